Background: an optimization exercise with open tools, aiming at small area. Do not read the settings as production practice. RTL that was checked went through simulation tests only; none was proved equivalent to the original. The runs stand in the order in which they began. Some may have run side by side, so a run need not build on the results above it, and the first need not be the original design. The series may have gaps, and a smaller design here may also do less where the tests do not look. Only the layout flow was run in runs 16 and 20; the RTL was not checked for function there. The clock cells of runs 9 to 21 come from the design's own scripts or RTL, not from TritonCTS. The clock input has no modelled driver; a real chip could not lean on it and would need a root buffer or a full tree.

==> design.v <==
module arpreq (
    input transinit_v,
    input [1:0] bresp_v,
    input bvalid_v,
    output bready_v,
    output [12:0] awaddr_Waddr,
    output awvalid_Waddr,
    input awready_Waddr,
    input wready_Wdata,
    output wvalid_Wdata,
    output [3:0] wstrb_Wdata,
    output [31:0] wdata_Wdata,
    input arready_Raddr,
    output arvalid_Raddr,
    output [12:0] araddr_Raddr,
    input [31:0] rdata_Rdata,
    input [1:0] rresp_Rdata,
    output rready_Rdata,
    input rvalid_Rdata,
    input CLK,
    input RST
);
    logic [12:0] awaddr_in_Waddr;
    logic [3:0] wstrb_in_Wdata;
    logic [31:0] wdata_in_Wdata;
    logic [12:0] araddr_in_Raddr;
    logic [31:0] rdata_v;
    logic valid_to_lower_port1_v;
    logic valid_from_upper_port1_Waddr;
    logic update_from_lower_port1_v;
    logic update_to_upper_port1_Waddr;
    logic valid_from_upper_port1_Wdata;
    logic update_to_upper_port1_Wdata;
    logic valid_to_lower_port2_v;
    logic valid_from_upper_port2_Raddr;
    logic update_from_lower_port2_v;
    logic update_to_upper_port2_Raddr;
    logic valid_to_lower_port2_Rdata;
    logic valid_from_upper_port2_v;
    logic update_from_lower_port2_Rdata;
    logic update_to_upper_port2_v;
    logic [1:0] bundle_valid_SUML_from_v_port1;
    logic [1:0] bundle_update_SUML_from_v_port1;
    logic bundle_valid_SUML_from_v_port2;
    logic bundle_update_SUML_from_v_port2;
    logic bundle_valid_SUML_from_Rdata_port2;
    logic bundle_update_SUML_from_Rdata_port2;
    logic bundle_valid_MUSL_from_Waddr_port1;
    logic bundle_update_MUSL_from_Waddr_port1;
    logic bundle_valid_MUSL_from_Wdata_port1;
    logic bundle_update_MUSL_from_Wdata_port1;
    logic bundle_valid_MUSL_from_Raddr_port2;
    logic bundle_update_MUSL_from_Raddr_port2;
    logic bundle_valid_MUSL_from_v_port2;
    logic bundle_update_MUSL_from_v_port2;
    logic CLK_Raddr;
    logic CLK_Rdata;
    logic CLK_Waddr;
    logic CLK_Wdata;
    logic CLK_v;
    logic RST_Raddr;
    logic RST_Rdata;
    logic RST_Waddr;
    logic RST_Wdata;
    logic RST_v;
    logic [12:0] araddr_v;
    logic [12:0] awaddr_v;
    logic [31:0] rdata_out_Rdata;
    logic update_mlay2suml_from_Rdata_port2;
    logic update_mlay2suml_from_v_port1;
    logic update_mlay2suml_from_v_port2;
    logic update_musl2mlay_to_Raddr_port2;
    logic update_musl2mlay_to_Waddr_port1;
    logic update_musl2mlay_to_Wdata_port1;
    logic update_musl2mlay_to_v_port2;
    logic update_suml2musl_Rdata_port2_to_v_port2;
    logic update_suml2musl_v_port1_to_Waddr_port1;
    logic update_suml2musl_v_port1_to_Wdata_port1;
    logic update_suml2musl_v_port2_to_Raddr_port2;
    logic valid_mlay2suml_from_Rdata_port2;
    logic valid_mlay2suml_from_v_port1;
    logic valid_mlay2suml_from_v_port2;
    logic valid_musl2mlay_to_Raddr_port2;
    logic valid_musl2mlay_to_Waddr_port1;
    logic valid_musl2mlay_to_Wdata_port1;
    logic valid_musl2mlay_to_v_port2;
    logic valid_suml2musl_Rdata_port2_to_v_port2;
    logic valid_suml2musl_v_port1_to_Waddr_port1;
    logic valid_suml2musl_v_port1_to_Wdata_port1;
    logic valid_suml2musl_v_port2_to_Raddr_port2;
    logic [31:0] wdata_v;
    logic [3:0] wstrb_v;
    imSUML_v_port1_to_Waddr_port1_and_Wdata_port1 uSUML_from_v_port1 (
        .CLK(CLK),
        .RST(RST),
        .valid_to_lower_port0(valid_mlay2suml_from_v_port1),
        .update_from_lower_port0(update_mlay2suml_from_v_port1),
        .valid_from_upper_port0(bundle_valid_SUML_from_v_port1),
        .update_to_upper_port0(bundle_update_SUML_from_v_port1)
    );
    imSUML_v_port2_to_Raddr_port2 uSUML_from_v_port2 (
        .CLK(CLK),
        .RST(RST),
        .valid_to_lower_port0(valid_mlay2suml_from_v_port2),
        .update_from_lower_port0(update_mlay2suml_from_v_port2),
        .valid_from_upper_port0(bundle_valid_SUML_from_v_port2),
        .update_to_upper_port0(bundle_update_SUML_from_v_port2)
    );
    imSUML_Rdata_port2_to_v_port2 uSUML_from_Rdata_port2 (
        .CLK(CLK),
        .RST(RST),
        .valid_to_lower_port0(valid_mlay2suml_from_Rdata_port2),
        .update_from_lower_port0(update_mlay2suml_from_Rdata_port2),
        .valid_from_upper_port0(bundle_valid_SUML_from_Rdata_port2),
        .update_to_upper_port0(bundle_update_SUML_from_Rdata_port2)
    );
    imMUSL_Waddr_port1_from_v_port1 uMUSL_from_Waddr_port1 (
        .CLK(CLK),
        .RST(RST),
        .valid_to_lower_port0(bundle_valid_MUSL_from_Waddr_port1),
        .update_from_lower_port0(bundle_update_MUSL_from_Waddr_port1),
        .valid_from_upper_port0(valid_musl2mlay_to_Waddr_port1),
        .update_to_upper_port0(update_musl2mlay_to_Waddr_port1)
    );
    imMUSL_Wdata_port1_from_v_port1 uMUSL_from_Wdata_port1 (
        .CLK(CLK),
        .RST(RST),
        .valid_to_lower_port0(bundle_valid_MUSL_from_Wdata_port1),
        .update_from_lower_port0(bundle_update_MUSL_from_Wdata_port1),
        .valid_from_upper_port0(valid_musl2mlay_to_Wdata_port1),
        .update_to_upper_port0(update_musl2mlay_to_Wdata_port1)
    );
    imMUSL_Raddr_port2_from_v_port2 uMUSL_from_Raddr_port2 (
        .CLK(CLK),
        .RST(RST),
        .valid_to_lower_port0(bundle_valid_MUSL_from_Raddr_port2),
        .update_from_lower_port0(bundle_update_MUSL_from_Raddr_port2),
        .valid_from_upper_port0(valid_musl2mlay_to_Raddr_port2),
        .update_to_upper_port0(update_musl2mlay_to_Raddr_port2)
    );
    imMUSL_v_port2_from_Rdata_port2 uMUSL_from_v_port2 (
        .CLK(CLK),
        .RST(RST),
        .valid_to_lower_port0(bundle_valid_MUSL_from_v_port2),
        .update_from_lower_port0(bundle_update_MUSL_from_v_port2),
        .valid_from_upper_port0(valid_musl2mlay_to_v_port2),
        .update_to_upper_port0(update_musl2mlay_to_v_port2)
    );
    v v_inst (
        .bready(bready_v),
        .bresp(bresp_v),
        .bvalid(bvalid_v),
        .awaddr(awaddr_v),
        .araddr(araddr_v),
        .wstrb(wstrb_v),
        .wdata(wdata_v),
        .rdata(rdata_v),
        .transinit(transinit_v),
        .CLK(CLK_v),
        .RST(RST_v),
        .valid_to_lower_port1(valid_to_lower_port1_v),
        .update_from_lower_port1(update_from_lower_port1_v),
        .valid_to_lower_port2(valid_to_lower_port2_v),
        .update_from_lower_port2(update_from_lower_port2_v),
        .valid_from_upper_port2(valid_from_upper_port2_v),
        .update_to_upper_port2(update_to_upper_port2_v)
    );
    Waddr Waddr_inst (
        .awaddr(awaddr_Waddr),
        .awready(awready_Waddr),
        .awvalid(awvalid_Waddr),
        .awaddr_in(awaddr_in_Waddr),
        .CLK(CLK_Waddr),
        .RST(RST_Waddr),
        .valid_from_upper_port1(valid_from_upper_port1_Waddr),
        .update_to_upper_port1(update_to_upper_port1_Waddr)
    );
    Wdata Wdata_inst (
        .wdata(wdata_Wdata),
        .wstrb(wstrb_Wdata),
        .wvalid(wvalid_Wdata),
        .wready(wready_Wdata),
        .wdata_in(wdata_in_Wdata),
        .wstrb_in(wstrb_in_Wdata),
        .CLK(CLK_Wdata),
        .RST(RST_Wdata),
        .valid_from_upper_port1(valid_from_upper_port1_Wdata),
        .update_to_upper_port1(update_to_upper_port1_Wdata)
    );
    Raddr Raddr_inst (
        .araddr(araddr_Raddr),
        .arready(arready_Raddr),
        .arvalid(arvalid_Raddr),
        .araddr_in(araddr_in_Raddr),
        .CLK(CLK_Raddr),
        .RST(RST_Raddr),
        .valid_from_upper_port2(valid_from_upper_port2_Raddr),
        .update_to_upper_port2(update_to_upper_port2_Raddr)
    );
    Rdata Rdata_inst (
        .rready(rready_Rdata),
        .rvalid(rvalid_Rdata),
        .rdata(rdata_Rdata),
        .rresp(rresp_Rdata),
        .rdata_out(rdata_out_Rdata),
        .CLK(CLK_Rdata),
        .RST(RST_Rdata),
        .valid_to_lower_port2(valid_to_lower_port2_Rdata),
        .update_from_lower_port2(update_from_lower_port2_Rdata)
    );
    always_comb begin
        awaddr_in_Waddr = awaddr_v;
        wstrb_in_Wdata = wstrb_v;
        wdata_in_Wdata = wdata_v;
        araddr_in_Raddr = araddr_v;
        rdata_v = rdata_out_Rdata;
    end
    always_comb begin
        valid_suml2musl_v_port1_to_Waddr_port1 = bundle_valid_SUML_from_v_port1[0];
        valid_suml2musl_v_port1_to_Wdata_port1 = bundle_valid_SUML_from_v_port1[1];
        bundle_update_SUML_from_v_port1[0] = update_suml2musl_v_port1_to_Waddr_port1;
        bundle_update_SUML_from_v_port1[1] = update_suml2musl_v_port1_to_Wdata_port1;
    end
    always_comb begin
        valid_suml2musl_v_port2_to_Raddr_port2 = bundle_valid_SUML_from_v_port2;
        bundle_update_SUML_from_v_port2 = update_suml2musl_v_port2_to_Raddr_port2;
    end
    always_comb begin
        valid_suml2musl_Rdata_port2_to_v_port2 = bundle_valid_SUML_from_Rdata_port2;
        bundle_update_SUML_from_Rdata_port2 = update_suml2musl_Rdata_port2_to_v_port2;
    end
    always_comb begin
        bundle_valid_MUSL_from_Waddr_port1 = valid_suml2musl_v_port1_to_Waddr_port1;
        update_suml2musl_v_port1_to_Waddr_port1 = bundle_update_MUSL_from_Waddr_port1;
    end
    always_comb begin
        bundle_valid_MUSL_from_Wdata_port1 = valid_suml2musl_v_port1_to_Wdata_port1;
        update_suml2musl_v_port1_to_Wdata_port1 = bundle_update_MUSL_from_Wdata_port1;
    end
    always_comb begin
        bundle_valid_MUSL_from_Raddr_port2 = valid_suml2musl_v_port2_to_Raddr_port2;
        update_suml2musl_v_port2_to_Raddr_port2 = bundle_update_MUSL_from_Raddr_port2;
    end
    always_comb begin
        bundle_valid_MUSL_from_v_port2 = valid_suml2musl_Rdata_port2_to_v_port2;
        update_suml2musl_Rdata_port2_to_v_port2 = bundle_update_MUSL_from_v_port2;
    end
    always_comb begin
        update_from_lower_port1_v = update_mlay2suml_from_v_port1;
        valid_mlay2suml_from_v_port1 = valid_to_lower_port1_v;
        update_from_lower_port2_v = update_mlay2suml_from_v_port2;
        valid_mlay2suml_from_v_port2 = valid_to_lower_port2_v;
        update_from_lower_port2_Rdata = update_mlay2suml_from_Rdata_port2;
        valid_mlay2suml_from_Rdata_port2 = valid_to_lower_port2_Rdata;
    end
    always_comb begin
        update_musl2mlay_to_Waddr_port1 = update_to_upper_port1_Waddr;
        valid_from_upper_port1_Waddr = valid_musl2mlay_to_Waddr_port1;
        update_musl2mlay_to_Wdata_port1 = update_to_upper_port1_Wdata;
        valid_from_upper_port1_Wdata = valid_musl2mlay_to_Wdata_port1;
        update_musl2mlay_to_Raddr_port2 = update_to_upper_port2_Raddr;
        valid_from_upper_port2_Raddr = valid_musl2mlay_to_Raddr_port2;
        update_musl2mlay_to_v_port2 = update_to_upper_port2_v;
        valid_from_upper_port2_v = valid_musl2mlay_to_v_port2;
    end
    always_comb begin
        CLK_v = CLK;
        RST_v = RST;
    end
    always_comb begin
        CLK_Waddr = CLK;
        RST_Waddr = RST;
    end
    always_comb begin
        CLK_Wdata = CLK;
        RST_Wdata = RST;
    end
    always_comb begin
        CLK_Raddr = CLK;
        RST_Raddr = RST;
    end
    always_comb begin
        CLK_Rdata = CLK;
        RST_Rdata = RST;
    end
endmodule
module v (
    output logic bready,
    input [1:0] bresp,
    input bvalid,
    output logic [12:0] awaddr,
    output logic [12:0] araddr,
    output logic [3:0] wstrb,
    output logic [31:0] wdata,
    input [31:0] rdata,
    input transinit,
    input CLK,
    input RST,
    output logic valid_to_lower_port1,
    input logic update_from_lower_port1,
    output logic valid_to_lower_port2,
    input logic update_from_lower_port2,
    input logic valid_from_upper_port2,
    output logic update_to_upper_port2
);
    localparam idle = 0;
    localparam addr1 = 1;
    localparam addr2 = 2;
    localparam addr3 = 3;
    localparam typeRegister = 4;
    localparam lenRegister = 5;
    localparam dataRegister = 6;
    localparam setStatus = 7;
    localparam readStatus = 8;
    localparam waitStatus = 9;
    localparam readall = 10;
    logic [(32 * 7)-1:0] dvec;
    logic [(32 * 7)-1:0] dbuf;
    logic [(32 * 7)-1:0] dtarget;
    reg [3:0] etherrecv;
    logic [31:0] _count;
    logic [31:0] _counter;
    logic [31:0] _subcount;
    logic [31:0] _waitcount;
    logic [3:0] ether;
    logic fire;
    logic phybusy;
    logic rissued;
    logic [31:0] rtemp;
    logic waitStatusDone;
    always_ff @( posedge CLK ) begin
        if (RST) begin
            etherrecv <= 0;
        end else begin
            case (etherrecv)
                idle: begin
                    if (transinit) begin
                        etherrecv <= addr1;
                    end
                end
                addr1: begin
                    if (((valid_from_upper_port2 & update_to_upper_port2) & (_subcount == 2))) begin
                        etherrecv <= addr2;
                    end
                end
                addr2: begin
                    if (((valid_from_upper_port2 & update_to_upper_port2) & (_counter == 2))) begin
                        etherrecv <= addr3;
                    end
                end
                addr3: begin
                    if (((valid_from_upper_port2 & update_to_upper_port2) & (_counter == 2))) begin
                        etherrecv <= typeRegister;
                    end
                end
                typeRegister: begin
                    if (((valid_from_upper_port2 & update_to_upper_port2) & (_counter == 2))) begin
                        etherrecv <= lenRegister;
                    end
                end
                lenRegister: begin
                    if (((valid_from_upper_port2 & update_to_upper_port2) & (_counter == 2))) begin
                        etherrecv <= dataRegister;
                    end
                end
                dataRegister: begin
                    if (((valid_from_upper_port2 & update_to_upper_port2) & ((_count == (7 - 1)) & (_subcount == 2)))) begin
                        etherrecv <= readall;
                    end
                end
                setStatus: begin
                    if (((valid_to_lower_port1 & update_from_lower_port1) & (_count == 2))) begin
                        etherrecv <= readStatus;
                    end
                end
                readStatus: begin
                    if (rissued) begin
                        etherrecv <= waitStatus;
                    end
                end
                waitStatus: begin
                    if (waitStatusDone) begin
                        etherrecv <= idle;
                    end else if (phybusy) begin
                        etherrecv <= readStatus;
                    end
                end
                readall: begin
                    if (((_waitcount == 200) & (_count == 11))) begin
                        etherrecv <= setStatus;
                    end
                end
            endcase
        end
    end
    always_comb begin
        ether = etherrecv;
        dvec[31:0] = 67502088;
        dvec[63:32] = 256;
        dvec[95:64] = 3472490590;
        dvec[127:96] = 33558700;
        dvec[159:128] = 0;
        dvec[191:160] = 279707648;
        dvec[223:192] = 256;
        rissued = (valid_to_lower_port2 & update_from_lower_port2);
        phybusy = ((valid_from_upper_port2 & update_to_upper_port2) & rdata[0]);
        waitStatusDone = ((valid_from_upper_port2 & update_to_upper_port2) & (~rdata[0]));
        bready = 1;
    end
    always_comb begin
        awaddr = 0;
        wstrb = 0;
        wdata = 0;
        araddr = 0;
        valid_to_lower_port1 = 0;
        valid_to_lower_port2 = 0;
        update_to_upper_port2 = 0;
        if ((ether == addr1)) begin
            if ((_subcount == 0)) begin
                awaddr = 0;
                wstrb = 15;
                wdata = (~0);
                valid_to_lower_port1 = fire;
                if ((valid_to_lower_port1 & update_from_lower_port1)) begin
                end
            end else if ((_subcount == 1)) begin
                araddr = 0;
                valid_to_lower_port2 = 1;
                if ((valid_to_lower_port2 & update_from_lower_port2)) begin
                end
            end else if ((_subcount == 2)) begin
                update_to_upper_port2 = 1;
                if ((valid_from_upper_port2 & update_to_upper_port2)) begin
                end
            end
        end else if ((ether == addr2)) begin
            if ((_counter == 32'd0)) begin
                awaddr = 4;
                wstrb = 15;
                wdata = 65535;
                valid_to_lower_port1 = 1;
                if ((valid_to_lower_port1 & update_from_lower_port1)) begin
                end
            end else if ((_counter == 1)) begin
                araddr = 4;
                valid_to_lower_port2 = 1;
                if ((valid_to_lower_port2 & update_from_lower_port2)) begin
                end
            end else if ((_counter == 2)) begin
                update_to_upper_port2 = 1;
                if ((valid_from_upper_port2 & update_to_upper_port2)) begin
                end
            end
        end else if ((ether == addr3)) begin
            if ((_counter == 0)) begin
                awaddr = 8;
                wstrb = 15;
                wdata = 3472490590;
                valid_to_lower_port1 = 1;
                if ((valid_to_lower_port1 & update_from_lower_port1)) begin
                end
            end else if ((_counter == 1)) begin
                araddr = 8;
                valid_to_lower_port2 = 1;
                if ((valid_to_lower_port2 & update_from_lower_port2)) begin
                end
            end else if ((_counter == 2)) begin
                update_to_upper_port2 = 1;
                if ((valid_from_upper_port2 & update_to_upper_port2)) begin
                end
            end
        end else if ((ether == typeRegister)) begin
            if ((_counter == 0)) begin
                awaddr = 12;
                wstrb = 15;
                wdata = ((256 << 16) | 1544);
                valid_to_lower_port1 = 1;
                if ((valid_to_lower_port1 & update_from_lower_port1)) begin
                end
            end else if ((_counter == 1)) begin
                araddr = 12;
                valid_to_lower_port2 = 1;
                if ((valid_to_lower_port2 & update_from_lower_port2)) begin
                end
            end else if ((_counter == 2)) begin
                update_to_upper_port2 = 1;
                if ((valid_from_upper_port2 & update_to_upper_port2)) begin
                end
            end
        end else if ((ether == lenRegister)) begin
            if ((_counter == 0)) begin
                awaddr = 2036;
                wstrb = 3;
                wdata = (28 + 14);
                valid_to_lower_port1 = 1;
                if ((valid_to_lower_port1 & update_from_lower_port1)) begin
                end
            end else if ((_counter == 1)) begin
                araddr = 2036;
                valid_to_lower_port2 = 1;
                if ((valid_to_lower_port2 & update_from_lower_port2)) begin
                end
            end else if ((_counter == 2)) begin
                update_to_upper_port2 = 1;
                if ((valid_from_upper_port2 & update_to_upper_port2)) begin
                end
            end
        end else if ((ether == dataRegister)) begin
            if ((_subcount == 0)) begin
                awaddr = (16 + (_count[12:0] << 2));
                wstrb = 15;
                valid_to_lower_port1 = 1;
                wdata = dvec[((_count << 5) + 31) -: 32];
                if ((valid_to_lower_port1 & update_from_lower_port1)) begin
                end
            end else if ((_subcount == 1)) begin
                araddr = (16 + (_count[12:0] << 2));
                valid_to_lower_port2 = 1;
                if ((valid_to_lower_port2 & update_from_lower_port2)) begin
                end
            end else if ((_subcount == 2)) begin
                update_to_upper_port2 = 1;
                if ((valid_from_upper_port2 & update_to_upper_port2)) begin
                    if ((_count < (7 - 1))) begin
                    end else begin
                    end
                end
            end
        end else if ((ether == readall)) begin
            if ((_count == 11)) begin
                if ((_waitcount == 200)) begin
                end else begin
                end
            end else begin
                if ((_subcount == 0)) begin
                    araddr = (0 + (_count[12:0] << 2));
                    valid_to_lower_port2 = 1;
                    if ((valid_to_lower_port2 & update_from_lower_port2)) begin
                    end
                end else begin
                    update_to_upper_port2 = 1;
                    if ((valid_from_upper_port2 & update_to_upper_port2)) begin
                    end
                end
            end
        end else if ((ether == setStatus)) begin
            valid_to_lower_port1 = 0;
            if ((_count == 0)) begin
                araddr = 2044;
                valid_to_lower_port2 = 1;
                if ((valid_to_lower_port2 & update_from_lower_port2)) begin
                end
            end else if ((_count == 1)) begin
                update_to_upper_port2 = 1;
                if ((valid_from_upper_port2 & update_to_upper_port2)) begin
                end
            end else begin
                valid_to_lower_port1 = 1;
                awaddr = 2044;
                wstrb = 15;
                wdata[0] = 1;
                wdata[31:1] = rtemp[31:1];
                if ((valid_to_lower_port1 & update_from_lower_port1)) begin
                end
            end
        end else begin
            valid_to_lower_port1 = 0;
        end
        if ((ether == readStatus)) begin
            araddr = 2044;
            valid_to_lower_port2 = 1;
        end
        if ((ether == waitStatus)) begin
            update_to_upper_port2 = 1;
        end
    end
    always_ff @( posedge CLK ) begin
        if (RST) begin
            _count <= 0;
            _counter <= 0;
            _subcount <= 0;
            _waitcount <= 0;
            fire <= 0;
            rtemp <= 0;
        end else begin
            fire <= (fire | transinit);
            if ((ether == addr1)) begin
                if ((_subcount == 0)) begin
                    if ((valid_to_lower_port1 & update_from_lower_port1)) begin
                        _subcount <= 1;
                    end
                end else if ((_subcount == 1)) begin
                    if ((valid_to_lower_port2 & update_from_lower_port2)) begin
                        _subcount <= 2;
                    end
                end else if ((_subcount == 2)) begin
                    if ((valid_from_upper_port2 & update_to_upper_port2)) begin
                        _subcount <= 0;
                    end
                end
            end else if ((ether == addr2)) begin
                if ((_counter == 32'd0)) begin
                    if ((valid_to_lower_port1 & update_from_lower_port1)) begin
                        _counter <= 1;
                    end
                end else if ((_counter == 1)) begin
                    if ((valid_to_lower_port2 & update_from_lower_port2)) begin
                        _counter <= 2;
                    end
                end else if ((_counter == 2)) begin
                    if ((valid_from_upper_port2 & update_to_upper_port2)) begin
                        _counter <= 0;
                    end
                end
            end else if ((ether == addr3)) begin
                if ((_counter == 0)) begin
                    if ((valid_to_lower_port1 & update_from_lower_port1)) begin
                        _counter <= 1;
                    end
                end else if ((_counter == 1)) begin
                    if ((valid_to_lower_port2 & update_from_lower_port2)) begin
                        _counter <= 2;
                    end
                end else if ((_counter == 2)) begin
                    if ((valid_from_upper_port2 & update_to_upper_port2)) begin
                        _counter <= 0;
                    end
                end
            end else if ((ether == typeRegister)) begin
                if ((_counter == 0)) begin
                    if ((valid_to_lower_port1 & update_from_lower_port1)) begin
                        _counter <= 1;
                    end
                end else if ((_counter == 1)) begin
                    if ((valid_to_lower_port2 & update_from_lower_port2)) begin
                        _counter <= 2;
                    end
                end else if ((_counter == 2)) begin
                    if ((valid_from_upper_port2 & update_to_upper_port2)) begin
                        _counter <= 0;
                    end
                end
            end else if ((ether == lenRegister)) begin
                if ((_counter == 0)) begin
                    if ((valid_to_lower_port1 & update_from_lower_port1)) begin
                        _counter <= 1;
                    end
                end else if ((_counter == 1)) begin
                    if ((valid_to_lower_port2 & update_from_lower_port2)) begin
                        _counter <= 2;
                    end
                end else if ((_counter == 2)) begin
                    if ((valid_from_upper_port2 & update_to_upper_port2)) begin
                        _counter <= 0;
                    end
                end
            end else if ((ether == dataRegister)) begin
                if ((_subcount == 0)) begin
                    if ((valid_to_lower_port1 & update_from_lower_port1)) begin
                        _subcount <= 1;
                    end
                end else if ((_subcount == 1)) begin
                    if ((valid_to_lower_port2 & update_from_lower_port2)) begin
                        _subcount <= 2;
                    end
                end else if ((_subcount == 2)) begin
                    if ((valid_from_upper_port2 & update_to_upper_port2)) begin
                        _subcount <= 0;
                        if ((_count < (7 - 1))) begin
                            _count <= (_count + 1);
                        end else begin
                            _count <= 32'd0;
                        end
                    end
                end
            end else if ((ether == readall)) begin
                if ((_count == 11)) begin
                    if ((_waitcount == 200)) begin
                        _waitcount <= 0;
                        _count <= 0;
                    end else begin
                        _waitcount <= (_waitcount + 32'd1);
                    end
                end else begin
                    if ((_subcount == 0)) begin
                        if ((valid_to_lower_port2 & update_from_lower_port2)) begin
                            _subcount <= 1;
                        end
                    end else begin
                        if ((valid_from_upper_port2 & update_to_upper_port2)) begin
                            _subcount <= 32'd0;
                            _count <= (_count + 1);
                        end
                    end
                end
            end else if ((ether == setStatus)) begin
                if ((_count == 0)) begin
                    if ((valid_to_lower_port2 & update_from_lower_port2)) begin
                        _count <= (_count + 1);
                    end
                end else if ((_count == 1)) begin
                    rtemp <= rdata;
                    if ((valid_from_upper_port2 & update_to_upper_port2)) begin
                        _count <= (_count + 1);
                    end
                end else begin
                    if ((valid_to_lower_port1 & update_from_lower_port1)) begin
                        _count <= 0;
                    end
                end
            end else begin
            end
            if ((ether == readStatus)) begin
            end
            if ((ether == waitStatus)) begin
            end
        end
    end
endmodule
module Waddr (
    output logic [12:0] awaddr,
    input awready,
    output logic awvalid,
    input [12:0] awaddr_in,
    input CLK,
    input RST,
    input logic valid_from_upper_port1,
    output logic update_to_upper_port1
);
    always_comb begin
        awaddr = awaddr_in;
        update_to_upper_port1 = awready;
        awvalid = valid_from_upper_port1;
    end
endmodule
module Wdata (
    output logic [31:0] wdata,
    output logic [3:0] wstrb,
    output logic wvalid,
    input wready,
    input [31:0] wdata_in,
    input [3:0] wstrb_in,
    input CLK,
    input RST,
    input logic valid_from_upper_port1,
    output logic update_to_upper_port1
);
    always_comb begin
        wdata = wdata_in;
        wstrb = wstrb_in;
        update_to_upper_port1 = wready;
        wvalid = valid_from_upper_port1;
    end
endmodule
module Raddr (
    output logic [12:0] araddr,
    input arready,
    output logic arvalid,
    input [12:0] araddr_in,
    input CLK,
    input RST,
    input logic valid_from_upper_port2,
    output logic update_to_upper_port2
);
    always_comb begin
        araddr = araddr_in;
        update_to_upper_port2 = arready;
        arvalid = valid_from_upper_port2;
    end
endmodule
module Rdata (
    output logic rready,
    input rvalid,
    input [31:0] rdata,
    input [1:0] rresp,
    output logic [31:0] rdata_out,
    input CLK,
    input RST,
    output logic valid_to_lower_port2,
    input logic update_from_lower_port2
);
    always_comb begin
        rdata_out = rdata;
        valid_to_lower_port2 = rvalid;
        rready = update_from_lower_port2;
    end
endmodule
module imSUML_v_port1_to_Waddr_port1_and_Wdata_port1 (
    input valid_to_lower_port0,
    output logic update_from_lower_port0,
    output logic [1:0] valid_from_upper_port0,
    input [1:0] update_to_upper_port0,
    input CLK,
    input RST
);
    logic transphase_global;
    logic accepted_child1_comb;
    logic accepted_child1_reg;
    logic accepted_child2_comb;
    logic accepted_child2_reg;
    logic acceptedall;
    logic transphase_local_child1;
    logic transphase_local_child2;
    logic update_to_upper_port0_1;
    logic update_to_upper_port0_2;
    logic valid_from_upper_port0_1;
    logic valid_from_upper_port0_2;
    always_comb begin
        update_to_upper_port0_1 = update_to_upper_port0[0];
        update_to_upper_port0_2 = update_to_upper_port0[1];
    end
    always_comb begin
        valid_from_upper_port0[0] = valid_from_upper_port0_1;
        valid_from_upper_port0[1] = valid_from_upper_port0_2;
    end
    always_comb begin
        accepted_child1_comb = (valid_from_upper_port0_1 & update_to_upper_port0_1);
    end
    always_ff @( posedge CLK ) begin
        if (RST) begin
            accepted_child1_reg <= 0;
        end else begin
            if (acceptedall) begin
                accepted_child1_reg <= 0;
            end else begin
                accepted_child1_reg <= (accepted_child1_comb | accepted_child1_reg);
            end
        end
    end
    always_ff @( posedge CLK ) begin
        if (RST) begin
            transphase_local_child1 <= 0;
        end else begin
            if ((accepted_child1_comb | accepted_child1_reg)) begin
                transphase_local_child1 <= (~transphase_global);
            end
        end
    end
    always_comb begin
        valid_from_upper_port0_1 = (valid_to_lower_port0 & (~(~(transphase_local_child1 == transphase_global))));
    end
    always_comb begin
        accepted_child2_comb = (valid_from_upper_port0_2 & update_to_upper_port0_2);
    end
    always_ff @( posedge CLK ) begin
        if (RST) begin
            accepted_child2_reg <= 0;
        end else begin
            if (acceptedall) begin
                accepted_child2_reg <= 0;
            end else begin
                accepted_child2_reg <= (accepted_child2_comb | accepted_child2_reg);
            end
        end
    end
    always_ff @( posedge CLK ) begin
        if (RST) begin
            transphase_local_child2 <= 0;
        end else begin
            if ((accepted_child2_comb | accepted_child2_reg)) begin
                transphase_local_child2 <= (~transphase_global);
            end
        end
    end
    always_comb begin
        valid_from_upper_port0_2 = (valid_to_lower_port0 & (~(~(transphase_local_child2 == transphase_global))));
    end
    always_ff @( posedge CLK ) begin
        if (RST) begin
            transphase_global <= 0;
        end else begin
            if (acceptedall) begin
                transphase_global <= (~transphase_global);
            end
        end
    end
    always_comb begin
        acceptedall = ((1'd1 & (accepted_child1_comb | accepted_child1_reg)) & (accepted_child2_comb | accepted_child2_reg));
    end
    always_comb begin
        update_from_lower_port0 = ((1'd1 & ((accepted_child1_comb | accepted_child1_reg) | update_to_upper_port0_1)) & ((accepted_child2_comb | accepted_child2_reg) | update_to_upper_port0_2));
    end
endmodule
module imSUML_v_port2_to_Raddr_port2 (
    input valid_to_lower_port0,
    output logic update_from_lower_port0,
    output logic valid_from_upper_port0,
    input update_to_upper_port0,
    input CLK,
    input RST
);
    logic transphase_global;
    logic accepted_child1_comb;
    logic accepted_child1_reg;
    logic acceptedall;
    logic transphase_local_child1;
    logic update_to_upper_port0_1;
    logic valid_from_upper_port0_1;
    always_comb begin
        update_to_upper_port0_1 = update_to_upper_port0;
    end
    always_comb begin
        valid_from_upper_port0 = valid_from_upper_port0_1;
    end
    always_comb begin
        accepted_child1_comb = (valid_from_upper_port0_1 & update_to_upper_port0_1);
    end
    always_ff @( posedge CLK ) begin
        if (RST) begin
            accepted_child1_reg <= 0;
        end else begin
            if (acceptedall) begin
                accepted_child1_reg <= 0;
            end else begin
                accepted_child1_reg <= (accepted_child1_comb | accepted_child1_reg);
            end
        end
    end
    always_ff @( posedge CLK ) begin
        if (RST) begin
            transphase_local_child1 <= 0;
        end else begin
            if ((accepted_child1_comb | accepted_child1_reg)) begin
                transphase_local_child1 <= (~transphase_global);
            end
        end
    end
    always_comb begin
        valid_from_upper_port0_1 = (valid_to_lower_port0 & (~(~(transphase_local_child1 == transphase_global))));
    end
    always_ff @( posedge CLK ) begin
        if (RST) begin
            transphase_global <= 0;
        end else begin
            if (acceptedall) begin
                transphase_global <= (~transphase_global);
            end
        end
    end
    always_comb begin
        acceptedall = (1'd1 & (accepted_child1_comb | accepted_child1_reg));
    end
    always_comb begin
        update_from_lower_port0 = (1'd1 & ((accepted_child1_comb | accepted_child1_reg) | update_to_upper_port0_1));
    end
endmodule
module imSUML_Rdata_port2_to_v_port2 (
    input valid_to_lower_port0,
    output logic update_from_lower_port0,
    output logic valid_from_upper_port0,
    input update_to_upper_port0,
    input CLK,
    input RST
);
    logic transphase_global;
    logic accepted_child1_comb;
    logic accepted_child1_reg;
    logic acceptedall;
    logic transphase_local_child1;
    logic update_to_upper_port0_1;
    logic valid_from_upper_port0_1;
    always_comb begin
        update_to_upper_port0_1 = update_to_upper_port0;
    end
    always_comb begin
        valid_from_upper_port0 = valid_from_upper_port0_1;
    end
    always_comb begin
        accepted_child1_comb = (valid_from_upper_port0_1 & update_to_upper_port0_1);
    end
    always_ff @( posedge CLK ) begin
        if (RST) begin
            accepted_child1_reg <= 0;
        end else begin
            if (acceptedall) begin
                accepted_child1_reg <= 0;
            end else begin
                accepted_child1_reg <= (accepted_child1_comb | accepted_child1_reg);
            end
        end
    end
    always_ff @( posedge CLK ) begin
        if (RST) begin
            transphase_local_child1 <= 0;
        end else begin
            if ((accepted_child1_comb | accepted_child1_reg)) begin
                transphase_local_child1 <= (~transphase_global);
            end
        end
    end
    always_comb begin
        valid_from_upper_port0_1 = (valid_to_lower_port0 & (~(~(transphase_local_child1 == transphase_global))));
    end
    always_ff @( posedge CLK ) begin
        if (RST) begin
            transphase_global <= 0;
        end else begin
            if (acceptedall) begin
                transphase_global <= (~transphase_global);
            end
        end
    end
    always_comb begin
        acceptedall = (1'd1 & (accepted_child1_comb | accepted_child1_reg));
    end
    always_comb begin
        update_from_lower_port0 = (1'd1 & ((accepted_child1_comb | accepted_child1_reg) | update_to_upper_port0_1));
    end
endmodule
module imMUSL_Waddr_port1_from_v_port1 (
    input update_to_upper_port0,
    output logic valid_from_upper_port0,
    input valid_to_lower_port0,
    output logic update_from_lower_port0,
    input CLK,
    input RST
);
    always_comb begin
        update_from_lower_port0 = (update_to_upper_port0 & (&(valid_to_lower_port0)));
    end
    always_comb begin
        valid_from_upper_port0 = (&(valid_to_lower_port0));
    end
endmodule
module imMUSL_Wdata_port1_from_v_port1 (
    input update_to_upper_port0,
    output logic valid_from_upper_port0,
    input valid_to_lower_port0,
    output logic update_from_lower_port0,
    input CLK,
    input RST
);
    always_comb begin
        update_from_lower_port0 = (update_to_upper_port0 & (&(valid_to_lower_port0)));
    end
    always_comb begin
        valid_from_upper_port0 = (&(valid_to_lower_port0));
    end
endmodule
module imMUSL_Raddr_port2_from_v_port2 (
    input update_to_upper_port0,
    output logic valid_from_upper_port0,
    input valid_to_lower_port0,
    output logic update_from_lower_port0,
    input CLK,
    input RST
);
    always_comb begin
        update_from_lower_port0 = (update_to_upper_port0 & (&(valid_to_lower_port0)));
    end
    always_comb begin
        valid_from_upper_port0 = (&(valid_to_lower_port0));
    end
endmodule
module imMUSL_v_port2_from_Rdata_port2 (
    input update_to_upper_port0,
    output logic valid_from_upper_port0,
    input valid_to_lower_port0,
    output logic update_from_lower_port0,
    input CLK,
    input RST
);
    always_comb begin
        update_from_lower_port0 = (update_to_upper_port0 & (&(valid_to_lower_port0)));
    end
    always_comb begin
        valid_from_upper_port0 = (&(valid_to_lower_port0));
    end
endmodule
module arpreq_wrapper (
    input transinit,
    input [1:0] bresp,
    input bvalid,
    output bready,
    output [12:0] awaddr,
    output awvalid,
    input awready,
    input wready,
    output wvalid,
    output [3:0] wstrb,
    output [31:0] wdata,
    input arready,
    output arvalid,
    output [12:0] araddr,
    input [31:0] rdata,
    input [1:0] rresp,
    output rready,
    input rvalid,
    input CLK,
    input RST
);
    arpreq uarpreq (
        .transinit_v(transinit),
        .bresp_v(bresp),
        .bvalid_v(bvalid),
        .bready_v(bready),
        .awaddr_Waddr(awaddr),
        .awvalid_Waddr(awvalid),
        .awready_Waddr(awready),
        .wready_Wdata(wready),
        .wvalid_Wdata(wvalid),
        .wstrb_Wdata(wstrb),
        .wdata_Wdata(wdata),
        .arready_Raddr(arready),
        .arvalid_Raddr(arvalid),
        .araddr_Raddr(araddr),
        .rdata_Rdata(rdata),
        .rresp_Rdata(rresp),
        .rready_Rdata(rready),
        .rvalid_Rdata(rvalid),
        .CLK(CLK),
        .RST(RST)
    );
endmodule
==> run.sh <==
#!/bin/bash
# synth_recipe.tcl (not shown) runs the flow's synth.tcl, then flattens the netlist and writes it again
# the make line also repeats each setting of config.mk as NAME=value (left out here)
make -C /OpenROAD-flow-scripts/flow DESIGN_CONFIG=/design/flow/config.mk WORK_HOME=/design/flow/orfs CLKGATE_MAP_FILE= SYNTH_SCRIPT=/design/flow/synth_recipe.tcl finish
==> config.mk <==
export PLATFORM = sky130hd
export DESIGN_NAME = arpreq_wrapper
export DESIGN_NICKNAME = arpreq_wrapper
export VERILOG_FILES = /design/flow/design.v
export SDC_FILE = /design/flow/constraint.sdc
export NUM_CORES = 4
export LEC_CHECK = 0
export CAP_MARGIN = 20
export CORE_MARGIN = 2
export CORE_UTILIZATION = 40
export SLEW_MARGIN = 20
==> constraint.sdc <==
create_clock -name core_clock -period 10.0 [get_ports {CLK}]
set_input_delay 2.0000 -clock core_clock [delete_from_list [all_inputs] [get_ports {CLK}]]
set_output_delay 2.0000 -clock core_clock [all_outputs]
set_load 0.01 [all_outputs]
==> metrics.csv, run 1 <==
stage,metric,value,unit
setup_path,cell chain of the critical path,clkdlybuf4s50_1 > inv_1 > a2111oi_1 > a31oi_2 > inv_2 > clkdlybuf4s50_1,
route,DRC violations left,0,
timing,"Setup violations, final",0,
cts,sinks on the clock net,139,
logic_synthesis,sequential area share after synthesis,0.343,
setup_path,R2R Setup Slk,5570,ps
timing,Final Skew,15.1,ps
timing,"Period Utilization, post-route",0.635,
grt,global-route wire length before repair,39.2,mm
flow_run,max cap viols,0,
worst_hold_path,hold wc startpoint,uarpreq.v_inst.rtemp[15],
logic_synthesis,synthesized flop and latch total,139,
logic_synthesis,distinct cell type count after synthesis,80,
setup_path,Reg-to-Reg Start,uarpreq.v_inst.etherrecv[0],
route,post-route ant nets,0,
setup_path,critical-path maximum fanout,5,
cts,CTS root buf,clkbuf_16,
grt,grt ovf,0,
setup_path,R2R depth,8,
place,detailed placement HPWL,16.6,mm
die,width of the die,146,um
route,final WL,24.2,mm
cts,Skew-Pair Late Insertion Delay,430,ps
cts,H-Tree Depth,4,
die,Die Y,146,um
place,port buffer count,100,
cts,clock slew at reported path FFs,70,ps
run_status,status,timing/DRC/antenna clean,
setup_path,crit start category,input pin,
setup_path,WP data arrival,4350,ps
cts,total CTS buffers,17,
timing,setup TNS,0,ps
layout,design area,0.00982,mm2
route,via count,8169,
logic_synthesis,ys async rst share,0,
cts,number of setup buffers added after CTS,0,
setup_path,"most used cell, CP",clkdlybuf4s50_1,
setup_path,CP Data Required Time,8000,ps
place,Placer Congestion,0.920,
setup_path,"Slowest-stage cell, CP",a2111oi_1,
setup_path,reg-to-reg endpoint,uarpreq.v_inst._count[24],
worst_hold_path,Hold Path Depth,2,
layout,Layout Nets,1200,
setup_path,critical path class,in2out,
place,dpl cell area,0.00922,mm2
grt,antenna violations before repair,0,
worst_hold_path,worst hold-check path type,reg2reg,
route,DR WL/cell,16.9,um
layout,ant diodes,0,
layout,Top Registers,"uarpreq.v_inst._count (32), uarpreq.v_inst._subcount (32), uarpreq.v_inst._waitcount (32)",
timing,post-layout minimum cycle time,6350,ps
logic_synthesis,prevailing post-synth register cell,dfxtp_1,
timing,Hold Fails Final Rpt,0,
die,core outline area,0.0201,mm2
timing,Rel. slew slack,0.273,
route,1st-pass router iterations,5,
logic_synthesis,Post-synth EDFFs,0,
setup_path,Max stage delay on crit path,740,ps
logic_synthesis,Netlist Area Pre-Place,0.00812,mm2
setup_path,kind of end point of the critical path,output pin,
layout,share of layout cells above drive strength 1,0.0595,
logic_synthesis,Synth Area per Inst,7.45,um2
die,Std-Cell Rows,52,
logic_synthesis,Synth Warn #,13,
route,DR vias/cell,5.72,
layout,area growth from synthesis to layout,21.0,%
timing,worst-margin pin slew,1090,ps
route,initial drt markers,697,
cts,CTS tree,built,
die,die area,0.0215,mm2
timing,f_max,0.157,GHz
die,IO Count,111,
die,Starting Density,0.404,
worst_hold_path,hold endpoint,uarpreq.v_inst.rtemp[15],
cts,Clock Tree Buf Depth,2,
timing,RSZ-0062 raised after global routing,no,
grt,largest net degree at the start of global routing,80,
grt,vias in the first global route,7640,
cts,hold buffer count at CTS,0,
timing,Slew Limit Fails,0,
cts,post-cts resize count,0,
grt,total track usage,0.224,
logic_synthesis,Post-Synthesis Cells,1090,
[worst max-delay path, delay by kind of cell]
kind,cells,cell delay (ps)
buf+inv,4,1390
compound gates,2,960
[final cells by class]
cell class / instances / area, um2
inverter: 20 / 75.1
tap: 270 / 338
sequential: 139 / 2780
fill: 1984 / 10300
multi-input combinational: 860 / 4970
clock inverter: 14 / 146
timing repair buffer: 108 / 1060
clock buffer: 18 / 439
[stage by stage]
stage,setup WS (ps),std cells,hold WS [ps],util
after floorplan,5160,1093,420,-
after global placement,3720,1396,435,0.459
after detailed placement,3680,1396,440,0.459
after CTS,3680,1428,452,0.488
after global routing,3600,1429,470,0.488
final,3650,1429,451,0.488
[how the worst max path moves through the flow]
stage	start	endpoint	slack [ps]	depth (start not counted)
2_1_floorplan	rvalid	rready	5160	4
3_3_place_gp	rvalid	rready	3720	6
3_5_place_dp	rvalid	rready	3680	6
4_1_cts	rvalid	rready	3680	6
5_1_grt	rvalid	rready	3600	6
6_report	rvalid	rready	3650	6
[routing by layer]
layer | track usage | up-vias | routed length (um)
li1 | - | 4052 | -
met1 | 0.316 | 3851 | 11600
met2 | 0.345 | 230 | 10900
met3 | 0.0431 | 36 | 1350
met4 | 0.0757 | 0 | 404
met5 | 0 | - | 0
[placed cells by master (no fill, tap or decap), types with 16 or more instances in the layout]
| cell type | n |
|---|---|
| nand4_1 | 23 |
| or3_1 | 19 |
| clkbuf_16 | 17 |
| clkdlybuf4s50_1 | 99 |
| o21ai_0 | 70 |
| xnor2_1 | 22 |
| nor4_1 | 21 |
| nand3_1 | 40 |
| a311oi_1 | 16 |
| a21oi_1 | 97 |
| dfxtp_1 | 139 |
| and2_1 | 38 |
| nor2_1 | 104 |
| inv_1 | 17 |
| nand2_1 | 167 |
| nor3_1 | 22 |
[cells in the mapped netlist (7+ instances only)]
library cell,number,area [um2]
nor3_1,22,110
nand3_1,40,200
ha_1,10,125
nand4_1,23,144
a41oi_1,7,61.3
o31ai_1,11,82.6
inv_1,17,63.8
a311oi_1,16,140
and2_1,38,238
and4_1,9,78.8
a211oi_1,9,67.6
nor4_1,21,131
nor2_1,106,398
or3_1,19,119
buf_4,7,52.6
nor2b_1,8,50.1
or4_1,9,67.6
and3_1,12,75.1
a31oi_1,14,87.6
o21a_1,15,113
xnor2_1,22,193
buf_2,11,55.1
clkbuf_1,51,191
o21ai_0,70,350
xor2_1,12,105
dfxtp_1,139,2780
a21oi_1,98,490
nand2b_1,8,50.1
nand2_1,167,627
[kinds of logic after synthesis]
logic type | synth area share
other | 0.000925
multiplexers | 0.00139
AO/OA/AOI/OAI | 0.232
AND/OR/NAND/NOR | 0.321
flip-flops | 0.343
adder cells (fa/ha/maj) | 0.0154
XOR/XNOR | 0.0367
buffers and inverters | 0.0493
Power of run 1 is not shown: the default activity estimate is doubtful for this run.
==> run 2, diff against run 1 <==
==> design.v (replaced) <==
module arpreq (
    input transinit_v,
    input [1:0] bresp_v,
    input bvalid_v,
    output bready_v,
    output [12:0] awaddr_Waddr,
    output awvalid_Waddr,
    input awready_Waddr,
    input wready_Wdata,
    output wvalid_Wdata,
    output [3:0] wstrb_Wdata,
    output [31:0] wdata_Wdata,
    input arready_Raddr,
    output arvalid_Raddr,
    output [12:0] araddr_Raddr,
    input [31:0] rdata_Rdata,
    input [1:0] rresp_Rdata,
    output rready_Rdata,
    input rvalid_Rdata,
    input CLK,
    input RST
);
    localparam [1:0] P_NONE = 2'd0, P_W = 2'd1, P_A = 2'd2, P_R = 2'd3;
    localparam [2:0] S_IDLE = 3'd0,  
                     S_WS   = 3'd1,  
                     S_LEN  = 3'd2,  
                     S_RA   = 3'd3,  
                     S_WAIT = 3'd4,  
                     S_ST   = 3'd5,  
                     S_POLL = 3'd6;  
    reg [1:0] ph;
    reg [2:0] sec;
    reg [7:0] c;
    reg awd, wd;           
    reg [31:1] rt;         
    wire pw = (ph == P_W);
    wire pa = (ph == P_A);
    wire pr = (ph == P_R);
    wire wdone = (awd | awready_Waddr) & (wd | wready_Wdata);
    wire hi = (sec == S_LEN) | (sec == S_ST) | (sec == S_POLL);
    wire stp = (sec == S_ST) | (sec == S_POLL);
    assign bready_v = 1'b1;
    assign awvalid_Waddr = pw & ~awd;
    assign wvalid_Wdata = pw & ~wd;
    assign arvalid_Raddr = pa;
    assign rready_Rdata = pr;
    wire [12:0] addr = {2'b00, {5{hi}}, c[3] | hi, c[2] | hi, c[1] | stp, c[0] | hi, 2'b00};
    assign awaddr_Waddr = addr;
    assign araddr_Raddr = addr;
    assign wstrb_Wdata = {{2{sec != S_LEN}}, 2'b11};
    localparam [32*11-1:0] KTAB = {32'h00000100, 32'h10AC0000, 32'h00000000,
        32'h020010AC, 32'hCEFA005E, 32'h00000100, 32'h04060008, 32'h01000608,
        32'hCEFA005E, 32'h0000FFFF, 32'hFFFFFFFF};
    reg [31:0] k;
    integer i;
    always @(*) begin
        k = 32'd0;
        for (i = 0; i < 11; i = i + 1)
            if (c[3:0] == i) k = k | KTAB[32*i +: 32];
        if (sec == S_LEN) k = 32'h0000002A;
        if (sec == S_ST) k = 32'h00000001;
    end
    assign wdata_Wdata = {rt, 1'b0} | k;
    always @(posedge CLK) begin
        awd <= pw & ~wdone & (awd | awready_Waddr);
        wd <= pw & ~wdone & (wd | wready_Wdata);
        if (sec == S_ST && pr) rt <= rdata_Rdata[31:1];
        else if (!(sec == S_ST && pw)) rt <= 31'd0;
    end
    always @(posedge CLK) begin
        if (RST) begin
            ph <= P_NONE;
            sec <= S_IDLE;
        end else begin
            case (sec)
                S_IDLE: if (transinit_v) begin
                    sec <= S_WS;
                    ph <= P_W;
                end
                S_WS, S_LEN: begin
                    if (pw && wdone) ph <= P_A;
                    if (pa && arready_Raddr) ph <= P_R;
                    if (pr && rvalid_Rdata) begin
                        if (sec == S_LEN) begin
                            sec <= S_WS;
                            ph <= P_W;
                        end else if (c == 8'd3) begin
                            sec <= S_LEN;
                            ph <= P_W;
                        end else if (c == 8'd10) begin
                            sec <= S_RA;
                            ph <= P_A;
                        end else begin
                            ph <= P_W;
                        end
                    end
                end
                S_RA: begin
                    if (pa && arready_Raddr) ph <= P_R;
                    if (pr && rvalid_Rdata) begin
                        if (c == 8'd10) begin
                            sec <= S_WAIT;
                            ph <= P_NONE;
                        end else begin
                            ph <= P_A;
                        end
                    end
                end
                S_WAIT: if (c == 8'd211) begin
                    sec <= S_ST;
                    ph <= P_A;
                end
                S_ST: begin
                    if (pa && arready_Raddr) ph <= P_R;
                    if (pr && rvalid_Rdata) ph <= P_W;
                    if (pw && wdone) begin
                        sec <= S_POLL;
                        ph <= P_A;
                    end
                end
                default: begin
                    if (pa && arready_Raddr) ph <= P_R;
                    if (pr && rvalid_Rdata) begin
                        if (rdata_Rdata[0]) begin
                            ph <= P_A;
                        end else begin
                            sec <= S_IDLE;
                            ph <= P_NONE;
                        end
                    end
                end
            endcase
        end
    end
    always @(posedge CLK) begin
        case (sec)
            S_WS: if (pr && rvalid_Rdata) c <= (c == 8'd10) ? 8'd0 : c + 8'd1;
            S_LEN: ;
            S_RA: if (pr && rvalid_Rdata) c <= c + 8'd1;
            S_WAIT: c <= (c == 8'd211) ? 8'd0 : c + 8'd1;
            default: c <= 8'd0;
        endcase
    end
endmodule
module arpreq_wrapper (
    input transinit,
    input [1:0] bresp,
    input bvalid,
    output bready,
    output [12:0] awaddr,
    output awvalid,
    input awready,
    input wready,
    output wvalid,
    output [3:0] wstrb,
    output [31:0] wdata,
    input arready,
    output arvalid,
    output [12:0] araddr,
    input [31:0] rdata,
    input [1:0] rresp,
    output rready,
    input rvalid,
    input CLK,
    input RST
);
    arpreq uarpreq (
        .transinit_v(transinit),
        .bresp_v(bresp),
        .bvalid_v(bvalid),
        .bready_v(bready),
        .awaddr_Waddr(awaddr),
        .awvalid_Waddr(awvalid),
        .awready_Waddr(awready),
        .wready_Wdata(wready),
        .wvalid_Wdata(wvalid),
        .wstrb_Wdata(wstrb),
        .wdata_Wdata(wdata),
        .arready_Raddr(arready),
        .arvalid_Raddr(arvalid),
        .araddr_Raddr(araddr),
        .rdata_Rdata(rdata),
        .rresp_Rdata(rresp),
        .rready_Rdata(rready),
        .rvalid_Rdata(rvalid),
        .CLK(CLK),
        .RST(RST)
    );
endmodule
==> metrics.csv, run 2 <==
stage,metric,value,unit,change
layout,largest reg by FF count,uarpreq.rt,,
logic_synthesis,Post-Synthesis Cells,305,,-72%
die,core outline area,0.00714,mm2,-65%
grt,total track usage,0.171,,-0.0531
logic_synthesis,compound-gate portion of the synthesized area,0.153,,-0.0791
cts,CTS tree,built,,
route,DR WL/cell,13.9,um,-18%
timing,worst-margin pin slew,745,ps,-343 ps
setup_path,WP depth,6,,unchanged
worst_hold_path,hold wc startpoint,uarpreq.awd,,
timing,f_max,0.200,GHz,+27%
place,port buffer count,94,,-6.0%
logic_synthesis,synthesized flop and latch total,46,,-67%
logic_synthesis,post-synth top area share,0.402,,+0.0589
route,final WL,6.66,mm,-72%
setup_path,Critical path origin,uarpreq.sec[0],,
setup_path,kind of end point of the critical path,output pin,,
layout,design area,0.00387,mm2,-61%
grt,antenna violations before repair,0,,unchanged
worst_hold_path,worst hold-check path type,reg2reg,,
layout,area growth from synthesis to layout,32.6,%,
die,Starting Density,0.408,,+0.00470
setup_path,R2R depth,6,,-2
grt,global-route wire length before repair,10.6,mm,-73%
layout,ant diodes,0,,unchanged
logic_synthesis,mux share of post-synthesis cell area,0.00687,,+0.00548
logic_synthesis,top post-synthesis cells by count,"39 x edfxtp_1, 32 x and2_1, 26 x buf_4",,
layout,Layout Nets,426,,-65%
setup_path,worst setup path end,wdata[27],,
logic_synthesis,post-synthesis adder-cell area fraction,0.0172,,+0.00175
setup_path,worst path bufs/invs,2,,-2
die,Die Y,89.4,um,-39%
cts,Skew-Pair Late Insertion Delay,300,ps,-130 ps
layout,max reg flops,31,,
timing,Final Skew,4.08,ps,-11.1 ps
timing,Slew Limit Fails,0,,unchanged
logic_synthesis,ys async rst share,0,,unchanged
place,detailed placement HPWL,4.85,mm,-71%
setup_path,"Slowest-stage cell, CP",dfxtp_1,,
cts,clock slew at reported path FFs,90,ps,+20 ps
timing,RSZ-0062 raised after global routing,no,,
route,1st-pass router iterations,4,,-1
logic_synthesis,Post-synth EDFFs,39,,+39
cts,post-cts resize count,0,,unchanged
timing,Rel. slew slack,0.500,,+0.227
logic_synthesis,Synth Area per Inst,9.56,um2,+28%
layout,share of layout cells above drive strength 1,0.0633,,+0.00379
place,Placer Congestion,0.898,,-2.4%
layout,Top Registers,"uarpreq.rt (31), uarpreq.c (8), uarpreq.sec (3)",,
logic_synthesis,distinct cell type count after synthesis,51,,-36%
die,die area,0.00799,mm2,-63%
setup_path,CP top delay family,simple AND/OR/NAND/NOR gates,,
logic_synthesis,fraction of the mapped netlist area in simple logic gates,0.251,,-0.0701
cts,H-Tree Depth,2,,-2
route,DR vias/cell,5.03,,-12%
cts,CTS root buf,clkbuf_8,,
layout,"leading cell type in the layout, fill and taps excluded",clkdlybuf4s50_1,,
place,dpl cell area,0.00378,mm2,-59%
timing,setup TNS,0,ps,unchanged
setup_path,cell chain of the critical path,inv_1 > nand2_1 > nand2_1 > nor3_1 > or2_2 > clkdlybuf4s50_1,,
logic_synthesis,prevailing post-synth register cell,edfxtp_1,,
timing,"Setup violations, final",0,,unchanged
grt,vias in the first global route,2222,,-71%
layout,"commonest cells after routing, fill and taps aside","94 x clkdlybuf4s50_1, 39 x edfxtp_1, 32 x and2_1",,
setup_path,WP data arrival,2990,ps,-1360 ps
logic_synthesis,xor/xnor share of the synthesized area,0.0210,,-0.0157
die,IO Count,111,,unchanged
cts,number of setup buffers added after CTS,0,,unchanged
route,via count,2404,,-71%
cts,hold buffer count at CTS,0,,unchanged
die,Std-Cell Rows,31,,-40%
setup_path,critical path class,reg2out,,
route,initial drt markers,95,,-86%
setup_path,Max stage delay on crit path,690,ps,-50 ps
setup_path,crit start category,flip-flop,,
logic_synthesis,Synth Warn #,1,,-12
logic_synthesis,top post-synthesis cells by area,"edfxtp_1 40%, and2_1 6.9%, buf_4 6.7%",,
logic_synthesis,Yosys top cell by area,edfxtp_1,,
timing,post-layout minimum cycle time,4990,ps,-1360 ps
timing,"Period Utilization, post-route",0.499,,-0.136
grt,grt ovf,0,,unchanged
cts,total CTS buffers,5,,-12
die,width of the die,89.4,um,-39%
cts,Clock Tree Buf Depth,2,,unchanged
logic_synthesis,sequential area share after synthesis,0.450,,+0.107
setup_path,reg-to-reg endpoint,uarpreq.ph[0],,
cts,sinks on the clock net,46,,-67%
setup_path,R2R Setup Slk,7530,ps,+1960 ps
run_status,status,timing/DRC/antenna clean,,
route,DRC violations left,0,,unchanged
setup_path,"most used cell, CP",nand2_1,,
timing,Hold Fails Final Rpt,0,,unchanged
grt,largest net degree at the start of global routing,32,,-60%
flow_run,max cap viols,0,,unchanged
setup_path,Reg-to-Reg Start,uarpreq.c[0],,
logic_synthesis,largest family of logic cells by synthesized area,simple AND/OR/NAND/NOR gates,,
setup_path,CP Data Required Time,8000,ps,about the same
setup_path,critical-path maximum fanout,17,,+12
route,post-route ant nets,0,,unchanged
logic_synthesis,Netlist Area Pre-Place,0.00292,mm2,-64%
logic_synthesis,most numerous cell in the Yosys netlist,edfxtp_1,,
-- run 2: changes by cell type in the layout (fill, tap and decap cells not counted), moves of 19 or more --
cell / previous run / this run
a21oi_1: 97 / 14
dfxtp_1: 139 / 7
edfxtp_1: 0 / 39
nand2_1: 167 / 18
nand3_1: 40 / 9
nand4_1: 23 / 3
nor2_1: 104 / 24
nor3_1: 22 / 3
nor4_1: 21 / 2
o21ai_0: 70 / 12
xnor2_1: 22 / 2
-- run 2: worst min path at each step --
stage | to | slack (ps) | depth (start not counted)
2_1_floorplan | uarpreq.awd | 420 | 1
3_3_place_gp | uarpreq.awd | 450 | 1
3_5_place_dp | uarpreq.wd | 450 | 1
4_1_cts | uarpreq.wd | 460 | 1
5_1_grt | uarpreq.awd | 470 | 1
6_report | uarpreq.wd | 450 | 1
-- run 2: layout make-up --
class / instances / area [um2]
tap: 99 / 124
fill: 678 / 3270
sequential: 46 / 1310
clock inverter: 3 / 16.3
multi-input combinational: 220 / 1360
clock buffer: 5 / 68.8
timing repair buffer: 96 / 956
inverter: 9 / 33.8
-- run 2: cells by family after synthesis --
group / count (synthesis)
xor gates and xnor gates: 7
and+or+nand+nor: 132
buffers and inverters: 48
DFF: 46
other: 2
adders and majority gates: 4
AOI/OAI and AO/OA: 64
muxes: 2
-- run 2: routing by layer --
| metal | part of all wire | wire [um] | global-route usage |
|---|---|---|---|
| met5 | 0 | 0 | 0 |
| met4 | 0.0051 | 34 | 0.0502 |
| met3 | 0.085 | 569 | 0.0554 |
| met2 | 0.48 | 3210 | 0.276 |
| met1 | 0.43 | 2850 | 0.220 |
-- run 2: metrics by stage --
| step | std cells | hold WS, ps | setup WS [ps] | utilization |
|---|---|---|---|---|
| after global placement | 470 | 448 | 5340 | 0.530 |
| after floorplan | 314 | 423 | 6100 | - |
| after global routing | 478 | 474 | 4750 | 0.542 |
| final | 478 | 453 | 5010 | 0.542 |
| after detailed placement | 470 | 446 | 5340 | 0.530 |
| after CTS | 478 | 459 | 4980 | 0.542 |
Power of run 2 is not shown: the default activity estimate is doubtful for this run.
==> run 3, diff against run 2 <==
==> design.v (replaced) <==
module arpreq (
    input transinit_v,
    input [1:0] bresp_v,
    input bvalid_v,
    output bready_v,
    output [12:0] awaddr_Waddr,
    output awvalid_Waddr,
    input awready_Waddr,
    input wready_Wdata,
    output wvalid_Wdata,
    output [3:0] wstrb_Wdata,
    output [31:0] wdata_Wdata,
    input arready_Raddr,
    output arvalid_Raddr,
    output [12:0] araddr_Raddr,
    input [31:0] rdata_Rdata,
    input [1:0] rresp_Rdata,
    output rready_Rdata,
    input rvalid_Rdata,
    input CLK,
    input RST
);
    localparam [2:0] S_IDLE = 3'b000,  
                     S_WS   = 3'b001,  
                     S_RA   = 3'b010,  
                     S_WAIT = 3'b011,  
                     S_LEN  = 3'b100,  
                     S_ST   = 3'b110,  
                     S_POLL = 3'b111;  
    reg awv, wv, arv, rr;   
    reg [2:0] sec;
    reg [3:0] c;            
    reg [31:5] rtn;         
    wire hi = sec[2];
    wire stp = sec[2] & sec[1];
    wire [3:0] word = {c[3] | hi, c[2] | hi, c[1] | stp, c[0] | hi};
    assign bready_v = 1'b1;
    assign awvalid_Waddr = awv;
    assign wvalid_Wdata = wv;
    assign arvalid_Raddr = arv;
    assign rready_Rdata = rr;
    assign awaddr_Waddr = {2'b00, {5{hi}}, word, 2'b00};
    assign araddr_Raddr = {2'b00, {5{hi}}, word, 2'b00};
    assign wstrb_Wdata = {{2{sec != S_LEN}}, 2'b11};
    localparam [32*16-1:0] KTAB = {
        32'h00000001, 32'hC8F80108, 32'h0000002A, 32'h0000002A,
        32'h11AC0601, 32'h00000100, 32'h10AC0000, 32'h00000000,
        32'h020010AC, 32'hCEFA005E, 32'h00000100, 32'h04060008,
        32'h01000608, 32'hCEFA005E, 32'h0000FFFF, 32'hFFFFFFFF};
    reg [31:0] k;
    integer i;
    always @(*) begin
        k = 32'd0;
        for (i = 0; i < 16; i = i + 1)
            if (word == i) k = k | KTAB[32*i +: 32];
    end
    assign wdata_Wdata = {~rtn, {4{sec == S_ST}} & c, 1'b0} | k;
    wire wdone = (awv | wv) & (~awv | awready_Waddr) & (~wv | wready_Wdata);
    wire adone = arv & arready_Raddr;
    wire rdone = rr & rvalid_Rdata;
    wire c3 = ~c[2] & c[1] & c[0];
    wire c10 = c[3] & c[1];
    wire wend = (rtn[12:5] == 8'b11110100);
    wire start = (sec == S_IDLE) & transinit_v;
    wire enter_w = start | (rdone & (((sec == S_WS) & ~c10) | (sec == S_LEN) | (sec == S_ST)));
    wire enter_a = wdone | ((sec == S_WAIT) & wend) |
                   (rdone & (((sec == S_WS) & c10) | ((sec == S_RA) & ~c10) |
                             ((sec == S_POLL) & rdata_Rdata[0])));
    always @(posedge CLK) begin
        if (RST) begin
            awv <= 1'b0;
            wv <= 1'b0;
            arv <= 1'b0;
            rr <= 1'b0;
        end else begin
            awv <= enter_w | (awv & ~awready_Waddr);
            wv <= enter_w | (wv & ~wready_Wdata);
            arv <= enter_a | (arv & ~arready_Raddr);
            rr <= adone | (rr & ~rvalid_Rdata);
        end
    end
    always @(posedge CLK) begin
        if (RST) begin
            sec <= S_IDLE;
        end else begin
            case (sec)
                S_IDLE: if (transinit_v) sec <= S_WS;
                S_WS: if (rdone) begin
                    if (c3) sec <= S_LEN;
                    else if (c10) sec <= S_RA;
                end
                S_LEN: if (rdone) sec <= S_WS;
                S_RA: if (rdone & c10) sec <= S_WAIT;
                S_WAIT: if (wend) sec <= S_ST;
                S_ST: if (wdone) sec <= S_POLL;
                S_POLL: if (rdone & ~rdata_Rdata[0]) sec <= S_IDLE;
                default: sec <= S_IDLE;
            endcase
        end
    end
    always @(posedge CLK) begin
        case (sec)
            S_IDLE: c <= 4'd0;
            S_WS: if (rdone) c <= c10 ? 4'd0 : c + 4'd1;
            S_RA: if (rdone) c <= c + 4'd1;
            S_ST: if (rr) c <= rdata_Rdata[4:1];
            default: ;
        endcase
    end
    always @(posedge CLK) begin
        if (sec == S_WAIT)
            rtn <= {{19{1'b1}}, rtn[11:5], rtn[12] ^ rtn[10] ^ rtn[9] ^ rtn[8]};
        else
            rtn <= ~({27{sec == S_ST}} & (rr ? rdata_Rdata[31:5] : ~rtn));
    end
endmodule
module arpreq_wrapper (
    input transinit,
    input [1:0] bresp,
    input bvalid,
    output bready,
    output [12:0] awaddr,
    output awvalid,
    input awready,
    input wready,
    output wvalid,
    output [3:0] wstrb,
    output [31:0] wdata,
    input arready,
    output arvalid,
    output [12:0] araddr,
    input [31:0] rdata,
    input [1:0] rresp,
    output rready,
    input rvalid,
    input CLK,
    input RST
);
    arpreq uarpreq (
        .transinit_v(transinit),
        .bresp_v(bresp),
        .bvalid_v(bvalid),
        .bready_v(bready),
        .awaddr_Waddr(awaddr),
        .awvalid_Waddr(awvalid),
        .awready_Waddr(awready),
        .wready_Wdata(wready),
        .wvalid_Wdata(wvalid),
        .wstrb_Wdata(wstrb),
        .wdata_Wdata(wdata),
        .arready_Raddr(arready),
        .arvalid_Raddr(arvalid),
        .araddr_Raddr(araddr),
        .rdata_Rdata(rdata),
        .rresp_Rdata(rresp),
        .rready_Rdata(rready),
        .rvalid_Rdata(rvalid),
        .CLK(CLK),
        .RST(RST)
    );
endmodule
==> flow/run.sh (new file) <==
#!/bin/bash
# The standard layout, with three changes:
#  - synthesis maps the logic with flow/area.abc (registers untouched);
#  - port buffers use the smallest buffer cell;
set -euo pipefail
here=$(pwd)
cp standard.sh standard_sh.txt
# synthesis script: the standard flow's, with the ABC mapping script replaced
{
  echo "source $here/flow/abc_override.tcl"
  cat synth_recipe.tcl
} > my_synth.tcl
sed "s#SYNTH_SCRIPT=[^ ]*#SYNTH_SCRIPT=$here/my_synth.tcl#" standard.sh > my_standard.sh
export AREA_ABC_SCRIPT="$here/flow/area.abc"
export BUFFER_PORTS_ARGS="-buffer_cell sky130_fd_sc_hd__buf_1"
bash my_standard.sh > standard.log 2>&1
==> flow/abc_override.tcl (new file) <==
# Map the logic with flow/area.abc instead of ORFS's ABC script; everything
# else in the synthesis (registers included) is the standard synthesis.
proc abc {args} {
  set i [lsearch -exact $args -script]
  if {$i >= 0} {
    set args [lreplace $args [expr {$i + 1}] [expr {$i + 1}] $::env(AREA_ABC_SCRIPT)]
  }
  puts "abc (area.abc): $args"
  yosys abc {*}$args
}
==> flow/area.abc (new file) <==
&get -n
&st
&dch
&nf
&put
==> standard.sh (new file) <==
#!/bin/bash
# synth_recipe.tcl (not shown) runs the flow's synth.tcl, then flattens the netlist and writes it again
# the make line also repeats each setting of config.mk as NAME=value (left out here)
make -C /OpenROAD-flow-scripts/flow DESIGN_CONFIG=/design/flow/config.mk WORK_HOME=/design/flow/orfs CLKGATE_MAP_FILE= SYNTH_SCRIPT=/design/flow/synth_recipe.tcl "${@:-finish}"
--- a/config.mk
+++ b/config.mk
@@ -7,2 +7,3 @@
 export LEC_CHECK = 0
+export ABC_AREA = 1
 export CAP_MARGIN = 20
removed: run.sh
==> metrics.csv, run 3 <==
stage,metric,value,unit,change
cts,hold buffer count at CTS,0,,unchanged
worst_hold_path,worst hold-check path type,reg2reg,,
grt,largest net degree at the start of global routing,60,,+88%
place,pre-CTS setup slack,5700,ps,+360 ps
logic_synthesis,Synth Area per Inst,7.30,um2,-24%
timing,hold_ws,482,ps,+28.6 ps
cts,total CTS buffers,5,,unchanged
setup_path,kind of end point of the critical path,output pin,,
cts,CTS root buf,clkbuf_8,,
logic_synthesis,post-synth top area share,0.321,,-0.0804
die,die area,0.00589,mm2,-26%
route,post-route ant nets,0,,unchanged
grt,antenna violations before repair,0,,unchanged
layout,share of layout cells above drive strength 1,0.0317,,-0.0316
grt,GR Layer Usage met1,0.266,,+0.0456
layout,FILL cells,570,,-16%
logic_synthesis,top post-synthesis cells by count,"84 x nand2_1, 34 x dfxtp_1, 34 x o21ai_0",,
logic_synthesis,prevailing post-synth register cell,dfxtp_1,,
layout,area growth from synthesis to layout,18.7,%,
die,width of the die,76.8,um,-14%
place,detailed placement HPWL,3.86,mm,-20%
route,1st-pass router iterations,4,,unchanged
logic_synthesis,Netlist Area Pre-Place,0.00212,mm2,-27%
logic_synthesis,most numerous cell in the Yosys netlist,nand2_1,,
place,Placed Cells,440,,-6.4%
route,initial drt markers,130,,+37%
logic_synthesis,synthesized flop and latch total,38,,-17%
layout,"commonest cells after routing, fill and taps aside","94 x buf_1, 84 x nand2_1, 34 x o21ai_0",,
cts,H-Tree Depth,2,,unchanged
logic_synthesis,Synth Warn #,1,,unchanged
route,final WL,5.41,mm,-19%
place,port buffer count,94,,unchanged
timing,Final Skew,3.91,ps,-0.166 ps
logic_synthesis,Yosys top cell by area,dfxtp_1,,
logic_synthesis,Post-Synthesis Cells,290,,-4.9%
logic_synthesis,ys async rst share,0,,unchanged
grt,total track usage,0.185,,+0.0134
setup_path,CP Data Required Time,8000,ps,about the same
die,IO Count,111,,unchanged
layout,max reg flops,27,,-13%
grt,grt ovf,0,,unchanged
layout,Top Registers,"uarpreq.rtn (27), uarpreq.c (4), uarpreq.sec (3)",,
cts,Skew-Pair Late Insertion Delay,290,ps,about the same
logic_synthesis,distinct cell type count after synthesis,39,,-24%
layout,"leading cell type in the layout, fill and taps excluded",buf_1,,
logic_synthesis,sequential area share after synthesis,0.378,,-0.0718
timing,Hold Fails Final Rpt,0,,unchanged
die,Die Y,76.8,um,-14%
route,DR vias/cell,4.94,,-1.8%
logic_synthesis,top post-synthesis cells by area,"dfxtp_1 32%, nand2_1 15%, buf_4 9.2%",,
flow_run,max cap viols,0,,unchanged
die,core outline area,0.00511,mm2,-28%
layout,Layout Nets,422,,-0.94%
timing,RSZ-0062 raised after global routing,no,,
timing,"Setup violations, final",0,,unchanged
cts,post-cts resize count,0,,unchanged
layout,Finished Layout Cells,448,,-6.3%
setup_path,crit start category,flip-flop,,
route,via count,2212,,-8.0%
grt,vias in the first global route,1956,,-12%
setup_path,critical-path maximum fanout,28,,+11
cts,CTS tree,built,,
run_status,status,timing/DRC/antenna clean,,
cts,sinks on the clock net,38,,-17%
timing,f_max,0.218,GHz,+8.8%
route,DRC violations left,0,,unchanged
place,Placer Congestion,0.788,,-12%
layout,largest reg by FF count,uarpreq.rtn,,
timing,post-layout minimum cycle time,4590,ps,-406 ps
layout,ant diodes,0,,unchanged
timing,"Worst Setup Slack, final",5410,ps,+406 ps
grt,GR Util met2,0.274,,-0.00241
cts,number of setup buffers added after CTS,0,,unchanged
die,Std-Cell Rows,26,,-16%
cts,clock slew at reported path FFs,70,ps,-20 ps
timing,worst-margin pin slew,808,ps,+62.9 ps
grt,busiest grt layer,met2,,
route,DR WL/cell,12.1,um,-13%
setup_path,WP data arrival,2590,ps,-400 ps
timing,Slew Limit Fails,0,,unchanged
timing,Rel. slew slack,0.461,,-0.0393
logic_synthesis,Post-synth EDFFs,4,,-90%
die,Starting Density,0.415,,+0.00626
timing,"Period Utilization, post-route",0.459,,-0.0406
grt,global-route wire length before repair,9.07,mm,-15%
grt,M3 GR Usage,0.0412,,-0.0142
cts,Clock Tree Buf Depth,2,,unchanged
setup_path,critical path class,reg2out,,
timing,setup TNS,0,ps,unchanged
run 3: cell count changes after synthesis, moves of 7 or more:
cell      change
a21o_1        -7
and2_1       -32
clkbuf_1     -11
clkinv_1      +7
dfxtp_1      +27
edfxtp_1     -35
inv_1         -9
nand2_1      +66
nand2b_1     -15
nor2_1        -7
o21ai_0      +20
run 3: logic make-up (layout without fill, tap and decap cells):
logic type | count (synthesis) | after routing | share of synthesized area
adder cells (fa/ha/maj) | 1 | 1 | 0.00591
other | 2 | 11 | 0.00355
AND/OR/NAND/NOR | 138 | 138 | 0.285
flip-flops | 38 | 38 | 0.378
buffers and inverters | 33 | 112 | 0.105
AO/OA/AOI/OAI | 73 | 73 | 0.202
XOR/XNOR | 5 | 5 | 0.0207
run 3: metrics by stage:
step                 util  area (um2)
global route        0.492        2510
CTS                 0.492        2510
floorplan               -        2150
finish              0.492        2510
global placement    0.475        2420
detailed placement  0.475        2420
run 3: area by class of cell:
type,count,area (um2),share of cell area
Clock inverter,1,5.00,0.00199
Tap cell,70,87.6,0.0348
Sequential cell,38,802,0.319
Timing Repair Buffer,97,375,0.149
Inverter,7,26.3,0.0104
Multi-Input combinational cell,228,1130,0.450
Clock buffer,7,86.3,0.0343
run 3: final timing paths:
kind / slack [ps] / cells after the start / end / start
setup / recovery: 5410 / 6 / wdata[3] / uarpreq.sec[2]
hold / removal: 480 / 2 / uarpreq.rtn[29] / uarpreq.rtn[29]
setup reg to reg: 7360 / 7 / uarpreq.sec[0] / uarpreq.sec[2]
hold reg to reg: 480 / 2 / uarpreq.rtn[29] / uarpreq.rtn[29]
run 3: critical path, stage by stage (launching register included):
cell and delay (ps):
dfxtp_1 850, nand2_1 140, nor2_2 550, buf_4 370, nand2_1 80, nand4_1 110, buf_1 180
run 3: metal layers:
| metal | up-vias | part of all wire |
|---|---|---|
| met4 | 0 | 0.0092 |
| met3 | 7 | 0.072 |
| met1 | 988 | 0.50 |
| met5 | - | 0 |
| li1 | 1139 | - |
| met2 | 78 | 0.42 |
Power of run 3 is not shown: the default activity estimate is doubtful for this run.
==> run 4, diff against run 3 <==
--- a/flow/run.sh
+++ b/flow/run.sh
@@ -4,2 +4,3 @@
 #  - port buffers use the smallest buffer cell;
+#  - the clock tree is one cluster of sinks, with no dummy loads.
 set -euo pipefail
@@ -15,2 +16,3 @@
 export BUFFER_PORTS_ARGS="-buffer_cell sky130_fd_sc_hd__buf_1"
+export CTS_ARGS="-sink_clustering_enable -sink_clustering_size 50 -sink_clustering_max_diameter 500 -buf_list sky130_fd_sc_hd__clkbuf_8 -root_buf sky130_fd_sc_hd__clkbuf_8 -dont_use_dummy_load -repair_clock_nets"
 bash my_standard.sh > standard.log 2>&1
==> metrics.csv, run 4 <==
stage,metric,value,unit,change
run_status,status,timing/DRC/antenna clean,,
logic_synthesis,Post-synth EDFFs,4,,unchanged
timing,f_max,0.218,GHz,about the same
place,port buffer count,94,,unchanged
setup_path,critical path class,reg2out,,
grt,global-route wire length before repair,9.07,mm,about the same
layout,ant diodes,0,,unchanged
place,dpl cell area,0.00242,mm2,unchanged
cts,total CTS buffers,5,,unchanged
logic_synthesis,Synth Area per Inst,7.30,um2,unchanged
die,width of the die,76.8,um,unchanged
cts,clock slew at reported path FFs,70,ps,about the same
timing,Final Skew,5.07,ps,+1.16 ps
cts,sinks on the clock net,38,,unchanged
setup_path,Max stage delay on crit path,850,ps,about the same
logic_synthesis,synthesized flop and latch total,38,,unchanged
setup_path,"Slowest-stage cell, CP",dfxtp_1,,
die,die area,0.00589,mm2,unchanged
layout,max reg flops,27,,unchanged
layout,FILL cells,572,,+0.35%
logic_synthesis,top post-synthesis cells by count,"84 x nand2_1, 34 x dfxtp_1, 34 x o21ai_0",,
layout,Layout Nets,422,,unchanged
layout,design area,0.00249,mm2,-0.90%
logic_synthesis,sequential area share after synthesis,0.378,,unchanged
cts,Skew-Pair Late Insertion Delay,280,ps,about the same
route,via count,2203,,-0.41%
logic_synthesis,top post-synthesis cells by area,"dfxtp_1 32%, nand2_1 15%, buf_4 9.2%",,
grt,vias in the first global route,1953,,-0.15%
logic_synthesis,Yosys top cell by area,dfxtp_1,,
setup_path,WP data arrival,2590,ps,about the same
flow_run,max cap viols,0,,unchanged
die,Std-Cell Rows,26,,unchanged
timing,hold_ws,477,ps,-4.49 ps
setup_path,"most used cell, CP",nand2_1,,
layout,multi-input logic area,0.00113,mm2,unchanged
logic_synthesis,most numerous cell in the Yosys netlist,nand2_1,,
logic_synthesis,ys async rst share,0,,unchanged
setup_path,CP top delay family,simple AND/OR/NAND/NOR gates,,
logic_synthesis,Netlist Area Pre-Place,0.00212,mm2,unchanged
timing,worst-margin pin slew,813,ps,+5.05 ps
grt,largest net degree at the start of global routing,60,,unchanged
layout,"leading cell type in the layout, fill and taps excluded",buf_1,,
place,pre-CTS setup slack,5700,ps,unchanged
route,initial drt markers,124,,-4.6%
layout,share of layout cells above drive strength 1,0.0267,,-0.00508
timing,Hold Fails Final Rpt,0,,unchanged
route,DR vias/cell,4.95,,+0.26%
setup_path,worst path bufs/invs,2,,unchanged
route,post-route ant nets,0,,unchanged
layout,Top Registers,"uarpreq.rtn (27), uarpreq.c (4), uarpreq.sec (3)",,
logic_synthesis,post-synth top area share,0.321,,unchanged
layout,"commonest cells after routing, fill and taps aside","94 x buf_1, 84 x nand2_1, 34 x o21ai_0",,
layout,FF/Latch Area,802,um2,unchanged
setup_path,CP Data Required Time,8000,ps,about the same
cts,Clock Tree Buf Depth,2,,unchanged
layout,area growth from synthesis to layout,17.7,%,
logic_synthesis,Post-Synthesis Cells,290,,unchanged
timing,RSZ-0062 raised after global routing,no,,
timing,Rel. slew slack,0.457,,-0.00337
setup_path,critical-path maximum fanout,28,,unchanged
timing,"Setup violations, final",0,,unchanged
die,core outline area,0.00511,mm2,unchanged
place,detailed placement HPWL,3.86,mm,unchanged
die,Starting Density,0.415,,unchanged
timing,Slew Limit Fails,0,,unchanged
route,final WL,5.41,mm,about the same
setup_path,cell chain of the critical path,nand2_1 > nor2_2 > buf_4 > nand2_1 > nand4_1 > buf_1,,
setup_path,kind of end point of the critical path,output pin,,
cts,H-Tree Depth,2,,unchanged
setup_path,crit start category,flip-flop,,
grt,total track usage,0.186,,+0.00125
cts,post-cts resize count,0,,unchanged
timing,post-layout minimum cycle time,4590,ps,+4.30 ps
grt,antenna violations before repair,0,,unchanged
worst_hold_path,worst hold-check path type,reg2reg,,
place,Placer Congestion,0.788,,unchanged
die,Die Y,76.8,um,unchanged
cts,hold buffer count at CTS,0,,unchanged
timing,"Period Utilization, post-route",0.459,,about the same
cts,number of setup buffers added after CTS,0,,unchanged
grt,grt ovf,0,,unchanged
logic_synthesis,Synth Warn #,1,,unchanged
cts,CTS tree,built,,
layout,largest reg by FF count,uarpreq.rtn,,
route,1st-pass router iterations,4,,unchanged
cts,CTS root buf,clkbuf_8,,
die,IO Count,111,,unchanged
logic_synthesis,distinct cell type count after synthesis,39,,unchanged
logic_synthesis,prevailing post-synth register cell,dfxtp_1,,
timing,"Worst Setup Slack, final",5410,ps,-4.30 ps
route,DR WL/cell,12.2,um,+0.75%
timing,setup TNS,0,ps,unchanged
route,DRC violations left,0,,unchanged
run 4: metal layers:
metal	share of wire	routed length (um)	global-route usage
met1	0.50	2730	0.264
met2	0.42	2260	0.275
met3	0.075	405	0.0553
met4	0.0035	19	0.0455
met5	0	0	0
run 4: path summary, 6_finish.rpt:
check	start	to	slack (ps)	cells past startpoint
max	uarpreq.sec[2]	wdata[3]	5410	6
min	uarpreq.rtn[29]	uarpreq.rtn[29]	480	2
min reg2reg	uarpreq.rtn[29]	uarpreq.rtn[29]	480	2
max reg2reg	uarpreq.sec[2]	uarpreq.sec[0]	7340	7
run 4: cell families (layout without fill, tap and decap cells):
kind of cell,after synthesis,after routing,synth area share
adders and majority gates,1,1,0.00591
AOI/OAI and AO/OA,73,73,0.202
xor gates and xnor gates,5,5,0.0207
other,2,11,0.00355
and+or+nand+nor,138,138,0.285
DFF,38,38,0.378
buffers and inverters,33,109,0.105
run 4: worst register-to-register path: cells and delay by family, from the launching register on:
family / cells / cell delay, ps
buffers and inverters: 2 / 560
flip-flops: 1 / 850
AND/OR/NAND/NOR: 4 / 1030
AO/OA/AOI/OAI: 1 / 160
run 4: through the flow:
step / util / instances
floorplan: - / 299
global placement: 0.475 / 440
detailed placement: 0.475 / 440
CTS: 0.488 / 445
global route: 0.488 / 445
finish: 0.488 / 445
run 4: final cells by class:
cell class                      count  area share
Timing Repair Buffer               97       0.151
Multi-Input combinational cell    228       0.454
Tap cell                           70      0.0351
Sequential cell                    38       0.322
Clock buffer                        5      0.0276
Inverter                            7      0.0105
Power of run 4 is not shown: the default activity estimate is doubtful for this run.
==> run 5, diff against run 4 <==
--- a/design.v
+++ b/design.v
@@ -109,2 +109,4 @@
     end
+    wire st_cap = (sec == S_ST) & rr;     
+    wire st_hold = (sec == S_ST) & ~rr;   
     always @(posedge CLK) begin
@@ -113,3 +115,3 @@
         else
-            rtn <= ~({27{sec == S_ST}} & (rr ? rdata_Rdata[31:5] : ~rtn));
+            rtn <= ~(({27{st_cap}} & rdata_Rdata[31:5]) | ({27{st_hold}} & ~rtn));
     end
==> flow/area.abc (replaced) <==
&get -n
&st
&dch -f
&nf -R 1000
&put
topo
==> metrics.csv, run 5 <==
stage,metric,value,unit,change
run_status,status,timing/DRC/antenna clean,,
layout,max reg flops,27,,unchanged
timing,worst-margin pin slew,997,ps,+184 ps
setup_path,"Slowest-stage cell, CP",dfxtp_1,,
route,initial drt markers,92,,-26%
timing,Rel. slew slack,0.336,,-0.122
logic_synthesis,prevailing post-synth register cell,dfxtp_1,,
logic_synthesis,xor/xnor share of the synthesized area,0.0261,,+0.00543
die,Die Y,74.9,um,-2.4%
route,final WL,5.35,mm,-1.1%
grt,largest net degree at the start of global routing,29,,-52%
logic_synthesis,synthesized flop and latch total,38,,unchanged
timing,"Setup violations, final",0,,unchanged
die,IO Count,111,,unchanged
logic_synthesis,Post-synth EDFFs,4,,unchanged
logic_synthesis,Synth Area per Inst,7.46,um2,+2.1%
route,1st-pass router iterations,4,,unchanged
place,Placer Congestion,0.842,,+6.8%
flow_run,max cap viols,0,,unchanged
route,via count,2080,,-5.6%
layout,largest reg by FF count,uarpreq.rtn,,
route,post-route ant nets,0,,unchanged
place,detailed placement HPWL,3.95,mm,+2.3%
route,DR vias/cell,4.95,,about the same
setup_path,worst path bufs/invs,2,,unchanged
route,DR WL/cell,12.7,um,+4.8%
timing,f_max,0.209,GHz,-4.1%
setup_path,critical-path maximum fanout,22,,-21%
layout,ant diodes,0,,unchanged
die,Starting Density,0.421,,+0.00591
layout,share of layout cells above drive strength 1,0.0170,,-0.00967
grt,global-route wire length before repair,8.59,mm,-5.3%
timing,post-layout minimum cycle time,4780,ps,+194 ps
cts,H-Tree Depth,2,,unchanged
logic_synthesis,distinct cell type count after synthesis,29,,-26%
cts,Clock Tree Buf Depth,2,,unchanged
layout,FILL cells,538,,-5.9%
setup_path,cell chain of the critical path,nor2_1 > clkinv_1 > nor2_1 > nand3_1 > o21ai_0 > a31oi_1 > o31a_1 > nand2_1 > buf_1,,
cts,total CTS buffers,5,,unchanged
setup_path,CP top delay family,compound AO/OA/AOI/OAI gates,,
cts,sinks on the clock net,38,,unchanged
logic_synthesis,fraction of the mapped netlist area in simple logic gates,0.273,,-0.0125
logic_synthesis,Yosys top cell by area,dfxtp_1,,
setup_path,CP Data Required Time,8000,ps,about the same
grt,vias in the first global route,1908,,-2.3%
setup_path,crit start category,flip-flop,,
layout,"commonest cells after routing, fill and taps aside","94 x buf_1, 52 x nor2_1, 43 x nand2_1",,
layout,FF/Latch Area,801,um2,-0.16%
worst_hold_path,worst hold-check path type,reg2reg,,
timing,setup TNS,0,ps,unchanged
logic_synthesis,compound-gate portion of the synthesized area,0.181,,-0.0205
cts,Skew-Pair Late Insertion Delay,280,ps,about the same
layout,Layout Nets,400,,-5.2%
logic_synthesis,top post-synthesis cells by area,"dfxtp_1 34%, buf_4 9.7%, nor2_1 9.7%",,
logic_synthesis,Synth Warn #,1,,unchanged
setup_path,Critical path origin,uarpreq.sec[2],,
place,port buffer count,94,,unchanged
die,core outline area,0.00479,mm2,-6.3%
timing,Slew Limit Fails,0,,unchanged
die,die area,0.00562,mm2,-4.7%
grt,grt ovf,0,,unchanged
logic_synthesis,mux share of post-synthesis cell area,0,,unchanged
cts,post-cts resize count,0,,unchanged
setup_path,Max stage delay on crit path,730,ps,-120 ps
grt,total track usage,0.199,,+0.0132
logic_synthesis,most numerous cell in the Yosys netlist,nor2_1,,
logic_synthesis,top post-synthesis cells by count,"52 x nor2_1, 43 x nand2_1, 34 x dfxtp_1",,
layout,area growth from synthesis to layout,17.5,%,
setup_path,kind of end point of the critical path,output pin,,
setup_path,critical path class,reg2out,,
layout,Top Registers,"uarpreq.rtn (27), uarpreq.c (4), uarpreq.sec (3)",,
cts,number of setup buffers added after CTS,0,,unchanged
cts,clock slew at reported path FFs,70,ps,about the same
logic_synthesis,post-synth top area share,0.338,,+0.0168
timing,Final Skew,13.6,ps,+8.58 ps
cts,CTS root buf,clkbuf_8,,
worst_hold_path,hold wc startpoint,uarpreq.rtn[29],,
layout,multi-input logic area,0.00102,mm2,-9.8%
logic_synthesis,ys async rst share,0,,unchanged
layout,"leading cell type in the layout, fill and taps excluded",buf_1,,
setup_path,"most used cell, CP",nor2_1,,
timing,RSZ-0062 raised after global routing,no,,
timing,Hold Fails Final Rpt,0,,unchanged
setup_path,Reg-to-Reg Start,uarpreq.sec[2],,
grt,antenna violations before repair,0,,unchanged
setup_path,WP data arrival,2780,ps,+190 ps
timing,"Period Utilization, post-route",0.478,,+0.0194
logic_synthesis,largest family of logic cells by synthesized area,simple AND/OR/NAND/NOR gates,,
die,Std-Cell Rows,25,,-3.8%
route,DRC violations left,0,,unchanged
logic_synthesis,Post-Synthesis Cells,270,,-6.9%
cts,CTS tree,built,,
die,width of the die,74.9,um,-2.4%
logic_synthesis,sequential area share after synthesis,0.398,,+0.0197
logic_synthesis,Netlist Area Pre-Place,0.00201,mm2,-5.0%
logic_synthesis,post-synthesis adder-cell area fraction,0.00622,,+0.000308
cts,hold buffer count at CTS,0,,unchanged
[run 5: cell count changes after synthesis, sizes merged, moves of 6 or more]
cell / change
nor2: +35
nand2: -41
a211oi: +6
o21ai: -22
a21oi: +9
[run 5: cells by family (layout without fill, tap and decap cells)]
group / after synthesis / after routing
xor+xnor: 6 / 6
simple gates: 129 / 129
fa+ha+maj: 1 / 1
flops: 38 / 38
compound gates: 60 / 60
other cells: 2 / 11
buf+inv: 34 / 108
[run 5: final timing paths]
kind / to / slack [ps] / depth (start not counted)
max: wdata[21] / 5220 / 9
min: uarpreq.rtn[29] / 490 / 2
max reg2reg: uarpreq.sec[1] / 7110 / 8
min reg2reg: uarpreq.rtn[29] / 490 / 2
[run 5: final cells by class]
type                    instances  area share
multi-input cells             207       0.432
flip-flops and latches         38       0.339
well taps                      67      0.0354
repair buffers                 95       0.152
inverters                       8      0.0127
clock buffers                   5      0.0291
[run 5: per-layer routing]
metal  part of all wire  wire, um  vias up  global-route usage
li1                   -         -     1062                   -
met1               0.44      2330      938               0.242
met2               0.47      2510       76               0.341
met3              0.087       467        4              0.0616
met4             0.0078        42        0              0.0536
met5                  0         0        -                   0
[run 5: through the flow]
stage	cell area, um2	setup slack (ps)	utilization	hold slack (ps)	cells
5_1_grt	2360	4860	0.494	506	420
3_5_place_dp	2300	5460	0.480	478	415
2_1_floorplan	2050	6030	-	466	279
4_1_cts	2360	5160	0.494	492	420
3_3_place_gp	2300	5480	0.480	474	415
6_report	2360	5220	0.494	489	420
[run 5: worst min-delay path, delay by kind of cell, from the launching register on]
family | cells | cell delay (ps)
simple gates | 1 | 90
flops | 1 | 310
compound gates | 1 | 40
Power of run 5 is not shown: the default activity estimate is doubtful for this run.
==> run 6, diff against run 5 <==
--- a/flow/run.sh
+++ b/flow/run.sh
@@ -16,3 +16,3 @@
 export BUFFER_PORTS_ARGS="-buffer_cell sky130_fd_sc_hd__buf_1"
-export CTS_ARGS="-sink_clustering_enable -sink_clustering_size 50 -sink_clustering_max_diameter 500 -buf_list sky130_fd_sc_hd__clkbuf_8 -root_buf sky130_fd_sc_hd__clkbuf_8 -dont_use_dummy_load -repair_clock_nets"
+export CTS_ARGS="-sink_clustering_enable -sink_clustering_size 50 -sink_clustering_max_diameter 500 -sink_buffer_max_cap_derate 1.0 -buf_list sky130_fd_sc_hd__clkbuf_16 -root_buf sky130_fd_sc_hd__clkbuf_4 -dont_use_dummy_load -repair_clock_nets"
 bash my_standard.sh > standard.log 2>&1
==> metrics.csv, run 6 <==
stage,metric,value,unit,change
layout,area growth from synthesis to layout,15.9,%,
logic_synthesis,post-synth top area share,0.338,,unchanged
setup_path,Reg-to-Reg Start,uarpreq.sec[2],,
timing,Slew Limit Fails,0,,unchanged
route,post-route ant nets,0,,unchanged
grt,largest net degree at the start of global routing,29,,unchanged
logic_synthesis,distinct cell type count after synthesis,29,,unchanged
cts,Skew-Pair Late Insertion Delay,350,ps,+70 ps
die,Std-Cell Rows,25,,unchanged
layout,ant diodes,0,,unchanged
cts,H-Tree Depth,2,,unchanged
cts,number of setup buffers added after CTS,0,,unchanged
grt,antenna violations before repair,0,,unchanged
place,detailed placement HPWL,3.95,mm,unchanged
logic_synthesis,prevailing post-synth register cell,dfxtp_1,,
place,Placer Congestion,0.842,,unchanged
setup_path,reg-to-reg endpoint,uarpreq.sec[2],,
layout,max reg flops,27,,unchanged
timing,Hold Fails Final Rpt,0,,unchanged
logic_synthesis,sequential area share after synthesis,0.398,,unchanged
cts,clock slew at reported path FFs,110,ps,+40 ps
logic_synthesis,Post-Synthesis Cells,270,,unchanged
worst_hold_path,worst hold-check path type,reg2reg,,
grt,global-route wire length before repair,8.58,mm,-0.16%
cts,total CTS buffers,5,,unchanged
layout,Layout Nets,400,,unchanged
cts,Clock Tree Buf Depth,2,,unchanged
cts,post-cts resize count,0,,unchanged
place,dpl cell area,0.00230,mm2,unchanged
run_status,status,timing/DRC/antenna clean,,
logic_synthesis,ys async rst share,0,,unchanged
die,die area,0.00562,mm2,unchanged
timing,worst-margin pin slew,992,ps,-4.81 ps
logic_synthesis,Netlist Area Pre-Place,0.00201,mm2,unchanged
logic_synthesis,top post-synthesis cells by count,"52 x nor2_1, 43 x nand2_1, 34 x dfxtp_1",,
route,final WL,5.34,mm,-0.32%
die,IO Count,111,,unchanged
timing,setup TNS,0,ps,unchanged
logic_synthesis,Post-synth EDFFs,4,,unchanged
setup_path,R2R Setup Slk,7150,ps,+40 ps
cts,sinks on the clock net,38,,unchanged
die,core outline area,0.00479,mm2,unchanged
timing,f_max,0.206,GHz,-1.6%
grt,total track usage,0.200,,+0.000835
timing,Final Skew,25.6,ps,+12.0 ps
layout,"commonest cells after routing, fill and taps aside","94 x buf_1, 52 x nor2_1, 43 x nand2_1",,
timing,Rel. slew slack,0.339,,+0.00321
grt,grt ovf,0,,unchanged
layout,"leading cell type in the layout, fill and taps excluded",buf_1,,
route,DR vias/cell,4.97,,+0.34%
timing,post-layout minimum cycle time,4860,ps,+75.5 ps
layout,design area,0.00233,mm2,-1.3%
timing,"Setup violations, final",0,,unchanged
route,1st-pass router iterations,4,,unchanged
place,port buffer count,94,,unchanged
logic_synthesis,most numerous cell in the Yosys netlist,nor2_1,,
layout,FILL cells,539,,+0.19%
die,width of the die,74.9,um,unchanged
die,Die Y,74.9,um,unchanged
die,Starting Density,0.421,,unchanged
setup_path,critical-path maximum fanout,22,,unchanged
logic_synthesis,Synth Area per Inst,7.46,um2,unchanged
route,via count,2087,,+0.34%
grt,vias in the first global route,1905,,-0.16%
layout,largest reg by FF count,uarpreq.rtn,,
layout,share of layout cells above drive strength 1,0.0170,,unchanged
setup_path,kind of end point of the critical path,output pin,,
logic_synthesis,Yosys top cell by area,dfxtp_1,,
timing,RSZ-0062 raised after global routing,no,,
cts,hold buffer count at CTS,0,,unchanged
setup_path,WP data arrival,2860,ps,+80 ps
setup_path,Critical path origin,uarpreq.sec[2],,
setup_path,CP Data Required Time,8000,ps,about the same
setup_path,crit start category,flip-flop,,
logic_synthesis,Synth Warn #,1,,unchanged
cts,CTS root buf,clkbuf_4,,
flow_run,max cap viols,0,,unchanged
timing,"Period Utilization, post-route",0.486,,+0.00755
logic_synthesis,top post-synthesis cells by area,"dfxtp_1 34%, buf_4 9.7%, nor2_1 9.7%",,
route,DRC violations left,0,,unchanged
setup_path,critical path class,reg2out,,
cts,CTS tree,built,,
logic_synthesis,synthesized flop and latch total,38,,unchanged
setup_path,worst setup path end,wdata[21],,
setup_path,R2R depth,8,,unchanged
layout,Top Registers,"uarpreq.rtn (27), uarpreq.c (4), uarpreq.sec (3)",,
route,DR WL/cell,12.7,um,-0.32%
route,initial drt markers,92,,unchanged
[run 6: cell families after synthesis]
family | count (synthesis) | synth area share
AND/OR/NAND/NOR | 129 | 0.273
AO/OA/AOI/OAI | 60 | 0.181
flip-flops | 38 | 0.398
buffers and inverters | 34 | 0.112
XOR/XNOR | 6 | 0.0261
other | 2 | 0.00373
adder cells (fa/ha/maj) | 1 | 0.00621
[run 6: area by class of cell]
| type | count | area [um2] | area share |
|---|---|---|---|
| clock buffer | 5 | 37.5 | 0.0161 |
| timing repair buffer | 95 | 360 | 0.154 |
| tap | 67 | 83.8 | 0.0359 |
| multi-input combinational | 207 | 1020 | 0.438 |
| inverter | 8 | 30.0 | 0.0129 |
| sequential | 38 | 801 | 0.343 |
[run 6: worst min-delay path by stage]
stage                                from         endpoint  depth (start not counted)
after global routing      uarpreq.rtn[18]  uarpreq.rtn[18]                          2
after floorplan           uarpreq.rtn[18]  uarpreq.rtn[18]                          2
after detailed placement  uarpreq.rtn[19]  uarpreq.rtn[19]                          2
after global placement        uarpreq.arv       uarpreq.rr                          2
final                     uarpreq.rtn[25]  uarpreq.rtn[25]                          2
after CTS                     uarpreq.arv       uarpreq.rr                          2
[run 6: critical path, cell delays in order (launching register included)]
cell and delay [ps]:
dfxtp_1 740, nor2_1 320, clkinv_1 150, nor2_1 60, nand3_1 220, o21ai_0 130, a31oi_1 440, o31a_1 290
nand2_1 70, buf_1 120
[run 6: per-stage QoR]
step                worst slack (ps)  hold slack [ps]  instances   util
floorplan                       6030              466        279      -
global placement                5480              474        415  0.480
detailed placement              5460              478        415  0.480
CTS                             5090              498        420  0.488
global route                    4790              512        420  0.488
finish                          5140              494        420  0.488
[run 6: routing by layer]
| metal | track usage | wire length [um] | up-vias |
|---|---|---|---|
| li1 | - | - | 1062 |
| met1 | 0.246 | 2390 | 949 |
| met2 | 0.330 | 2470 | 70 |
| met3 | 0.0696 | 418 | 6 |
| met4 | 0.0595 | 54 | 0 |
| met5 | 0 | 0 | - |
Power of run 6 is not shown: the default activity estimate is doubtful for this run.
==> run 7, diff against run 6 <==
--- a/flow/run.sh
+++ b/flow/run.sh
@@ -4,3 +4,3 @@
 #  - port buffers use the smallest buffer cell;
-#  - the clock tree is one cluster of sinks, with no dummy loads.
+#  - the clock tree is a single clock buffer (flow/cts_override.tcl).
 set -euo pipefail
@@ -16,3 +16,4 @@
 export BUFFER_PORTS_ARGS="-buffer_cell sky130_fd_sc_hd__buf_1"
-export CTS_ARGS="-sink_clustering_enable -sink_clustering_size 50 -sink_clustering_max_diameter 500 -sink_buffer_max_cap_derate 1.0 -buf_list sky130_fd_sc_hd__clkbuf_16 -root_buf sky130_fd_sc_hd__clkbuf_4 -dont_use_dummy_load -repair_clock_nets"
+export PRE_CTS_TCL="$here/flow/cts_override.tcl"
+export CLK_ROOT_BUF=${CLK_ROOT_BUF:-sky130_fd_sc_hd__clkbuf_8}
 bash my_standard.sh > standard.log 2>&1
==> flow/cts_override.tcl (new file) <==
# Clock tree: a single clock buffer, placed at the centre of the registers,
# drives every register's clock pin (in place of TritonCTS's H-tree).
rename clock_tree_synthesis triton_clock_tree_synthesis
proc clock_tree_synthesis {args} {
  set block [ord::get_db_block]
  set clk_net [$block findNet CLK]
  set n 0
  set sx 0
  set sy 0
  foreach iterm [$clk_net getITerms] {
    set inst [$iterm getInst]
    set box [$inst getBBox]
    incr sx [expr {([$box xMin] + [$box xMax]) / 2}]
    incr sy [expr {([$box yMin] + [$box yMax]) / 2}]
    incr n
  }
  set dbu [$block getDbUnitsPerMicron]
  set x [expr {double($sx) / $n / $dbu}]
  set y [expr {double($sy) / $n / $dbu}]
  puts "clock buffer $::env(CLK_ROOT_BUF) for $n sinks at ($x, $y)"
  insert_buffer -buffer_cell $::env(CLK_ROOT_BUF) -net CLK -location [list $x $y] \
    -buffer_name clkbuf_root -net_name clknet_root
  [$block findNet clknet_root] setSigType CLOCK
  global_connect
}
==> metrics.csv, run 7 <==
stage,metric,value,unit,change
logic_synthesis,Yosys top cell by area,dfxtp_1,,
logic_synthesis,most numerous cell in the Yosys netlist,nor2_1,,
logic_synthesis,Synth Warn #,1,,unchanged
die,Starting Density,0.421,,unchanged
die,Die Y,74.9,um,unchanged
run_status,tool error,"Error: cts.tcl, 36 invalid command name ""NULL""",,
logic_synthesis,distinct cell type count after synthesis,29,,unchanged
logic_synthesis,Post-Synthesis Cells,270,,unchanged
logic_synthesis,Post-synth EDFFs,4,,unchanged
run_status,status,aborted with a tool error,,
place,detailed placement HPWL,3.95,mm,unchanged
die,width of the die,74.9,um,unchanged
place,port buffer count,94,,unchanged
logic_synthesis,ys async rst share,0,,unchanged
place,Placer Congestion,0.842,,unchanged
die,IO Count,111,,unchanged
logic_synthesis,sequential area share after synthesis,0.398,,unchanged
place,dpl cell area,0.00230,mm2,unchanged
logic_synthesis,Netlist Area Pre-Place,0.00201,mm2,unchanged
logic_synthesis,Synth Area per Inst,7.46,um2,unchanged
place,Placed Cells,415,,unchanged
logic_synthesis,top post-synthesis cells by area,"dfxtp_1 34%, buf_4 9.7%, nor2_1 9.7%",,
logic_synthesis,prevailing post-synth register cell,dfxtp_1,,
logic_synthesis,synthesized flop and latch total,38,,unchanged
logic_synthesis,top post-synthesis cells by count,"52 x nor2_1, 43 x nand2_1, 34 x dfxtp_1",,
logic_synthesis,post-synth top area share,0.338,,unchanged
run_status,Last stage,4_1_cts,,
die,Std-Cell Rows,25,,unchanged
-- run 7: cell counts after synthesis --
No cell type changed its count.
-- run 7: logic make-up after synthesis --
family / after synthesis / share of synthesized area
simple gates: 129 / 0.273
flops: 38 / 0.398
xor+xnor: 6 / 0.0261
other cells: 2 / 0.00373
buf+inv: 34 / 0.112
compound gates: 60 / 0.181
fa+ha+maj: 1 / 0.00621
-- run 7: worst max path at each step --
stage	from	endpoint	slack, ps	cells past startpoint
after floorplan	uarpreq.sec[2]	wdata[19]	6030	8
after global placement	uarpreq.sec[2]	wdata[21]	5480	9
after detailed placement	uarpreq.sec[2]	wdata[21]	5460	9
-- run 7: through the flow --
step,hold WS [ps],setup slack (ps)
after global placement,474,5480
after detailed placement,478,5460
after floorplan,466,6030
==> run 8, diff against run 7 <==
--- a/flow/run.sh
+++ b/flow/run.sh
@@ -17,3 +17,3 @@
 export PRE_CTS_TCL="$here/flow/cts_override.tcl"
-export CLK_ROOT_BUF=${CLK_ROOT_BUF:-sky130_fd_sc_hd__clkbuf_8}
+export CLK_ROOT_BUF=${CLK_ROOT_BUF:-sky130_fd_sc_hd__clkbuf_16}
 bash my_standard.sh > standard.log 2>&1
==> metrics.csv, run 8 <==
stage,metric,value,unit,change
run_status,status,aborted with a tool error,,
run_status,Last stage,4_1_cts,,
run_status,tool error,"Error: cts.tcl, 36 invalid command name ""NULL""",,
logic_synthesis,Post-Synthesis Cells,270,,unchanged
logic_synthesis,Netlist Area Pre-Place,0.00201,mm2,unchanged
logic_synthesis,Synth Area per Inst,7.46,um2,unchanged
place,detailed placement HPWL,3.95,mm,unchanged
logic_synthesis,top post-synthesis cells by count,"52 x nor2_1, 43 x nand2_1, 34 x dfxtp_1",,
logic_synthesis,most numerous cell in the Yosys netlist,nor2_1,,
logic_synthesis,ys async rst share,0,,unchanged
logic_synthesis,sequential area share after synthesis,0.398,,unchanged
logic_synthesis,Yosys top cell by area,dfxtp_1,,
die,Starting Density,0.421,,unchanged
logic_synthesis,post-synth top area share,0.338,,unchanged
die,IO Count,111,,unchanged
place,port buffer count,94,,unchanged
logic_synthesis,distinct cell type count after synthesis,29,,unchanged
die,Std-Cell Rows,25,,unchanged
die,Die Y,74.9,um,unchanged
die,width of the die,74.9,um,unchanged
logic_synthesis,Synth Warn #,1,,unchanged
logic_synthesis,top post-synthesis cells by area,"dfxtp_1 34%, buf_4 9.7%, nor2_1 9.7%",,
place,Placer Congestion,0.842,,unchanged
logic_synthesis,prevailing post-synth register cell,dfxtp_1,,
logic_synthesis,Post-synth EDFFs,4,,unchanged
logic_synthesis,synthesized flop and latch total,38,,unchanged
-- run 8: cell counts after synthesis --
Identical to the previous run, type by type.
-- run 8: worst max path at each step --
stage / start / to / slack, ps / cells after the start
3_5_place_dp: uarpreq.sec[2] / wdata[21] / 5460 / 9
3_3_place_gp: uarpreq.sec[2] / wdata[21] / 5480 / 9
2_1_floorplan: uarpreq.sec[2] / wdata[19] / 6030 / 8
-- run 8: metrics by stage --
step | setup WS (ps) | area, um2 | utilization | hold slack (ps) | instances
floorplan | 6030 | 2050 | - | 466 | 279
global placement | 5480 | 2300 | 0.480 | 474 | 415
detailed placement | 5460 | 2300 | 0.480 | 478 | 415
-- run 8: logic make-up after synthesis --
logic type	share of synthesized area
xor gates and xnor gates	0.0261
adders and majority gates	0.00621
and+or+nand+nor	0.273
DFF	0.398
buffers and inverters	0.112
AOI/OAI and AO/OA	0.181
other	0.00373
==> run 9, diff against run 8 <==
--- a/flow/run.sh
+++ b/flow/run.sh
@@ -4,3 +4,3 @@
 #  - port buffers use the smallest buffer cell;
-#  - the clock tree is a single clock buffer (flow/cts_override.tcl).
+#  - the clock tree is one level of clock buffers (flow/cts_override.tcl).
 set -euo pipefail
@@ -17,3 +17,4 @@
 export PRE_CTS_TCL="$here/flow/cts_override.tcl"
-export CLK_ROOT_BUF=${CLK_ROOT_BUF:-sky130_fd_sc_hd__clkbuf_16}
+export CLK_CLUSTERS=${CLK_CLUSTERS:-4}
+export CLK_LEAF_BUF=${CLK_LEAF_BUF:-sky130_fd_sc_hd__clkbuf_4}
 bash my_standard.sh > standard.log 2>&1
==> flow/cts_override.tcl (replaced) <==
# Clock tree: the registers are split into CLK_CLUSTERS groups by position
# (k-means), and each group's clock pins are driven by one clock buffer placed
# at the group's centre; the clock port drives only these buffers.
rename clock_tree_synthesis triton_clock_tree_synthesis
proc clock_tree_synthesis {args} {
  set block [ord::get_db_block]
  set clk_net [$block findNet CLK]
  set k $::env(CLK_CLUSTERS)
  set pts {}
  foreach iterm [$clk_net getITerms] {
    set inst [$iterm getInst]
    set box [$inst getBBox]
    lappend pts [list [expr {([$box xMin] + [$box xMax]) / 2.0}] \
      [expr {([$box yMin] + [$box yMax]) / 2.0}] \
      "[$inst getName]/[[$iterm getMTerm] getName]"]
  }
  set pts [lsort -real -index 0 $pts]
  set n [llength $pts]
  # initial centres: spread along x
  set cs {}
  for {set i 0} {$i < $k} {incr i} {
    set p [lindex $pts [expr {int(($i + 0.5) * $n / $k)}]]
    lappend cs [list [lindex $p 0] [lindex $p 1]]
  }
  for {set it 0} {$it < 50} {incr it} {
    set groups {}
    for {set i 0} {$i < $k} {incr i} { lappend groups {} }
    foreach p $pts {
      set best 0
      set bd 1e30
      for {set i 0} {$i < $k} {incr i} {
        set c [lindex $cs $i]
        set d [expr {abs([lindex $p 0] - [lindex $c 0]) + abs([lindex $p 1] - [lindex $c 1])}]
        if {$d < $bd} { set bd $d; set best $i }
      }
      lset groups $best [concat [lindex $groups $best] [list $p]]
    }
    set ncs {}
    for {set i 0} {$i < $k} {incr i} {
      set g [lindex $groups $i]
      if {[llength $g] == 0} { lappend ncs [lindex $cs $i]; continue }
      set sx 0; set sy 0
      foreach p $g { set sx [expr {$sx + [lindex $p 0]}]; set sy [expr {$sy + [lindex $p 1]}] }
      lappend ncs [list [expr {$sx / [llength $g]}] [expr {$sy / [llength $g]}]]
    }
    set cs $ncs
  }
  set dbu [$block getDbUnitsPerMicron]
  for {set i 0} {$i < $k} {incr i} {
    set g [lindex $groups $i]
    if {[llength $g] == 0} { continue }
    set pins {}
    foreach p $g { lappend pins [get_pins [lindex $p 2]] }
    set c [lindex $cs $i]
    set x [expr {[lindex $c 0] / $dbu}]
    set y [expr {[lindex $c 1] / $dbu}]
    puts "clock buffer $::env(CLK_LEAF_BUF) for [llength $g] sinks at ($x, $y)"
    insert_buffer -buffer_cell $::env(CLK_LEAF_BUF) -net CLK -load_pins $pins \
      -location [list $x $y] -buffer_name clkbuf_leaf_$i -net_name clknet_leaf_$i
  }
  global_connect
}
==> metrics.csv, run 9 <==
stage,metric,value,unit,change
cts,clock slew at reported path FFs,100,ps,
logic_synthesis,Post-Synthesis Cells,270,,unchanged
die,Die Y,74.9,um,unchanged
setup_path,R2R depth,8,,
grt,total track usage,0.186,,
timing,f_max,0.213,GHz,
worst_hold_path,worst hold-check path type,reg2reg,,
worst_hold_path,hold endpoint,uarpreq.rtn[25],,
cts,Skew-Pair Late Insertion Delay,160,ps,
layout,Layout Nets,399,,
timing,"Period Utilization, post-route",0.470,,
setup_path,crit start category,flip-flop,,
logic_synthesis,post-synth top area share,0.338,,unchanged
layout,max reg flops,27,,
logic_synthesis,Synth Area per Inst,7.46,um2,unchanged
run_status,status,timing/DRC/antenna clean,,
setup_path,CP Data Required Time,8000,ps,
grt,antenna violations before repair,0,,
route,via count,2075,,
route,1st-pass router iterations,4,,
route,post-route ant nets,0,,
layout,share of layout cells above drive strength 1,0.0142,,
cts,post-cts resize count,0,,
die,IO Count,111,,unchanged
logic_synthesis,Synth Warn #,1,,unchanged
timing,Final Skew,10.1,ps,
layout,area growth from synthesis to layout,15.5,%,
flow_run,max cap viols,0,,
setup_path,WP data arrival,2700,ps,
timing,setup TNS,0,ps,
logic_synthesis,prevailing post-synth register cell,dfxtp_1,,
die,Starting Density,0.421,,unchanged
setup_path,Reg-to-Reg Start,uarpreq.sec[2],,
cts,hold buffer count at CTS,0,,
place,Placer Congestion,0.842,,unchanged
worst_hold_path,hold wc startpoint,uarpreq.rtn[25],,
logic_synthesis,Netlist Area Pre-Place,0.00201,mm2,unchanged
route,initial drt markers,111,,
timing,post-layout minimum cycle time,4700,ps,
layout,"commonest cells after routing, fill and taps aside","94 x buf_1, 52 x nor2_1, 43 x nand2_1",,
setup_path,critical path class,reg2out,,
setup_path,critical-path maximum fanout,22,,
logic_synthesis,sequential area share after synthesis,0.398,,unchanged
logic_synthesis,top post-synthesis cells by count,"52 x nor2_1, 43 x nand2_1, 34 x dfxtp_1",,
grt,grt ovf,0,,
route,DRC violations left,0,,
cts,number of setup buffers added after CTS,0,,
timing,"Setup violations, final",0,,
die,core outline area,0.00479,mm2,
timing,Rel. slew slack,0.326,,
layout,"leading cell type in the layout, fill and taps excluded",buf_1,,
layout,Top Registers,"uarpreq.rtn (27), uarpreq.c (4), uarpreq.sec (3)",,
grt,global-route wire length before repair,8.47,mm,
grt,largest net degree at the start of global routing,29,,
logic_synthesis,synthesized flop and latch total,38,,unchanged
place,port buffer count,94,,unchanged
route,DR WL/cell,12.6,um,
route,DR vias/cell,4.95,,
logic_synthesis,most numerous cell in the Yosys netlist,nor2_1,,
setup_path,R2R Setup Slk,7120,ps,
route,final WL,5.26,mm,
layout,ant diodes,0,,
setup_path,reg-to-reg endpoint,uarpreq.sec[2],,
timing,Hold Fails Final Rpt,0,,
die,width of the die,74.9,um,unchanged
logic_synthesis,Yosys top cell by area,dfxtp_1,,
logic_synthesis,ys async rst share,0,,unchanged
logic_synthesis,distinct cell type count after synthesis,29,,unchanged
die,Std-Cell Rows,25,,unchanged
place,detailed placement HPWL,3.95,mm,unchanged
worst_hold_path,Hold Path Depth,2,,
logic_synthesis,Post-synth EDFFs,4,,unchanged
timing,RSZ-0062 raised after global routing,no,,
setup_path,kind of end point of the critical path,output pin,,
timing,Slew Limit Fails,0,,
die,die area,0.00562,mm2,
grt,vias in the first global route,1867,,
timing,worst-margin pin slew,1010,ps,
logic_synthesis,top post-synthesis cells by area,"dfxtp_1 34%, buf_4 9.7%, nor2_1 9.7%",,
layout,largest reg by FF count,uarpreq.rtn,,
[run 9: cell counts after synthesis]
No cell type changed its count.
[run 9: worst max-delay path by stage]
stage                   startpoint         to  slack [ps]  depth (start not counted)
CTS                 uarpreq.sec[2]  wdata[21]        5460                          9
finish              uarpreq.sec[2]  wdata[21]        5300                          9
global placement    uarpreq.sec[2]  wdata[21]        5480                          9
detailed placement  uarpreq.sec[2]  wdata[21]        5460                          9
floorplan           uarpreq.sec[2]  wdata[19]        6030                          8
global route        uarpreq.sec[2]  wdata[23]        4940                          9
[run 9: cell families after synthesis]
logic type,Yosys count,synth area share
other cells,2,0.00373
buf+inv,34,0.112
flops,38,0.398
fa+ha+maj,1,0.00621
xor+xnor,6,0.0261
simple gates,129,0.273
compound gates,60,0.181
[run 9: layout make-up, clock buffers not listed]
type                       count  area (um2)
fill                         542        2460
timing repair buffer          95         360
inverter                       8        30.0
sequential                    38         801
tap                           67        83.8
multi-input combinational    207        1020
[run 9: worst max-delay path, stage by stage (launching register included)]
cell and delay, ps:
dfxtp_1 740, nor2_1 320, clkinv_1 150, nor2_1 60, nand3_1 210, o21ai_0 130
a31oi_1 430, o31a_1 290, nand2_1 70, buf_1 120
[run 9: stage by stage]
step	setup slack (ps)	cell area (um2)	instances	hold slack [ps]	utilization
global route	4940	2330	419	512	0.486
global placement	5480	2300	415	474	0.480
CTS	5460	2330	419	482	0.486
floorplan	6030	2050	279	466	-
finish	5300	2330	419	492	0.486
detailed placement	5460	2300	415	478	0.480
[run 9: per-layer routing]
metal	GRT usage	vias to the layer above	part of all wire
met2	0.331	72	0.47
met4	0.0139	0	0.0091
met1	0.241	939	0.44
li1	-	1059	-
met5	0	-	0
met3	0.0415	5	0.074
Power of run 9 is not shown: the default activity estimate is doubtful for this run.
==> run 10, diff against run 9 <==
--- a/design.v
+++ b/design.v
@@ -32,3 +32,10 @@
     reg [3:0] c;            
-    reg [31:5] rtn;         
+    reg [31:5] rt;          
+    wire idle = (sec == S_IDLE);
+    wire ws = (sec == S_WS);
+    wire ra = (sec == S_RA);
+    wire wt = (sec == S_WAIT);
+    wire len = (sec == S_LEN);
+    wire st = (sec == S_ST);
+    wire poll = (sec == S_POLL);
     wire hi = sec[2];
@@ -43,3 +50,3 @@
     assign araddr_Raddr = {2'b00, {5{hi}}, word, 2'b00};
-    assign wstrb_Wdata = {{2{sec != S_LEN}}, 2'b11};
+    assign wstrb_Wdata = {{2{~len}}, 2'b11};
     localparam [32*16-1:0] KTAB = {
@@ -56,3 +63,3 @@
     end
-    assign wdata_Wdata = {~rtn, {4{sec == S_ST}} & c, 1'b0} | k;
+    assign wdata_Wdata = {rt, k[4:1] | ({4{st}} & c), k[0]};
     wire wdone = (awv | wv) & (~awv | awready_Waddr) & (~wv | wready_Wdata);
@@ -62,8 +69,7 @@
     wire c10 = c[3] & c[1];
-    wire wend = (rtn[12:5] == 8'b11110100);
-    wire start = (sec == S_IDLE) & transinit_v;
-    wire enter_w = start | (rdone & (((sec == S_WS) & ~c10) | (sec == S_LEN) | (sec == S_ST)));
-    wire enter_a = wdone | ((sec == S_WAIT) & wend) |
-                   (rdone & (((sec == S_WS) & c10) | ((sec == S_RA) & ~c10) |
-                             ((sec == S_POLL) & rdata_Rdata[0])));
+    wire wcount = wt & ~rr;
+    wire wrap = &c;
+    wire wend = wcount & c[1] & c[0] & (rt[8:5] == 4'b0100);
+    wire enter_w = (idle & transinit_v) | (rdone & (ws | len | st));
+    wire enter_a = wdone | wend | (rdone & (ra | (poll & rdata_Rdata[0])));
     always @(posedge CLK) begin
@@ -87,3 +93,3 @@
                 S_IDLE: if (transinit_v) sec <= S_WS;
-                S_WS: if (rdone) begin
+                S_WS: if (adone) begin
                     if (c3) sec <= S_LEN;
@@ -91,4 +97,4 @@
                 end
-                S_LEN: if (rdone) sec <= S_WS;
-                S_RA: if (rdone & c10) sec <= S_WAIT;
+                S_LEN: if (adone) sec <= S_WS;
+                S_RA: if (adone & c10) sec <= S_WAIT;
                 S_WAIT: if (wend) sec <= S_ST;
@@ -100,18 +106,19 @@
     end
+    wire c_inc = (adone & ((ws & ~c10) | ra)) | wcount;
+    wire c_hold = (~adone & (ws | ra)) | len | (st & ~rr) | (wt & rr);
+    wire c_cap = st & rr;
     always @(posedge CLK) begin
-        case (sec)
-            S_IDLE: c <= 4'd0;
-            S_WS: if (rdone) c <= c10 ? 4'd0 : c + 4'd1;
-            S_RA: if (rdone) c <= c + 4'd1;
-            S_ST: if (rr) c <= rdata_Rdata[4:1];
-            default: ;
-        endcase
+        c <= {4{~RST}} & (({4{c_inc}} & (c + 4'd1)) | ({4{c_hold}} & c) |
+                          ({4{c_cap}} & rdata_Rdata[4:1]));
     end
-    wire st_cap = (sec == S_ST) & rr;     
-    wire st_hold = (sec == S_ST) & ~rr;   
+    wire st_cap = st & rr;           
+    wire st_hold = st & ~rr;         
+    wire w_hold = st_hold | (wcount & ~wrap);    
+    wire w_step = wcount & wrap;                 
+    wire ld = ~st & ~wcount;                     
+    wire [8:5] lfsr_in = {rt[7:5], ~(rt[8] ^ rt[7])};
     always @(posedge CLK) begin
-        if (sec == S_WAIT)
-            rtn <= {{19{1'b1}}, rtn[11:5], rtn[12] ^ rtn[10] ^ rtn[9] ^ rtn[8]};
-        else
-            rtn <= ~(({27{st_cap}} & rdata_Rdata[31:5]) | ({27{st_hold}} & ~rtn));
+        rt[31:9] <= ({23{st_cap}} & rdata_Rdata[31:9]) | ({23{st_hold}} & rt[31:9]) | k[31:9];
+        rt[8:5] <= ({4{st_cap}} & rdata_Rdata[8:5]) | ({4{w_hold}} & rt[8:5]) |
+                   ({4{w_step}} & lfsr_in) | ({4{ld}} & k[8:5]);
     end
--- a/flow/run.sh
+++ b/flow/run.sh
@@ -18,3 +18,5 @@
 export CLK_CLUSTERS=${CLK_CLUSTERS:-4}
-export CLK_LEAF_BUF=${CLK_LEAF_BUF:-sky130_fd_sc_hd__clkbuf_4}
+export CLK_LEAF_BUF=${CLK_LEAF_BUF:-sky130_fd_sc_hd__clkbuf_8}
+export CLK_LEAF_BUF_BIG=${CLK_LEAF_BUF_BIG:-sky130_fd_sc_hd__clkbuf_8}
+export CLK_SLEW_UPSIZE=${CLK_SLEW_UPSIZE:-0.125}
 bash my_standard.sh > standard.log 2>&1
--- a/flow/cts_override.tcl
+++ b/flow/cts_override.tcl
@@ -1,4 +1,6 @@
-# Clock tree: the registers are split into CLK_CLUSTERS groups by position
-# (k-means), and each group's clock pins are driven by one clock buffer placed
-# at the group's centre; the clock port drives only these buffers.
+# Clock tree: the registers are split into CLK_CLUSTERS groups of nearly equal
+# size by position (k-means with a size cap), and each group's clock pins are
+# driven by one clock buffer placed at the group's centre; the clock port
+# drives only these buffers. A buffer whose estimated clock-pin slew is over
+# CLK_SLEW_UPSIZE ns is swapped for CLK_LEAF_BUF_BIG.
 rename clock_tree_synthesis triton_clock_tree_synthesis
@@ -18,3 +20,3 @@
   set n [llength $pts]
-  # initial centres: spread along x
+  set cap [expr {($n + $k - 1) / $k}]
   set cs {}
@@ -24,14 +26,22 @@
   }
-  for {set it 0} {$it < 50} {incr it} {
-    set groups {}
-    for {set i 0} {$i < $k} {incr i} { lappend groups {} }
-    foreach p $pts {
-      set best 0
-      set bd 1e30
+  for {set it 0} {$it < 30} {incr it} {
+    # assign points to centres, nearest pairs first, at most cap per centre
+    set pairs {}
+    for {set j 0} {$j < $n} {incr j} {
+      set p [lindex $pts $j]
       for {set i 0} {$i < $k} {incr i} {
         set c [lindex $cs $i]
-        set d [expr {abs([lindex $p 0] - [lindex $c 0]) + abs([lindex $p 1] - [lindex $c 1])}]
-        if {$d < $bd} { set bd $d; set best $i }
+        lappend pairs [list [expr {abs([lindex $p 0] - [lindex $c 0]) + abs([lindex $p 1] - [lindex $c 1])}] $j $i]
       }
-      lset groups $best [concat [lindex $groups $best] [list $p]]
+    }
+    set pairs [lsort -real -index 0 $pairs]
+    set taken [lrepeat $n 0]
+    set sizes [lrepeat $k 0]
+    set groups [lrepeat $k {}]
+    foreach pr $pairs {
+      lassign $pr d j i
+      if {[lindex $taken $j] || [lindex $sizes $i] >= $cap} { continue }
+      lset taken $j 1
+      lset sizes $i [expr {[lindex $sizes $i] + 1}]
+      lset groups $i [concat [lindex $groups $i] [list [lindex $pts $j]]]
     }
@@ -48,2 +58,3 @@
   set dbu [$block getDbUnitsPerMicron]
+  set bufs {}
   for {set i 0} {$i < $k} {incr i} {
@@ -57,6 +68,25 @@
     puts "clock buffer $::env(CLK_LEAF_BUF) for [llength $g] sinks at ($x, $y)"
-    insert_buffer -buffer_cell $::env(CLK_LEAF_BUF) -net CLK -load_pins $pins \
-      -location [list $x $y] -buffer_name clkbuf_leaf_$i -net_name clknet_leaf_$i
+    lappend bufs [insert_buffer -buffer_cell $::env(CLK_LEAF_BUF) -net CLK -load_pins $pins \
+      -location [list $x $y] -buffer_name clkbuf_leaf_$i -net_name clknet_leaf_$i]
   }
   global_connect
+  # upsize the buffers of slow groups
+  set_propagated_clock [all_clocks]
+  estimate_parasitics -placement
+  foreach b $bufs {
+    set name [get_full_name $b]
+    set out [get_pins $name/X]
+    set net [get_nets -of_objects $out]
+    set worst 0
+    foreach p [get_pins -of_objects $net -filter "direction==input"] {
+      set s [get_property $p slew_max]
+      if {$s > $worst} { set worst $s }
+    }
+    puts "clock buffer $name: estimated worst clock-pin slew $worst"
+    if {$worst > $::env(CLK_SLEW_UPSIZE)} {
+      puts "  swapped for $::env(CLK_LEAF_BUF_BIG)"
+      replace_cell $b $::env(CLK_LEAF_BUF_BIG)
+    }
+  }
+  unset_propagated_clock [all_clocks]
 }
==> metrics.csv, run 10 <==
stage,metric,value,unit,change
run_status,status,timing/DRC/antenna clean,,
layout,design area,0.00229,mm2,-1.4%
logic_synthesis,Synth Warn #,1,,unchanged
cts,hold buffer count at CTS,0,,unchanged
setup_path,cell chain of the critical path,nor2_1 > clkinv_1 > nor3_1 > nor2_1 > nand3_1 > buf_1,,
timing,post-layout minimum cycle time,4530,ps,-171 ps
logic_synthesis,Post-Synthesis Cells,240,,-11%
setup_path,"most used cell, CP",nor2_1,,
grt,largest net degree at the start of global routing,26,,-10%
route,1st-pass router iterations,4,,unchanged
layout,multi-input logic area,0.00100,mm2,-1.7%
logic_synthesis,top post-synthesis cells by area,"dfxtp_1 39%, buf_4 10%, a22oi_1 6.9%",,
timing,setup TNS,0,ps,unchanged
route,via count,1980,,-4.6%
die,die area,0.00546,mm2,-2.8%
place,Placer Congestion,0.834,,-0.89%
setup_path,WP data arrival,2530,ps,-170 ps
layout,FF/Latch Area,761,um2,-5.0%
cts,post-cts resize count,0,,unchanged
logic_synthesis,most numerous cell in the Yosys netlist,dfxtp_1,,
route,DR WL/cell,12.8,um,+2.1%
setup_path,worst path bufs/invs,2,,unchanged
layout,max reg flops,27,,unchanged
layout,FILL cells,510,,-5.9%
logic_synthesis,synthesized flop and latch total,38,,unchanged
route,final WL,4.99,mm,-5.2%
timing,"Setup violations, final",0,,unchanged
timing,Final Skew,3.85,ps,-6.26 ps
die,width of the die,73.9,um,-1.4%
grt,antenna violations before repair,0,,unchanged
logic_synthesis,Netlist Area Pre-Place,0.00195,mm2,-3.0%
grt,grt ovf,0,,unchanged
place,dpl cell area,0.00224,mm2,-2.5%
timing,Hold Fails Final Rpt,0,,unchanged
logic_synthesis,top post-synthesis cells by count,"38 x dfxtp_1, 34 x nand2_1, 26 x buf_4",,
setup_path,CP top delay family,simple AND/OR/NAND/NOR gates,,
place,port buffer count,94,,unchanged
timing,RSZ-0062 raised after global routing,no,,
timing,Slew Limit Fails,0,,unchanged
die,core outline area,0.00472,mm2,-1.3%
setup_path,critical path class,reg2out,,
cts,number of setup buffers added after CTS,0,,unchanged
die,Die Y,73.9,um,-1.4%
setup_path,kind of end point of the critical path,output pin,,
grt,total track usage,0.177,,-0.00874
cts,Skew-Pair Late Insertion Delay,130,ps,-30 ps
route,post-route ant nets,0,,unchanged
worst_hold_path,worst hold-check path type,reg2reg,,
layout,"commonest cells after routing, fill and taps aside","94 x buf_1, 38 x dfxtp_1, 34 x nand2_1",,
timing,Rel. slew slack,0.311,,-0.0148
layout,Layout Nets,370,,-7.3%
layout,share of layout cells above drive strength 1,0.0186,,+0.00443
layout,fin util,0.486,,about the same
logic_synthesis,ys async rst share,0,,unchanged
logic_synthesis,sequential area share after synthesis,0.389,,-0.00827
timing,hold_ws,461,ps,-30.8 ps
layout,ant diodes,0,,unchanged
setup_path,crit start category,flip-flop,,
timing,"Period Utilization, post-route",0.453,,-0.0171
logic_synthesis,Post-synth EDFFs,0,,-4
setup_path,"Slowest-stage cell, CP",nor3_1,,
setup_path,Max stage delay on crit path,640,ps,-100 ps
layout,"leading cell type in the layout, fill and taps excluded",buf_1,,
grt,global-route wire length before repair,8.00,mm,-5.5%
route,DR vias/cell,5.09,,+2.8%
timing,f_max,0.221,GHz,+3.8%
cts,clock slew at reported path FFs,70,ps,-30 ps
route,initial drt markers,186,,+68%
logic_synthesis,Yosys top cell by area,dfxtp_1,,
flow_run,max cap viols,0,,unchanged
logic_synthesis,distinct cell type count after synthesis,33,,+14%
grt,vias in the first global route,1763,,-5.6%
timing,worst-margin pin slew,1030,ps,+21.0 ps
logic_synthesis,prevailing post-synth register cell,dfxtp_1,,
layout,largest reg by FF count,uarpreq.rt,,
die,Std-Cell Rows,25,,unchanged
setup_path,CP Data Required Time,8000,ps,about the same
route,DRC violations left,0,,unchanged
die,IO Count,111,,unchanged
die,Starting Density,0.414,,-0.00714
logic_synthesis,post-synth top area share,0.389,,+0.0514
setup_path,critical-path maximum fanout,22,,unchanged
layout,Top Registers,"uarpreq.rt (27), uarpreq.c (4), uarpreq.sec (3)",,
place,detailed placement HPWL,3.71,mm,-6.1%
layout,area growth from synthesis to layout,17.4,%,
logic_synthesis,Synth Area per Inst,8.14,um2,+9.1%
run 10: cell count changes after synthesis, moves of 4 or more:
| cell | delta |
|---|---|
| nor2_1 | -29 |
| a22oi_1 | +18 |
| a21oi_1 | -11 |
| nand2_1 | -9 |
| a221o_1 | +8 |
| a222oi_1 | +5 |
| a211oi_1 | -4 |
| dfxtp_1 | +4 |
| edfxtp_1 | -4 |
run 10: routing by layer:
metal / global-route usage / part of all wire
met5: 0 / 0
met2: 0.304 / 0.46
met4: 0.0263 / 0.014
met3: 0.0165 / 0.054
met1: 0.247 / 0.47
run 10: metrics by stage:
step | std cells | worst slack, ps
finish | 389 | 5470
global route | 389 | 5170
CTS | 389 | 5620
detailed placement | 385 | 5630
global placement | 385 | 5640
floorplan | 249 | 6180
run 10: worst min-delay path, cell delays in order, from the launching register on:
cell and delay [ps]:
dfxtp_1 330, a21oi_1 60, nand2_1 50
run 10: final cells by class, clock buffers not listed:
class	count	area share
well taps	67	0.0366
inverters	8	0.0131
flip-flops and latches	38	0.332
multi-input cells	177	0.438
repair buffers	95	0.157
run 10: cells by family after synthesis:
logic type | count (synthesis) | share of synthesized area
flops | 38 | 0.389
simple gates | 88 | 0.201
buf+inv | 34 | 0.115
other cells | 2 | 0.00385
compound gates | 73 | 0.264
fa+ha+maj | 2 | 0.0128
xor+xnor | 3 | 0.0135
run 10: worst paths after layout:
check / slack, ps / from / endpoint / cells past startpoint
max: 5470 / uarpreq.sec[2] / wdata[2] / 6
min: 460 / uarpreq.rt[24] / uarpreq.rt[24] / 2
max reg2reg: 7440 / uarpreq.c[1] / uarpreq.sec[1] / 7
min reg2reg: 460 / uarpreq.rt[24] / uarpreq.rt[24] / 2
Power of run 10 is not shown: the default activity estimate is doubtful for this run.
==> run 11, diff against run 10 <==
--- a/flow/run.sh
+++ b/flow/run.sh
@@ -18,3 +18,3 @@
 export CLK_CLUSTERS=${CLK_CLUSTERS:-4}
-export CLK_LEAF_BUF=${CLK_LEAF_BUF:-sky130_fd_sc_hd__clkbuf_8}
+export CLK_LEAF_BUF=${CLK_LEAF_BUF:-sky130_fd_sc_hd__clkbuf_4}
 export CLK_LEAF_BUF_BIG=${CLK_LEAF_BUF_BIG:-sky130_fd_sc_hd__clkbuf_8}
==> metrics.csv, run 11 <==
stage,metric,value,unit,change
run_status,status,timing/DRC/antenna clean,,
logic_synthesis,top post-synthesis cells by count,"38 x dfxtp_1, 34 x nand2_1, 26 x buf_4",,
logic_synthesis,Netlist Area Pre-Place,0.00195,mm2,unchanged
die,Std-Cell Rows,25,,unchanged
layout,share of layout cells above drive strength 1,0.0186,,unchanged
die,die area,0.00546,mm2,unchanged
layout,FILL cells,511,,+0.20%
setup_path,WP data arrival,2590,ps,+60 ps
layout,largest reg by FF count,uarpreq.rt,,
route,DR WL/cell,12.7,um,-0.54%
timing,f_max,0.218,GHz,-1.3%
logic_synthesis,Yosys top cell by area,dfxtp_1,,
die,Starting Density,0.414,,unchanged
setup_path,cell chain of the critical path,nor2_1 > clkinv_1 > nor3_1 > nor2_1 > nand3_1 > buf_1,,
layout,FF/Latch Area,761,um2,unchanged
grt,vias in the first global route,1764,,+0.057%
cts,hold buffer count at CTS,0,,unchanged
grt,antenna violations before repair,0,,unchanged
worst_hold_path,worst hold-check path type,reg2reg,,
timing,"Period Utilization, post-route",0.459,,+0.00606
logic_synthesis,top post-synthesis cells by area,"dfxtp_1 39%, buf_4 10%, a22oi_1 6.9%",,
logic_synthesis,Post-Synthesis Cells,240,,unchanged
setup_path,critical-path maximum fanout,22,,unchanged
timing,worst-margin pin slew,1020,ps,-14.3 ps
logic_synthesis,distinct cell type count after synthesis,33,,unchanged
setup_path,critical path class,reg2out,,
setup_path,crit start category,flip-flop,,
logic_synthesis,synthesized flop and latch total,38,,unchanged
die,width of the die,73.9,um,unchanged
route,via count,1988,,+0.40%
layout,Top Registers,"uarpreq.rt (27), uarpreq.c (4), uarpreq.sec (3)",,
place,detailed placement HPWL,3.71,mm,unchanged
layout,max reg flops,27,,unchanged
setup_path,CP Data Required Time,8000,ps,about the same
grt,global-route wire length before repair,7.99,mm,about the same
timing,Slew Limit Fails,0,,unchanged
grt,largest net degree at the start of global routing,26,,unchanged
timing,post-layout minimum cycle time,4590,ps,+60.6 ps
route,initial drt markers,153,,-18%
grt,grt ovf,0,,unchanged
logic_synthesis,post-synth top area share,0.389,,unchanged
logic_synthesis,most numerous cell in the Yosys netlist,dfxtp_1,,
route,final WL,4.96,mm,-0.54%
setup_path,kind of end point of the critical path,output pin,,
flow_run,max cap viols,0,,unchanged
setup_path,Max stage delay on crit path,650,ps,about the same
cts,number of setup buffers added after CTS,0,,unchanged
cts,clock slew at reported path FFs,110,ps,+40 ps
layout,area growth from synthesis to layout,16.1,%,
route,DR vias/cell,5.11,,+0.40%
logic_synthesis,Synth Warn #,1,,unchanged
route,1st-pass router iterations,5,,+1
logic_synthesis,Synth Area per Inst,8.14,um2,unchanged
route,post-route ant nets,0,,unchanged
grt,total track usage,0.177,,-0.000284
setup_path,CP top delay family,simple AND/OR/NAND/NOR gates,,
place,port buffer count,94,,unchanged
route,DRC violations left,0,,unchanged
setup_path,"most used cell, CP",nor2_1,,
place,Placer Congestion,0.834,,unchanged
logic_synthesis,prevailing post-synth register cell,dfxtp_1,,
timing,hold_ws,470,ps,+9.08 ps
layout,multi-input logic area,0.00100,mm2,unchanged
cts,Skew-Pair Late Insertion Delay,170,ps,+40 ps
timing,Final Skew,5.09,ps,+1.23 ps
logic_synthesis,Post-synth EDFFs,0,,unchanged
timing,RSZ-0062 raised after global routing,no,,
layout,"leading cell type in the layout, fill and taps excluded",buf_1,,
layout,"commonest cells after routing, fill and taps aside","94 x buf_1, 38 x dfxtp_1, 34 x nand2_1",,
setup_path,worst path bufs/invs,2,,unchanged
timing,Rel. slew slack,0.320,,+0.00955
layout,ant diodes,0,,unchanged
layout,Layout Nets,370,,unchanged
logic_synthesis,ys async rst share,0,,unchanged
timing,setup TNS,0,ps,unchanged
logic_synthesis,sequential area share after synthesis,0.389,,unchanged
setup_path,"Slowest-stage cell, CP",nor3_1,,
cts,post-cts resize count,0,,unchanged
die,core outline area,0.00472,mm2,unchanged
timing,"Setup violations, final",0,,unchanged
die,IO Count,111,,unchanged
die,Die Y,73.9,um,unchanged
timing,Hold Fails Final Rpt,0,,unchanged
[run 11: cell counts after synthesis]
Identical to the previous run, type by type.
[run 11: area by class of cell, clock buffers not listed]
type	count	share of cell area
multi-input combinational	177	0.442
sequential	38	0.335
timing repair buffer	95	0.159
tap	67	0.0370
inverter	8	0.0132
[run 11: metrics by stage]
stage          utilization  area (um2)  cells  worst slack, ps
2_1_floorplan            -        1990    249             6180
3_3_place_gp         0.474        2240    385             5640
3_5_place_dp         0.474        2240    385             5630
4_1_cts              0.480        2270    389             5620
5_1_grt              0.480        2270    389             5120
6_report             0.480        2270    389             5410
[run 11: worst paths after layout]
check / start / to / slack (ps) / cells past startpoint
min reg2reg: uarpreq.rt[24] / uarpreq.rt[24] / 470 / 2
max: uarpreq.sec[2] / wdata[2] / 5410 / 6
min: uarpreq.rt[24] / uarpreq.rt[24] / 470 / 2
max reg2reg: uarpreq.c[1] / uarpreq.sec[1] / 7440 / 7
[run 11: worst min-delay path, cell delays in order, from the launching register on]
cell     delay (ps)
dfxtp_1         340
a21oi_1          60
nand2_1          50
[run 11: cell families (layout without fill, tap and decap cells)]
kind of cell,after synthesis,in the layout,synth area share
flops,38,38,0.389
simple gates,88,88,0.201
compound gates,73,73,0.264
fa+ha+maj,2,2,0.0128
buf+inv,34,107,0.115
other cells,2,11,0.00385
xor+xnor,3,3,0.0135
[run 11: per-layer routing]
layer  wire [um]  track usage  part of all wire  vias up
met4          63       0.0242             0.013        0
met1        2320        0.244              0.47      906
met5           0            0                 0        -
met2        2320        0.307              0.47       62
met3         250       0.0165             0.050        6
li1            -            -                 -     1014
Power of run 11 is not shown: the default activity estimate is doubtful for this run.
==> run 12, diff against run 11 <==
--- a/design.v
+++ b/design.v
@@ -22,9 +22,9 @@
 );
-    localparam [2:0] S_IDLE = 3'b000,  
-                     S_WS   = 3'b001,  
-                     S_RA   = 3'b010,  
-                     S_WAIT = 3'b011,  
-                     S_LEN  = 3'b100,  
-                     S_ST   = 3'b110,  
-                     S_POLL = 3'b111;  
+    localparam [2:0] S_IDLE = 3'b110,  
+                     S_WS   = 3'b000,  
+                     S_RA   = 3'b111,  
+                     S_WAIT = 3'b101,  
+                     S_LEN  = 3'b010,  
+                     S_ST   = 3'b011,  
+                     S_POLL = 3'b100;  
     reg awv, wv, arv, rr;   
@@ -40,4 +40,4 @@
     wire poll = (sec == S_POLL);
-    wire hi = sec[2];
-    wire stp = sec[2] & sec[1];
+    wire hi = len | st | poll;
+    wire stp = st | poll;
     wire [3:0] word = {c[3] | hi, c[2] | hi, c[1] | stp, c[0] | hi};
--- a/config.mk
+++ b/config.mk
@@ -8,5 +8,5 @@
 export ABC_AREA = 1
-export CAP_MARGIN = 20
+export CAP_MARGIN = 0
 export CORE_MARGIN = 2
 export CORE_UTILIZATION = 40
-export SLEW_MARGIN = 20
+export SLEW_MARGIN = 0
==> metrics.csv, run 12 <==
stage,metric,value,unit,change
die,core outline area,0.00469,mm2,-0.66%
route,post-route ant nets,0,,unchanged
logic_synthesis,Synth Area per Inst,8.36,um2,+2.7%
setup_path,reg-to-reg endpoint,uarpreq.rt[21],,
worst_hold_path,hold wc startpoint,uarpreq.rt[23],,
setup_path,R2R Setup Slk,6910,ps,-530 ps
grt,total track usage,0.174,,-0.00302
setup_path,worst path bufs/invs,2,,unchanged
setup_path,CP Data Required Time,8000,ps,about the same
setup_path,CP top delay family,simple AND/OR/NAND/NOR gates,,
setup_path,"most used cell, CP",nor2_1,,
grt,grt ovf,0,,unchanged
layout,Layout Nets,361,,-2.4%
layout,FILL cells,520,,+1.8%
timing,Final Skew,10.7,ps,+5.56 ps
timing,Slew Limit Fails,0,,unchanged
logic_synthesis,Yosys top cell by area,dfxtp_1,,
setup_path,Reg-to-Reg Start,uarpreq.sec[1],,
grt,vias in the first global route,1628,,-7.7%
logic_synthesis,synthesized flop and latch total,38,,unchanged
route,final WL,5.07,mm,+2.2%
route,DR vias/cell,5.40,,+5.7%
flow_run,max cap viols,0,,unchanged
timing,Rel. slew slack,0.364,,+0.0432
run_status,status,timing/DRC/antenna clean,,
logic_synthesis,Post-Synthesis Cells,230,,-4.2%
timing,hold_ws,481,ps,+11.0 ps
setup_path,WP data arrival,2950,ps,+360 ps
route,DRC violations left,0,,unchanged
layout,share of layout cells above drive strength 1,0.0224,,+0.00373
timing,"Setup violations, final",0,,unchanged
place,detailed placement HPWL,3.76,mm,+1.3%
layout,max reg flops,27,,unchanged
setup_path,Max stage delay on crit path,570,ps,-80 ps
setup_path,R2R depth,12,,+5
layout,ant diodes,0,,unchanged
cts,hold buffer count at CTS,0,,unchanged
timing,"Worst Setup Slack, final",5050,ps,-364 ps
layout,"leading cell type in the layout, fill and taps excluded",buf_1,,
timing,setup TNS,0,ps,unchanged
setup_path,crit start category,flip-flop,,
logic_synthesis,top post-synthesis cells by count,"38 x dfxtp_1, 35 x nand2_1, 26 x buf_4",,
route,initial drt markers,130,,-15%
cts,number of setup buffers added after CTS,0,,unchanged
logic_synthesis,most numerous cell in the Yosys netlist,dfxtp_1,,
logic_synthesis,distinct cell type count after synthesis,35,,+6.1%
logic_synthesis,Post-synth EDFFs,0,,unchanged
layout,area growth from synthesis to layout,16.1,%,about the same
worst_hold_path,worst hold-check path type,reg2reg,,
timing,RSZ-0062 raised after global routing,no,,
timing,Hold Fails Final Rpt,0,,unchanged
layout,multi-input logic area,975,um2,-2.9%
die,die area,0.00538,mm2,-1.5%
timing,worst-margin pin slew,947,ps,-71.0 ps
layout,FF/Latch Area,761,um2,unchanged
logic_synthesis,top post-synthesis cells by area,"dfxtp_1 40%, buf_4 10%, a221o_1 7.3%",,
logic_synthesis,post-synth top area share,0.396,,+0.00634
setup_path,critical path class,reg2out,,
place,port buffer count,94,,unchanged
die,Std-Cell Rows,25,,unchanged
layout,"commonest cells after routing, fill and taps aside","94 x buf_1, 38 x dfxtp_1, 35 x nand2_1",,
timing,f_max,0.202,GHz,-7.4%
die,width of the die,73.3,um,-0.76%
layout,Top Registers,"uarpreq.rt (27), uarpreq.c (4), uarpreq.sec (3)",,
cts,Skew-Pair Late Insertion Delay,170,ps,about the same
logic_synthesis,prevailing post-synth register cell,dfxtp_1,,
setup_path,worst setup path end,wdata[1],,
route,DR WL/cell,13.8,um,+8.3%
grt,global-route wire length before repair,7.75,mm,-3.0%
place,Placer Congestion,0.829,,-0.59%
worst_hold_path,Hold Path Depth,2,,unchanged
logic_synthesis,Netlist Area Pre-Place,0.00192,mm2,-1.6%
route,via count,1982,,-0.30%
setup_path,kind of end point of the critical path,output pin,,
die,Die Y,73.3,um,-0.76%
cts,clock slew at reported path FFs,110,ps,about the same
setup_path,Critical path origin,uarpreq.sec[1],,
layout,largest reg by FF count,uarpreq.rt,,
timing,"Period Utilization, post-route",0.495,,+0.0364
logic_synthesis,Synth Warn #,1,,unchanged
die,IO Count,111,,unchanged
place,pre-CTS setup slack,5290,ps,-334 ps
die,Starting Density,0.410,,-0.00391
setup_path,cell chain of the critical path,nand2_1 > nor2_1 > nor2_1 > nand2_1 > nor2_1 > clkinv_1 > o31ai_1 > a221o_1 > buf_1,,
setup_path,"Slowest-stage cell, CP",nor2_1,,
grt,antenna violations before repair,0,,unchanged
timing,post-layout minimum cycle time,4950,ps,+364 ps
logic_synthesis,ys async rst share,0,,unchanged
logic_synthesis,sequential area share after synthesis,0.396,,+0.00634
cts,post-cts resize count,0,,unchanged
grt,largest net degree at the start of global routing,26,,unchanged
setup_path,critical-path maximum fanout,13,,-41%
setup_path,WP depth,9,,+3
route,1st-pass router iterations,5,,unchanged
run 12: worst reg2reg max path, stage by stage, from the launching register on:
cell and delay (ps):
dfxtp_1 520, nand2_1 160, nor2_1 500, nor2_1 80
nand2_1 310, nor2_1 240, nand2_1 140, nor3_1 100
a31oi_1 210, and2_0 160, clkinv_1 160, a31oi_1 320
nand2_1 80
run 12: layer usage:
metal | wire length, um | vias to the layer above | GRT usage
met2 | 2380 | 77 | 0.303
met5 | 0 | - | 0
li1 | - | 992 | -
met3 | 290 | 4 | 0.0165
met4 | 47 | 0 | 0.0182
met1 | 2350 | 909 | 0.243
run 12: stage by stage:
step / util / std cells / area (um2)
3_3_place_gp: 0.469 / 363 / 2200
3_5_place_dp: 0.469 / 363 / 2200
5_1_grt: 0.475 / 367 / 2230
6_report: 0.475 / 367 / 2230
4_1_cts: 0.475 / 367 / 2230
2_1_floorplan: - / 239 / 1960
run 12: worst min path at each step:
stage                          end  slack [ps]
floorplan           uarpreq.rt[19]         520
global placement    uarpreq.rt[23]         460
detailed placement  uarpreq.rt[19]         460
CTS                 uarpreq.rt[23]         460
global route        uarpreq.rt[27]         510
finish              uarpreq.rt[23]         480
run 12: kinds of logic (layout without fill, tap and decap cells):
family                     count (synthesis)  count (layout)  share of synthesized area
buffers and inverters                     34             108                      0.117
and+or+nand+nor                           82              82                      0.188
other                                      2              11                    0.00391
AOI/OAI and AO/OA                         69              69                      0.268
xor gates and xnor gates                   2               2                    0.00912
muxes                                      1               1                    0.00521
DFF                                       38              38                      0.396
adders and majority gates                  2               2                     0.0130
run 12: final cells by class, clock buffers not listed:
| class | instances | share of cell area |
|---|---|---|
| inverter | 8 | 0.0135 |
| multi-input combinational | 167 | 0.437 |
| sequential | 38 | 0.341 |
| timing repair buffer | 96 | 0.165 |
| tap | 54 | 0.0303 |
Power of run 12 is not shown: the default activity estimate is doubtful for this run.
==> run 13, diff against run 12 <==
--- a/flow/run.sh
+++ b/flow/run.sh
@@ -16,2 +16,3 @@
 export BUFFER_PORTS_ARGS="-buffer_cell sky130_fd_sc_hd__buf_1"
+export PRE_GLOBAL_PLACE_TCL="$here/flow/pre_gpl.tcl"
 export PRE_CTS_TCL="$here/flow/cts_override.tcl"
==> flow/pre_gpl.tcl (new file) <==
# Global placement runs without timing-driven mode (which would do this), so
# remove the synthesis buffers here, before the port buffers go in.
remove_buffers
--- a/config.mk
+++ b/config.mk
@@ -8,5 +8,6 @@
 export ABC_AREA = 1
-export CAP_MARGIN = 0
+export CAP_MARGIN = 20
 export CORE_MARGIN = 2
 export CORE_UTILIZATION = 40
-export SLEW_MARGIN = 0
+export GPL_TIMING_DRIVEN = 0
+export SLEW_MARGIN = 20
==> metrics.csv, run 13 <==
stage,metric,value,unit,change
die,core outline area,0.00469,mm2,unchanged
route,met3 WL,273,um,-5.9%
flow_run,max cap viols,0,,unchanged
route,met2 wire length,2.39,mm,+0.76%
cts,hold buffer count at CTS,0,,unchanged
grt,grt ovf,0,,unchanged
die,Starting Density,0.410,,unchanged
timing,Final Skew,28.9,ps,+18.2 ps
place,Placer Congestion,0.843,,+1.6%
route,Metal-1 WL,2.33,mm,-1.1%
route,final WL,5.07,mm,about the same
layout,"leading cell type in the layout, fill and taps excluded",buf_1,,
layout,FILL cells,532,,+2.3%
route,via count,1978,,-0.20%
logic_synthesis,synthesized flop and latch total,38,,unchanged
logic_synthesis,top post-synthesis cells by area,"dfxtp_1 40%, buf_4 10%, a221o_1 7.3%",,
die,Die Y,73.3,um,unchanged
timing,f_max,0.204,GHz,+1.0%
route,initial drt markers,69,,-47%
die,die area,0.00538,mm2,unchanged
setup_path,CP Data Required Time,8000,ps,about the same
route,DRC violations left,0,,unchanged
die,IO Count,111,,unchanged
grt,largest net degree at the start of global routing,23,,-12%
grt,vias in the first global route,1718,,+5.5%
setup_path,critical path class,reg2out,,
cts,number of setup buffers added after CTS,0,,unchanged
layout,Top Registers,"uarpreq.rt (27), uarpreq.c (4), uarpreq.sec (3)",,
route,post-route ant nets,0,,unchanged
cts,post-cts resize count,0,,unchanged
logic_synthesis,Netlist Area Pre-Place,0.00192,mm2,unchanged
die,Std-Cell Rows,25,,unchanged
setup_path,crit start category,flip-flop,,
logic_synthesis,sequential area share after synthesis,0.396,,unchanged
setup_path,kind of end point of the critical path,output pin,,
layout,"commonest cells after routing, fill and taps aside","94 x buf_1, 38 x dfxtp_1, 35 x nand2_1",,
layout,ant diodes,0,,unchanged
logic_synthesis,Yosys top cell by area,dfxtp_1,,
cts,Skew-Pair Late Insertion Delay,170,ps,about the same
logic_synthesis,top post-synthesis cells by count,"38 x dfxtp_1, 35 x nand2_1, 26 x buf_4",,
timing,"Setup violations, final",0,,unchanged
logic_synthesis,most numerous cell in the Yosys netlist,dfxtp_1,,
setup_path,WP data arrival,2900,ps,-50 ps
logic_synthesis,Post-synth EDFFs,0,,unchanged
logic_synthesis,Synth Area per Inst,8.36,um2,unchanged
logic_synthesis,Synth Warn #,1,,unchanged
logic_synthesis,prevailing post-synth register cell,dfxtp_1,,
worst_hold_path,worst hold-check path type,reg2reg,,
timing,Slew Limit Fails,0,,unchanged
grt,global-route wire length before repair,7.95,mm,+2.6%
timing,post-layout minimum cycle time,4900,ps,-51.4 ps
route,1st-pass router iterations,4,,-1
setup_path,critical-path maximum fanout,13,,unchanged
layout,Layout Nets,362,,+0.28%
layout,area growth from synthesis to layout,17.2,%,
timing,setup TNS,0,ps,unchanged
timing,worst-margin pin slew,927,ps,-20.3 ps
layout,share of layout cells above drive strength 1,0.0255,,+0.00311
logic_synthesis,Post-Synthesis Cells,230,,unchanged
timing,RSZ-0062 raised after global routing,no,,
die,width of the die,73.3,um,unchanged
timing,Hold Fails Final Rpt,0,,unchanged
grt,antenna violations before repair,0,,unchanged
route,DR WL/cell,13.8,um,-0.23%
layout,largest reg by FF count,uarpreq.rt,,
logic_synthesis,ys async rst share,0,,unchanged
route,DR vias/cell,5.38,,-0.47%
place,detailed placement HPWL,3.80,mm,+1.1%
cts,clock slew at reported path FFs,100,ps,about the same
route,max layer used,met4,,
logic_synthesis,post-synth top area share,0.396,,unchanged
timing,"Period Utilization, post-route",0.490,,-0.00514
layout,max reg flops,27,,unchanged
logic_synthesis,distinct cell type count after synthesis,35,,unchanged
place,port buffer count,94,,unchanged
grt,total track usage,0.178,,+0.00411
timing,Rel. slew slack,0.377,,+0.0136
run_status,status,timing/DRC/antenna clean,,
run 13: logic make-up (layout without fill, tap and decap cells):
family                   after synthesis  in the layout  synth area share
buffers and inverters                 34            109             0.117
XOR/XNOR                               2              2           0.00912
adder cells (fa/ha/maj)                2              2            0.0130
AND/OR/NAND/NOR                       82             82             0.188
AO/OA/AOI/OAI                         69             69             0.268
flip-flops                            38             38             0.396
other                                  2             11           0.00391
multiplexers                           1              1           0.00521
run 13: per-stage QoR:
stage	area (um2)	hold slack (ps)	utilization	setup slack (ps)	cells
final	2250	490	0.480	5100	368
after global routing	2250	516	0.480	4790	368
after CTS	2250	471	0.480	5280	368
after detailed placement	2220	466	0.472	5290	364
after global placement	2180	462	0.465	5320	361
after floorplan	1960	516	-	5800	239
run 13: final timing paths:
| check | cells after the start | slack, ps | start | end |
|---|---|---|---|---|
| min | 2 | 490 | uarpreq.rt[19] | uarpreq.rt[19] |
| min reg2reg | 2 | 490 | uarpreq.rt[19] | uarpreq.rt[19] |
| max reg2reg | 12 | 6950 | uarpreq.sec[1] | uarpreq.rt[23] |
| max | 9 | 5100 | uarpreq.sec[1] | wdata[1] |
run 13: critical path, cell delays in order (launching register included):
cell and delay [ps]:
dfxtp_1 400, nand2_1 150, nor2_1 150, nor2_1 120, nand2_1 240, nor2_1 580, clkinv_1 250, o31ai_1 500
a221o_1 200, buf_1 170
run 13: layout make-up, clock buffers not listed:
class	count	area, um2	area share
Multi-Input combinational cell	167	975	0.433
Sequential cell	38	761	0.338
Timing Repair Buffer	97	383	0.170
Tap cell	54	67.6	0.0300
Inverter	8	30.0	0.0133
run 13: per-layer routing:
layer	global-route usage	vias up
met5	0	-
met4	0.0242	0
met3	0.0206	8
met2	0.311	63
met1	0.243	917
li1	-	990
Power of run 13 is not shown: the default activity estimate is doubtful for this run.
==> run 14, diff against run 13 <==
--- a/flow/run.sh
+++ b/flow/run.sh
@@ -16,3 +16,2 @@
 export BUFFER_PORTS_ARGS="-buffer_cell sky130_fd_sc_hd__buf_1"
-export PRE_GLOBAL_PLACE_TCL="$here/flow/pre_gpl.tcl"
 export PRE_CTS_TCL="$here/flow/cts_override.tcl"
--- a/config.mk
+++ b/config.mk
@@ -10,4 +10,3 @@
 export CORE_MARGIN = 2
-export CORE_UTILIZATION = 40
-export GPL_TIMING_DRIVEN = 0
+export CORE_UTILIZATION = 55
 export SLEW_MARGIN = 20
removed: flow/pre_gpl.tcl
==> metrics.csv, run 14 <==
stage,metric,value,unit,change
setup_path,reg-to-reg endpoint,uarpreq.rt[21],,
timing,"Period Utilization, post-route",0.489,,-0.000954
place,pre-CTS setup slack,5340,ps,+46.9 ps
timing,RSZ-0062 raised after global routing,no,,
setup_path,Critical path origin,uarpreq.sec[1],,
logic_synthesis,sequential area share after synthesis,0.396,,unchanged
die,Die Y,63.1,um,-14%
run_status,status,timing/DRC/antenna clean,,
timing,Slew Limit Fails,0,,unchanged
layout,design area,0.00222,mm2,-1.4%
die,die area,0.00398,mm2,-26%
logic_synthesis,synthesized flop and latch total,38,,unchanged
logic_synthesis,Yosys top cell by area,dfxtp_1,,
setup_path,R2R Setup Slk,6910,ps,-40 ps
cts,hold buffer count at CTS,0,,unchanged
setup_path,critical-path maximum fanout,13,,unchanged
setup_path,Reg-to-Reg Start,uarpreq.sec[1],,
grt,global-route wire length before repair,7.87,mm,-1.0%
layout,area growth from synthesis to layout,15.6,%,
grt,largest net degree at the start of global routing,32,,+39%
grt,grt ovf,0,,unchanged
cts,number of setup buffers added after CTS,0,,unchanged
logic_synthesis,distinct cell type count after synthesis,35,,unchanged
place,dpl cell area,0.00219,mm2,-1.1%
route,final WL,4.68,mm,-7.6%
setup_path,CP Data Required Time,8000,ps,about the same
logic_synthesis,most numerous cell in the Yosys netlist,dfxtp_1,,
grt,antenna violations before repair,0,,unchanged
timing,"Setup violations, final",0,,unchanged
timing,post-layout minimum cycle time,4890,ps,-9.54 ps
route,via count,1970,,-0.40%
place,detailed placement HPWL,3.45,mm,-9.3%
setup_path,kind of end point of the critical path,output pin,,
route,DR WL/cell,13.0,um,-5.3%
logic_synthesis,Netlist Area Pre-Place,0.00192,mm2,unchanged
layout,share of layout cells above drive strength 1,0.0224,,-0.00311
grt,total track usage,0.233,,+0.0549
layout,FF/Latch Area,761,um2,unchanged
cts,clock slew at reported path FFs,110,ps,about the same
layout,Layout Nets,361,,-0.28%
timing,Rel. slew slack,0.398,,+0.0207
logic_synthesis,top post-synthesis cells by area,"dfxtp_1 40%, buf_4 10%, a221o_1 7.3%",,
timing,"Worst Setup Slack, final",5110,ps,+9.54 ps
layout,Top Registers,"uarpreq.rt (27), uarpreq.c (4), uarpreq.sec (3)",,
route,1st-pass router iterations,4,,unchanged
setup_path,worst setup path end,wdata[1],,
die,width of the die,63.1,um,-14%
route,initial drt markers,142,,+110%
logic_synthesis,Post-synth EDFFs,0,,unchanged
logic_synthesis,Post-Synthesis Cells,230,,unchanged
setup_path,WP data arrival,2890,ps,about the same
layout,"commonest cells after routing, fill and taps aside","94 x buf_1, 38 x dfxtp_1, 35 x nand2_1",,
logic_synthesis,post-synth top area share,0.396,,unchanged
place,Placer Congestion,0.914,,+8.5%
layout,largest reg by FF count,uarpreq.rt,,
layout,"leading cell type in the layout, fill and taps excluded",buf_1,,
timing,Final Skew,10.6,ps,-18.3 ps
logic_synthesis,Synth Area per Inst,8.36,um2,unchanged
setup_path,critical path class,reg2out,,
layout,fin util,0.666,,+0.186
die,Std-Cell Rows,21,,-16%
layout,FILL cells,337,,-37%
route,DR vias/cell,5.49,,+2.1%
route,post-route ant nets,0,,unchanged
timing,setup TNS,0,ps,unchanged
route,DRC violations left,0,,unchanged
flow_run,max cap viols,0,,unchanged
die,core outline area,0.00334,mm2,-29%
setup_path,crit start category,flip-flop,,
logic_synthesis,ys async rst share,0,,unchanged
grt,vias in the first global route,1716,,-0.12%
timing,Hold Fails Final Rpt,0,,unchanged
cts,post-cts resize count,0,,unchanged
logic_synthesis,Synth Warn #,1,,unchanged
cts,Skew-Pair Late Insertion Delay,160,ps,about the same
timing,f_max,0.204,GHz,+0.20%
die,Starting Density,0.576,,+0.166
setup_path,R2R depth,12,,unchanged
die,IO Count,111,,unchanged
place,port buffer count,94,,unchanged
layout,max reg flops,27,,unchanged
logic_synthesis,prevailing post-synth register cell,dfxtp_1,,
worst_hold_path,worst hold-check path type,reg2reg,,
logic_synthesis,top post-synthesis cells by count,"38 x dfxtp_1, 35 x nand2_1, 26 x buf_4",,
timing,worst-margin pin slew,896,ps,-30.8 ps
layout,multi-input logic area,975,um2,unchanged
layout,ant diodes,0,,unchanged
-- run 14: cell counts after synthesis --
Identical to the previous run, type by type.
-- run 14: through the flow --
step,instances,hold slack (ps)
after floorplan,239,516
after global placement,355,462
after detailed placement,355,463
after CTS,359,466
after global routing,359,514
final,359,487
-- run 14: cell families after synthesis --
group / after synthesis / synth area share
compound gates: 69 / 0.268
simple gates: 82 / 0.188
buf+inv: 34 / 0.117
xor+xnor: 2 / 0.00912
mux: 1 / 0.00521
fa+ha+maj: 2 / 0.0130
other cells: 2 / 0.00391
flops: 38 / 0.396
-- run 14: area by class of cell, clock buffers not listed --
| type | instances | share of cell area |
|---|---|---|
| multi-input cells | 167 | 0.439 |
| flip-flops and latches | 38 | 0.343 |
| repair buffers | 96 | 0.166 |
| well taps | 46 | 0.0259 |
| inverters | 8 | 0.0135 |
-- run 14: how the worst min path moves through the flow --
stage | startpoint | to | slack [ps] | depth (start not counted)
floorplan | uarpreq.rt[19] | uarpreq.rt[19] | 520 | 2
global placement | uarpreq.rt[21] | uarpreq.rt[21] | 460 | 2
detailed placement | uarpreq.rt[19] | uarpreq.rt[19] | 460 | 2
CTS | uarpreq.rt[19] | uarpreq.rt[19] | 470 | 2
global route | uarpreq.rt[17] | uarpreq.rt[17] | 510 | 2
finish | uarpreq.rt[9] | uarpreq.rt[9] | 490 | 2
-- run 14: critical path, stage by stage (launching register included) --
cell and delay, ps:
dfxtp_1 420, nand2_1 150, nor2_1 150, nor2_1 130, nand2_1 230, nor2_1 560, clkinv_1 230, o31ai_1 510
a221o_1 210, buf_1 150
-- run 14: routing by layer --
metal / GRT usage / share of wire / up-vias
met1: 0.323 / 0.46 / 881
met4: 0.0556 / 0.018 / 0
met3: 0.0268 / 0.074 / 8
li1: - / - / 993
met2: 0.388 / 0.45 / 88
met5: 0 / 0 / -
Power of run 14 is not shown: the default activity estimate is doubtful for this run.
==> run 15, diff against run 14 <==
--- a/config.mk
+++ b/config.mk
@@ -10,3 +10,3 @@
 export CORE_MARGIN = 2
-export CORE_UTILIZATION = 55
+export CORE_UTILIZATION = 40
 export SLEW_MARGIN = 20
==> metrics.csv, run 15 <==
stage,metric,value,unit,change
timing,setup TNS,0,ps,unchanged
layout,"commonest cells after routing, fill and taps aside","94 x buf_1, 38 x dfxtp_1, 35 x nand2_1",,
logic_synthesis,post-synth top area share,0.396,,unchanged
logic_synthesis,largest family of logic cells by synthesized area,compound AO/OA/AOI/OAI gates,,
grt,busiest grt layer,met2,,
setup_path,R2R depth,12,,unchanged
logic_synthesis,post-synthesis adder-cell area fraction,0.0130,,unchanged
setup_path,reg-to-reg endpoint,uarpreq.rt[21],,
die,Die Y,73.3,um,+16%
route,via count,1982,,+0.61%
grt,total track usage,0.174,,-0.0590
timing,Final Skew,10.7,ps,+0.0833 ps
cts,hold buffer count at CTS,0,,unchanged
logic_synthesis,fraction of the mapped netlist area in simple logic gates,0.188,,unchanged
timing,Rel. slew slack,0.364,,-0.0343
setup_path,Reg-to-Reg Start,uarpreq.sec[1],,
timing,worst-margin pin slew,947,ps,+51.1 ps
logic_synthesis,synthesized flop and latch total,38,,unchanged
layout,share of layout cells above drive strength 1,0.0224,,unchanged
logic_synthesis,mux share of post-synthesis cell area,0.00521,,unchanged
setup_path,R2R Setup Slk,6910,ps,about the same
die,IO Count,111,,unchanged
grt,grt ovf,0,,unchanged
grt,largest net degree at the start of global routing,26,,-19%
route,DR vias/cell,5.40,,-1.6%
grt,M3 GR Usage,0.0165,,-0.0103
worst_hold_path,hold wc startpoint,uarpreq.rt[23],,
timing,Hold Fails Final Rpt,0,,unchanged
logic_synthesis,prevailing post-synth register cell,dfxtp_1,,
logic_synthesis,ys async rst share,0,,unchanged
setup_path,crit start category,flip-flop,,
grt,vias in the first global route,1628,,-5.1%
logic_synthesis,distinct cell type count after synthesis,35,,unchanged
worst_hold_path,hold endpoint,uarpreq.rt[23],,
worst_hold_path,Hold Path Depth,2,,unchanged
logic_synthesis,xor/xnor share of the synthesized area,0.00911,,unchanged
layout,fin util,0.475,,-0.190
die,core outline area,0.00469,mm2,+41%
logic_synthesis,Netlist Area Pre-Place,0.00192,mm2,unchanged
cts,clock slew at reported path FFs,110,ps,about the same
setup_path,critical-path maximum fanout,13,,unchanged
route,initial drt markers,130,,-8.5%
setup_path,kind of end point of the critical path,output pin,,
logic_synthesis,sequential area share after synthesis,0.396,,unchanged
layout,"leading cell type in the layout, fill and taps excluded",buf_1,,
setup_path,WP data arrival,2950,ps,+60 ps
timing,"Period Utilization, post-route",0.495,,+0.00609
run_status,status,timing/DRC/antenna clean,,
place,Placer Congestion,0.829,,-9.3%
layout,Layout Nets,361,,unchanged
layout,area growth from synthesis to layout,16.1,%,
die,Starting Density,0.410,,-0.166
place,port buffer count,94,,unchanged
timing,"Setup violations, final",0,,unchanged
route,1st-pass router iterations,5,,+1
worst_hold_path,worst hold-check path type,reg2reg,,
logic_synthesis,Post-Synthesis Cells,230,,unchanged
timing,RSZ-0062 raised after global routing,no,,
logic_synthesis,Yosys top cell by area,dfxtp_1,,
logic_synthesis,Synth Area per Inst,8.36,um2,unchanged
layout,largest reg by FF count,uarpreq.rt,,
logic_synthesis,compound-gate portion of the synthesized area,0.268,,unchanged
timing,f_max,0.202,GHz,-1.2%
cts,number of setup buffers added after CTS,0,,unchanged
flow_run,max cap viols,0,,unchanged
route,final WL,5.07,mm,+8.2%
grt,antenna violations before repair,0,,unchanged
setup_path,critical path class,reg2out,,
timing,post-layout minimum cycle time,4950,ps,+60.9 ps
timing,Slew Limit Fails,0,,unchanged
logic_synthesis,top post-synthesis cells by area,"dfxtp_1 40%, buf_4 10%, a221o_1 7.3%",,
route,DRC violations left,0,,unchanged
cts,Skew-Pair Late Insertion Delay,170,ps,about the same
layout,max reg flops,27,,unchanged
place,detailed placement HPWL,3.76,mm,+9.1%
logic_synthesis,Post-synth EDFFs,0,,unchanged
die,Std-Cell Rows,25,,+19%
route,post-route ant nets,0,,unchanged
setup_path,CP Data Required Time,8000,ps,about the same
grt,GR Util met2,0.303,,-0.0850
logic_synthesis,Synth Warn #,1,,unchanged
grt,GR Layer Usage met1,0.243,,-0.0806
die,width of the die,73.3,um,+16%
layout,Top Registers,"uarpreq.rt (27), uarpreq.c (4), uarpreq.sec (3)",,
cts,post-cts resize count,0,,unchanged
grt,global-route wire length before repair,7.75,mm,-1.5%
logic_synthesis,top post-synthesis cells by count,"38 x dfxtp_1, 35 x nand2_1, 26 x buf_4",,
die,die area,0.00538,mm2,+35%
logic_synthesis,most numerous cell in the Yosys netlist,dfxtp_1,,
layout,ant diodes,0,,unchanged
layout,FILL cells,520,,+54%
route,DR WL/cell,13.8,um,+5.8%
## run 15: cell counts after synthesis
Identical to the previous run, type by type.
## run 15: kinds of logic after synthesis
group	after synthesis
adder cells (fa/ha/maj)	2
buffers and inverters	34
XOR/XNOR	2
flip-flops	38
AND/OR/NAND/NOR	82
AO/OA/AOI/OAI	69
other	2
multiplexers	1
## run 15: how the worst max path moves through the flow
| stage | start | endpoint | slack (ps) | cells after the start |
|---|---|---|---|---|
| floorplan | uarpreq.sec[0] | wdata[1] | 5800 | 7 |
| global placement | uarpreq.sec[1] | wdata[1] | 5320 | 9 |
| detailed placement | uarpreq.sec[1] | wdata[1] | 5290 | 9 |
| CTS | uarpreq.sec[1] | wdata[1] | 5270 | 9 |
| global route | uarpreq.sec[1] | wdata[1] | 4770 | 9 |
| finish | uarpreq.sec[1] | wdata[1] | 5050 | 9 |
## run 15: critical path, stage by stage, from the launching register on
cell and delay (ps):
dfxtp_1 420, nand2_1 150, nor2_1 160, nor2_1 130
nand2_1 230, nor2_1 570, clkinv_1 250, o31ai_1 510
a221o_1 190, buf_1 170
## run 15: layout make-up, clock buffers not listed
cell class	count	area [um2]	area share
sequential	38	761	0.341
inverter	8	30.0	0.0135
multi-input combinational	167	975	0.437
tap	54	67.6	0.0303
timing repair buffer	96	368	0.165
## run 15: layer usage
metal	part of all wire	vias to the layer above
met1	0.46	909
met4	0.0093	0
met2	0.47	77
met3	0.057	4
li1	-	992
met5	0	-
## run 15: per-stage QoR
stage / hold WS, ps / cells / worst slack (ps) / cell area, um2
2_1_floorplan: 516 / 239 / 5800 / 1960
3_3_place_gp: 465 / 363 / 5320 / 2200
3_5_place_dp: 460 / 363 / 5290 / 2200
4_1_cts: 463 / 367 / 5270 / 2230
5_1_grt: 510 / 367 / 4770 / 2230
6_report: 481 / 367 / 5050 / 2230
Power of run 15 is not shown: the default activity estimate is doubtful for this run.
==> run 16, diff against run 15 <==
--- a/design.v
+++ b/design.v
@@ -40,4 +40,4 @@
     wire poll = (sec == S_POLL);
-    wire hi = len | st | poll;
-    wire stp = st | poll;
+    wire hi = sec[2] ^ sec[1];                             
+    wire stp = sec[2] ? ~sec[1] : (sec[1] & sec[0]);     
     wire [3:0] word = {c[3] | hi, c[2] | hi, c[1] | stp, c[0] | hi};
@@ -50,3 +50,3 @@
     assign araddr_Raddr = {2'b00, {5{hi}}, word, 2'b00};
-    assign wstrb_Wdata = {{2{~len}}, 2'b11};
+    assign wstrb_Wdata = {{2{~sec[1] | sec[0] | sec[2]}}, 2'b11};   
     localparam [32*16-1:0] KTAB = {
==> metrics.csv, run 16 <==
stage,metric,value,unit,change
run_status,status,timing/DRC/antenna clean,,
grt,grt ovf,0,,unchanged
setup_path,CP Data Required Time,8000,ps,about the same
die,width of the die,73.1,um,-0.28%
timing,f_max,0.211,GHz,+4.8%
logic_synthesis,Post-Synthesis Cells,235,,+2.2%
logic_synthesis,Post-synth EDFFs,0,,unchanged
route,via count,1918,,-3.2%
logic_synthesis,most numerous cell in the Yosys netlist,nand2_1,,
setup_path,Reg-to-Reg Start,uarpreq.sec[2],,
setup_path,R2R depth,9,,-3
cts,clock slew at reported path FFs,100,ps,about the same
layout,ant diodes,0,,unchanged
timing,Final Skew,3.12,ps,-7.53 ps
flow_run,max cap viols,0,,unchanged
timing,"Period Utilization, post-route",0.473,,-0.0226
setup_path,critical path class,reg2out,,
layout,"leading cell type in the layout, fill and taps excluded",buf_1,,
cts,number of setup buffers added after CTS,0,,unchanged
grt,global-route wire length before repair,7.38,mm,-4.7%
layout,max reg flops,27,,unchanged
logic_synthesis,ys async rst share,0,,unchanged
layout,share of layout cells above drive strength 1,0.0252,,+0.00279
cts,Skew-Pair Late Insertion Delay,160,ps,about the same
worst_hold_path,hold endpoint,uarpreq.rt[20],,
logic_synthesis,prevailing post-synth register cell,dfxtp_1,,
logic_synthesis,top post-synthesis cells by count,"39 x nand2_1, 38 x dfxtp_1, 26 x buf_4",,
place,port buffer count,94,,unchanged
setup_path,reg-to-reg endpoint,uarpreq.rt[21],,
grt,largest net degree at the start of global routing,32,,+23%
grt,total track usage,0.167,,-0.00676
timing,"Setup violations, final",0,,unchanged
grt,antenna violations before repair,0,,unchanged
logic_synthesis,Synth Warn #,1,,unchanged
logic_synthesis,post-synth top area share,0.398,,+0.00233
layout,"commonest cells after routing, fill and taps aside","94 x buf_1, 39 x nand2_1, 38 x dfxtp_1",,
timing,Slew Limit Fails,0,,unchanged
timing,post-layout minimum cycle time,4730,ps,-226 ps
timing,Rel. slew slack,0.529,,+0.165
worst_hold_path,hold wc startpoint,uarpreq.rt[20],,
timing,RSZ-0062 raised after global routing,no,,
layout,area growth from synthesis to layout,16.4,%,
route,DRC violations left,0,,unchanged
setup_path,kind of end point of the critical path,output pin,,
die,Starting Density,0.410,,about the same
timing,worst-margin pin slew,704,ps,-243 ps
logic_synthesis,sequential area share after synthesis,0.398,,+0.00233
place,Placer Congestion,0.799,,-3.7%
worst_hold_path,worst hold-check path type,reg2reg,,
timing,"Worst Setup Slack, final",5270,ps,+226 ps
logic_synthesis,Yosys top cell by area,dfxtp_1,,
die,IO Count,111,,unchanged
die,core outline area,0.00466,mm2,-0.67%
logic_synthesis,Netlist Area Pre-Place,0.00191,mm2,-0.59%
die,die area,0.00535,mm2,-0.56%
logic_synthesis,synthesized flop and latch total,38,,unchanged
grt,vias in the first global route,1577,,-3.1%
logic_synthesis,distinct cell type count after synthesis,30,,-14%
setup_path,WP data arrival,2730,ps,-220 ps
timing,setup TNS,0,ps,unchanged
layout,fin util,0.477,,+0.00185
layout,Top Registers,"uarpreq.rt (27), uarpreq.c (4), uarpreq.sec (3)",,
route,post-route ant nets,0,,unchanged
logic_synthesis,top post-synthesis cells by area,"dfxtp_1 40%, buf_4 10%, nand2_1 7.7%",,
route,1st-pass router iterations,4,,-1
cts,hold buffer count at CTS,0,,unchanged
route,initial drt markers,80,,-38%
cts,post-cts resize count,0,,unchanged
setup_path,R2R Setup Slk,7270,ps,+360 ps
layout,Layout Nets,366,,+1.4%
worst_hold_path,Hold Path Depth,1,,-1
route,DR vias/cell,5.16,,-4.5%
place,detailed placement HPWL,3.64,mm,-3.3%
timing,Hold Fails Final Rpt,0,,unchanged
layout,largest reg by FF count,uarpreq.rt,,
route,DR WL/cell,12.9,um,-6.6%
setup_path,crit start category,flip-flop,,
die,Std-Cell Rows,25,,unchanged
die,Die Y,73.1,um,-0.28%
setup_path,critical-path maximum fanout,13,,unchanged
place,pre-CTS setup slack,5490,ps,+199 ps
logic_synthesis,Synth Area per Inst,8.13,um2,-2.7%
route,final WL,4.79,mm,-5.4%
-- run 16: layer usage --
metal	track usage	share of wire
met1	0.247	0.47
met2	0.272	0.45
met3	0.0166	0.074
met4	0.0185	0.012
met5	0	0
-- run 16: cell families (layout without fill, tap and decap cells) --
logic type      after synthesis  in the layout  synth area share
buf+inv                      35            109             0.120
compound gates               63             63             0.240
flops                        38             38             0.398
simple gates                 91             91             0.206
xor+xnor                      3              3            0.0138
fa+ha+maj                     2              2            0.0131
mux                           1              1           0.00524
other cells                   2             11           0.00393
-- run 16: per-stage QoR --
step,cells,hold WS [ps],cell area [um2]
floorplan,244,495,1940
global placement,368,466,2190
detailed placement,368,473,2190
CTS,372,476,2220
global route,372,514,2220
finish,372,494,2220
-- run 16: worst max-delay path: stages, from the launching register on --
cell and delay [ps]:
dfxtp_1 620, xor2_1 330, nor2_1 500, nand2_1 140, nor2_1 460, nor2_1 200, nand3_1 150, buf_1 160
-- run 16: cell type report, clock buffers not listed --
type	count	area, um2
multi-input combinational	171	965
sequential	38	761
fill	505	2440
inverter	9	33.8
timing repair buffer	96	368
tap	54	67.6
-- run 16: worst max path at each step --
stage                               from       end  cells past startpoint
after CTS                 uarpreq.sec[2]  wdata[2]                      7
after global routing      uarpreq.sec[2]  wdata[1]                      7
final                     uarpreq.sec[2]  wdata[2]                      7
after detailed placement  uarpreq.sec[2]  wdata[2]                      7
after floorplan           uarpreq.sec[2]  wdata[1]                      7
after global placement    uarpreq.sec[2]  wdata[2]                      7
Power of run 16 is not shown: the default activity estimate is doubtful for this run.
==> run 17, diff against run 16 <==
--- a/design.v
+++ b/design.v
@@ -22,8 +22,8 @@
 );
-    localparam [2:0] S_IDLE = 3'b110,  
-                     S_WS   = 3'b000,  
-                     S_RA   = 3'b111,  
-                     S_WAIT = 3'b101,  
-                     S_LEN  = 3'b010,  
-                     S_ST   = 3'b011,  
+    localparam [2:0] S_IDLE = 3'b000,  
+                     S_WS   = 3'b001,  
+                     S_RA   = 3'b011,  
+                     S_WAIT = 3'b111,  
+                     S_LEN  = 3'b101,  
+                     S_ST   = 3'b110,  
                      S_POLL = 3'b100;  
@@ -33,11 +33,9 @@
     reg [31:5] rt;          
-    wire idle = (sec == S_IDLE);
-    wire ws = (sec == S_WS);
-    wire ra = (sec == S_RA);
-    wire wt = (sec == S_WAIT);
-    wire len = (sec == S_LEN);
-    wire st = (sec == S_ST);
-    wire poll = (sec == S_POLL);
-    wire hi = sec[2] ^ sec[1];                             
-    wire stp = sec[2] ? ~sec[1] : (sec[1] & sec[0]);     
+    wire idle = ~sec[2] & ~sec[0];
+    wire wsra = ~sec[2] & sec[0];                  
+    wire wt = sec[2] & sec[1] & sec[0];
+    wire len = sec[2] & ~sec[1] & sec[0];
+    wire st = sec[1] & ~sec[0];
+    wire hi = sec[2];                              
+    wire stp = sec[2] & ~sec[0];                   
     wire [3:0] word = {c[3] | hi, c[2] | hi, c[1] | stp, c[0] | hi};
@@ -50,3 +48,3 @@
     assign araddr_Raddr = {2'b00, {5{hi}}, word, 2'b00};
-    assign wstrb_Wdata = {{2{~sec[1] | sec[0] | sec[2]}}, 2'b11};   
+    assign wstrb_Wdata = {{2{~(sec[2] & sec[0])}}, 2'b11};   
     localparam [32*16-1:0] KTAB = {
@@ -63,3 +61,3 @@
     end
-    assign wdata_Wdata = {rt, k[4:1] | ({4{st}} & c), k[0]};
+    assign wdata_Wdata = {rt, k[4:1] | ({4{sec[1]}} & c), k[0]};
     wire wdone = (awv | wv) & (~awv | awready_Waddr) & (~wv | wready_Wdata);
@@ -72,4 +70,9 @@
     wire wend = wcount & c[1] & c[0] & (rt[8:5] == 4'b0100);
-    wire enter_w = (idle & transinit_v) | (rdone & (ws | len | st));
-    wire enter_a = wdone | wend | (rdone & (ra | (poll & rdata_Rdata[0])));
+    wire r_wls = sec[0] ^ sec[1];                  
+    wire r_ra = ~sec[2] & sec[1];                  
+    wire r_poll = sec[2] & ~sec[1] & ~sec[0];      
+    wire a_ws = ~sec[2] & ~sec[1];                 
+    wire a_ra = ~sec[2] & sec[1];                  
+    wire enter_w = (idle & transinit_v) | (rdone & r_wls);
+    wire enter_a = wdone | wend | (rdone & (r_ra | (r_poll & rdata_Rdata[0])));
     always @(posedge CLK) begin
@@ -88,22 +91,10 @@
     always @(posedge CLK) begin
-        if (RST) begin
-            sec <= S_IDLE;
-        end else begin
-            case (sec)
-                S_IDLE: if (transinit_v) sec <= S_WS;
-                S_WS: if (adone) begin
-                    if (c3) sec <= S_LEN;
-                    else if (c10) sec <= S_RA;
-                end
-                S_LEN: if (adone) sec <= S_WS;
-                S_RA: if (adone & c10) sec <= S_WAIT;
-                S_WAIT: if (wend) sec <= S_ST;
-                S_ST: if (wdone) sec <= S_POLL;
-                S_POLL: if (rdone & ~rdata_Rdata[0]) sec <= S_IDLE;
-                default: sec <= S_IDLE;
-            endcase
-        end
+        sec[0] <= ~RST & ((idle & transinit_v) | (sec[0] & ~wend));
+        sec[1] <= ~RST & ((adone & a_ws & c10) | (sec[1] & ~wdone));
+        sec[2] <= ~RST & ((adone & ((a_ws & c3) | (a_ra & c10))) |
+                          (sec[2] & ~(adone & sec[0]) &
+                           ~(rdone & ~sec[1] & ~sec[0] & ~rdata_Rdata[0])));
     end
-    wire c_inc = (adone & ((ws & ~c10) | ra)) | wcount;
-    wire c_hold = (~adone & (ws | ra)) | len | (st & ~rr) | (wt & rr);
+    wire c_inc = (adone & ((a_ws & ~c10) | a_ra)) | wcount;
+    wire c_hold = (~adone & wsra) | len | (st & ~rr) | (wt & rr);
     wire c_cap = st & rr;
@@ -117,3 +108,3 @@
     wire w_step = wcount & wrap;                 
-    wire ld = ~st & ~wcount;                     
+    wire ld = ~wcount;                           
     wire [8:5] lfsr_in = {rt[7:5], ~(rt[8] ^ rt[7])};
==> metrics.csv, run 17 <==
stage,metric,value,unit,change
logic_synthesis,top post-synthesis cells by count,"38 x dfxtp_1, 26 x buf_4, 26 x nand2_1",,
timing,"Period Utilization, post-route",0.453,,-0.0204
die,core outline area,0.00441,mm2,-5.3%
layout,"leading cell type in the layout, fill and taps excluded",buf_1,,
layout,ant diodes,0,,unchanged
logic_synthesis,Synth Area per Inst,8.78,um2,+7.9%
logic_synthesis,most numerous cell in the Yosys netlist,dfxtp_1,,
route,DRC violations left,0,,unchanged
cts,clock slew at reported path FFs,100,ps,about the same
logic_synthesis,synthesized flop and latch total,38,,unchanged
die,Die Y,72.2,um,-1.2%
timing,setup TNS,0,ps,unchanged
route,post-route ant nets,0,,unchanged
logic_synthesis,sequential area share after synthesis,0.409,,+0.0107
worst_hold_path,worst hold-check path type,reg2reg,,
cts,post-cts resize count,0,,unchanged
place,detailed placement HPWL,3.35,mm,-7.8%
logic_synthesis,post-synth top area share,0.409,,+0.0107
layout,multi-input logic area,918,um2,-4.8%
grt,vias in the first global route,1587,,+0.63%
grt,grt ovf,0,,unchanged
timing,f_max,0.221,GHz,+4.5%
layout,"commonest cells after routing, fill and taps aside","94 x buf_1, 38 x dfxtp_1, 26 x nand2_1",,
layout,max reg flops,27,,unchanged
route,final WL,4.48,mm,-6.6%
setup_path,kind of end point of the critical path,output pin,,
timing,RSZ-0062 raised after global routing,no,,
setup_path,CP Data Required Time,8000,ps,about the same
grt,largest net degree at the start of global routing,26,,-19%
timing,Rel. slew slack,0.319,,-0.210
logic_synthesis,Netlist Area Pre-Place,0.00186,mm2,-2.6%
grt,global-route wire length before repair,7.17,mm,-2.9%
layout,share of layout cells above drive strength 1,0.0204,,-0.00475
layout,FF/Latch Area,761,um2,unchanged
grt,antenna violations before repair,0,,unchanged
setup_path,crit start category,flip-flop,,
cts,hold buffer count at CTS,0,,unchanged
logic_synthesis,Synth Warn #,1,,unchanged
cts,number of setup buffers added after CTS,0,,unchanged
place,port buffer count,94,,unchanged
timing,Final Skew,15.3,ps,+12.2 ps
place,Placer Congestion,0.801,,+0.23%
timing,Hold Fails Final Rpt,0,,unchanged
route,DR WL/cell,12.9,um,+0.41%
route,initial drt markers,72,,-10%
die,IO Count,111,,unchanged
layout,area growth from synthesis to layout,16.3,%,about the same
logic_synthesis,prevailing post-synth register cell,dfxtp_1,,
logic_synthesis,Yosys top cell by area,dfxtp_1,,
layout,FILL cells,472,,-6.5%
route,via count,1794,,-6.5%
logic_synthesis,top post-synthesis cells by area,"dfxtp_1 41%, buf_4 10%, a221o_1 10%",,
die,Starting Density,0.421,,+0.0116
timing,worst-margin pin slew,1020,ps,+313 ps
logic_synthesis,Post-Synthesis Cells,212,,-9.8%
layout,largest reg by FF count,uarpreq.rt,,
timing,Slew Limit Fails,0,,unchanged
layout,Top Registers,"uarpreq.rt (27), uarpreq.c (4), uarpreq.sec (3)",,
cts,Skew-Pair Late Insertion Delay,160,ps,about the same
die,Std-Cell Rows,24,,-4.0%
flow_run,max cap viols,0,,unchanged
die,width of the die,72.2,um,-1.2%
setup_path,WP data arrival,2530,ps,-200 ps
route,DR vias/cell,5.18,,+0.56%
timing,"Setup violations, final",0,,unchanged
logic_synthesis,Post-synth EDFFs,0,,unchanged
grt,total track usage,0.162,,-0.00527
logic_synthesis,ys async rst share,0,,unchanged
logic_synthesis,distinct cell type count after synthesis,36,,+20%
setup_path,critical-path maximum fanout,21,,+8
layout,Layout Nets,343,,-6.3%
route,1st-pass router iterations,4,,unchanged
timing,post-layout minimum cycle time,4530,ps,-204 ps
run_status,status,timing/DRC/antenna clean,,
die,die area,0.00521,mm2,-2.5%
setup_path,critical path class,reg2out,,
-- run 17: kinds of logic after synthesis --
group | Yosys count | synth area share
AOI/OAI and AO/OA | 64 | 0.261
muxes | 1 | 0.00538
xor gates and xnor gates | 2 | 0.00942
DFF | 38 | 0.409
adders and majority gates | 3 | 0.0202
other | 2 | 0.00404
and+or+nand+nor | 70 | 0.174
buffers and inverters | 32 | 0.117
-- run 17: stage by stage --
step / cell area (um2) / utilization / hold WS [ps] / cells / setup WS, ps
detailed placement: 2130 / 0.484 / 469 / 342 / 5640
global route: 2160 / 0.490 / 509 / 346 / 5200
CTS: 2160 / 0.490 / 473 / 346 / 5670
floorplan: 1890 / - / 514 / 221 / 6230
global placement: 2120 / 0.480 / 466 / 341 / 5670
finish: 2160 / 0.490 / 491 / 346 / 5470
-- run 17: worst max-delay path: stages (launching register included) --
cell      delay, ps
dfxtp_1         500
nor2b_1         240
nor2_1          260
clkinv_1        260
nor3_1          540
nor2_1          230
nand3_1         160
buf_1           160
-- run 17: routing by layer --
| metal | GRT usage | routed length, um | vias up |
|---|---|---|---|
| li1 | - | - | 924 |
| met4 | 0.0210 | 65 | 0 |
| met1 | 0.224 | 2070 | 798 |
| met5 | 0 | 0 | - |
| met3 | 0.0236 | 375 | 5 |
| met2 | 0.275 | 1970 | 67 |
-- run 17: path summary, 6_finish.rpt --
check / start / endpoint / slack [ps] / depth (start not counted)
worst min-delay path: uarpreq.rt[10] / uarpreq.rt[10] / 490 / 1
worst max-delay path: uarpreq.sec[2] / wdata[2] / 5470 / 7
worst max register to register: uarpreq.sec[2] / uarpreq.rt[19] / 7280 / 7
worst min register to register: uarpreq.rt[10] / uarpreq.rt[10] / 490 / 1
-- run 17: cell type report, clock buffers not listed --
cell class	instances	share of cell area
timing repair buffer	95	0.170
sequential	38	0.351
tap	52	0.0301
multi-input combinational	151	0.424
inverter	6	0.0104
Power of run 17 is not shown: the default activity estimate is doubtful for this run.
==> run 18, diff against run 17 <==
--- a/design.v
+++ b/design.v
@@ -50,4 +50,4 @@
     localparam [32*16-1:0] KTAB = {
-        32'h00000001, 32'hC8F80108, 32'h0000002A, 32'h0000002A,
-        32'h11AC0601, 32'h00000100, 32'h10AC0000, 32'h00000000,
+        32'h00000001, 32'h00000000, 32'h0000002A, 32'h00040000,
+        32'h00000000, 32'h00000100, 32'h10AC0000, 32'h00000000,
         32'h020010AC, 32'hCEFA005E, 32'h00000100, 32'h04060008,
==> metrics.csv, run 18 <==
stage,metric,value,unit,change
timing,Final Skew,11.6,ps,-3.65 ps
die,Die Y,71.9,um,-0.48%
layout,fin util,0.488,,-0.00263
route,1st-pass router iterations,4,,unchanged
layout,ant diodes,0,,unchanged
worst_hold_path,worst hold-check path type,reg2reg,,
timing,setup TNS,0,ps,unchanged
route,initial drt markers,132,,+83%
grt,total track usage,0.163,,+0.000983
setup_path,CP Data Required Time,8000,ps,about the same
cts,post-cts resize count,0,,unchanged
timing,"Setup violations, final",0,,unchanged
logic_synthesis,most numerous cell in the Yosys netlist,dfxtp_1,,
timing,Hold Fails Final Rpt,0,,unchanged
timing,Rel. slew slack,0.331,,+0.0124
logic_synthesis,post-synth top area share,0.413,,+0.00417
cts,hold buffer count at CTS,0,,unchanged
grt,antenna violations before repair,0,,unchanged
layout,share of layout cells above drive strength 1,0.0203,,-0.000138
timing,"Worst Setup Slack, final",5390,ps,-80.8 ps
logic_synthesis,top post-synthesis cells by area,"dfxtp_1 41%, buf_4 11%, nand2_1 6.7%",,
die,Std-Cell Rows,24,,unchanged
logic_synthesis,Post-synth EDFFs,0,,unchanged
die,core outline area,0.00438,mm2,-0.68%
flow_run,max cap viols,0,,unchanged
timing,post-layout minimum cycle time,4610,ps,+80.8 ps
logic_synthesis,synthesized flop and latch total,38,,unchanged
grt,grt ovf,0,,unchanged
timing,f_max,0.217,GHz,-1.8%
route,DR WL/cell,13.2,um,+2.2%
cts,clock slew at reported path FFs,100,ps,about the same
route,post-route ant nets,0,,unchanged
logic_synthesis,Netlist Area Pre-Place,0.00184,mm2,-1.0%
place,Placer Congestion,0.863,,+7.8%
grt,global-route wire length before repair,7.10,mm,-0.96%
timing,"Period Utilization, post-route",0.461,,+0.00808
die,IO Count,111,,unchanged
grt,largest net degree at the start of global routing,32,,+23%
layout,"commonest cells after routing, fill and taps aside","94 x buf_1, 38 x dfxtp_1, 33 x nand2_1",,
layout,multi-input logic area,896,um2,-2.5%
timing,worst-margin pin slew,999,ps,-18.5 ps
setup_path,crit start category,flip-flop,,
logic_synthesis,Post-Synthesis Cells,214,,+0.94%
logic_synthesis,prevailing post-synth register cell,dfxtp_1,,
layout,Layout Nets,345,,+0.58%
cts,Skew-Pair Late Insertion Delay,160,ps,about the same
layout,FF/Latch Area,761,um2,unchanged
logic_synthesis,ys async rst share,0,,unchanged
layout,Top Registers,"uarpreq.rt (27), uarpreq.c (4), uarpreq.sec (3)",,
place,pre-CTS setup slack,5560,ps,-77.5 ps
timing,RSZ-0062 raised after global routing,no,,
grt,vias in the first global route,1601,,+0.88%
route,final WL,4.60,mm,+2.8%
layout,design area,0.00214,mm2,-1.2%
place,port buffer count,94,,unchanged
layout,FILL cells,461,,-2.3%
logic_synthesis,Synth Area per Inst,8.61,um2,-1.9%
layout,"leading cell type in the layout, fill and taps excluded",buf_1,,
die,width of the die,71.9,um,-0.48%
logic_synthesis,sequential area share after synthesis,0.413,,+0.00417
run_status,status,timing/DRC/antenna clean,,
place,dpl cell area,0.00211,mm2,-1.2%
setup_path,critical path class,reg2out,,
layout,area growth from synthesis to layout,16.1,%,
route,via count,1836,,+2.3%
logic_synthesis,distinct cell type count after synthesis,35,,-2.8%
route,DR vias/cell,5.28,,+1.8%
logic_synthesis,top post-synthesis cells by count,"38 x dfxtp_1, 33 x nand2_1, 26 x buf_4",,
die,die area,0.00516,mm2,-0.95%
logic_synthesis,Synth Warn #,1,,unchanged
setup_path,kind of end point of the critical path,output pin,,
timing,Slew Limit Fails,0,,unchanged
layout,largest reg by FF count,uarpreq.rt,,
place,detailed placement HPWL,3.45,mm,+3.0%
layout,max reg flops,27,,unchanged
cts,number of setup buffers added after CTS,0,,unchanged
setup_path,WP data arrival,2610,ps,+80 ps
logic_synthesis,Yosys top cell by area,dfxtp_1,,
route,DRC violations left,0,,unchanged
setup_path,critical-path maximum fanout,21,,unchanged
die,Starting Density,0.420,,-0.00139
setup_path,R2R Setup Slk,7650,ps,+370 ps
==> run 18: cell count changes in the layout (fill, tap and decap cells not counted), sizes merged, moves of 3 or more <==
cell,before,now
nand3,7,10
a22oi,5,13
a222oi,2,5
a31oi,3,6
nand2,26,33
a221o,19,11
a21oi,13,9
o21ai,8,2
==> run 18: layer usage <==
metal | global-route usage | wire [um] | vias up
met1 | 0.230 | 2080 | 841
met3 | 0.0225 | 373 | 6
li1 | - | - | 922
met2 | 0.272 | 2070 | 67
met4 | 0.0252 | 74 | 0
met5 | 0 | 0 | -
==> run 18: cells by family (layout without fill, tap and decap cells) <==
group / count (synthesis) / after routing / synth area share
DFF: 38 / 38 / 0.413
xor gates and xnor gates: 2 / 2 / 0.00951
other: 2 / 11 / 0.00408
and+or+nand+nor: 79 / 79 / 0.194
muxes: 1 / 1 / 0.00543
AOI/OAI and AO/OA: 56 / 56 / 0.233
adders and majority gates: 3 / 3 / 0.0204
buffers and inverters: 33 / 106 / 0.120
==> run 18: area by class of cell, clock buffers not listed <==
class | count | area share
well taps | 52 | 0.0304
repair buffers | 95 | 0.169
flip-flops and latches | 38 | 0.356
multi-input cells | 152 | 0.419
inverters | 7 | 0.0123
==> run 18: stage by stage <==
stage / hold slack [ps] / std cells
3_3_place_gp: 466 / 344
5_1_grt: 521 / 348
4_1_cts: 473 / 348
2_1_floorplan: 515 / 223
3_5_place_dp: 472 / 344
6_report: 490 / 348
==> run 18: path summary, 6_finish.rpt <==
kind              cells after the start            from       endpoint
setup / recovery                      7  uarpreq.sec[2]       wdata[1]
hold / removal                        1   uarpreq.rt[9]  uarpreq.rt[9]
setup reg to reg                      6  uarpreq.sec[1]   uarpreq.c[1]
hold reg to reg                       1   uarpreq.rt[9]  uarpreq.rt[9]
==> run 18: critical path, cell delays in order (launching register included) <==
cell and delay (ps):
dfxtp_1 500, nor2b_1 250, nor2_1 330, clkinv_1 220, nor3_1 600, nor2_1 220, nand3_1 160, buf_1 160
Power of run 18 is not shown: the default activity estimate is doubtful for this run.
==> run 19, diff against run 18 <==
--- a/flow/run.sh
+++ b/flow/run.sh
@@ -16,2 +16,3 @@
 export BUFFER_PORTS_ARGS="-buffer_cell sky130_fd_sc_hd__buf_1"
+export GPL_KEEP_OVERFLOW=0
 export PRE_CTS_TCL="$here/flow/cts_override.tcl"
==> metrics.csv, run 19 <==
stage,metric,value,unit,change
logic_synthesis,prevailing post-synth register cell,dfxtp_1,,
setup_path,Reg-to-Reg Start,uarpreq.sec[2],,
route,max layer used,met4,,
grt,vias in the first global route,1642,,+2.6%
die,core outline area,0.00438,mm2,unchanged
logic_synthesis,Yosys top cell by area,dfxtp_1,,
route,initial drt markers,106,,-20%
run_status,status,timing/DRC/antenna clean,,
logic_synthesis,Synth Area per Inst,8.61,um2,unchanged
die,width of the die,71.9,um,unchanged
logic_synthesis,sequential area share after synthesis,0.413,,unchanged
timing,f_max,0.216,GHz,-0.60%
layout,Layout Nets,346,,+0.29%
grt,grt ovf,0,,unchanged
timing,Rel. slew slack,0.540,,+0.209
logic_synthesis,distinct cell type count after synthesis,35,,unchanged
die,Starting Density,0.420,,unchanged
cts,number of setup buffers added after CTS,0,,unchanged
setup_path,crit start category,flip-flop,,
layout,"commonest cells after routing, fill and taps aside","94 x buf_1, 38 x dfxtp_1, 33 x nand2_1",,
layout,ant diodes,0,,unchanged
cts,clock slew at reported path FFs,110,ps,about the same
setup_path,Critical path origin,uarpreq.sec[2],,
route,DR WL/cell,13.3,um,+0.73%
route,1st-pass router iterations,4,,unchanged
layout,"leading cell type in the layout, fill and taps excluded",buf_1,,
route,DR vias/cell,5.22,,-1.0%
setup_path,critical-path maximum fanout,21,,unchanged
worst_hold_path,worst hold-check path type,reg2reg,,
timing,post-layout minimum cycle time,4630,ps,+28.0 ps
setup_path,kind of end point of the critical path,output pin,,
cts,hold buffer count at CTS,0,,unchanged
setup_path,CP Data Required Time,8000,ps,about the same
place,detailed placement HPWL,3.58,mm,+3.7%
die,Std-Cell Rows,24,,unchanged
flow_run,max cap viols,0,,unchanged
grt,total track usage,0.170,,+0.00704
timing,Slew Limit Fails,0,,unchanged
grt,largest net degree at the start of global routing,22,,-31%
setup_path,WP data arrival,2630,ps,+20 ps
layout,share of layout cells above drive strength 1,0.0236,,+0.00330
timing,Hold Fails Final Rpt,0,,unchanged
grt,antenna violations before repair,0,,unchanged
route,met2 wire length,2.11,mm,+1.8%
timing,worst-margin pin slew,684,ps,-315 ps
worst_hold_path,Hold Path Depth,1,,unchanged
route,met3 WL,335,um,-10%
timing,"Setup violations, final",0,,unchanged
grt,global-route wire length before repair,7.45,mm,+4.9%
worst_hold_path,hold wc startpoint,uarpreq.rt[16],,
place,port buffer count,94,,unchanged
layout,largest reg by FF count,uarpreq.rt,,
logic_synthesis,Post-Synthesis Cells,214,,unchanged
route,Metal-1 WL,2.15,mm,+2.9%
timing,Final Skew,7.83,ps,-3.79 ps
die,die area,0.00516,mm2,unchanged
layout,Top Registers,"uarpreq.rt (27), uarpreq.c (4), uarpreq.sec (3)",,
route,via count,1822,,-0.76%
layout,FILL cells,472,,+2.4%
die,Die Y,71.9,um,unchanged
logic_synthesis,ys async rst share,0,,unchanged
logic_synthesis,Post-synth EDFFs,0,,unchanged
setup_path,R2R depth,6,,unchanged
logic_synthesis,top post-synthesis cells by area,"dfxtp_1 41%, buf_4 11%, nand2_1 6.7%",,
logic_synthesis,top post-synthesis cells by count,"38 x dfxtp_1, 33 x nand2_1, 26 x buf_4",,
die,IO Count,111,,unchanged
place,Placer Congestion,0.865,,+0.21%
timing,setup TNS,0,ps,unchanged
timing,"Period Utilization, post-route",0.463,,+0.00280
place,dpl cell area,0.00213,mm2,+0.89%
setup_path,critical path class,reg2out,,
cts,post-cts resize count,0,,unchanged
logic_synthesis,most numerous cell in the Yosys netlist,dfxtp_1,,
route,DRC violations left,0,,unchanged
layout,area growth from synthesis to layout,17.1,%,
layout,max reg flops,27,,unchanged
route,final WL,4.65,mm,+1.0%
logic_synthesis,synthesized flop and latch total,38,,unchanged
logic_synthesis,Netlist Area Pre-Place,0.00184,mm2,unchanged
layout,design area,0.00216,mm2,+0.88%
cts,Skew-Pair Late Insertion Delay,170,ps,about the same
logic_synthesis,Synth Warn #,1,,unchanged
route,post-route ant nets,0,,unchanged
timing,RSZ-0062 raised after global routing,no,,
logic_synthesis,post-synth top area share,0.413,,unchanged
run 19: logic make-up (layout without fill, tap and decap cells):
family          Yosys count  in the layout  share of synthesized area
buf+inv                  33            107                      0.120
compound gates           56             56                      0.233
simple gates             79             79                      0.194
flops                    38             38                      0.413
fa+ha+maj                 3              3                     0.0204
other cells               2             11                    0.00408
mux                       1              1                    0.00543
xor+xnor                  2              2                    0.00951
run 19: area by class of cell, clock buffers not listed:
class                           count  area, um2  share of cell area
Inverter                            7       26.3              0.0122
Multi-Input combinational cell    152        896               0.415
Sequential cell                    38        761               0.353
Tap cell                           52       65.1              0.0302
Timing Repair Buffer               96        379               0.176
run 19: routing by layer:
metal	vias up	GRT usage
met5	-	0
met4	0	0.0294
met3	5	0.0267
met2	61	0.283
met1	835	0.237
li1	921	-
run 19: worst max-delay path: stages (launching register included):
cell and delay [ps]:
dfxtp_1 510, nor2b_1 240, nor2_1 320, clkinv_1 230, nor3_1 610, nor2_1 220, nand3_1 160, buf_1 160
run 19: metrics by stage:
| step | hold WS, ps | cells | setup slack (ps) | utilization |
|---|---|---|---|---|
| after CTS | 474 | 349 | 5550 | 0.492 |
| after floorplan | 515 | 223 | 6160 | - |
| after detailed placement | 474 | 345 | 5550 | 0.485 |
| after global routing | 521 | 349 | 5080 | 0.492 |
| final | 491 | 349 | 5370 | 0.492 |
| after global placement | 466 | 343 | 5570 | 0.479 |
run 19: worst paths after layout:
path / endpoint / slack, ps
worst max register to register: uarpreq.rt[6] / 7720
worst min-delay path: uarpreq.rt[16] / 490
worst max-delay path: wdata[1] / 5370
worst min register to register: uarpreq.rt[16] / 490
Power of run 19 is not shown: the default activity estimate is doubtful for this run.
==> run 20, diff against run 19 <==
--- a/design.v
+++ b/design.v
@@ -67,3 +67,4 @@
     wire c10 = c[3] & c[1];
-    wire wcount = wt & ~rr;
+    wire c11 = c[3] & c[1] & c[0];
+    wire wcount = wt;
     wire wrap = &c;
@@ -76,3 +77,3 @@
     wire enter_w = (idle & transinit_v) | (rdone & r_wls);
-    wire enter_a = wdone | wend | (rdone & (r_ra | (r_poll & rdata_Rdata[0])));
+    wire enter_a = wdone | wend | (rdone & ((r_ra & ~c11) | (r_poll & rdata_Rdata[0])));
     always @(posedge CLK) begin
@@ -93,3 +94,3 @@
         sec[1] <= ~RST & ((adone & a_ws & c10) | (sec[1] & ~wdone));
-        sec[2] <= ~RST & ((adone & ((a_ws & c3) | (a_ra & c10))) |
+        sec[2] <= ~RST & ((adone & a_ws & c3) | (rdone & r_ra & c11) |
                           (sec[2] & ~(adone & sec[0]) &
@@ -98,3 +99,3 @@
     wire c_inc = (adone & ((a_ws & ~c10) | a_ra)) | wcount;
-    wire c_hold = (~adone & wsra) | len | (st & ~rr) | (wt & rr);
+    wire c_hold = (~adone & wsra) | len | (st & ~rr);
     wire c_cap = st & rr;
--- a/flow/run.sh
+++ b/flow/run.sh
@@ -16,3 +16,2 @@
 export BUFFER_PORTS_ARGS="-buffer_cell sky130_fd_sc_hd__buf_1"
-export GPL_KEEP_OVERFLOW=0
 export PRE_CTS_TCL="$here/flow/cts_override.tcl"
==> metrics.csv, run 20 <==
stage,metric,value,unit,change
setup_path,R2R depth,8,,+2
layout,largest reg by FF count,uarpreq.rt,,
cts,hold buffer count at CTS,0,,unchanged
setup_path,worst path bufs/invs,2,,unchanged
route,DR vias/cell,5.15,,-1.4%
route,DR WL/cell,13.2,um,-0.90%
timing,Hold Fails Final Rpt,0,,unchanged
setup_path,"most used cell, CP",nor2_1,,
setup_path,"Slowest-stage cell, CP",nor3_1,,
logic_synthesis,synthesized flop and latch total,38,,unchanged
logic_synthesis,prevailing post-synth register cell,dfxtp_1,,
cts,clock slew at reported path FFs,90,ps,-20 ps
die,Starting Density,0.420,,unchanged
setup_path,crit start category,flip-flop,,
cts,Skew-Pair Late Insertion Delay,170,ps,about the same
die,core outline area,0.00438,mm2,unchanged
route,final WL,4.61,mm,-0.90%
worst_hold_path,worst hold-check path type,reg2reg,,
timing,"Period Utilization, post-route",0.459,,-0.00464
cts,number of setup buffers added after CTS,0,,unchanged
grt,grt ovf,0,,unchanged
logic_synthesis,Post-Synthesis Cells,215,,+0.47%
route,DRC violations left,0,,unchanged
logic_synthesis,most numerous cell in the Yosys netlist,dfxtp_1,,
timing,worst-margin pin slew,1020,ps,+334 ps
timing,Slew Limit Fails,0,,unchanged
setup_path,Max stage delay on crit path,800,ps,+190 ps
place,detailed placement HPWL,3.42,mm,-4.5%
logic_synthesis,Synth Area per Inst,8.57,um2,-0.47%
layout,Layout Nets,346,,unchanged
layout,share of layout cells above drive strength 1,0.0202,,-0.00337
layout,design area,0.00214,mm2,-0.87%
logic_synthesis,distinct cell type count after synthesis,36,,+2.9%
grt,largest net degree at the start of global routing,26,,+18%
layout,Top Registers,"uarpreq.rt (27), uarpreq.c (4), uarpreq.sec (3)",,
route,initial drt markers,73,,-31%
place,port buffer count,94,,unchanged
setup_path,WP depth,7,,unchanged
timing,Rel. slew slack,0.318,,-0.222
setup_path,WP data arrival,2590,ps,-40 ps
die,Die Y,71.9,um,unchanged
setup_path,critical path class,reg2out,,
logic_synthesis,ys async rst share,0,,unchanged
layout,ant diodes,0,,unchanged
layout,max reg flops,27,,unchanged
setup_path,critical-path maximum fanout,22,,+4.8%
die,IO Count,111,,unchanged
grt,vias in the first global route,1609,,-2.0%
flow_run,max cap viols,0,,unchanged
grt,total track usage,0.168,,-0.00200
timing,Final Skew,15.4,ps,+7.61 ps
route,post-route ant nets,0,,unchanged
route,via count,1797,,-1.4%
logic_synthesis,Synth Warn #,1,,unchanged
die,Std-Cell Rows,24,,unchanged
logic_synthesis,Netlist Area Pre-Place,0.00184,mm2,unchanged
timing,"Setup violations, final",0,,unchanged
grt,antenna violations before repair,0,,unchanged
logic_synthesis,top post-synthesis cells by count,"38 x dfxtp_1, 36 x nand2_1, 26 x buf_4",,
setup_path,kind of end point of the critical path,output pin,,
layout,"commonest cells after routing, fill and taps aside","94 x buf_1, 38 x dfxtp_1, 36 x nand2_1",,
worst_hold_path,Hold Path Depth,2,,+1
setup_path,CP Data Required Time,8000,ps,about the same
timing,f_max,0.218,GHz,+1.0%
timing,setup TNS,0,ps,unchanged
timing,post-layout minimum cycle time,4590,ps,-46.4 ps
setup_path,cell chain of the critical path,nor2b_1 > nor2_1 > clkinv_1 > nor3_1 > nor2_1 > nand3_1 > buf_1,,
layout,area growth from synthesis to layout,16.1,%,
place,Placer Congestion,0.783,,-9.5%
grt,global-route wire length before repair,7.31,mm,-1.8%
logic_synthesis,post-synth top area share,0.413,,unchanged
die,width of the die,71.9,um,unchanged
logic_synthesis,Yosys top cell by area,dfxtp_1,,
timing,RSZ-0062 raised after global routing,no,,
setup_path,CP top delay family,simple AND/OR/NAND/NOR gates,,
layout,"leading cell type in the layout, fill and taps excluded",buf_1,,
die,die area,0.00516,mm2,unchanged
cts,post-cts resize count,0,,unchanged
logic_synthesis,sequential area share after synthesis,0.413,,unchanged
route,1st-pass router iterations,4,,unchanged
layout,FILL cells,499,,+5.7%
logic_synthesis,top post-synthesis cells by area,"dfxtp_1 41%, buf_4 11%, nand2_1 7.3%",,
logic_synthesis,Post-synth EDFFs,0,,unchanged
place,dpl cell area,0.00211,mm2,-0.88%
run_status,status,timing/DRC/antenna clean,,
-- run 20: cell types whose count changed after synthesis, sizes merged, moves of 3 or more --
cell | before | now
a31oi | 6 | 1
a21oi | 9 | 14
nand2 | 33 | 36
nand3 | 10 | 7
-- run 20: cell families after synthesis --
logic type               synth area share
multiplexers                      0.00543
XOR/XNOR                          0.00951
flip-flops                          0.413
AND/OR/NAND/NOR                     0.204
buffers and inverters               0.118
AO/OA/AOI/OAI                       0.226
other                             0.00408
adder cells (fa/ha/maj)            0.0204
-- run 20: final timing paths --
check	from	endpoint	slack, ps
worst min register to register	uarpreq.rt[28]	uarpreq.rt[28]	490
worst max-delay path	uarpreq.sec[2]	wdata[1]	5410
worst min-delay path	uarpreq.rt[28]	uarpreq.rt[28]	490
worst max register to register	uarpreq.sec[2]	uarpreq.rt[5]	7570
-- run 20: area by class of cell, clock buffers not listed --
type / instances / area, um2 / area share
multi-input cells: 154 / 900 / 0.421
well taps: 52 / 65.1 / 0.0304
repair buffers: 95 / 360 / 0.169
flip-flops and latches: 38 / 761 / 0.356
inverters: 6 / 22.5 / 0.0105
-- run 20: metrics by stage --
step                      cells  worst slack [ps]  hold slack (ps)  utilization
after floorplan             224              6150              516            -
after global placement      345              5580              460        0.481
after detailed placement    345              5540              466        0.481
after CTS                   349              5540              467        0.488
after global routing        349              5100              519        0.488
final                       349              5410              489        0.488
-- run 20: worst min-delay path, delay by kind of cell (launching register included) --
kind	cells	cell delay, ps
and+or+nand+nor	1	60
DFF	1	330
AOI/OAI and AO/OA	1	70
-- run 20: metal layers --
layer / wire, um / up-vias / global-route usage
li1: - / 915 / -
met1: 2120 / 818 / 0.233
met2: 2110 / 62 / 0.290
met3: 342 / 2 / 0.0239
met4: 35 / 0 / 0.0126
met5: 0 / - / 0
Power of run 20 is not shown: the default activity estimate is doubtful for this run.
==> run 21, diff against run 20 <==
--- a/design.v
+++ b/design.v
@@ -67,4 +67,3 @@
     wire c10 = c[3] & c[1];
-    wire c11 = c[3] & c[1] & c[0];
-    wire wcount = wt;
+    wire wcount = wt & ~rr;
     wire wrap = &c;
@@ -77,3 +76,3 @@
     wire enter_w = (idle & transinit_v) | (rdone & r_wls);
-    wire enter_a = wdone | wend | (rdone & ((r_ra & ~c11) | (r_poll & rdata_Rdata[0])));
+    wire enter_a = wdone | wend | (rdone & (r_ra | (r_poll & rdata_Rdata[0])));
     always @(posedge CLK) begin
@@ -94,3 +93,3 @@
         sec[1] <= ~RST & ((adone & a_ws & c10) | (sec[1] & ~wdone));
-        sec[2] <= ~RST & ((adone & a_ws & c3) | (rdone & r_ra & c11) |
+        sec[2] <= ~RST & ((adone & ((a_ws & c3) | (a_ra & c10))) |
                           (sec[2] & ~(adone & sec[0]) &
@@ -99,3 +98,3 @@
     wire c_inc = (adone & ((a_ws & ~c10) | a_ra)) | wcount;
-    wire c_hold = (~adone & wsra) | len | (st & ~rr);
+    wire c_hold = (~adone & wsra) | len | (st & ~rr) | (wt & rr);
     wire c_cap = st & rr;
--- a/flow/run.sh
+++ b/flow/run.sh
@@ -1,4 +1,5 @@
 #!/bin/bash
-# The standard layout, with three changes:
-#  - synthesis maps the logic with flow/area.abc (registers untouched);
+# The standard layout, with these changes:
+#  - synthesis maps the logic with flow/area.abc, adders included
+#    (registers untouched);
 #  - port buffers use the smallest buffer cell;
@@ -13,3 +14,4 @@
 } > my_synth.tcl
-sed "s#SYNTH_SCRIPT=[^ ]*#SYNTH_SCRIPT=$here/my_synth.tcl#" standard.sh > my_standard.sh
+# (and with no adder cells: ADDER_MAP_FILE empty leaves adders to ABC too)
+sed "s#SYNTH_SCRIPT=[^ ]*#SYNTH_SCRIPT=$here/my_synth.tcl ADDER_MAP_FILE=#" standard.sh > my_standard.sh
 export AREA_ABC_SCRIPT="$here/flow/area.abc"
==> metrics.csv, run 21 <==
stage,metric,value,unit,change
run_status,status,timing/DRC/antenna clean,,
logic_synthesis,synthesized flop and latch total,38,,unchanged
route,DR vias/cell,5.36,,+4.2%
setup_path,crit start category,flip-flop,,
logic_synthesis,Post-Synthesis Cells,216,,+0.47%
grt,largest net degree at the start of global routing,22,,-15%
layout,share of layout cells above drive strength 1,0.0268,,+0.00655
timing,"Period Utilization, post-route",0.451,,-0.00786
logic_synthesis,post-synthesis adder-cell area fraction,0,,-0.0204
logic_synthesis,most numerous cell in the Yosys netlist,dfxtp_1,,
logic_synthesis,xor/xnor share of the synthesized area,0.0143,,+0.00482
timing,"Setup violations, final",0,,unchanged
die,IO Count,111,,unchanged
cts,number of setup buffers added after CTS,0,,unchanged
timing,worst-margin pin slew,943,ps,-74.8 ps
grt,grt ovf,0,,unchanged
layout,"commonest cells after routing, fill and taps aside","94 x buf_1, 38 x dfxtp_1, 27 x nor2_1",,
timing,Rel. slew slack,0.368,,+0.0502
setup_path,kind of end point of the critical path,output pin,,
place,pre-CTS setup slack,5720,ps,+179 ps
grt,global-route wire length before repair,7.43,mm,+1.6%
route,via count,1883,,+4.8%
logic_synthesis,sequential area share after synthesis,0.415,,+0.00197
setup_path,critical path class,reg2out,,
setup_path,CP top delay family,simple AND/OR/NAND/NOR gates,,
layout,largest reg by FF count,uarpreq.rt,,
die,Std-Cell Rows,24,,unchanged
setup_path,worst path bufs/invs,2,,unchanged
logic_synthesis,Netlist Area Pre-Place,0.00183,mm2,-0.48%
flow_run,max cap viols,0,,unchanged
logic_synthesis,fraction of the mapped netlist area in simple logic gates,0.220,,+0.0160
logic_synthesis,compound-gate portion of the synthesized area,0.230,,+0.00449
route,initial drt markers,76,,+4.1%
worst_hold_path,worst hold-check path type,reg2reg,,
logic_synthesis,Synth Area per Inst,8.49,um2,-0.94%
logic_synthesis,largest family of logic cells by synthesized area,compound AO/OA/AOI/OAI gates,,
logic_synthesis,distinct cell type count after synthesis,30,,-17%
route,1st-pass router iterations,4,,unchanged
cts,Skew-Pair Late Insertion Delay,160,ps,about the same
die,die area,0.00514,mm2,-0.44%
logic_synthesis,post-synth top area share,0.415,,+0.00197
die,Starting Density,0.418,,-0.00200
die,Die Y,71.7,um,-0.22%
grt,antenna violations before repair,0,,unchanged
layout,ant diodes,0,,unchanged
timing,Hold Fails Final Rpt,0,,unchanged
setup_path,Max stage delay on crit path,610,ps,-190 ps
setup_path,critical-path maximum fanout,21,,-4.5%
cts,hold buffer count at CTS,0,,unchanged
place,port buffer count,94,,unchanged
route,final WL,4.75,mm,+3.0%
layout,Layout Nets,345,,-0.29%
setup_path,WP data arrival,2510,ps,-80 ps
timing,Slew Limit Fails,0,,unchanged
setup_path,CP Data Required Time,8000,ps,about the same
logic_synthesis,Yosys top cell by area,dfxtp_1,,
timing,Final Skew,8.17,ps,-7.26 ps
timing,setup TNS,0,ps,unchanged
logic_synthesis,mux share of post-synthesis cell area,0,,-0.00543
place,detailed placement HPWL,3.56,mm,+4.0%
route,post-route ant nets,0,,unchanged
cts,clock slew at reported path FFs,100,ps,about the same
logic_synthesis,top post-synthesis cells by area,"dfxtp_1 42%, buf_4 11%, a221o_1 7.1%",,
timing,"Worst Setup Slack, final",5490,ps,+78.6 ps
place,Placer Congestion,0.840,,+7.4%
route,DR WL/cell,13.5,um,+2.5%
grt,total track usage,0.170,,+0.00230
setup_path,"most used cell, CP",nor2_1,,
layout,Finished Layout Cells,351,,+0.57%
logic_synthesis,ys async rst share,0,,unchanged
layout,Top Registers,"uarpreq.rt (27), uarpreq.c (4), uarpreq.sec (3)",,
layout,"leading cell type in the layout, fill and taps excluded",buf_1,,
logic_synthesis,Synth Warn #,1,,unchanged
place,Placed Cells,347,,+0.58%
die,core outline area,0.00438,mm2,unchanged
setup_path,"Slowest-stage cell, CP",nor3_1,,
route,DRC violations left,0,,unchanged
layout,area growth from synthesis to layout,17.0,%,
logic_synthesis,top post-synthesis cells by count,"38 x dfxtp_1, 27 x nor2_1, 26 x buf_4",,
timing,post-layout minimum cycle time,4510,ps,-78.6 ps
timing,f_max,0.222,GHz,+1.7%
logic_synthesis,prevailing post-synth register cell,dfxtp_1,,
grt,vias in the first global route,1589,,-1.2%
setup_path,cell chain of the critical path,nor2b_1 > nor2_1 > clkinv_1 > nor3_1 > nor2_1 > nand3_1 > buf_1,,
cts,post-cts resize count,0,,unchanged
timing,RSZ-0062 raised after global routing,no,,
logic_synthesis,Post-synth EDFFs,0,,unchanged
die,width of the die,71.7,um,-0.22%
layout,max reg flops,27,,unchanged
-- run 21: kinds of logic (layout without fill, tap and decap cells) --
family | after synthesis | after routing
XOR/XNOR | 3 | 3
flip-flops | 38 | 38
AO/OA/AOI/OAI | 55 | 55
other | 2 | 11
buffers and inverters | 31 | 105
AND/OR/NAND/NOR | 87 | 87
-- run 21: through the flow --
| step | area (um2) | utilization | hold slack, ps |
|---|---|---|---|
| 6_report | 2140 | 0.489 | 490 |
| 5_1_grt | 2140 | 0.489 | 519 |
| 4_1_cts | 2140 | 0.489 | 473 |
| 3_5_place_dp | 2110 | 0.482 | 471 |
| 3_3_place_gp | 2110 | 0.482 | 468 |
| 2_1_floorplan | 1870 | - | 519 |
-- run 21: layout make-up, clock buffers not listed --
| type | count | area [um2] |
|---|---|---|
| multi-input combinational | 156 | 902 |
| inverter | 5 | 18.8 |
| sequential | 38 | 761 |
| tap | 52 | 65.1 |
| fill | 495 | 2240 |
| timing repair buffer | 96 | 368 |
-- run 21: final timing paths --
check                               startpoint        endpoint  slack, ps  cells past startpoint
worst max-delay path            uarpreq.sec[2]        wdata[1]       5490                      7
worst min-delay path            uarpreq.rt[23]  uarpreq.rt[23]        490                      1
worst max register to register  uarpreq.sec[2]  uarpreq.rt[17]       7710                      6
worst min register to register  uarpreq.rt[23]  uarpreq.rt[23]        490                      1
-- run 21: per-layer routing --
metal / GRT usage / share of wire / wire [um]
met4: 0.0189 / 0.011 / 51
met2: 0.289 / 0.46 / 2190
met3: 0.0225 / 0.076 / 361
met1: 0.239 / 0.45 / 2140
met5: 0 / 0 / 0
Power of run 21 is not shown: the default activity estimate is doubtful for this run.

## what the ideal ports hide
In the flow no input, the clock included, has a driving cell. The finished layouts below were timed again as built, in two steps.
Step 1, drivers: a clkbuf_16 drives CLK and a buf_2 each remaining input, both assumed.
Step 2, shift: input delay + t, output delay - t, t = (earliest + latest rising clock arrival at the registers) / 2. This alone moves slack from input paths to output paths.
a / b / c = no drivers / after step 1 / after step 2; a / b = the first two.
run	shift t [ns]	setup slack, ns	worst setup path at the end	worst register clock-pin slew, ns
run 1	0.476	3.647 / 3.623 / 3.623	input to output	0.07 / 0.07
run 2	0.322	5.008 / 4.983 / 5.304	register to output	0.09 / 0.09
run 3	0.312	5.414 / 5.386 / 5.698	register to output	0.07 / 0.07
run 4	0.308	5.409 / 5.382 / 5.690	register to output	0.07 / 0.07
run 5	0.305	5.215 / 5.188 / 5.493	register to output	0.07 / 0.07
run 6	0.361	5.140 / 5.114 / 5.475	register to output	0.12 / 0.12
run 9	0.209	5.299 / 5.248 / 5.457	register to output	0.10 / 0.10
run 10	0.187	5.470 / 5.414 / 5.601	register to output	0.07 / 0.07
run 11	0.209	5.409 / 5.363 / 5.573	register to output	0.11 / 0.11
run 12	0.210	5.045 / 5.000 / 5.211	register to output	0.11 / 0.11
run 13	0.204	5.097 / 5.044 / 5.248	register to output	0.11 / 0.11
run 14	0.205	5.106 / 5.061 / 5.265	register to output	0.11 / 0.11
run 15	0.210	5.045 / 5.000 / 5.211	register to output	0.11 / 0.11
run 16	0.205	5.271 / 5.226 / 5.431	register to output	0.10 / 0.10
run 17	0.205	5.475 / 5.426 / 5.630	register to output	0.10 / 0.10
run 18	0.209	5.394 / 5.343 / 5.553	register to output	0.10 / 0.10
run 19	0.209	5.366 / 5.322 / 5.531	register to output	0.11 / 0.11
run 20	0.210	5.413 / 5.364 / 5.574	register to output	0.11 / 0.11
run 21	0.208	5.491 / 5.440 / 5.648	register to output	0.10 / 0.10
After both steps every run listed still meets setup and hold. For run 1, which loses most, drivers alone change the setup slack by -0.024 ns; drivers and shift together by -0.024 ns.
